Source: an optimization exercise on an open RTL-to-GDS flow (aim: small area). Production flows keep margins and buffers that such runs may drop. RTL that was checked went through simulation tests only; none was proved equivalent to the original. Runs are listed by start time; runs that overlapped did not see each other's results, and the first one shown may already differ from the original design. Some runs may be left out. An edit can pass the tests and still lose a function that they never use. Function not checked in runs 1, 2 and 4 to 7: the RTL went through the layout flow alone.

## flow/run.sh

```bash
#!/bin/bash
# synth_recipe.tcl (not shown) runs the flow's synth.tcl, then flattens the netlist and writes it again
# the make line also repeats each setting of config.mk as NAME=value (left out here)
make -C /OpenROAD-flow-scripts/flow DESIGN_CONFIG=/design/flow/config.mk WORK_HOME=/design/flow/orfs CLKGATE_MAP_FILE= SYNTH_SCRIPT=/design/flow/synth_recipe.tcl finish
```

## flow/config.mk

```make
export PLATFORM = sky130hd
export DESIGN_NAME = SonarOnChip
export DESIGN_NICKNAME = SonarOnChip
export VERILOG_FILES = /design/flow/design.v
export SDC_FILE = /design/flow/constraint.sdc
export NUM_CORES = 4
export LEC_CHECK = 0
export CAP_MARGIN = 20
export CORE_MARGIN = 2
export CORE_UTILIZATION = 45
export PLACE_DENSITY = 0.6
export SLEW_MARGIN = 20
```

## flow/constraint.sdc

```tcl
create_clock -name core_clock -period 12.0 [get_ports {wb_clk_i}]
set_input_delay 2.4000 -clock core_clock [delete_from_list [all_inputs] [get_ports {wb_clk_i}]]
set_output_delay 2.4000 -clock core_clock [all_outputs]
set_load 0.01 [all_outputs]
```

## flow/design.v

```verilog
module RSS0 #(parameter N = 16)(
  input clk, we, rst,
  input              data_in,
  output reg [N-1:0] data_out
);
   wire signed[N-1:0] pre_dec_sum;
   wire signed[N-1:0] dec_out;
   wire signed [N-1:0] sum0;
   wire signed [N-1:0] sum1;
  reg [N-1:0] ff0; 
  reg [N-1:0] ff1;
  reg [N-1:0] ff2;
  reg [N-1:0] ff3; 
  reg [N-1:0] ff4;
  reg [N-1:0] ff5;
  reg [N-1:0] ff6; 
  reg [N-1:0] ff7;
  reg [N-1:0] ff8;
  reg [N-1:0] ff9; 
  reg [N-1:0] ff10;
  reg [N-1:0] ff11;
  reg [N-1:0] ff12; 
  reg [N-1:0] ff13;
  reg [N-1:0] ff14;
  reg [N-1:0] ff15; 
  reg [N-1:0] ff16;
  reg [N-1:0] ff17;
  reg [N-1:0] ff18; 
  reg [N-1:0] ff19;
  reg [N-1:0] ff20;
  reg [N-1:0] ff21; 
  reg [N-1:0] ff22;
  reg [N-1:0] ff23;
  reg [N-1:0] ff24; 
  reg [N-1:0] ff25;
  reg [N-1:0] ff26;
  reg [N-1:0] ff27; 
  reg [N-1:0] ff28;
  reg [N-1:0] ff29;
  reg [N-1:0] ff30; 
  reg [N-1:0] ff31;
  reg [N-1:0] ff32;
   wire [N-1 : 0] data_N_in;
   assign data_N_in = data_in;
   assign sum0 = data_N_in-ff31;
   assign sum1 = sum0+ff32;
  always @(posedge clk)
    begin
      if (rst) begin
        ff0 <= 0;
        ff1 <= 0;
        ff2 <= 0;
        ff3 <= 0;
        ff4 <= 0;
        ff5 <= 0;
        ff6 <= 0;
        ff7 <= 0;
        ff8 <= 0;
        ff9 <= 0;
        ff10 <= 0;
        ff11 <= 0;
        ff12 <= 0;
        ff13 <= 0;
        ff14 <= 0;
        ff15 <= 0;
        ff16 <= 0;
        ff17 <= 0;
        ff18 <= 0;
        ff19 <= 0;
        ff20 <= 0;
        ff21 <= 0;
        ff22 <= 0;
        ff23 <= 0;
        ff24 <= 0;
        ff25 <= 0;
        ff26 <= 0;
        ff27 <= 0;
        ff28 <= 0;
        ff29 <= 0;
        ff30 <= 0;
        ff31 <= 0;
        ff32 <= 0;
        data_out <= 0; 
      end
      else if (we) begin
        ff0 <= data_in;
        ff1 <= ff0;
        ff2 <= ff1;
        ff3 <= ff2;
        ff4 <= ff3;
        ff5 <= ff4;
        ff6 <= ff5;
        ff7 <= ff6;
        ff8 <= ff7;
        ff9 <= ff8;
        ff10 <= ff9;
        ff11 <= ff10;
        ff12 <= ff11;
        ff13 <= ff12;
        ff14 <= ff13;
        ff15 <= ff14;
        ff16 <= ff15;
        ff17 <= ff16;
        ff18 <= ff17;
        ff19 <= ff18;
        ff20 <= ff19;
        ff21 <= ff20;
        ff22 <= ff21;
        ff23 <= ff22;
        ff24 <= ff23;
        ff25 <= ff24;
        ff26 <= ff25;
        ff27 <= ff26;
        ff28 <= ff27;
        ff29 <= ff28;
        ff30 <= ff29;
        ff31 <= ff30;
        ff32 <= sum1;
        data_out <= dec_out;  
      end
    end
     DEC dec(clk,we,rst,sum1,dec_out);
endmodule
module PRE_DEC#(parameter N=16)(
  				input[N-1:0] data_in,
  				input rst,clk,we,Ctrl,
  				output reg[N-1:0] data_out);
  wire [N-1:0] sum;
  wire[N-1:0] mux_o;
  wire[N-1:0] ff_to_sum;
  assign mux_o = (Ctrl) ? 0:data_in;  
  assign sum = data_in+ff_to_sum;	  
  always @(posedge clk)
    begin
      if (rst) begin
        data_out <= 0; 
      end
      else if (we) begin
        data_out <= sum;  
      end
   end
  FF ff(mux_o,rst,clk,we,ff_to_sum);
endmodule
module FF#(parameter N=16)(
  	input[N-1:0] data_i,
	input rst,clk,we,
  	output reg[N-1:0] Q);
  always @(posedge clk)  
	begin
      if(rst) Q<=0;  
         else if(we)
			Q<=data_i;
	end
endmodule
module DEC #(parameter N=16, parameter R=10)(
input clk, we, rst,
input [N-1:0] data_in,
output reg [N-1:0] data_out);
 reg [3:0] local_counter;  
  always @(posedge clk)
     begin
       if (rst) begin
         data_out <= 0;
         local_counter <= 0;
       end
       else begin
            if(we) begin
              if (data_in >= 0 || data_in <= 0) begin
             		local_counter <= local_counter + 1;               
                if (local_counter == R) begin
                      data_out <= data_in;  
                      local_counter <= 1;   
                   end  
                end
             end
   		end   
  end
endmodule 
module CLOCK_DIVIDER #(parameter N=8)( 
input clk, rst,
input [N-1:0] C,
output reg we_pcm);
  reg [N-1:0] count;  
  always @(posedge clk)
     begin
       if (rst) begin
         we_pcm <= 1'b0;
         count <= 0;
       end
       else begin
            count <= count + 1;               
                if (count == C-1) begin
			if (we_pcm) we_pcm <= 1'b0;
                      	else we_pcm <= 1'b1;
		   count <= 0;   
                end 
   	end   
  end
endmodule 
module REG(clk,rst,ce, D, Q);
	parameter n=16;  
  input wire [n-1:0] D;
	input wire rst,clk,ce;
  output reg [n-1:0] Q;
  always @(posedge clk)
	begin
      if(rst) Q<=0;
		else 
          if(ce)
			Q<=D;
	end
endmodule
module signext(
  input  wire [15:0] data_i,
  output wire [31:0] data_o);
  assign data_o = {{16{data_i[15]}},data_i};
endmodule
module MULTI   #(parameter n =32)  (data_i,amplify, multiplier_o);
  input   wire [n-1:0]   data_i;
  input   wire [n-1:0]   amplify;
  output  wire [n-1:0]   multiplier_o;
  assign multiplier_o = data_i * amplify; 
endmodule
module Abs
  #(  parameter n=32)( 
  input  [n-1:0] data_in,
  output [n-1:0] data_out);
  assign data_out = ~data_in[n-1] ? data_in : ~data_in; 
endmodule
module IIR_Filter
  #(
    parameter N  = 16)
  (
    input wire clk,
    input wire rst,
    input wire en,
    input wire [N-1:0] X,
    input wire [N-1:0] a0,
    input wire [N-1:0] a1,
    input wire [N-1:0] a2,
    input wire [N-1:0] b1,
    input wire [N-1:0] b2,
    output reg  valid,
    output reg [2*N-1:0] Y);
  reg [N-1:0] X1, X2;
  reg [N-1:0] Y1, Y2;
  wire [N-1:0] Yt;
  always@(posedge clk) begin
    if(rst ==1'b1) 
    begin
      Y1 <= 0;
      Y2 <= 0;
      X1 <= 0;
      X2 <= 0;
			Y <= 0;
			valid <=0;
    end
    else if(en == 1'b1) 
    begin 
      Y1 <= Y;
      Y2 <= Y1;
      X1 <= X;
      X2 <= X1;
  	  Y <= X*a0 + X1*a1 + a2*X2 - Y1*b1 + Y2*b2;
			valid <=1;
    end
		else 
			valid <=0;
  end
endmodule
module MAF_FILTER
(
  input wire clk,
  input wire rst,
  input wire we,
  input wire [32-1:0]data_in,
  output wire [32-1:0] data_out 
);
wire [32-1:0] connect_wire[4:0];  
wire [32-1:0] connect_wire_adder[4-2:0];  
  wire [32-1:0] connect_wire_shifter[1:0];  
assign data_out = connect_wire_shifter[0];   
assign connect_wire[0] = data_in;
genvar i;
generate
   for (i=1; i <= 4; i=i+1) begin
     dff DFF(clk, rst, we, connect_wire[i-1], connect_wire[i]);
      if(i == 1)
        adder ADD(clk, rst, we,connect_wire[i], connect_wire[i+1], connect_wire_adder[0]);
      if( i <= 4-1 && i > 1 )
        adder ADD(clk, rst, we, connect_wire_adder[i-2], connect_wire[i+1], connect_wire_adder[i-1]);
      if( i == 4 )
        shifter shift(clk, rst, we, connect_wire_adder[i-2], connect_wire_shifter[0]);
   end     
endgenerate
endmodule
module dff (
  input      clk,
  input      rst,
  input		 we,
  input      [32-1:0] d,
  output reg     [32-1:0] q);
  always @(posedge clk)
  begin
	if (rst) begin
      	q <= 0;
    end
    else begin
    	if (we) begin
         q <= d;
        end
    end 
  end
endmodule
module adder(
    input clk,
  	input rst,
    input we,
    input [32-1:0] data_in_a,
    input [32-1:0] data_in_b,
    output reg [32-1:0] data_out_adder);
    always @(posedge clk) begin
      if (rst) begin
        data_out_adder <= 0;
      end
      else begin
        if (we) begin
        	data_out_adder <= data_in_a + data_in_b;
        end
      end
     end
endmodule
module shifter(
  input clk,
  input rst,
  input we,
  input [32-1:0] data_in_shifter,
  output reg [32-1:0] data_out_shifter);
    always @(posedge clk) begin
      if (rst) begin
      	data_out_shifter <= 0;
      end
      else begin
        if (we) begin
        	data_out_shifter <= data_in_shifter >> 2;
        end
      end
    end
endmodule
module comparator #(parameter n=32)(data_i,threshold,compare_o);
  input wire [n-1:0] data_i, threshold;  
  output wire compare_o;  
  assign compare_o = (data_i >= threshold) ? 1'b1:1'b0;
endmodule
module SonarOnChip(
    input wire wb_clk_i,
    input wire wb_rst_i,
    input wire wbs_stb_i,
    input wire wbs_cyc_i,
    input wire wbs_we_i,
    input wire [3:0] wbs_sel_i,
    input wire [31:0] wbs_dat_i,
    input wire [31:0] wbs_adr_i,
    output wire wbs_ack_o,
    output wire [31:0] wbs_dat_o,
    input wire  [37:0] io_in,
    output wire [37:0] io_out,
    output wire [37:0] io_oeb
	);
  localparam BUS_WIDTH = 16;
  wire clk;
  wire rst;
  assign io_oeb = 38'h00FFFF0000;
  assign clk = wb_clk_i;
  assign rst = wb_rst_i;
  wire mclk;
  wire [2*BUS_WIDTH-1:0] maf_o;
  wire compare_ch1_out;
  assign io_out = {21'd0, compare_ch1_out, 14'd0, mclk, 1'b0};
  wire [BUS_WIDTH-1:0] pcm_reg_i;
  wire [BUS_WIDTH-1:0] pcm_reg_o;
  wire [2*BUS_WIDTH-1:0] pcm32, pcm32abs;
  wire ce;
  assign ce = 1;
  wire [2*BUS_WIDTH-1:0] mul_o;
	reg [31:0] rdata;
	reg wbs_done;
	wire wb_valid;
	assign wbs_ack_o = wbs_done;
	assign wb_valid = wbs_cyc_i && wbs_stb_i;
	assign wbs_dat_o = rdata;
	localparam CONTROL_ADDR = 'd0;
	localparam A0_ADDR = 'd1;
	localparam A1_ADDR = 'd2;
	localparam A2_ADDR = 'd3;
	localparam B1_ADDR = 'd4;
	localparam B2_ADDR = 'd5;
	localparam AMP_ADDR = 'd6;
	localparam THRESHOLD_ADDR = 'd7;
	localparam PCM_ADDR = 'd8;
	localparam IIR_ADDR = 'd9;
	localparam MAF_ADDR = 'd10;
	localparam STATUS_ADDR = 'd11;
	reg [BUS_WIDTH-1:0] control;
	reg [BUS_WIDTH-1:0] amp;
	reg [BUS_WIDTH-1:0] a0;
	reg [BUS_WIDTH-1:0] a1;
	reg [BUS_WIDTH-1:0] a2;
	reg [BUS_WIDTH-1:0] b1;
	reg [BUS_WIDTH-1:0] b2;
  reg [2*BUS_WIDTH-1:0] threshold;
  reg [7:0] pdm_clk_div_reg;
  reg [7:0] pcm_clk_div_reg;
	wire iir_valid;
	wire [2*BUS_WIDTH-1:0]iir_data;
	always@(posedge clk) begin
		if(rst) begin
			wbs_done <= 0;
			control <= 0;
			threshold <= 0;
			a0 <= 0;
			a1 <= 0;
			a2 <= 0;
			b1 <= 0;
			b2 <= 0;
      amp <= 0;
      pdm_clk_div_reg <= 8'h09;
      pcm_clk_div_reg <= 8'h65;
		end
		else begin
			wbs_done <= 0;
			if(wb_valid) begin
				if(wbs_we_i) begin
				case(wbs_adr_i[5:2])
					CONTROL_ADDR		: control <= wbs_dat_i[15:0];
					A0_ADDR					: a0 <= wbs_dat_i[15:0];
					A1_ADDR					: a1 <= wbs_dat_i[15:0];
					A2_ADDR					: a2 <= wbs_dat_i[15:0];
					B1_ADDR					: b1 <= wbs_dat_i[15:0];
					B2_ADDR					: b2 <= wbs_dat_i[15:0];
					AMP_ADDR				: amp <= wbs_dat_i[15:0];
					THRESHOLD_ADDR	: threshold <= wbs_dat_i;
					default:;
				endcase
				end
				wbs_done <= 1;
			end
		end
	end
	always@(posedge clk) begin
		if(rst)
			rdata <= 0;
		else
			case(wbs_adr_i[5:2])
				CONTROL_ADDR		: rdata <= {16'd0, control};
				A0_ADDR					: rdata <= {16'd0, a0};
				A1_ADDR					: rdata <= {16'd0, a1};
				A2_ADDR					: rdata <= {16'd0, a2};
				B1_ADDR					: rdata <= {16'd0, b1};
				B2_ADDR					: rdata <= {16'd0, b2};
				AMP_ADDR				: rdata <= {16'd0, amp};
				THRESHOLD_ADDR	: rdata <= threshold;
				PCM_ADDR				: rdata <= {16'd0, pcm_reg_o};
				IIR_ADDR				: rdata <= iir_data;
				MAF_ADDR				: rdata <= maf_o;
				STATUS_ADDR			: rdata <= {30'd0, mclk, compare_ch1_out};
				default					: rdata <= 0;
			endcase
	end
  wire mic_in;
  assign mic_in = io_in[0];
  wire [BUS_WIDTH-1:0] cic_out;
  RSS0  cicmodule(clk, mclk, rst, mic_in, cic_out);
  assign pcm_reg_i = cic_out;
  REG pcm_reg(clk, rst, control[0], pcm_reg_i, pcm_reg_o);
  signext se(pcm_reg_o, pcm32);
	wire [2*BUS_WIDTH-1:0]mul_i;
	assign mul_i = (io_in[4]) ? pcm32 : iir_data;
  MULTI mul(mul_i, {16'd0, amp}, mul_o);
  Abs  abs(mul_o, pcm32abs);
	IIR_Filter u_Filter(
    .clk(clk),
    .rst(rst),
    .en(ce),
    .X(pcm_reg_o),
    .a0(a0),
    .a1(a1),
    .a2(a2),
    .b1(b1),
    .b2(b2),
    .valid(iir_valid),
    .Y(iir_data)
		);
  MAF_FILTER maf(clk, rst, ce, pcm32abs, maf_o);
  comparator comp(maf_o, threshold, compare_ch1_out);
  wire [7:0] pdm_clkdiv_i;
  assign pdm_clkdiv_i = pdm_clk_div_reg;
  CLOCK_DIVIDER divpdm(clk, rst, pdm_clkdiv_i, mclk);
  wire [7:0] pcm_clkdiv_i;
  wire  we_pcm;
  assign pcm_clkdiv_i = pcm_clk_div_reg;
  CLOCK_DIVIDER divpcm(clk, rst, pcm_clkdiv_i, we_pcm);
endmodule
```

==> summary.md, run 1 <==
| Metric | Value |
|---|---|
| Outcome | finished clean |
| Routed vias | between 50000 and 60000 |
| Core area | roughly 180000 um^2 |
| H-tree depth | 3 |
| Layout cells sized above 1 | 0.0310 |
| Crit path required time | between 10 and 15 ns |
| HPWL Detailed | 189 mm |
| # rows | approximately 160 |
| Syn Std Cell Area | 80600 um^2 |
| Pre-CTS setup slack | approximately 1.1 ns |
| Worst setup slack after layout | ~1.7 ns |
| WL/cell | 20.9 um |
| Critical path class | in -> reg |
| Largest net degree at the start of global routing | around 180 |
| Avg Synthesized Cell Area | 9.07 um^2 |
| CTS root buf | clkbuf_16 |
| Slew headroom | 0.142 |
| DRT Wirelength | ~230 mm |
| CP endpoint kind | flip-flop |
| Initial DRC Count | roughly 3800 |
| Sum Neg Setup Slack | 0 ns |
| Number of synthesized flops with an enable pin | 0 |
| Sequential-to-total area share from yosys stat | 0.157 |
| Commonest non-fill, non-tap cell in the layout | inv_1 |
| Placer Congestion | roughly 0.96 |
| Highest Clock Rate | 0.0971 GHz |
| Clock-pin slew on the worst setup and hold paths | about 0.060 ns |
| Die height | ~430 um |
| Die area | 183000 um^2 |
| Final Cycle Share | 0.858 |
| Synth cell types | 83 |
| Fill cell total of the finished layout | between 15000 and 20000 |
| Slew Limit Fails | 0 |
| Synth warn | 10 |
| Worst-Margin Slew | approximately 1.3 ns |
| Worst skew pair latency | slightly above 0.7 ns |
| Most frequent cells in the layout | 1778 x inv_1, 1520 x fa_1, 1362 x nand2_1 |
| PortBufs | between 70 and 80 |
| GR Util All Layers | 0.264 |
| Arrival @ worst endpoint | around 11 ns |
| P&R area growth vs syn | 6.32% |
| Most common flop cell mapped by yosys | dfxtp_1 |
| Clock sink total | about 630 |
| Hold buffers post-CTS | 0 |
| Clock Skews | around 0.037 ns |
| Crit Path Max Fanout | 38 |
| FF+latch count, synth | about 630 |
| Hold Path Class | reg -> reg |
| Pre-antenna DRT Iters | 9 |
| Synth Instances | 8887 |
| Drt drc | 0 |
| Starting Density | 0.452 |
| Layout Utilization | 0.481 |
| Grt ovf | 0 |
| Async S/R FF share, synth | 0 |
| Setup bufs post-CTS | 0 |
| CTS tree | built |
| Die Wd | between 400 and 500 um |
| CTS buffer count | 76 |
| Count of boundary I/O pins | 220 |
| Tmin final | 10.30 ns |
| Setup-failing EPs final | 0 |
| RSZ-0062 raised after global routing | no |
| Max-cap violations | 0 |
| ANT nets after route | 0 |
| Global-route wire length before repair | 367 mm |
| Startpoint Class | input pin |
| Fin nets | around 11000 |
| Initial antenna violation count | 21 |
| CTS resizes | 0 |
| Hold Vio Cnt, Final | 0 |
| CTS Buffer Depth | 3 |
| Vias per cell | ~5.2 |
| Number of global-route vias before repair | 62431 |
## area by class of cell
type	instances	area (um^2)	share of cell area
Multi-Input combinational cell	6035	59300	0.692
Sequential cell	634	12700	0.148
Inverter	1778	6670	0.0778
Tap cell	2355	2950	0.0344
Clock buffer	106	2220	0.0258
Timing Repair Buffer	164	1440	0.0168
Clock inverter	30	408	0.00476
Antenna cell	11	27.5	0.000321
## routing by layer
layer / track usage / up-vias / share of wire
li1: - / 26028 / -
met1: 0.328 / 29610 / 0.40
met2: 0.445 / 1838 / 0.48
met3: 0.0460 / 543 / 0.066
met4: 0.128 / 10 / 0.056
met5: 0 / - / 0.00023
## state kept, by name (all words and copies together), names as in the netlist, 30 cells and up
name	count
maf.genblk1.genblk3.shift.data_out_shifter	30
threshold	32
maf.genblk1.genblk1.ADD.data_out_adder	32
maf.genblk1.genblk2.ADD.data_out_adder	62
maf.genblk1.DFF.q	128
u_Filter.Y	32
rdata	32
## Yosys cell counts, types with 5 or more instances
library cell	number	area, um^2
inv_1	1778	6670
fa_1	1520	30400
nand2_1	1362	5110
and2_1	699	4370
dfxtp_1	634	12700
ha_1	613	7670
clkbuf_1	407	1530
nor2_1	315	1180
a21oi_1	285	1430
nor2b_1	229	1430
xnor2_1	153	1340
buf_4	86	646
mux2i_1	81	811
a21o_1	71	533
o21ai_0	71	355
xor2_1	67	587
nor3_1	45	225
nand2b_1	34	213
nand3_1	31	155
o21a_1	31	233
a221oi_1	30	263
a222oi_1	29	290
a22o_1	28	245
a31oi_1	23	144
a211oi_1	21	158
mux2_2	18	203
and3_1	17	106
o21bai_1	16	120
nand4_1	15	93.8
a22oi_1	11	82.6
o22ai_1	11	68.8
o21ai_1	9	45.0
or3_1	9	56.3
a211o_1	8	70.1
and2_0	7	43.8
buf_1	7	26.3
o31ai_1	7	52.6
o2111ai_1	6	52.6
o211ai_1	6	45.0
clkbuf_2	5	25.0
nor3b_1	5	37.5
nor4b_1	5	43.8
o41ai_1	5	43.8
## metrics by stage
stage	hold WS, ns	instances	cell area [um^2]
6_report	0.421	11113	85700
4_1_cts	0.409	11102	85700
3_5_place_dp	0.423	10966	83100
5_1_grt	0.436	11105	85700
3_3_place_gp	0.425	10966	83100
2_1_floorplan	0.414	8960	80900
## critical path: stages
cell	delay [ns]
buf_2	0.76
nand2_1	0.60
o21ai_1	0.74
nand2_1	0.18
fa_1	0.54
inv_1	0.06
fa_1	0.48
inv_1	0.05
fa_1	0.49
fa_1	0.55
fa_1	0.51
inv_1	0.05
fa_1	0.44
ha_1	0.38
a21o_1	0.21
a21o_1	0.17
a21o_1	0.21
nand4_1	0.10
nand3_1	0.12
o41ai_2	0.52
o21ai_1	0.25
xor2_4	0.16
buf_4	0.45
and3_1	0.28
nor3_2	0.06
## path summary, 6_finish.rpt
path              slack (ns)  cells after the start                                         start                                               end
setup reg to reg        1.96                     28                                         a2[4]                                    u_Filter.Y[30]
hold reg to reg         0.42                      1  maf.genblk1[3].genblk2.ADD.data_out_adder[9]  maf.genblk1[4].genblk3.shift.data_out_shifter[7]
setup / recovery        1.70                     25                                      io_in[4]                           maf.genblk1[1].DFF.q[7]
hold / removal          0.42                      1  maf.genblk1[3].genblk2.ADD.data_out_adder[9]  maf.genblk1[4].genblk3.shift.data_out_shifter[7]
## cell families (layout without fill, tap and decap cells)
kind of cell / after synthesis / after routing / share of synthesized area
fa+ha+maj: 2133 / 2133 / 0.472
compound gates: 705 / 705 / 0.0569
simple gates: 2796 / 2796 / 0.164
xor+xnor: 223 / 223 / 0.0245
other cells: 2 / 86 / 0.0000931
flops: 634 / 634 / 0.157
buf+inv: 2291 / 2078 / 0.111
mux: 103 / 103 / 0.0133
Power of run 1 is not shown: the default activity estimate is doubtful for this run.
==> run 2: too many edits to list; what changed since run 1 <==
flow/design.v: 503 -> 8509 lines; modules unchanged: 0
  GAIN_MUL: new, 1819 lines, not shown
  FA: new, 4 lines
  HA: new, 4 lines
  IIR_SUM: new, 6373 lines, shown in part
  MAF_SUM: new, 148 lines
  SonarOnChip: edited, 149 -> 161 lines
  removed: RSS0, PRE_DEC, FF, DEC, CLOCK_DIVIDER, REG, signext, MULTI, Abs, IIR_Filter, MAF_FILTER, dff, adder, shifter, comparator
==> module FA as of run 2 <==
module FA(input wire a, input wire b, input wire ci, output wire s, output wire co);
  assign s = a ^ b ^ ci;
  assign co = (a & b) | (a & ci) | (b & ci);
endmodule
==> module HA as of run 2 <==
module HA(input wire a, input wire b, output wire s, output wire co);
  assign s = a ^ b;
  assign co = a & b;
endmodule
==> module IIR_SUM as of run 2, first 122 of 6373 lines <==
module IIR_SUM(
  input  wire [15:0] X, X1, X2, Y1n, Y2,
  input  wire [15:0] a0, a1, a2, b1n, b2,
  output wire [31:0] Sn);
  wire i_p1;
  wire i_p2;
  wire i_p3;
  wire i_p4;
  wire i_p5;
  wire i_p6;
  wire i_p7;
  wire i_p8;
  wire i_p9;
  wire i_p10;
  wire i_p11;
  wire i_p12;
  wire i_p13;
  wire i_p14;
  wire i_p15;
  wire i_p16;
  wire i_p17;
  wire i_p18;
  wire i_p19;
  wire i_p20;
  wire i_p21;
  wire i_p22;
  wire i_p23;
  wire i_p24;
  wire i_p25;
  wire i_p26;
  wire i_p27;
  wire i_p28;
  wire i_p29;
  wire i_p30;
  wire i_p31;
  wire i_p32;
  wire i_p33;
  wire i_p34;
  wire i_p35;
  wire i_p36;
  wire i_p37;
  wire i_p38;
  wire i_p39;
  wire i_p40;
  wire i_p41;
  wire i_p42;
  wire i_p43;
  wire i_p44;
  wire i_p45;
  wire i_p46;
  wire i_p47;
  wire i_p48;
  wire i_p49;
  wire i_p50;
  wire i_p51;
  wire i_p52;
  wire i_p53;
  wire i_p54;
  wire i_p55;
  wire i_p56;
  wire i_p57;
  wire i_p58;
  wire i_p59;
  wire i_p60;
  wire i_p61;
  wire i_p62;
  wire i_p63;
  wire i_p64;
  wire i_p65;
  wire i_p66;
  wire i_p67;
  wire i_p68;
  wire i_p69;
  wire i_p70;
  wire i_p71;
  wire i_p72;
  wire i_p73;
  wire i_p74;
  wire i_p75;
  wire i_p76;
  wire i_p77;
  wire i_p78;
  wire i_p79;
  wire i_p80;
  wire i_p81;
  wire i_p82;
  wire i_p83;
  wire i_p84;
  wire i_p85;
  wire i_p86;
  wire i_p87;
  wire i_p88;
  wire i_p89;
  wire i_p90;
  wire i_p91;
  wire i_p92;
  wire i_p93;
  wire i_p94;
  wire i_p95;
  wire i_p96;
  wire i_p97;
  wire i_p98;
  wire i_p99;
  wire i_p100;
  wire i_p101;
  wire i_p102;
  wire i_p103;
  wire i_p104;
  wire i_p105;
  wire i_p106;
  wire i_p107;
  wire i_p108;
  wire i_p109;
  wire i_p110;
  wire i_p111;
  wire i_p112;
  wire i_p113;
  wire i_p114;
  wire i_p115;
  wire i_p116;
  wire i_p117;
  wire i_p118;
==> module MAF_SUM as of run 2 <==
module MAF_SUM(
  input  wire [30:0] d4, d5,
  input  wire        v4, v5,
  output wire [31:0] sn);
  wire [30:0] pn = ~(d4 & {31{v4}});
  wire [30:0] qn = ~(d5 & {31{v5}});
  wire m_s1;
  wire m_c2;
  wire m_s3;
  wire m_c4;
  wire m_s5;
  wire m_c6;
  wire m_s7;
  wire m_c8;
  wire m_s9;
  wire m_c10;
  wire m_s11;
  wire m_c12;
  wire m_s13;
  wire m_c14;
  wire m_s15;
  wire m_c16;
  wire m_s17;
  wire m_c18;
  wire m_s19;
  wire m_c20;
  wire m_s21;
  wire m_c22;
  wire m_s23;
  wire m_c24;
  wire m_s25;
  wire m_c26;
  wire m_s27;
  wire m_c28;
  wire m_s29;
  wire m_c30;
  wire m_s31;
  wire m_c32;
  wire m_s33;
  wire m_c34;
  wire m_s35;
  wire m_c36;
  wire m_s37;
  wire m_c38;
  wire m_s39;
  wire m_c40;
  wire m_s41;
  wire m_c42;
  wire m_s43;
  wire m_c44;
  wire m_s45;
  wire m_c46;
  wire m_s47;
  wire m_c48;
  wire m_s49;
  wire m_c50;
  wire m_s51;
  wire m_c52;
  wire m_s53;
  wire m_c54;
  wire m_s55;
  wire m_c56;
  wire m_s57;
  wire m_c58;
  wire m_s59;
  wire m_c60;
  wire m_s61;
  wire m_c62;
  wire m_s63;
  wire m_c64;
  wire m_s65;
  wire m_c66;
  wire m_s67;
  wire m_c68;
  wire m_s69;
  wire m_c70;
  wire m_s71;
  wire m_c72;
  wire m_s73;
  wire m_c74;
  wire m_s75;
  wire m_c76;
  wire m_s77;
  wire m_c78;
  wire m_s79;
  wire m_c80;
  wire m_s81;
  wire m_c82;
  wire m_s83;
  wire m_c84;
  FA mf2 (.a(pn[1]), .b(qn[0]), .ci(qn[1]), .s(m_s1), .co(m_c2));
  FA mf4 (.a(pn[2]), .b(qn[1]), .ci(qn[2]), .s(m_s3), .co(m_c4));
  FA mf6 (.a(pn[3]), .b(qn[2]), .ci(qn[3]), .s(m_s5), .co(m_c6));
  FA mf8 (.a(pn[4]), .b(qn[3]), .ci(qn[4]), .s(m_s7), .co(m_c8));
  FA mf10 (.a(pn[5]), .b(qn[4]), .ci(qn[5]), .s(m_s9), .co(m_c10));
  FA mf12 (.a(pn[6]), .b(qn[5]), .ci(qn[6]), .s(m_s11), .co(m_c12));
  FA mf14 (.a(pn[7]), .b(qn[6]), .ci(qn[7]), .s(m_s13), .co(m_c14));
  FA mf16 (.a(pn[8]), .b(qn[7]), .ci(qn[8]), .s(m_s15), .co(m_c16));
  FA mf18 (.a(pn[9]), .b(qn[8]), .ci(qn[9]), .s(m_s17), .co(m_c18));
  FA mf20 (.a(pn[10]), .b(qn[10]), .ci(qn[9]), .s(m_s19), .co(m_c20));
  FA mf22 (.a(pn[11]), .b(qn[10]), .ci(qn[11]), .s(m_s21), .co(m_c22));
  FA mf24 (.a(pn[12]), .b(qn[11]), .ci(qn[12]), .s(m_s23), .co(m_c24));
  FA mf26 (.a(pn[13]), .b(qn[12]), .ci(qn[13]), .s(m_s25), .co(m_c26));
  FA mf28 (.a(pn[14]), .b(qn[13]), .ci(qn[14]), .s(m_s27), .co(m_c28));
  FA mf30 (.a(pn[15]), .b(qn[14]), .ci(qn[15]), .s(m_s29), .co(m_c30));
  FA mf32 (.a(pn[16]), .b(qn[15]), .ci(qn[16]), .s(m_s31), .co(m_c32));
  FA mf34 (.a(pn[17]), .b(qn[16]), .ci(qn[17]), .s(m_s33), .co(m_c34));
  FA mf36 (.a(pn[18]), .b(qn[17]), .ci(qn[18]), .s(m_s35), .co(m_c36));
  FA mf38 (.a(pn[19]), .b(qn[18]), .ci(qn[19]), .s(m_s37), .co(m_c38));
  FA mf40 (.a(pn[20]), .b(qn[19]), .ci(qn[20]), .s(m_s39), .co(m_c40));
  FA mf42 (.a(pn[21]), .b(qn[20]), .ci(qn[21]), .s(m_s41), .co(m_c42));
  FA mf44 (.a(pn[22]), .b(qn[21]), .ci(qn[22]), .s(m_s43), .co(m_c44));
  FA mf46 (.a(pn[23]), .b(qn[22]), .ci(qn[23]), .s(m_s45), .co(m_c46));
  FA mf48 (.a(pn[24]), .b(qn[23]), .ci(qn[24]), .s(m_s47), .co(m_c48));
  FA mf50 (.a(pn[25]), .b(qn[24]), .ci(qn[25]), .s(m_s49), .co(m_c50));
  FA mf52 (.a(pn[26]), .b(qn[25]), .ci(qn[26]), .s(m_s51), .co(m_c52));
  FA mf54 (.a(pn[27]), .b(qn[26]), .ci(qn[27]), .s(m_s53), .co(m_c54));
  FA mf56 (.a(pn[28]), .b(qn[27]), .ci(qn[28]), .s(m_s55), .co(m_c56));
  FA mf58 (.a(pn[29]), .b(qn[28]), .ci(qn[29]), .s(m_s57), .co(m_c58));
  FA mf60 (.a(pn[30]), .b(qn[29]), .ci(qn[30]), .s(m_s59), .co(m_c60));
  assign m_s61 = ~(pn[0] ^ qn[0]);
  assign m_c62 = pn[0] | qn[0];
  assign sn[0] = m_s61;
  assign m_s63 = ~(m_s1 ^ m_c62);
  assign m_c64 = m_s1 | m_c62;
  assign sn[1] = m_s63;
  FA mf66 (.a(m_c2), .b(m_s3), .ci(m_c64), .s(m_s65), .co(m_c66));
  assign sn[2] = m_s65;
  FA mf68 (.a(m_c4), .b(m_s5), .ci(m_c66), .s(m_s67), .co(m_c68));
  assign sn[3] = m_s67;
  FA mf70 (.a(m_c6), .b(m_s7), .ci(m_c68), .s(m_s69), .co(m_c70));
  assign sn[4] = m_s69;
  FA mf72 (.a(m_c8), .b(m_s9), .ci(m_c70), .s(m_s71), .co(m_c72));
  assign sn[5] = m_s71;
  FA mf74 (.a(m_c10), .b(m_s11), .ci(m_c72), .s(m_s73), .co(m_c74));
  assign sn[6] = m_s73;
  FA mf76 (.a(m_c12), .b(m_s13), .ci(m_c74), .s(m_s75), .co(m_c76));
  assign sn[7] = m_s75;
  FA mf78 (.a(m_c14), .b(m_s15), .ci(m_c76), .s(m_s77), .co(m_c78));
  assign sn[8] = m_s77;
  FA mf80 (.a(m_c16), .b(m_s17), .ci(m_c78), .s(m_s79), .co(m_c80));
  assign sn[9] = m_s79;
  FA mf82 (.a(m_c18), .b(m_s19), .ci(m_c80), .s(m_s81), .co(m_c82));
  assign sn[10] = m_s81;
  FA mf84 (.a(m_c20), .b(m_s21), .ci(m_c82), .s(m_s83), .co(m_c84));
  assign sn[11] = m_s83;
  assign sn[31:12] = {qn[30], m_c58, m_c56, m_c54, m_c52, m_c50, m_c48, m_c46, m_c44, m_c42, m_c40, m_c38, m_c36, m_c34, m_c32, m_c30, m_c28, m_c26, m_c24, m_c22} + {m_c60, m_s59, m_s57, m_s55, m_s53, m_s51, m_s49, m_s47, m_s45, m_s43, m_s41, m_s39, m_s37, m_s35, m_s33, m_s31, m_s29, m_s27, m_s25, m_s23} + m_c84;
endmodule
==> module SonarOnChip as of run 2 <==
module SonarOnChip(
    input wire wb_clk_i,
    input wire wb_rst_i,
    input wire wbs_stb_i,
    input wire wbs_cyc_i,
    input wire wbs_we_i,
    input wire [3:0] wbs_sel_i,
    input wire [31:0] wbs_dat_i,
    input wire [31:0] wbs_adr_i,
    output wire wbs_ack_o,
    output wire [31:0] wbs_dat_o,
    input wire  [37:0] io_in,
    output wire [37:0] io_out,
    output wire [37:0] io_oeb
  );
  wire clk = wb_clk_i;
  wire rst = wb_rst_i;
  assign io_oeb = 38'h00FFFF0000;
  reg        wbs_done;
  reg [15:0] control, a0, a1, a2, b2, amp;
  reg [31:0] threshold;
  reg [31:0] rdata;
  wire       wb_valid = wbs_cyc_i & wbs_stb_i;
  wire [3:0] adr = wbs_adr_i[5:2];
  assign wbs_ack_o = wbs_done;
  assign wbs_dat_o = rdata;
  wire        wr = wb_valid & wbs_we_i;
  wire [31:0] wdat = wbs_dat_i & {32{~rst}};
  reg  [15:0] b1n;
  wire [15:0] b1 = ~b1n;
  always @(posedge clk) begin
    wbs_done <= wb_valid & ~rst;
    if (rst | (wr & (adr == 4'd0))) control   <= wdat[15:0];
    if (rst | (wr & (adr == 4'd1))) a0        <= wdat[15:0];
    if (rst | (wr & (adr == 4'd2))) a1        <= wdat[15:0];
    if (rst | (wr & (adr == 4'd3))) a2        <= wdat[15:0];
    if (rst | (wr & (adr == 4'd4))) b1n       <= ~wdat[15:0];
    if (rst | (wr & (adr == 4'd5))) b2        <= wdat[15:0];
    if (rst | (wr & (adr == 4'd6))) amp       <= wdat[15:0];
    if (rst | (wr & (adr == 4'd7))) threshold <= wdat;
  end
  reg [3:0] div_cnt;
  reg       mclk;
  always @(posedge clk) begin
    if (rst) begin
      div_cnt <= 4'd0;
      mclk <= 1'b0;
    end else if (div_cnt == 4'd8) begin
      div_cnt <= 4'd0;
      mclk <= ~mclk;
    end else
      div_cnt <= div_cnt + 4'd1;
  end
  reg [31:0] sr;
  reg [15:0] acc;
  reg [3:0]  dec_cnt;
  reg [15:0] cic_out;
  wire mic = io_in[0];
  wire up = mclk & mic & ~sr[31];
  wire dn = mclk & ~mic & sr[31];
  wire [15:0] acc_next;
  wire [15:0] acc_c;
  HA u_acc0(.a(acc[0]), .b(up | dn), .s(acc_next[0]), .co(acc_c[1]));
  genvar j;
  generate
    for (j = 1; j < 16; j = j + 1) begin : g_acc
      if (j < 15) begin : g_fa
        FA u_fa(.a(acc[j]), .b(dn), .ci(acc_c[j]), .s(acc_next[j]), .co(acc_c[j+1]));
      end else begin : g_top
        assign acc_next[j] = acc[j] ^ dn ^ acc_c[j];
      end
    end
  endgenerate
  always @(posedge clk) begin
    if (rst) begin
      sr <= 32'd0;
      acc <= 16'd0;
      dec_cnt <= 4'd0;
      cic_out <= 16'd0;
    end else begin
      acc <= acc_next;
      if (mclk) begin
        sr <= {sr[30:0], mic};
        if (dec_cnt == 4'd10)
          dec_cnt <= 4'd11;
        else if (dec_cnt == 4'd11) begin
          dec_cnt <= 4'd2;
          cic_out <= acc;
        end else
          dec_cnt <= dec_cnt + 4'd1;
      end
    end
  end
  reg [15:0] pcm;
  always @(posedge clk)
    if (rst) pcm <= 16'd0;
    else if (control[0]) pcm <= cic_out;
  reg [15:0] X1, X2, Y1n, Y2;
  reg [31:0] Y;
  wire [31:0] iir_sn;
  IIR_SUM u_iir(.X(pcm), .X1(X1), .X2(X2), .Y1n(Y1n), .Y2(Y2),
                .a0(a0), .a1(a1), .a2(a2), .b1n(b1n), .b2(b2), .Sn(iir_sn));
  always @(posedge clk) begin
    if (rst) begin
      X1 <= 16'd0; X2 <= 16'd0; Y1n <= 16'hffff; Y2 <= 16'd0; Y <= 32'd0;
    end else begin
      X1 <= pcm; X2 <= X1; Y1n <= ~Y[15:0]; Y2 <= ~Y1n; Y <= ~iir_sn;
    end
  end
  wire [31:0] mul_i = io_in[4] ? {{16{pcm[15]}}, pcm} : Y;
  wire [31:0] mn;
  GAIN_MUL u_gain(.mi(mul_i), .amp(amp), .mn(mn));
  wire [30:0] x = mn[30:0] ^ {31{mn[31]}};
  reg [30:0] d1, d2, d3, d4, d5;
  reg [5:1]  v;
  reg [29:0] maf;
  wire [31:0] maf_sn;
  MAF_SUM u_maf(.d4(d4), .d5(d5), .v4(v[4]), .v5(v[5]), .sn(maf_sn));
  always @(posedge clk) begin
    d1 <= x; d2 <= d1; d3 <= d2; d4 <= d3; d5 <= d4;
  end
  always @(posedge clk) begin
    if (rst) begin
      v <= 5'd0;
      maf <= 30'd0;
    end else begin
      v <= {v[4:1], 1'b1};
      maf <= ~maf_sn[31:2];
    end
  end
  wire [30:0] cmp_c;
  assign cmp_c[0] = 1'b1;
  genvar k;
  generate
    for (k = 0; k < 30; k = k + 1) begin : g_cmp
      assign cmp_c[k+1] = (maf[k] & ~threshold[k]) | (maf[k] & cmp_c[k]) | (~threshold[k] & cmp_c[k]);
    end
  endgenerate
  wire detect = cmp_c[30] & ~threshold[30] & ~threshold[31];
  assign io_out = {21'd0, detect, 14'd0, mclk, 1'b0};
  always @(posedge clk) begin
    if (rst)
      rdata <= 32'd0;
    else
      case (adr)
        4'd0:  rdata <= {16'd0, control};
        4'd1:  rdata <= {16'd0, a0};
        4'd2:  rdata <= {16'd0, a1};
        4'd3:  rdata <= {16'd0, a2};
        4'd4:  rdata <= {16'd0, b1};
        4'd5:  rdata <= {16'd0, b2};
        4'd6:  rdata <= {16'd0, amp};
        4'd7:  rdata <= threshold;
        4'd8:  rdata <= {16'd0, pcm};
        4'd9:  rdata <= Y;
        4'd10: rdata <= {2'b00, maf};
        4'd11: rdata <= {30'd0, mclk, detect};
        default: rdata <= 32'd0;
      endcase
  end
endmodule
--- a/flow/config.mk
+++ b/flow/config.mk
@@ -7,6 +7,9 @@
 export LEC_CHECK = 0
 export CAP_MARGIN = 20
 export CORE_MARGIN = 2
-export CORE_UTILIZATION = 45
-export PLACE_DENSITY = 0.6
+export CORE_UTILIZATION = 70
+export CTS_BUF_LIST = sky130_fd_sc_hd__clkbuf_4 sky130_fd_sc_hd__clkbuf_8
+export PLACE_DENSITY = 0.8
 export SLEW_MARGIN = 20
+export SYNTH_HIERARCHICAL = 1
+export SYNTH_MINIMUM_KEEP_SIZE = 0
==> summary.md, run 2 <==
| Metric | Value |
|---|---|
| M3 GR Usage | 0.310 (was 0.0460) |
| Final Cycle Share | 0.969 (was 0.858) |
| Core area | 88000 um^2 (was 178000 um^2) |
| Layout cells sized above 1 | 0.0801 (was 0.0310) |
| Die area | 90800 um^2 (was 183000 um^2) |
| Worst-Margin Slew | 1.20 ns (was 1.28 ns) |
| Highest Clock Rate | 0.0860 GHz (was 0.0971 GHz) |
| Arrival @ worst endpoint | 12.27 ns (was 10.84 ns) |
| CTS tree | built (unchanged) |
| CTS root buf | clkbuf_8 (was clkbuf_16) |
| Clock Skews | 0.0913 ns (was 0.0374 ns) |
| Hold Vio Cnt, Final | 0 (unchanged) |
| CP endpoint kind | flip-flop (unchanged) |
| HPWL Detailed | 171 mm (was 189 mm) |
| Slowest CP cell | dfxtp_1 (was buf_2) |
| RSZ-0062 raised after global routing | no (unchanged) |
| Sum Neg Setup Slack | 0 ns (unchanged) |
| WL/cell | 33.6 um (was 20.9 um) |
| DRT Wirelength | 229 mm (was 232 mm) |
| Cell mode on critical path | fa_1 (unchanged) |
| PortBufs | 77 (unchanged) |
| M2 GR Usage | 0.702 (was 0.445) |
| Outcome | finished clean (unchanged) |
| ANT nets after route | 0 (unchanged) |
| Avg Synthesized Cell Area | 10.9 um^2 (was 9.07 um^2) |
| Hold_ws | 0.318 ns (was 0.421 ns) |
| Vias per cell | 7.02 (was 5.22) |
| Setup bufs post-CTS | 0 (unchanged) |
| Startpoint Class | flip-flop (was input pin) |
| Fin nets | 7378 (was 10933) |
| Pre-antenna DRT Iters | 13 (was 9) |
| Count of boundary I/O pins | 220 (unchanged) |
| CTS Buffer Depth | 3 (unchanged) |
| Routed vias | 47917 (was 58029) |
| Most used routing layer | met2 (unchanged) |
| Clock-pin slew on the worst setup and hold paths | 0.06 ns (about the same) |
| Slew Limit Fails | 0 (unchanged) |
| Tmin final | 11.63 ns (was 10.30 ns) |
| Die height | 301 um (was 427 um) |
| Crit Path Max Fanout | 5 (was 38) |
| Drt drc | 0 (unchanged) |
| Number of global-route vias before repair | 50853 (was 62431) |
| # rows | 109 (was 155) |
| Crit path required time | 12.64 ns (was 12.54 ns) |
| CTS buffer count | 91 (was 76) |
| Starting Density | 0.703 (was 0.452) |
| Clock sink total | 552 (was 634) |
| Hold Path Class | reg -> reg (unchanged) |
| GR Util All Layers | 0.523 (was 0.264) |
| Initial DRC Count | 8736 (was 3791) |
| Most frequent cells in the layout | 1605 x nand2_1, 1599 x fa_1, 422 x nor2_1 (was 1778 x inv_1, 1520 x fa_1, 1362 x nand2_1) |
| Grt ovf | 0 (unchanged) |
| Met1 usage in global routing | 0.612 (was 0.328) |
| Largest net degree at the start of global routing | 103 (was 184) |
| CTS resizes | 0 (unchanged) |
| Critical Path Max Stage Delay | 0.80 ns (was 0.76 ns) |
| Slew headroom | 0.201 (was 0.142) |
| Syn Std Cell Area | 61900 um^2 (was 80600 um^2) |
| Critical path class | reg -> reg (was in -> reg) |
| Fill cell total of the finished layout | 5997 (was 16972) |
| Register Area | 12500 um^2 (was 12700 um^2) |
| Synth warn | 7 (was 10) |
| Initial antenna violation count | 15 (was 21) |
| Placer Congestion | 1.13 (was 0.964) |
| H-tree depth | 3 (unchanged) |
| Hold buffers post-CTS | 0 (unchanged) |
| Setup-failing EPs final | 0 (unchanged) |
| Synth Instances | 5701 (was 8887) |
| Commonest non-fill, non-tap cell in the layout | nand2_1 (was inv_1) |
| P&R area growth vs syn | 6.08% (was 6.32%) |
| Worst skew pair latency | 0.83 ns (was 0.71 ns) |
| Die Wd | 301 um (was 427 um) |
| Global-route wire length before repair | 334 mm (was 367 mm) |
| Footprint of the multi-input gates | 46500 um^2 (was 59300 um^2) |
| Max-cap violations | 0 (unchanged) |
==> run 2: final timing paths <==
check        startpoint     end  slack [ns]  cells after the start
min reg2reg      d3[25]  d4[25]        0.32                      0
min              d3[25]  d4[25]        0.32                      0
max               X2[2]   Y[28]        0.37                     28
max reg2reg       X2[2]   Y[28]        0.37                     28
==> run 2: per-layer routing <==
metal	part of all wire	up-vias
met5	0.0032	-
met4	0.11	34
met3	0.19	1811
met2	0.40	5345
met1	0.30	23549
li1	-	17178
==> run 2: area by class of cell <==
class                      count  share of cell area
antenna                       12            0.000458
clock buffer                 138              0.0270
clock inverter                28             0.00591
inverter                     133             0.00761
multi-input combinational   4488               0.708
sequential                   552               0.190
tap                         1165              0.0222
timing repair buffer         305              0.0382
==> run 2: per-stage QoR <==
stage | instances | utilization | setup slack (ns) | area (um^2)
finish | 6821 | 0.746 | 0.374 | 65600
global route | 6815 | 0.746 | 0.278 | 65600
CTS | 6808 | 0.746 | 0.672 | 65600
detailed placement | 6642 | 0.721 | 0.284 | 63400
global placement | 6642 | 0.721 | 0.411 | 63400
floorplan | 5773 | - | 0.374 | 62100
==> run 2: critical path, delay by kind of cell, from the launching register on <==
family	cells	cell delay, ns
AO/OA/AOI/OAI	2	0.38
flip-flops	1	0.80
XOR/XNOR	1	0.13
AND/OR/NAND/NOR	5	1.32
adder cells (fa/ha/maj)	20	8.87
Power of run 2 is not shown: the default activity estimate is doubtful for this run.
==> run 3: changes to the inputs <==
--- a/flow/design.v
+++ b/flow/design.v
@@ -1826,8 +1826,8 @@
   assign co = a & b;
 endmodule
 module IIR_SUM(
-  input  wire [15:0] X, X1, X2, Y1n, Y2,
-  input  wire [15:0] a0, a1, a2, b1n, b2,
+  input  wire [15:0] X, X1, X2, Y1, Y2,
+  input  wire [15:0] a0, a1, a2, b1, b2,
   output wire [31:0] Sn);
   wire i_p1;
   wire i_p2;
@@ -6396,262 +6396,262 @@
   assign i_p766 = ~(X2[15] & a2[13]);
   assign i_p767 = ~(X2[15] & a2[14]);
   assign i_p768 = ~(X2[15] & a2[15]);
-  assign i_p769 = ~(Y1n[0] | b1n[0]);
-  assign i_p770 = ~(Y1n[0] | b1n[1]);
-  assign i_p771 = ~(Y1n[0] | b1n[2]);
-  assign i_p772 = ~(Y1n[0] | b1n[3]);
-  assign i_p773 = ~(Y1n[0] | b1n[4]);
-  assign i_p774 = ~(Y1n[0] | b1n[5]);
-  assign i_p775 = ~(Y1n[0] | b1n[6]);
-  assign i_p776 = ~(Y1n[0] | b1n[7]);
-  assign i_p777 = ~(Y1n[0] | b1n[8]);
-  assign i_p778 = ~(Y1n[0] | b1n[9]);
-  assign i_p779 = ~(Y1n[0] | b1n[10]);
-  assign i_p780 = ~(Y1n[0] | b1n[11]);
-  assign i_p781 = ~(Y1n[0] | b1n[12]);
-  assign i_p782 = ~(Y1n[0] | b1n[13]);
-  assign i_p783 = ~(Y1n[0] | b1n[14]);
-  assign i_p784 = ~(Y1n[0] | b1n[15]);
-  assign i_p785 = ~(Y1n[1] | b1n[0]);
-  assign i_p786 = ~(Y1n[1] | b1n[1]);
-  assign i_p787 = ~(Y1n[1] | b1n[2]);
-  assign i_p788 = ~(Y1n[1] | b1n[3]);
-  assign i_p789 = ~(Y1n[1] | b1n[4]);
-  assign i_p790 = ~(Y1n[1] | b1n[5]);
-  assign i_p791 = ~(Y1n[1] | b1n[6]);
-  assign i_p792 = ~(Y1n[1] | b1n[7]);
-  assign i_p793 = ~(Y1n[1] | b1n[8]);
-  assign i_p794 = ~(Y1n[1] | b1n[9]);
-  assign i_p795 = ~(Y1n[1] | b1n[10]);
-  assign i_p796 = ~(Y1n[1] | b1n[11]);
-  assign i_p797 = ~(Y1n[1] | b1n[12]);
-  assign i_p798 = ~(Y1n[1] | b1n[13]);
-  assign i_p799 = ~(Y1n[1] | b1n[14]);
-  assign i_p800 = ~(Y1n[1] | b1n[15]);
-  assign i_p801 = ~(Y1n[2] | b1n[0]);
-  assign i_p802 = ~(Y1n[2] | b1n[1]);
-  assign i_p803 = ~(Y1n[2] | b1n[2]);
-  assign i_p804 = ~(Y1n[2] | b1n[3]);
-  assign i_p805 = ~(Y1n[2] | b1n[4]);
-  assign i_p806 = ~(Y1n[2] | b1n[5]);
-  assign i_p807 = ~(Y1n[2] | b1n[6]);
-  assign i_p808 = ~(Y1n[2] | b1n[7]);
-  assign i_p809 = ~(Y1n[2] | b1n[8]);
-  assign i_p810 = ~(Y1n[2] | b1n[9]);
-  assign i_p811 = ~(Y1n[2] | b1n[10]);
-  assign i_p812 = ~(Y1n[2] | b1n[11]);
-  assign i_p813 = ~(Y1n[2] | b1n[12]);
-  assign i_p814 = ~(Y1n[2] | b1n[13]);
-  assign i_p815 = ~(Y1n[2] | b1n[14]);
-  assign i_p816 = ~(Y1n[2] | b1n[15]);
-  assign i_p817 = ~(Y1n[3] | b1n[0]);
-  assign i_p818 = ~(Y1n[3] | b1n[1]);
-  assign i_p819 = ~(Y1n[3] | b1n[2]);
-  assign i_p820 = ~(Y1n[3] | b1n[3]);
-  assign i_p821 = ~(Y1n[3] | b1n[4]);
-  assign i_p822 = ~(Y1n[3] | b1n[5]);
-  assign i_p823 = ~(Y1n[3] | b1n[6]);
-  assign i_p824 = ~(Y1n[3] | b1n[7]);
-  assign i_p825 = ~(Y1n[3] | b1n[8]);
-  assign i_p826 = ~(Y1n[3] | b1n[9]);
-  assign i_p827 = ~(Y1n[3] | b1n[10]);
-  assign i_p828 = ~(Y1n[3] | b1n[11]);
-  assign i_p829 = ~(Y1n[3] | b1n[12]);
-  assign i_p830 = ~(Y1n[3] | b1n[13]);
-  assign i_p831 = ~(Y1n[3] | b1n[14]);
-  assign i_p832 = ~(Y1n[3] | b1n[15]);
-  assign i_p833 = ~(Y1n[4] | b1n[0]);
-  assign i_p834 = ~(Y1n[4] | b1n[1]);
-  assign i_p835 = ~(Y1n[4] | b1n[2]);
-  assign i_p836 = ~(Y1n[4] | b1n[3]);
-  assign i_p837 = ~(Y1n[4] | b1n[4]);
-  assign i_p838 = ~(Y1n[4] | b1n[5]);
-  assign i_p839 = ~(Y1n[4] | b1n[6]);
-  assign i_p840 = ~(Y1n[4] | b1n[7]);
-  assign i_p841 = ~(Y1n[4] | b1n[8]);
-  assign i_p842 = ~(Y1n[4] | b1n[9]);
-  assign i_p843 = ~(Y1n[4] | b1n[10]);
-  assign i_p844 = ~(Y1n[4] | b1n[11]);
-  assign i_p845 = ~(Y1n[4] | b1n[12]);
-  assign i_p846 = ~(Y1n[4] | b1n[13]);
-  assign i_p847 = ~(Y1n[4] | b1n[14]);
-  assign i_p848 = ~(Y1n[4] | b1n[15]);
-  assign i_p849 = ~(Y1n[5] | b1n[0]);
-  assign i_p850 = ~(Y1n[5] | b1n[1]);
-  assign i_p851 = ~(Y1n[5] | b1n[2]);
-  assign i_p852 = ~(Y1n[5] | b1n[3]);
-  assign i_p853 = ~(Y1n[5] | b1n[4]);
-  assign i_p854 = ~(Y1n[5] | b1n[5]);
-  assign i_p855 = ~(Y1n[5] | b1n[6]);
-  assign i_p856 = ~(Y1n[5] | b1n[7]);
-  assign i_p857 = ~(Y1n[5] | b1n[8]);
-  assign i_p858 = ~(Y1n[5] | b1n[9]);
-  assign i_p859 = ~(Y1n[5] | b1n[10]);
-  assign i_p860 = ~(Y1n[5] | b1n[11]);
-  assign i_p861 = ~(Y1n[5] | b1n[12]);
-  assign i_p862 = ~(Y1n[5] | b1n[13]);
-  assign i_p863 = ~(Y1n[5] | b1n[14]);
-  assign i_p864 = ~(Y1n[5] | b1n[15]);
-  assign i_p865 = ~(Y1n[6] | b1n[0]);
-  assign i_p866 = ~(Y1n[6] | b1n[1]);
-  assign i_p867 = ~(Y1n[6] | b1n[2]);
-  assign i_p868 = ~(Y1n[6] | b1n[3]);
-  assign i_p869 = ~(Y1n[6] | b1n[4]);
-  assign i_p870 = ~(Y1n[6] | b1n[5]);
-  assign i_p871 = ~(Y1n[6] | b1n[6]);
-  assign i_p872 = ~(Y1n[6] | b1n[7]);
-  assign i_p873 = ~(Y1n[6] | b1n[8]);
-  assign i_p874 = ~(Y1n[6] | b1n[9]);
-  assign i_p875 = ~(Y1n[6] | b1n[10]);
-  assign i_p876 = ~(Y1n[6] | b1n[11]);
-  assign i_p877 = ~(Y1n[6] | b1n[12]);
-  assign i_p878 = ~(Y1n[6] | b1n[13]);
-  assign i_p879 = ~(Y1n[6] | b1n[14]);
-  assign i_p880 = ~(Y1n[6] | b1n[15]);
-  assign i_p881 = ~(Y1n[7] | b1n[0]);
-  assign i_p882 = ~(Y1n[7] | b1n[1]);
-  assign i_p883 = ~(Y1n[7] | b1n[2]);
-  assign i_p884 = ~(Y1n[7] | b1n[3]);
-  assign i_p885 = ~(Y1n[7] | b1n[4]);
-  assign i_p886 = ~(Y1n[7] | b1n[5]);
-  assign i_p887 = ~(Y1n[7] | b1n[6]);
-  assign i_p888 = ~(Y1n[7] | b1n[7]);
-  assign i_p889 = ~(Y1n[7] | b1n[8]);
-  assign i_p890 = ~(Y1n[7] | b1n[9]);
-  assign i_p891 = ~(Y1n[7] | b1n[10]);
-  assign i_p892 = ~(Y1n[7] | b1n[11]);
-  assign i_p893 = ~(Y1n[7] | b1n[12]);
-  assign i_p894 = ~(Y1n[7] | b1n[13]);
-  assign i_p895 = ~(Y1n[7] | b1n[14]);
-  assign i_p896 = ~(Y1n[7] | b1n[15]);
-  assign i_p897 = ~(Y1n[8] | b1n[0]);
-  assign i_p898 = ~(Y1n[8] | b1n[1]);
-  assign i_p899 = ~(Y1n[8] | b1n[2]);
-  assign i_p900 = ~(Y1n[8] | b1n[3]);
-  assign i_p901 = ~(Y1n[8] | b1n[4]);
-  assign i_p902 = ~(Y1n[8] | b1n[5]);
-  assign i_p903 = ~(Y1n[8] | b1n[6]);
-  assign i_p904 = ~(Y1n[8] | b1n[7]);
-  assign i_p905 = ~(Y1n[8] | b1n[8]);
-  assign i_p906 = ~(Y1n[8] | b1n[9]);
-  assign i_p907 = ~(Y1n[8] | b1n[10]);
-  assign i_p908 = ~(Y1n[8] | b1n[11]);
-  assign i_p909 = ~(Y1n[8] | b1n[12]);
-  assign i_p910 = ~(Y1n[8] | b1n[13]);
-  assign i_p911 = ~(Y1n[8] | b1n[14]);
-  assign i_p912 = ~(Y1n[8] | b1n[15]);
-  assign i_p913 = ~(Y1n[9] | b1n[0]);
-  assign i_p914 = ~(Y1n[9] | b1n[1]);
-  assign i_p915 = ~(Y1n[9] | b1n[2]);
-  assign i_p916 = ~(Y1n[9] | b1n[3]);
-  assign i_p917 = ~(Y1n[9] | b1n[4]);
-  assign i_p918 = ~(Y1n[9] | b1n[5]);
-  assign i_p919 = ~(Y1n[9] | b1n[6]);
-  assign i_p920 = ~(Y1n[9] | b1n[7]);
-  assign i_p921 = ~(Y1n[9] | b1n[8]);
-  assign i_p922 = ~(Y1n[9] | b1n[9]);
-  assign i_p923 = ~(Y1n[9] | b1n[10]);
-  assign i_p924 = ~(Y1n[9] | b1n[11]);
-  assign i_p925 = ~(Y1n[9] | b1n[12]);
-  assign i_p926 = ~(Y1n[9] | b1n[13]);
-  assign i_p927 = ~(Y1n[9] | b1n[14]);
-  assign i_p928 = ~(Y1n[9] | b1n[15]);
-  assign i_p929 = ~(Y1n[10] | b1n[0]);
-  assign i_p930 = ~(Y1n[10] | b1n[1]);
-  assign i_p931 = ~(Y1n[10] | b1n[2]);
-  assign i_p932 = ~(Y1n[10] | b1n[3]);
-  assign i_p933 = ~(Y1n[10] | b1n[4]);
-  assign i_p934 = ~(Y1n[10] | b1n[5]);
-  assign i_p935 = ~(Y1n[10] | b1n[6]);
-  assign i_p936 = ~(Y1n[10] | b1n[7]);
-  assign i_p937 = ~(Y1n[10] | b1n[8]);
-  assign i_p938 = ~(Y1n[10] | b1n[9]);
-  assign i_p939 = ~(Y1n[10] | b1n[10]);
-  assign i_p940 = ~(Y1n[10] | b1n[11]);
-  assign i_p941 = ~(Y1n[10] | b1n[12]);
-  assign i_p942 = ~(Y1n[10] | b1n[13]);
-  assign i_p943 = ~(Y1n[10] | b1n[14]);
-  assign i_p944 = ~(Y1n[10] | b1n[15]);
-  assign i_p945 = ~(Y1n[11] | b1n[0]);
-  assign i_p946 = ~(Y1n[11] | b1n[1]);
-  assign i_p947 = ~(Y1n[11] | b1n[2]);
-  assign i_p948 = ~(Y1n[11] | b1n[3]);
-  assign i_p949 = ~(Y1n[11] | b1n[4]);
-  assign i_p950 = ~(Y1n[11] | b1n[5]);
-  assign i_p951 = ~(Y1n[11] | b1n[6]);
-  assign i_p952 = ~(Y1n[11] | b1n[7]);
-  assign i_p953 = ~(Y1n[11] | b1n[8]);
-  assign i_p954 = ~(Y1n[11] | b1n[9]);
-  assign i_p955 = ~(Y1n[11] | b1n[10]);
-  assign i_p956 = ~(Y1n[11] | b1n[11]);
-  assign i_p957 = ~(Y1n[11] | b1n[12]);
-  assign i_p958 = ~(Y1n[11] | b1n[13]);
-  assign i_p959 = ~(Y1n[11] | b1n[14]);
-  assign i_p960 = ~(Y1n[11] | b1n[15]);
-  assign i_p961 = ~(Y1n[12] | b1n[0]);
-  assign i_p962 = ~(Y1n[12] | b1n[1]);
-  assign i_p963 = ~(Y1n[12] | b1n[2]);
-  assign i_p964 = ~(Y1n[12] | b1n[3]);
-  assign i_p965 = ~(Y1n[12] | b1n[4]);
-  assign i_p966 = ~(Y1n[12] | b1n[5]);
-  assign i_p967 = ~(Y1n[12] | b1n[6]);
-  assign i_p968 = ~(Y1n[12] | b1n[7]);
-  assign i_p969 = ~(Y1n[12] | b1n[8]);
-  assign i_p970 = ~(Y1n[12] | b1n[9]);
-  assign i_p971 = ~(Y1n[12] | b1n[10]);
-  assign i_p972 = ~(Y1n[12] | b1n[11]);
-  assign i_p973 = ~(Y1n[12] | b1n[12]);
-  assign i_p974 = ~(Y1n[12] | b1n[13]);
-  assign i_p975 = ~(Y1n[12] | b1n[14]);
-  assign i_p976 = ~(Y1n[12] | b1n[15]);
-  assign i_p977 = ~(Y1n[13] | b1n[0]);
-  assign i_p978 = ~(Y1n[13] | b1n[1]);
-  assign i_p979 = ~(Y1n[13] | b1n[2]);
-  assign i_p980 = ~(Y1n[13] | b1n[3]);
-  assign i_p981 = ~(Y1n[13] | b1n[4]);
-  assign i_p982 = ~(Y1n[13] | b1n[5]);
-  assign i_p983 = ~(Y1n[13] | b1n[6]);
-  assign i_p984 = ~(Y1n[13] | b1n[7]);
-  assign i_p985 = ~(Y1n[13] | b1n[8]);
-  assign i_p986 = ~(Y1n[13] | b1n[9]);
-  assign i_p987 = ~(Y1n[13] | b1n[10]);
-  assign i_p988 = ~(Y1n[13] | b1n[11]);
-  assign i_p989 = ~(Y1n[13] | b1n[12]);
-  assign i_p990 = ~(Y1n[13] | b1n[13]);
-  assign i_p991 = ~(Y1n[13] | b1n[14]);
-  assign i_p992 = ~(Y1n[13] | b1n[15]);
-  assign i_p993 = ~(Y1n[14] | b1n[0]);
-  assign i_p994 = ~(Y1n[14] | b1n[1]);
-  assign i_p995 = ~(Y1n[14] | b1n[2]);
-  assign i_p996 = ~(Y1n[14] | b1n[3]);
-  assign i_p997 = ~(Y1n[14] | b1n[4]);
-  assign i_p998 = ~(Y1n[14] | b1n[5]);
-  assign i_p999 = ~(Y1n[14] | b1n[6]);
-  assign i_p1000 = ~(Y1n[14] | b1n[7]);
-  assign i_p1001 = ~(Y1n[14] | b1n[8]);
-  assign i_p1002 = ~(Y1n[14] | b1n[9]);
-  assign i_p1003 = ~(Y1n[14] | b1n[10]);
-  assign i_p1004 = ~(Y1n[14] | b1n[11]);
-  assign i_p1005 = ~(Y1n[14] | b1n[12]);
-  assign i_p1006 = ~(Y1n[14] | b1n[13]);
-  assign i_p1007 = ~(Y1n[14] | b1n[14]);
-  assign i_p1008 = ~(Y1n[14] | b1n[15]);
-  assign i_p1009 = ~(Y1n[15] | b1n[0]);
-  assign i_p1010 = ~(Y1n[15] | b1n[1]);
-  assign i_p1011 = ~(Y1n[15] | b1n[2]);
-  assign i_p1012 = ~(Y1n[15] | b1n[3]);
-  assign i_p1013 = ~(Y1n[15] | b1n[4]);
-  assign i_p1014 = ~(Y1n[15] | b1n[5]);
-  assign i_p1015 = ~(Y1n[15] | b1n[6]);
-  assign i_p1016 = ~(Y1n[15] | b1n[7]);
-  assign i_p1017 = ~(Y1n[15] | b1n[8]);
-  assign i_p1018 = ~(Y1n[15] | b1n[9]);
-  assign i_p1019 = ~(Y1n[15] | b1n[10]);
-  assign i_p1020 = ~(Y1n[15] | b1n[11]);
-  assign i_p1021 = ~(Y1n[15] | b1n[12]);
-  assign i_p1022 = ~(Y1n[15] | b1n[13]);
-  assign i_p1023 = ~(Y1n[15] | b1n[14]);
-  assign i_p1024 = ~(Y1n[15] | b1n[15]);
+  assign i_p769 = (Y1[0] & b1[0]);
+  assign i_p770 = (Y1[0] & b1[1]);
+  assign i_p771 = (Y1[0] & b1[2]);
+  assign i_p772 = (Y1[0] & b1[3]);
+  assign i_p773 = (Y1[0] & b1[4]);
+  assign i_p774 = (Y1[0] & b1[5]);
+  assign i_p775 = (Y1[0] & b1[6]);
+  assign i_p776 = (Y1[0] & b1[7]);
+  assign i_p777 = (Y1[0] & b1[8]);
+  assign i_p778 = (Y1[0] & b1[9]);
+  assign i_p779 = (Y1[0] & b1[10]);
+  assign i_p780 = (Y1[0] & b1[11]);
+  assign i_p781 = (Y1[0] & b1[12]);
+  assign i_p782 = (Y1[0] & b1[13]);
+  assign i_p783 = (Y1[0] & b1[14]);
+  assign i_p784 = (Y1[0] & b1[15]);
+  assign i_p785 = (Y1[1] & b1[0]);
+  assign i_p786 = (Y1[1] & b1[1]);
+  assign i_p787 = (Y1[1] & b1[2]);
+  assign i_p788 = (Y1[1] & b1[3]);
+  assign i_p789 = (Y1[1] & b1[4]);
+  assign i_p790 = (Y1[1] & b1[5]);
+  assign i_p791 = (Y1[1] & b1[6]);
+  assign i_p792 = (Y1[1] & b1[7]);
+  assign i_p793 = (Y1[1] & b1[8]);
+  assign i_p794 = (Y1[1] & b1[9]);
+  assign i_p795 = (Y1[1] & b1[10]);
+  assign i_p796 = (Y1[1] & b1[11]);
+  assign i_p797 = (Y1[1] & b1[12]);
+  assign i_p798 = (Y1[1] & b1[13]);
+  assign i_p799 = (Y1[1] & b1[14]);
+  assign i_p800 = (Y1[1] & b1[15]);
+  assign i_p801 = (Y1[2] & b1[0]);
+  assign i_p802 = (Y1[2] & b1[1]);
+  assign i_p803 = (Y1[2] & b1[2]);
+  assign i_p804 = (Y1[2] & b1[3]);
+  assign i_p805 = (Y1[2] & b1[4]);
+  assign i_p806 = (Y1[2] & b1[5]);
+  assign i_p807 = (Y1[2] & b1[6]);
+  assign i_p808 = (Y1[2] & b1[7]);
+  assign i_p809 = (Y1[2] & b1[8]);
+  assign i_p810 = (Y1[2] & b1[9]);
+  assign i_p811 = (Y1[2] & b1[10]);
+  assign i_p812 = (Y1[2] & b1[11]);
+  assign i_p813 = (Y1[2] & b1[12]);
+  assign i_p814 = (Y1[2] & b1[13]);
+  assign i_p815 = (Y1[2] & b1[14]);
+  assign i_p816 = (Y1[2] & b1[15]);
+  assign i_p817 = (Y1[3] & b1[0]);
+  assign i_p818 = (Y1[3] & b1[1]);
+  assign i_p819 = (Y1[3] & b1[2]);
+  assign i_p820 = (Y1[3] & b1[3]);
+  assign i_p821 = (Y1[3] & b1[4]);
+  assign i_p822 = (Y1[3] & b1[5]);
+  assign i_p823 = (Y1[3] & b1[6]);
+  assign i_p824 = (Y1[3] & b1[7]);
+  assign i_p825 = (Y1[3] & b1[8]);
+  assign i_p826 = (Y1[3] & b1[9]);
+  assign i_p827 = (Y1[3] & b1[10]);
+  assign i_p828 = (Y1[3] & b1[11]);
+  assign i_p829 = (Y1[3] & b1[12]);
+  assign i_p830 = (Y1[3] & b1[13]);
+  assign i_p831 = (Y1[3] & b1[14]);
+  assign i_p832 = (Y1[3] & b1[15]);
+  assign i_p833 = (Y1[4] & b1[0]);
+  assign i_p834 = (Y1[4] & b1[1]);
+  assign i_p835 = (Y1[4] & b1[2]);
+  assign i_p836 = (Y1[4] & b1[3]);
+  assign i_p837 = (Y1[4] & b1[4]);
+  assign i_p838 = (Y1[4] & b1[5]);
+  assign i_p839 = (Y1[4] & b1[6]);
+  assign i_p840 = (Y1[4] & b1[7]);
+  assign i_p841 = (Y1[4] & b1[8]);
+  assign i_p842 = (Y1[4] & b1[9]);
+  assign i_p843 = (Y1[4] & b1[10]);
+  assign i_p844 = (Y1[4] & b1[11]);
+  assign i_p845 = (Y1[4] & b1[12]);
+  assign i_p846 = (Y1[4] & b1[13]);
+  assign i_p847 = (Y1[4] & b1[14]);
+  assign i_p848 = (Y1[4] & b1[15]);
+  assign i_p849 = (Y1[5] & b1[0]);
+  assign i_p850 = (Y1[5] & b1[1]);
+  assign i_p851 = (Y1[5] & b1[2]);
+  assign i_p852 = (Y1[5] & b1[3]);
+  assign i_p853 = (Y1[5] & b1[4]);
+  assign i_p854 = (Y1[5] & b1[5]);
+  assign i_p855 = (Y1[5] & b1[6]);
+  assign i_p856 = (Y1[5] & b1[7]);
+  assign i_p857 = (Y1[5] & b1[8]);
+  assign i_p858 = (Y1[5] & b1[9]);
+  assign i_p859 = (Y1[5] & b1[10]);
+  assign i_p860 = (Y1[5] & b1[11]);
+  assign i_p861 = (Y1[5] & b1[12]);
+  assign i_p862 = (Y1[5] & b1[13]);
+  assign i_p863 = (Y1[5] & b1[14]);
+  assign i_p864 = (Y1[5] & b1[15]);
+  assign i_p865 = (Y1[6] & b1[0]);
+  assign i_p866 = (Y1[6] & b1[1]);
+  assign i_p867 = (Y1[6] & b1[2]);
+  assign i_p868 = (Y1[6] & b1[3]);
+  assign i_p869 = (Y1[6] & b1[4]);
+  assign i_p870 = (Y1[6] & b1[5]);
+  assign i_p871 = (Y1[6] & b1[6]);
+  assign i_p872 = (Y1[6] & b1[7]);
+  assign i_p873 = (Y1[6] & b1[8]);
+  assign i_p874 = (Y1[6] & b1[9]);
+  assign i_p875 = (Y1[6] & b1[10]);
+  assign i_p876 = (Y1[6] & b1[11]);
+  assign i_p877 = (Y1[6] & b1[12]);
+  assign i_p878 = (Y1[6] & b1[13]);
+  assign i_p879 = (Y1[6] & b1[14]);
+  assign i_p880 = (Y1[6] & b1[15]);
+  assign i_p881 = (Y1[7] & b1[0]);
+  assign i_p882 = (Y1[7] & b1[1]);
+  assign i_p883 = (Y1[7] & b1[2]);
+  assign i_p884 = (Y1[7] & b1[3]);
+  assign i_p885 = (Y1[7] & b1[4]);
+  assign i_p886 = (Y1[7] & b1[5]);
+  assign i_p887 = (Y1[7] & b1[6]);
+  assign i_p888 = (Y1[7] & b1[7]);
+  assign i_p889 = (Y1[7] & b1[8]);
+  assign i_p890 = (Y1[7] & b1[9]);
+  assign i_p891 = (Y1[7] & b1[10]);
+  assign i_p892 = (Y1[7] & b1[11]);
+  assign i_p893 = (Y1[7] & b1[12]);
+  assign i_p894 = (Y1[7] & b1[13]);
+  assign i_p895 = (Y1[7] & b1[14]);
+  assign i_p896 = (Y1[7] & b1[15]);
+  assign i_p897 = (Y1[8] & b1[0]);
+  assign i_p898 = (Y1[8] & b1[1]);
+  assign i_p899 = (Y1[8] & b1[2]);
+  assign i_p900 = (Y1[8] & b1[3]);
+  assign i_p901 = (Y1[8] & b1[4]);
+  assign i_p902 = (Y1[8] & b1[5]);
+  assign i_p903 = (Y1[8] & b1[6]);
+  assign i_p904 = (Y1[8] & b1[7]);
+  assign i_p905 = (Y1[8] & b1[8]);
+  assign i_p906 = (Y1[8] & b1[9]);
+  assign i_p907 = (Y1[8] & b1[10]);
+  assign i_p908 = (Y1[8] & b1[11]);
+  assign i_p909 = (Y1[8] & b1[12]);
+  assign i_p910 = (Y1[8] & b1[13]);
+  assign i_p911 = (Y1[8] & b1[14]);
+  assign i_p912 = (Y1[8] & b1[15]);
+  assign i_p913 = (Y1[9] & b1[0]);
+  assign i_p914 = (Y1[9] & b1[1]);
+  assign i_p915 = (Y1[9] & b1[2]);
+  assign i_p916 = (Y1[9] & b1[3]);
+  assign i_p917 = (Y1[9] & b1[4]);
+  assign i_p918 = (Y1[9] & b1[5]);
+  assign i_p919 = (Y1[9] & b1[6]);
+  assign i_p920 = (Y1[9] & b1[7]);
+  assign i_p921 = (Y1[9] & b1[8]);
+  assign i_p922 = (Y1[9] & b1[9]);
+  assign i_p923 = (Y1[9] & b1[10]);
+  assign i_p924 = (Y1[9] & b1[11]);
+  assign i_p925 = (Y1[9] & b1[12]);
+  assign i_p926 = (Y1[9] & b1[13]);
+  assign i_p927 = (Y1[9] & b1[14]);
+  assign i_p928 = (Y1[9] & b1[15]);
+  assign i_p929 = (Y1[10] & b1[0]);
+  assign i_p930 = (Y1[10] & b1[1]);
+  assign i_p931 = (Y1[10] & b1[2]);
+  assign i_p932 = (Y1[10] & b1[3]);
+  assign i_p933 = (Y1[10] & b1[4]);
+  assign i_p934 = (Y1[10] & b1[5]);
+  assign i_p935 = (Y1[10] & b1[6]);
+  assign i_p936 = (Y1[10] & b1[7]);
+  assign i_p937 = (Y1[10] & b1[8]);
+  assign i_p938 = (Y1[10] & b1[9]);
+  assign i_p939 = (Y1[10] & b1[10]);
+  assign i_p940 = (Y1[10] & b1[11]);
+  assign i_p941 = (Y1[10] & b1[12]);
+  assign i_p942 = (Y1[10] & b1[13]);
+  assign i_p943 = (Y1[10] & b1[14]);
+  assign i_p944 = (Y1[10] & b1[15]);
+  assign i_p945 = (Y1[11] & b1[0]);
+  assign i_p946 = (Y1[11] & b1[1]);
+  assign i_p947 = (Y1[11] & b1[2]);
+  assign i_p948 = (Y1[11] & b1[3]);
+  assign i_p949 = (Y1[11] & b1[4]);
+  assign i_p950 = (Y1[11] & b1[5]);
+  assign i_p951 = (Y1[11] & b1[6]);
+  assign i_p952 = (Y1[11] & b1[7]);
+  assign i_p953 = (Y1[11] & b1[8]);
+  assign i_p954 = (Y1[11] & b1[9]);
+  assign i_p955 = (Y1[11] & b1[10]);
+  assign i_p956 = (Y1[11] & b1[11]);
+  assign i_p957 = (Y1[11] & b1[12]);
+  assign i_p958 = (Y1[11] & b1[13]);
+  assign i_p959 = (Y1[11] & b1[14]);
+  assign i_p960 = (Y1[11] & b1[15]);
+  assign i_p961 = (Y1[12] & b1[0]);
+  assign i_p962 = (Y1[12] & b1[1]);
+  assign i_p963 = (Y1[12] & b1[2]);
+  assign i_p964 = (Y1[12] & b1[3]);
+  assign i_p965 = (Y1[12] & b1[4]);
+  assign i_p966 = (Y1[12] & b1[5]);
+  assign i_p967 = (Y1[12] & b1[6]);
+  assign i_p968 = (Y1[12] & b1[7]);
+  assign i_p969 = (Y1[12] & b1[8]);
+  assign i_p970 = (Y1[12] & b1[9]);
+  assign i_p971 = (Y1[12] & b1[10]);
+  assign i_p972 = (Y1[12] & b1[11]);
+  assign i_p973 = (Y1[12] & b1[12]);
+  assign i_p974 = (Y1[12] & b1[13]);
+  assign i_p975 = (Y1[12] & b1[14]);
+  assign i_p976 = (Y1[12] & b1[15]);
+  assign i_p977 = (Y1[13] & b1[0]);
+  assign i_p978 = (Y1[13] & b1[1]);
+  assign i_p979 = (Y1[13] & b1[2]);
+  assign i_p980 = (Y1[13] & b1[3]);
+  assign i_p981 = (Y1[13] & b1[4]);
+  assign i_p982 = (Y1[13] & b1[5]);
+  assign i_p983 = (Y1[13] & b1[6]);
+  assign i_p984 = (Y1[13] & b1[7]);
+  assign i_p985 = (Y1[13] & b1[8]);
+  assign i_p986 = (Y1[13] & b1[9]);
+  assign i_p987 = (Y1[13] & b1[10]);
+  assign i_p988 = (Y1[13] & b1[11]);
+  assign i_p989 = (Y1[13] & b1[12]);
+  assign i_p990 = (Y1[13] & b1[13]);
+  assign i_p991 = (Y1[13] & b1[14]);
+  assign i_p992 = (Y1[13] & b1[15]);
+  assign i_p993 = (Y1[14] & b1[0]);
+  assign i_p994 = (Y1[14] & b1[1]);
+  assign i_p995 = (Y1[14] & b1[2]);
+  assign i_p996 = (Y1[14] & b1[3]);
+  assign i_p997 = (Y1[14] & b1[4]);
+  assign i_p998 = (Y1[14] & b1[5]);
+  assign i_p999 = (Y1[14] & b1[6]);
+  assign i_p1000 = (Y1[14] & b1[7]);
+  assign i_p1001 = (Y1[14] & b1[8]);
+  assign i_p1002 = (Y1[14] & b1[9]);
+  assign i_p1003 = (Y1[14] & b1[10]);
+  assign i_p1004 = (Y1[14] & b1[11]);
+  assign i_p1005 = (Y1[14] & b1[12]);
+  assign i_p1006 = (Y1[14] & b1[13]);
+  assign i_p1007 = (Y1[14] & b1[14]);
+  assign i_p1008 = (Y1[14] & b1[15]);
+  assign i_p1009 = (Y1[15] & b1[0]);
+  assign i_p1010 = (Y1[15] & b1[1]);
+  assign i_p1011 = (Y1[15] & b1[2]);
+  assign i_p1012 = (Y1[15] & b1[3]);
+  assign i_p1013 = (Y1[15] & b1[4]);
+  assign i_p1014 = (Y1[15] & b1[5]);
+  assign i_p1015 = (Y1[15] & b1[6]);
+  assign i_p1016 = (Y1[15] & b1[7]);
+  assign i_p1017 = (Y1[15] & b1[8]);
+  assign i_p1018 = (Y1[15] & b1[9]);
+  assign i_p1019 = (Y1[15] & b1[10]);
+  assign i_p1020 = (Y1[15] & b1[11]);
+  assign i_p1021 = (Y1[15] & b1[12]);
+  assign i_p1022 = (Y1[15] & b1[13]);
+  assign i_p1023 = (Y1[15] & b1[14]);
+  assign i_p1024 = (Y1[15] & b1[15]);
   assign i_p1025 = ~(Y2[0] & b2[0]);
   assign i_p1026 = ~(Y2[0] & b2[1]);
   assign i_p1027 = ~(Y2[0] & b2[2]);
@@ -8365,27 +8365,33 @@
   wire rst = wb_rst_i;
   assign io_oeb = 38'h00FFFF0000;
   reg        wbs_done;
-  reg [15:0] control, a0, a1, a2, b2, amp;
+  reg [15:0] control, a0, a1, a2, b1, b2, amp;
   reg [31:0] threshold;
   reg [31:0] rdata;
   wire       wb_valid = wbs_cyc_i & wbs_stb_i;
   wire [3:0] adr = wbs_adr_i[5:2];
   assign wbs_ack_o = wbs_done;
   assign wbs_dat_o = rdata;
-  wire        wr = wb_valid & wbs_we_i;
-  wire [31:0] wdat = wbs_dat_i & {32{~rst}};
-  reg  [15:0] b1n;
-  wire [15:0] b1 = ~b1n;
   always @(posedge clk) begin
-    wbs_done <= wb_valid & ~rst;
-    if (rst | (wr & (adr == 4'd0))) control   <= wdat[15:0];
-    if (rst | (wr & (adr == 4'd1))) a0        <= wdat[15:0];
-    if (rst | (wr & (adr == 4'd2))) a1        <= wdat[15:0];
-    if (rst | (wr & (adr == 4'd3))) a2        <= wdat[15:0];
-    if (rst | (wr & (adr == 4'd4))) b1n       <= ~wdat[15:0];
-    if (rst | (wr & (adr == 4'd5))) b2        <= wdat[15:0];
-    if (rst | (wr & (adr == 4'd6))) amp       <= wdat[15:0];
-    if (rst | (wr & (adr == 4'd7))) threshold <= wdat;
+    if (rst) begin
+      wbs_done <= 1'b0;
+      control <= 16'd0; a0 <= 16'd0; a1 <= 16'd0; a2 <= 16'd0;
+      b1 <= 16'd0; b2 <= 16'd0; amp <= 16'd0; threshold <= 32'd0;
+    end else begin
+      wbs_done <= wb_valid;
+      if (wb_valid && wbs_we_i)
+        case (adr)
+          4'd0: control   <= wbs_dat_i[15:0];
+          4'd1: a0        <= wbs_dat_i[15:0];
+          4'd2: a1        <= wbs_dat_i[15:0];
+          4'd3: a2        <= wbs_dat_i[15:0];
+          4'd4: b1        <= wbs_dat_i[15:0];
+          4'd5: b2        <= wbs_dat_i[15:0];
+          4'd6: amp       <= wbs_dat_i[15:0];
+          4'd7: threshold <= wbs_dat_i;
+          default: ;
+        endcase
+    end
   end
   reg [3:0] div_cnt;
   reg       mclk;
@@ -8406,19 +8412,7 @@
   wire mic = io_in[0];
   wire up = mclk & mic & ~sr[31];
   wire dn = mclk & ~mic & sr[31];
-  wire [15:0] acc_next;
-  wire [15:0] acc_c;
-  HA u_acc0(.a(acc[0]), .b(up | dn), .s(acc_next[0]), .co(acc_c[1]));
-  genvar j;
-  generate
-    for (j = 1; j < 16; j = j + 1) begin : g_acc
-      if (j < 15) begin : g_fa
-        FA u_fa(.a(acc[j]), .b(dn), .ci(acc_c[j]), .s(acc_next[j]), .co(acc_c[j+1]));
-      end else begin : g_top
-        assign acc_next[j] = acc[j] ^ dn ^ acc_c[j];
-      end
-    end
-  endgenerate
+  wire [15:0] acc_next = acc + {{15{dn}}, up | dn};
   always @(posedge clk) begin
     if (rst) begin
       sr <= 32'd0;
@@ -8443,16 +8437,16 @@
   always @(posedge clk)
     if (rst) pcm <= 16'd0;
     else if (control[0]) pcm <= cic_out;
-  reg [15:0] X1, X2, Y1n, Y2;
+  reg [15:0] X1, X2, Y1, Y2;
   reg [31:0] Y;
   wire [31:0] iir_sn;
-  IIR_SUM u_iir(.X(pcm), .X1(X1), .X2(X2), .Y1n(Y1n), .Y2(Y2),
-                .a0(a0), .a1(a1), .a2(a2), .b1n(b1n), .b2(b2), .Sn(iir_sn));
+  IIR_SUM u_iir(.X(pcm), .X1(X1), .X2(X2), .Y1(Y1), .Y2(Y2),
+                .a0(a0), .a1(a1), .a2(a2), .b1(b1), .b2(b2), .Sn(iir_sn));
   always @(posedge clk) begin
     if (rst) begin
-      X1 <= 16'd0; X2 <= 16'd0; Y1n <= 16'hffff; Y2 <= 16'd0; Y <= 32'd0;
+      X1 <= 16'd0; X2 <= 16'd0; Y1 <= 16'd0; Y2 <= 16'd0; Y <= 32'd0;
     end else begin
-      X1 <= pcm; X2 <= X1; Y1n <= ~Y[15:0]; Y2 <= ~Y1n; Y <= ~iir_sn;
+      X1 <= pcm; X2 <= X1; Y1 <= Y[15:0]; Y2 <= Y1; Y <= ~iir_sn;
     end
   end
   wire [31:0] mul_i = io_in[4] ? {{16{pcm[15]}}, pcm} : Y;
@@ -8476,15 +8470,7 @@
       maf <= ~maf_sn[31:2];
     end
   end
-  wire [30:0] cmp_c;
-  assign cmp_c[0] = 1'b1;
-  genvar k;
-  generate
-    for (k = 0; k < 30; k = k + 1) begin : g_cmp
-      assign cmp_c[k+1] = (maf[k] & ~threshold[k]) | (maf[k] & cmp_c[k]) | (~threshold[k] & cmp_c[k]);
-    end
-  endgenerate
-  wire detect = cmp_c[30] & ~threshold[30] & ~threshold[31];
+  wire detect = {2'b00, maf} >= threshold;
   assign io_out = {21'd0, detect, 14'd0, mclk, 1'b0};
   always @(posedge clk) begin
     if (rst)
--- a/flow/config.mk
+++ b/flow/config.mk
@@ -7,9 +7,8 @@
 export LEC_CHECK = 0
 export CAP_MARGIN = 20
 export CORE_MARGIN = 2
-export CORE_UTILIZATION = 70
-export CTS_BUF_LIST = sky130_fd_sc_hd__clkbuf_4 sky130_fd_sc_hd__clkbuf_8
-export PLACE_DENSITY = 0.8
+export CORE_UTILIZATION = 65
+export PLACE_DENSITY = 0.75
 export SLEW_MARGIN = 20
 export SYNTH_HIERARCHICAL = 1
 export SYNTH_MINIMUM_KEEP_SIZE = 0
==> summary.md, run 3 <==
| Metric | Value |
|---|---|
| Footprint of the multi-input gates | 49300 um^2 (was 46500 um^2) |
| Hold Vio Cnt, Final | 0 (unchanged) |
| Drt drc | 0 (unchanged) |
| Highest Clock Rate | 0.0864 GHz (was 0.0860 GHz) |
| Register Area | 11100 um^2 (was 12500 um^2) |
| Critical Path Max Stage Delay | 0.71 ns (was 0.80 ns) |
| Starting Density | 0.656 (was 0.703) |
| Fin nets | 7883 (was 7378) |
| Startpoint Class | flip-flop (unchanged) |
| Setup-failing EPs final | 0 (unchanged) |
| Hold Crit Depth | 0 (unchanged) |
| Avg Synthesized Cell Area | 10.3 um^2 (was 10.9 um^2) |
| Tmin final | 11.57 ns (was 11.63 ns) |
| CP endpoint kind | flip-flop (unchanged) |
| Cell mode on critical path | fa_1 (unchanged) |
| Worst skew pair latency | 0.66 ns (was 0.83 ns) |
| CTS resizes | 0 (unchanged) |
| Die area | 100000 um^2 (was 90800 um^2) |
| Setup bufs post-CTS | 0 (unchanged) |
| Clock-pin slew on the worst setup and hold paths | 0.06 ns (about the same) |
| Vias per cell | 7.01 (was 7.02) |
| Sum Neg Setup Slack | 0 ns (unchanged) |
| Clock Skews | 0.0290 ns (was 0.0913 ns) |
| Layout cells sized above 1 | 0.0729 (was 0.0801) |
| Worst R2R Start | pcm[1] (was X2[2]) |
| Final Cycle Share | 0.964 (was 0.969) |
| RSZ-0062 raised after global routing | no (unchanged) |
| Worst R2R End | Y[28] (unchanged) |
| Core area | 96700 um^2 (was 88000 um^2) |
| Synth warn | 7 (unchanged) |
| P&R area growth vs syn | 6.81% (was 6.08%) |
| Routed vias | 52137 (was 47917) |
| Critical path class | reg -> reg (unchanged) |
| Hold buffers post-CTS | 0 (unchanged) |
| Crit path required time | 12.51 ns (was 12.64 ns) |
| WL/cell | 35.5 um (was 33.6 um) |
| Fill cell total of the finished layout | 7275 (was 5997) |
| Slowest CP cell | or4b_2 (was dfxtp_1) |
| Number of global-route vias before repair | 53399 (was 50853) |
| Max-cap violations | 0 (unchanged) |
| CTS tree | built (unchanged) |
| Internal reg-to-reg setup slack | 0.43 ns (was 0.37 ns) |
| Outcome | finished clean (unchanged) |
| Grt ovf | 0 (unchanged) |
| Global-route wire length before repair | 375 mm (was 334 mm) |
| Worst r2r path cells | 29 (was 28) |
| PortBufs | 77 (unchanged) |
| Placer Congestion | 1.17 (was 1.13) |
| ANT nets after route | 0 (unchanged) |
| Die height | 316 um (was 301 um) |
| Initial DRC Count | 9027 (was 8736) |
| Largest net degree at the start of global routing | 206 (was 103) |
| Worst-Margin Slew | 1.32 ns (was 1.20 ns) |
| Arrival @ worst endpoint | 12.07 ns (was 12.27 ns) |
| Slew headroom | 0.118 (was 0.201) |
| # rows | 114 (was 109) |
| Clock sink total | 552 (unchanged) |
| Hold_sp | d3[5] (was d3[25]) |
| Crit Path Max Fanout | 8 (was 5) |
| HPWL Detailed | 196 mm (was 171 mm) |
| H-tree depth | 3 (unchanged) |
| Syn Std Cell Area | 63400 um^2 (was 61900 um^2) |
| Die Wd | 316 um (was 301 um) |
| Count of boundary I/O pins | 220 (unchanged) |
| DRT Wirelength | 264 mm (was 229 mm) |
| Slew Limit Fails | 0 (unchanged) |
| WHS Endpoint | d4[5] (was d4[25]) |
| Most frequent cells in the layout | 1855 x nand2_1, 1586 x fa_1, 550 x dfxtp_1 (was 1605 x nand2_1, 1599 x fa_1, 422 x nor2_1) |
| Initial antenna violation count | 46 (was 15) |
| Synth Instances | 6170 (was 5701) |
| Pre-antenna DRT Iters | 11 (was 13) |
| GR Util All Layers | 0.543 (was 0.523) |
| CTS root buf | clkbuf_16 (was clkbuf_8) |
| CTS Buffer Depth | 3 (unchanged) |
| Commonest non-fill, non-tap cell in the layout | nand2_1 (unchanged) |
| Hold Path Class | reg -> reg (unchanged) |
| CTS buffer count | 66 (was 91) |
run 3: worst max-delay path, delay by kind of cell, from the launching register on:
kind	cells	cell delay, ns
buffers and inverters	1	0.20
adders and majority gates	20	8.80
xor gates and xnor gates	1	0.11
AOI/OAI and AO/OA	2	0.38
and+or+nand+nor	5	1.29
DFF	1	0.65
run 3: cell type report:
type                       instances  share of cell area
sequential                       552               0.163
clock buffer                      81              0.0267
antenna                           65             0.00240
inverter                         127             0.00704
tap                             1276              0.0236
clock inverter                    35             0.00626
multi-input combinational       4942               0.728
timing repair buffer             356              0.0429
run 3: per-stage QoR:
step	area [um^2]	hold slack (ns)	cells	util	setup slack [ns]
6_report	67700	0.321	7434	0.700	0.431
5_1_grt	67600	0.327	7389	0.699	0.137
4_1_cts	67500	0.321	7367	0.698	0.526
3_5_place_dp	65300	0.312	7251	0.675	0.115
3_3_place_gp	65300	0.310	7250	0.675	0.220
2_1_floorplan	63700	0.310	6242	-	0.374
run 3: how the worst max path moves through the flow:
stage	end	startpoint	slack [ns]	cells past startpoint
finish	Y[28]	pcm[1]	0.43	29
global route	Y[28]	a0[1]	0.14	29
CTS	Y[28]	pcm[1]	0.53	29
global placement	d1[3]	io_in[4]	0.22	25
floorplan	d1[0]	io_in[4]	0.37	29
detailed placement	d1[17]	io_in[4]	0.11	25
run 3: per-layer routing:
layer  share of wire  global-route usage  vias up  wire, um
li1                -                   -    18726         -
met1            0.32               0.648    25501     85500
met2            0.38               0.695     5866     99100
met3            0.19               0.350     2004     50800
met4            0.11               0.398       40     27900
met5          0.0024              0.0507        -       641
Power of run 3 is not shown: the default activity estimate is doubtful for this run.
==> run 4: changes to the inputs <==
--- a/flow/design.v
+++ b/flow/design.v
@@ -1461,25 +1461,29 @@
   FA gf406 (.a(g_p124), .b(g_p151), .ci(g_p37), .s(g_s405), .co(g_c406));
   FA gf408 (.a(g_p6), .b(g_p67), .ci(g_p96), .s(g_s407), .co(g_c408));
   FA gf410 (.a(g_c400), .b(g_s405), .ci(g_s407), .s(g_s409), .co(g_c410));
-  FA gf412 (.a(g_c402), .b(g_s409), .ci(g_c404), .s(g_s411), .co(g_c412));
+  assign g_s411 = ~(g_c402 ^ g_s409);
+  assign g_c412 = g_c402 | g_s409;
   FA gf414 (.a(g_p125), .b(g_p152), .ci(g_p178), .s(g_s413), .co(g_c414));
   FA gf416 (.a(g_p38), .b(g_p68), .ci(g_p7), .s(g_s415), .co(g_c416));
   FA gf418 (.a(g_p97), .b(g_c406), .ci(g_c408), .s(g_s417), .co(g_c418));
   FA gf420 (.a(g_s413), .b(g_s415), .ci(g_c410), .s(g_s419), .co(g_c420));
-  FA gf422 (.a(g_s417), .b(g_s419), .ci(g_c412), .s(g_s421), .co(g_c422));
+  assign g_s421 = ~(g_s417 ^ g_c412);
+  assign g_c422 = g_s417 | g_c412;
   FA gf424 (.a(g_p126), .b(g_p153), .ci(g_p179), .s(g_s423), .co(g_c424));
   FA gf426 (.a(g_p204), .b(g_p39), .ci(g_p69), .s(g_s425), .co(g_c426));
   FA gf428 (.a(g_p8), .b(g_p98), .ci(g_c414), .s(g_s427), .co(g_c428));
   FA gf430 (.a(g_c416), .b(g_s423), .ci(g_s425), .s(g_s429), .co(g_c430));
   FA gf432 (.a(g_c418), .b(g_s427), .ci(g_s429), .s(g_s431), .co(g_c432));
-  FA gf434 (.a(g_c420), .b(g_s431), .ci(g_c422), .s(g_s433), .co(g_c434));
+  assign g_s433 = ~(g_c420 ^ g_s431);
+  assign g_c434 = g_c420 | g_s431;
   FA gf436 (.a(g_p127), .b(g_p154), .ci(g_p180), .s(g_s435), .co(g_c436));
   FA gf438 (.a(g_p205), .b(g_p229), .ci(g_p40), .s(g_s437), .co(g_c438));
   FA gf440 (.a(g_p70), .b(g_p9), .ci(g_p99), .s(g_s439), .co(g_c440));
   FA gf442 (.a(g_c424), .b(g_c426), .ci(g_s435), .s(g_s441), .co(g_c442));
   FA gf444 (.a(g_s437), .b(g_s439), .ci(g_c428), .s(g_s443), .co(g_c444));
   FA gf446 (.a(g_c430), .b(g_s441), .ci(g_s443), .s(g_s445), .co(g_c446));
-  FA gf448 (.a(g_c432), .b(g_s445), .ci(g_c434), .s(g_s447), .co(g_c448));
+  assign g_s447 = ~(g_c432 ^ g_c434);
+  assign g_c448 = g_c432 | g_c434;
   FA gf450 (.a(g_p10), .b(g_p100), .ci(g_p128), .s(g_s449), .co(g_c450));
   FA gf452 (.a(g_p155), .b(g_p181), .ci(g_p206), .s(g_s451), .co(g_c452));
   FA gf454 (.a(g_p230), .b(g_p253), .ci(g_p41), .s(g_s453), .co(g_c454));
@@ -1487,7 +1491,8 @@
   FA gf458 (.a(g_c440), .b(g_s449), .ci(g_s451), .s(g_s457), .co(g_c458));
   FA gf460 (.a(g_s453), .b(g_c442), .ci(g_s455), .s(g_s459), .co(g_c460));
   FA gf462 (.a(g_s457), .b(g_c444), .ci(g_s459), .s(g_s461), .co(g_c462));
-  FA gf464 (.a(g_c446), .b(g_s461), .ci(g_c448), .s(g_s463), .co(g_c464));
+  assign g_s463 = ~(g_c446 ^ g_s461);
+  assign g_c464 = g_c446 | g_s461;
   FA gf466 (.a(g_p101), .b(g_p11), .ci(g_p129), .s(g_s465), .co(g_c466));
   FA gf468 (.a(g_p156), .b(g_p182), .ci(g_p207), .s(g_s467), .co(g_c468));
   FA gf470 (.a(g_p231), .b(g_p254), .ci(g_p276), .s(g_s469), .co(g_c470));
@@ -1496,7 +1501,8 @@
   FA gf476 (.a(g_s467), .b(g_s469), .ci(g_c456), .s(g_s475), .co(g_c476));
   FA gf478 (.a(g_c458), .b(g_s471), .ci(g_s473), .s(g_s477), .co(g_c478));
   FA gf480 (.a(g_c460), .b(g_s475), .ci(g_s477), .s(g_s479), .co(g_c480));
-  FA gf482 (.a(g_c462), .b(g_s479), .ci(g_c464), .s(g_s481), .co(g_c482));
+  assign g_s481 = ~(g_c462 ^ g_s479);
+  assign g_c482 = g_c462 | g_s479;
   FA gf484 (.a(g_p102), .b(g_p12), .ci(g_p130), .s(g_s483), .co(g_c484));
   FA gf486 (.a(g_p157), .b(g_p183), .ci(g_p208), .s(g_s485), .co(g_c486));
   FA gf488 (.a(g_p232), .b(g_p255), .ci(g_p277), .s(g_s487), .co(g_c488));
@@ -1506,7 +1512,7 @@
   FA gf496 (.a(g_s489), .b(g_c472), .ci(g_c474), .s(g_s495), .co(g_c496));
   FA gf498 (.a(g_s491), .b(g_s493), .ci(g_c476), .s(g_s497), .co(g_c498));
   FA gf500 (.a(g_c478), .b(g_s495), .ci(g_s497), .s(g_s499), .co(g_c500));
-  FA gf502 (.a(g_c480), .b(g_s499), .ci(g_c482), .s(g_s501), .co(g_c502));
+  FA gf502 (.a(g_c480), .b(g_c482), .ci(g_s499), .s(g_s501), .co(g_c502));
   FA gf504 (.a(g_p103), .b(g_p13), .ci(g_p131), .s(g_s503), .co(g_c504));
   FA gf506 (.a(g_p158), .b(g_p184), .ci(g_p209), .s(g_s505), .co(g_c506));
   FA gf508 (.a(g_p233), .b(g_p256), .ci(g_p278), .s(g_s507), .co(g_c508));
@@ -1517,7 +1523,8 @@
   FA gf518 (.a(g_c492), .b(g_c494), .ci(g_s511), .s(g_s517), .co(g_c518));
   FA gf520 (.a(g_s513), .b(g_s515), .ci(g_c496), .s(g_s519), .co(g_c520));
   FA gf522 (.a(g_s517), .b(g_c498), .ci(g_s519), .s(g_s521), .co(g_c522));
-  FA gf524 (.a(g_c500), .b(g_s521), .ci(g_c502), .s(g_s523), .co(g_c524));
+  assign g_s523 = ~(g_c500 ^ g_s521);
+  assign g_c524 = g_c500 | g_s521;
   FA gf526 (.a(g_p104), .b(g_p132), .ci(g_p14), .s(g_s525), .co(g_c526));
   FA gf528 (.a(g_p159), .b(g_p185), .ci(g_p210), .s(g_s527), .co(g_c528));
   FA gf530 (.a(g_p234), .b(g_p257), .ci(g_p279), .s(g_s529), .co(g_c530));
@@ -1529,7 +1536,8 @@
   FA gf542 (.a(g_c516), .b(g_s533), .ci(g_s535), .s(g_s541), .co(g_c542));
   FA gf544 (.a(g_s537), .b(g_c518), .ci(g_s539), .s(g_s543), .co(g_c544));
   FA gf546 (.a(g_s541), .b(g_c520), .ci(g_s543), .s(g_s545), .co(g_c546));
-  FA gf548 (.a(g_c522), .b(g_s545), .ci(g_c524), .s(g_s547), .co(g_c548));
+  assign g_s547 = ~(g_c522 ^ g_s545);
+  assign g_c548 = g_c522 | g_s545;
   FA gf550 (.a(g_p105), .b(g_p133), .ci(g_p15), .s(g_s549), .co(g_c550));
   FA gf552 (.a(g_p160), .b(g_p186), .ci(g_p211), .s(g_s551), .co(g_c552));
   FA gf554 (.a(g_p235), .b(g_p258), .ci(g_p280), .s(g_s553), .co(g_c554));
@@ -1542,7 +1550,8 @@
   FA gf568 (.a(g_s559), .b(g_s561), .ci(g_s563), .s(g_s567), .co(g_c568));
   FA gf570 (.a(g_c540), .b(g_c542), .ci(g_s565), .s(g_s569), .co(g_c570));
   FA gf572 (.a(g_s567), .b(g_c544), .ci(g_s569), .s(g_s571), .co(g_c572));
-  FA gf574 (.a(g_c546), .b(g_s571), .ci(g_c548), .s(g_s573), .co(g_c574));
+  assign g_s573 = ~(g_c546 ^ g_s571);
+  assign g_c574 = g_c546 | g_s571;
   FA gf576 (.a(g_p106), .b(g_p134), .ci(g_p16), .s(g_s575), .co(g_c576));
   FA gf578 (.a(g_p161), .b(g_p187), .ci(g_p212), .s(g_s577), .co(g_c578));
   FA gf580 (.a(g_p236), .b(g_p259), .ci(g_p281), .s(g_s579), .co(g_c580));
@@ -1556,7 +1565,8 @@
   FA gf596 (.a(g_s587), .b(g_s589), .ci(g_c566), .s(g_s595), .co(g_c596));
   FA gf598 (.a(g_s591), .b(g_c568), .ci(g_s593), .s(g_s597), .co(g_c598));
   FA gf600 (.a(g_s595), .b(g_c570), .ci(g_s597), .s(g_s599), .co(g_c600));
-  FA gf602 (.a(g_c572), .b(g_s599), .ci(g_c574), .s(g_s601), .co(g_c602));
+  assign g_s601 = ~(g_c572 ^ g_s599);
+  assign g_c602 = g_c572 | g_s599;
   FA gf604 (.a(g_p107), .b(g_p135), .ci(g_p162), .s(g_s603), .co(g_c604));
   FA gf606 (.a(g_p17), .b(g_p188), .ci(g_p213), .s(g_s605), .co(g_c606));
   FA gf608 (.a(g_p237), .b(g_p260), .ci(g_p282), .s(g_s607), .co(g_c608));
@@ -1794,28 +1804,22 @@
   assign g_s1043 = ~(g_s403 ^ g_c1042);
   assign g_c1044 = g_s403 | g_c1042;
   assign mn[4] = g_s1043;
-  assign g_s1045 = ~(g_s411 ^ g_c1044);
-  assign g_c1046 = g_s411 | g_c1044;
+  FA gf1046 (.a(g_s411), .b(g_c404), .ci(g_c1044), .s(g_s1045), .co(g_c1046));
   assign mn[5] = g_s1045;
-  assign g_s1047 = ~(g_s421 ^ g_c1046);
-  assign g_c1048 = g_s421 | g_c1046;
+  FA gf1048 (.a(g_s419), .b(g_s421), .ci(g_c1046), .s(g_s1047), .co(g_c1048));
   assign mn[6] = g_s1047;
-  assign g_s1049 = ~(g_s433 ^ g_c1048);
-  assign g_c1050 = g_s433 | g_c1048;
+  FA gf1050 (.a(g_c422), .b(g_s433), .ci(g_c1048), .s(g_s1049), .co(g_c1050));
   assign mn[7] = g_s1049;
-  assign g_s1051 = ~(g_s447 ^ g_c1050);
-  assign g_c1052 = g_s447 | g_c1050;
+  FA gf1052 (.a(g_s445), .b(g_s447), .ci(g_c1050), .s(g_s1051), .co(g_c1052));
   assign mn[8] = g_s1051;
-  assign g_s1053 = ~(g_s463 ^ g_c1052);
-  assign g_c1054 = g_s463 | g_c1052;
+  FA gf1054 (.a(g_c448), .b(g_s463), .ci(g_c1052), .s(g_s1053), .co(g_c1054));
   assign mn[9] = g_s1053;
-  assign g_s1055 = ~(g_s481 ^ g_c1054);
-  assign g_c1056 = g_s481 | g_c1054;
+  FA gf1056 (.a(g_c464), .b(g_s481), .ci(g_c1054), .s(g_s1055), .co(g_c1056));
   assign mn[10] = g_s1055;
   assign g_s1057 = ~(g_s501 ^ g_c1056);
   assign g_c1058 = g_s501 | g_c1056;
   assign mn[11] = g_s1057;
-  assign mn[31:12] = {g_c1022, g_c994, g_c966, g_c938, g_c910, g_c882, g_c854, g_c826, g_c798, g_c770, g_c742, g_c714, g_c686, g_c658, g_c630, g_s629, g_s601, g_s573, g_s547, g_s523} + {g_x1036, g_s1021, g_s993, g_s965, g_s937, g_s909, g_s881, g_s853, g_s825, g_s797, g_s769, g_s741, g_s713, g_s685, g_s657, g_c602, 1'b1, 1'b1, 1'b1, 1'b1} + g_c1058;
+  assign mn[31:12] = {g_c1022, g_c994, g_c966, g_c938, g_c910, g_c882, g_c854, g_c826, g_c798, g_c770, g_c742, g_c714, g_c686, g_c658, g_c630, g_c602, g_c574, g_c548, g_c524, g_s523} + {g_x1036, g_s1021, g_s993, g_s965, g_s937, g_s909, g_s881, g_s853, g_s825, g_s797, g_s769, g_s741, g_s713, g_s685, g_s657, g_s629, g_s601, g_s573, g_s547, g_c502} + g_c1058;
 endmodule
 module FA(input wire a, input wire b, input wire ci, output wire s, output wire co);
   assign s = a ^ b ^ ci;
@@ -1826,8 +1830,8 @@
   assign co = a & b;
 endmodule
 module IIR_SUM(
-  input  wire [15:0] X, X1, X2, Y1, Y2,
-  input  wire [15:0] a0, a1, a2, b1, b2,
+  input  wire [15:0] X, X1, X2, Y1n, Y2,
+  input  wire [15:0] a0, a1, a2, b1n, b2,
   output wire [31:0] Sn);
   wire i_p1;
   wire i_p2;
@@ -5620,14 +5624,6 @@
   wire i_c3789;
   wire i_s3790;
   wire i_c3791;
-  wire i_s3792;
-  wire i_c3793;
-  wire i_s3794;
-  wire i_c3795;
-  wire i_s3796;
-  wire i_c3797;
-  wire i_s3798;
-  wire i_c3799;
   assign i_p1 = ~(X[0] & a0[0]);
   assign i_p2 = ~(X[0] & a0[1]);
   assign i_p3 = ~(X[0] & a0[2]);
@@ -6396,262 +6392,262 @@
   assign i_p766 = ~(X2[15] & a2[13]);
   assign i_p767 = ~(X2[15] & a2[14]);
   assign i_p768 = ~(X2[15] & a2[15]);
-  assign i_p769 = (Y1[0] & b1[0]);
-  assign i_p770 = (Y1[0] & b1[1]);
-  assign i_p771 = (Y1[0] & b1[2]);
-  assign i_p772 = (Y1[0] & b1[3]);
-  assign i_p773 = (Y1[0] & b1[4]);
-  assign i_p774 = (Y1[0] & b1[5]);
-  assign i_p775 = (Y1[0] & b1[6]);
-  assign i_p776 = (Y1[0] & b1[7]);
-  assign i_p777 = (Y1[0] & b1[8]);
-  assign i_p778 = (Y1[0] & b1[9]);
-  assign i_p779 = (Y1[0] & b1[10]);
-  assign i_p780 = (Y1[0] & b1[11]);
-  assign i_p781 = (Y1[0] & b1[12]);
-  assign i_p782 = (Y1[0] & b1[13]);
-  assign i_p783 = (Y1[0] & b1[14]);
-  assign i_p784 = (Y1[0] & b1[15]);
-  assign i_p785 = (Y1[1] & b1[0]);
-  assign i_p786 = (Y1[1] & b1[1]);
-  assign i_p787 = (Y1[1] & b1[2]);
-  assign i_p788 = (Y1[1] & b1[3]);
-  assign i_p789 = (Y1[1] & b1[4]);
-  assign i_p790 = (Y1[1] & b1[5]);
-  assign i_p791 = (Y1[1] & b1[6]);
-  assign i_p792 = (Y1[1] & b1[7]);
-  assign i_p793 = (Y1[1] & b1[8]);
-  assign i_p794 = (Y1[1] & b1[9]);
-  assign i_p795 = (Y1[1] & b1[10]);
-  assign i_p796 = (Y1[1] & b1[11]);
-  assign i_p797 = (Y1[1] & b1[12]);
-  assign i_p798 = (Y1[1] & b1[13]);
-  assign i_p799 = (Y1[1] & b1[14]);
-  assign i_p800 = (Y1[1] & b1[15]);
-  assign i_p801 = (Y1[2] & b1[0]);
-  assign i_p802 = (Y1[2] & b1[1]);
-  assign i_p803 = (Y1[2] & b1[2]);
-  assign i_p804 = (Y1[2] & b1[3]);
-  assign i_p805 = (Y1[2] & b1[4]);
-  assign i_p806 = (Y1[2] & b1[5]);
-  assign i_p807 = (Y1[2] & b1[6]);
-  assign i_p808 = (Y1[2] & b1[7]);
-  assign i_p809 = (Y1[2] & b1[8]);
-  assign i_p810 = (Y1[2] & b1[9]);
-  assign i_p811 = (Y1[2] & b1[10]);
-  assign i_p812 = (Y1[2] & b1[11]);
-  assign i_p813 = (Y1[2] & b1[12]);
-  assign i_p814 = (Y1[2] & b1[13]);
-  assign i_p815 = (Y1[2] & b1[14]);
-  assign i_p816 = (Y1[2] & b1[15]);
-  assign i_p817 = (Y1[3] & b1[0]);
-  assign i_p818 = (Y1[3] & b1[1]);
-  assign i_p819 = (Y1[3] & b1[2]);
-  assign i_p820 = (Y1[3] & b1[3]);
-  assign i_p821 = (Y1[3] & b1[4]);
-  assign i_p822 = (Y1[3] & b1[5]);
-  assign i_p823 = (Y1[3] & b1[6]);
-  assign i_p824 = (Y1[3] & b1[7]);
-  assign i_p825 = (Y1[3] & b1[8]);
-  assign i_p826 = (Y1[3] & b1[9]);
-  assign i_p827 = (Y1[3] & b1[10]);
-  assign i_p828 = (Y1[3] & b1[11]);
-  assign i_p829 = (Y1[3] & b1[12]);
-  assign i_p830 = (Y1[3] & b1[13]);
-  assign i_p831 = (Y1[3] & b1[14]);
-  assign i_p832 = (Y1[3] & b1[15]);
-  assign i_p833 = (Y1[4] & b1[0]);
-  assign i_p834 = (Y1[4] & b1[1]);
-  assign i_p835 = (Y1[4] & b1[2]);
-  assign i_p836 = (Y1[4] & b1[3]);
-  assign i_p837 = (Y1[4] & b1[4]);
-  assign i_p838 = (Y1[4] & b1[5]);
-  assign i_p839 = (Y1[4] & b1[6]);
-  assign i_p840 = (Y1[4] & b1[7]);
-  assign i_p841 = (Y1[4] & b1[8]);
-  assign i_p842 = (Y1[4] & b1[9]);
-  assign i_p843 = (Y1[4] & b1[10]);
-  assign i_p844 = (Y1[4] & b1[11]);
-  assign i_p845 = (Y1[4] & b1[12]);
-  assign i_p846 = (Y1[4] & b1[13]);
-  assign i_p847 = (Y1[4] & b1[14]);
-  assign i_p848 = (Y1[4] & b1[15]);
-  assign i_p849 = (Y1[5] & b1[0]);
-  assign i_p850 = (Y1[5] & b1[1]);
-  assign i_p851 = (Y1[5] & b1[2]);
-  assign i_p852 = (Y1[5] & b1[3]);
-  assign i_p853 = (Y1[5] & b1[4]);
-  assign i_p854 = (Y1[5] & b1[5]);
-  assign i_p855 = (Y1[5] & b1[6]);
-  assign i_p856 = (Y1[5] & b1[7]);
-  assign i_p857 = (Y1[5] & b1[8]);
-  assign i_p858 = (Y1[5] & b1[9]);
-  assign i_p859 = (Y1[5] & b1[10]);
-  assign i_p860 = (Y1[5] & b1[11]);
-  assign i_p861 = (Y1[5] & b1[12]);
-  assign i_p862 = (Y1[5] & b1[13]);
-  assign i_p863 = (Y1[5] & b1[14]);
-  assign i_p864 = (Y1[5] & b1[15]);
-  assign i_p865 = (Y1[6] & b1[0]);
-  assign i_p866 = (Y1[6] & b1[1]);
-  assign i_p867 = (Y1[6] & b1[2]);
-  assign i_p868 = (Y1[6] & b1[3]);
-  assign i_p869 = (Y1[6] & b1[4]);
-  assign i_p870 = (Y1[6] & b1[5]);
-  assign i_p871 = (Y1[6] & b1[6]);
-  assign i_p872 = (Y1[6] & b1[7]);
-  assign i_p873 = (Y1[6] & b1[8]);
-  assign i_p874 = (Y1[6] & b1[9]);
-  assign i_p875 = (Y1[6] & b1[10]);
-  assign i_p876 = (Y1[6] & b1[11]);
-  assign i_p877 = (Y1[6] & b1[12]);
-  assign i_p878 = (Y1[6] & b1[13]);
-  assign i_p879 = (Y1[6] & b1[14]);
-  assign i_p880 = (Y1[6] & b1[15]);
-  assign i_p881 = (Y1[7] & b1[0]);
-  assign i_p882 = (Y1[7] & b1[1]);
-  assign i_p883 = (Y1[7] & b1[2]);
-  assign i_p884 = (Y1[7] & b1[3]);
-  assign i_p885 = (Y1[7] & b1[4]);
-  assign i_p886 = (Y1[7] & b1[5]);
-  assign i_p887 = (Y1[7] & b1[6]);
-  assign i_p888 = (Y1[7] & b1[7]);
-  assign i_p889 = (Y1[7] & b1[8]);
-  assign i_p890 = (Y1[7] & b1[9]);
-  assign i_p891 = (Y1[7] & b1[10]);
-  assign i_p892 = (Y1[7] & b1[11]);
-  assign i_p893 = (Y1[7] & b1[12]);
-  assign i_p894 = (Y1[7] & b1[13]);
-  assign i_p895 = (Y1[7] & b1[14]);
-  assign i_p896 = (Y1[7] & b1[15]);
-  assign i_p897 = (Y1[8] & b1[0]);
-  assign i_p898 = (Y1[8] & b1[1]);
-  assign i_p899 = (Y1[8] & b1[2]);
-  assign i_p900 = (Y1[8] & b1[3]);
-  assign i_p901 = (Y1[8] & b1[4]);
-  assign i_p902 = (Y1[8] & b1[5]);
-  assign i_p903 = (Y1[8] & b1[6]);
-  assign i_p904 = (Y1[8] & b1[7]);
-  assign i_p905 = (Y1[8] & b1[8]);
-  assign i_p906 = (Y1[8] & b1[9]);
-  assign i_p907 = (Y1[8] & b1[10]);
-  assign i_p908 = (Y1[8] & b1[11]);
-  assign i_p909 = (Y1[8] & b1[12]);
-  assign i_p910 = (Y1[8] & b1[13]);
-  assign i_p911 = (Y1[8] & b1[14]);
-  assign i_p912 = (Y1[8] & b1[15]);
-  assign i_p913 = (Y1[9] & b1[0]);
-  assign i_p914 = (Y1[9] & b1[1]);
-  assign i_p915 = (Y1[9] & b1[2]);
-  assign i_p916 = (Y1[9] & b1[3]);
-  assign i_p917 = (Y1[9] & b1[4]);
-  assign i_p918 = (Y1[9] & b1[5]);
-  assign i_p919 = (Y1[9] & b1[6]);
-  assign i_p920 = (Y1[9] & b1[7]);
-  assign i_p921 = (Y1[9] & b1[8]);
-  assign i_p922 = (Y1[9] & b1[9]);
-  assign i_p923 = (Y1[9] & b1[10]);
-  assign i_p924 = (Y1[9] & b1[11]);
-  assign i_p925 = (Y1[9] & b1[12]);
-  assign i_p926 = (Y1[9] & b1[13]);
-  assign i_p927 = (Y1[9] & b1[14]);
-  assign i_p928 = (Y1[9] & b1[15]);
-  assign i_p929 = (Y1[10] & b1[0]);
-  assign i_p930 = (Y1[10] & b1[1]);
-  assign i_p931 = (Y1[10] & b1[2]);
-  assign i_p932 = (Y1[10] & b1[3]);
-  assign i_p933 = (Y1[10] & b1[4]);
-  assign i_p934 = (Y1[10] & b1[5]);
-  assign i_p935 = (Y1[10] & b1[6]);
-  assign i_p936 = (Y1[10] & b1[7]);
-  assign i_p937 = (Y1[10] & b1[8]);
-  assign i_p938 = (Y1[10] & b1[9]);
-  assign i_p939 = (Y1[10] & b1[10]);
-  assign i_p940 = (Y1[10] & b1[11]);
-  assign i_p941 = (Y1[10] & b1[12]);
-  assign i_p942 = (Y1[10] & b1[13]);
-  assign i_p943 = (Y1[10] & b1[14]);
-  assign i_p944 = (Y1[10] & b1[15]);
-  assign i_p945 = (Y1[11] & b1[0]);
-  assign i_p946 = (Y1[11] & b1[1]);
-  assign i_p947 = (Y1[11] & b1[2]);
-  assign i_p948 = (Y1[11] & b1[3]);
-  assign i_p949 = (Y1[11] & b1[4]);
-  assign i_p950 = (Y1[11] & b1[5]);
-  assign i_p951 = (Y1[11] & b1[6]);
-  assign i_p952 = (Y1[11] & b1[7]);
-  assign i_p953 = (Y1[11] & b1[8]);
-  assign i_p954 = (Y1[11] & b1[9]);
-  assign i_p955 = (Y1[11] & b1[10]);
-  assign i_p956 = (Y1[11] & b1[11]);
-  assign i_p957 = (Y1[11] & b1[12]);
-  assign i_p958 = (Y1[11] & b1[13]);
-  assign i_p959 = (Y1[11] & b1[14]);
-  assign i_p960 = (Y1[11] & b1[15]);
-  assign i_p961 = (Y1[12] & b1[0]);
-  assign i_p962 = (Y1[12] & b1[1]);
-  assign i_p963 = (Y1[12] & b1[2]);
-  assign i_p964 = (Y1[12] & b1[3]);
-  assign i_p965 = (Y1[12] & b1[4]);
-  assign i_p966 = (Y1[12] & b1[5]);
-  assign i_p967 = (Y1[12] & b1[6]);
-  assign i_p968 = (Y1[12] & b1[7]);
-  assign i_p969 = (Y1[12] & b1[8]);
-  assign i_p970 = (Y1[12] & b1[9]);
-  assign i_p971 = (Y1[12] & b1[10]);
-  assign i_p972 = (Y1[12] & b1[11]);
-  assign i_p973 = (Y1[12] & b1[12]);
-  assign i_p974 = (Y1[12] & b1[13]);
-  assign i_p975 = (Y1[12] & b1[14]);
-  assign i_p976 = (Y1[12] & b1[15]);
-  assign i_p977 = (Y1[13] & b1[0]);
-  assign i_p978 = (Y1[13] & b1[1]);
-  assign i_p979 = (Y1[13] & b1[2]);
-  assign i_p980 = (Y1[13] & b1[3]);
-  assign i_p981 = (Y1[13] & b1[4]);
-  assign i_p982 = (Y1[13] & b1[5]);
-  assign i_p983 = (Y1[13] & b1[6]);
-  assign i_p984 = (Y1[13] & b1[7]);
-  assign i_p985 = (Y1[13] & b1[8]);
-  assign i_p986 = (Y1[13] & b1[9]);
-  assign i_p987 = (Y1[13] & b1[10]);
-  assign i_p988 = (Y1[13] & b1[11]);
-  assign i_p989 = (Y1[13] & b1[12]);
-  assign i_p990 = (Y1[13] & b1[13]);
-  assign i_p991 = (Y1[13] & b1[14]);
-  assign i_p992 = (Y1[13] & b1[15]);
-  assign i_p993 = (Y1[14] & b1[0]);
-  assign i_p994 = (Y1[14] & b1[1]);
-  assign i_p995 = (Y1[14] & b1[2]);
-  assign i_p996 = (Y1[14] & b1[3]);
-  assign i_p997 = (Y1[14] & b1[4]);
-  assign i_p998 = (Y1[14] & b1[5]);
-  assign i_p999 = (Y1[14] & b1[6]);
-  assign i_p1000 = (Y1[14] & b1[7]);
-  assign i_p1001 = (Y1[14] & b1[8]);
-  assign i_p1002 = (Y1[14] & b1[9]);
-  assign i_p1003 = (Y1[14] & b1[10]);
-  assign i_p1004 = (Y1[14] & b1[11]);
-  assign i_p1005 = (Y1[14] & b1[12]);
-  assign i_p1006 = (Y1[14] & b1[13]);
-  assign i_p1007 = (Y1[14] & b1[14]);
-  assign i_p1008 = (Y1[14] & b1[15]);
-  assign i_p1009 = (Y1[15] & b1[0]);
-  assign i_p1010 = (Y1[15] & b1[1]);
-  assign i_p1011 = (Y1[15] & b1[2]);
-  assign i_p1012 = (Y1[15] & b1[3]);
-  assign i_p1013 = (Y1[15] & b1[4]);
-  assign i_p1014 = (Y1[15] & b1[5]);
-  assign i_p1015 = (Y1[15] & b1[6]);
-  assign i_p1016 = (Y1[15] & b1[7]);
-  assign i_p1017 = (Y1[15] & b1[8]);
-  assign i_p1018 = (Y1[15] & b1[9]);
-  assign i_p1019 = (Y1[15] & b1[10]);
-  assign i_p1020 = (Y1[15] & b1[11]);
-  assign i_p1021 = (Y1[15] & b1[12]);
-  assign i_p1022 = (Y1[15] & b1[13]);
-  assign i_p1023 = (Y1[15] & b1[14]);
-  assign i_p1024 = (Y1[15] & b1[15]);
+  assign i_p769 = ~(Y1n[0] | b1n[0]);
+  assign i_p770 = ~(Y1n[0] | b1n[1]);
+  assign i_p771 = ~(Y1n[0] | b1n[2]);
+  assign i_p772 = ~(Y1n[0] | b1n[3]);
+  assign i_p773 = ~(Y1n[0] | b1n[4]);
+  assign i_p774 = ~(Y1n[0] | b1n[5]);
+  assign i_p775 = ~(Y1n[0] | b1n[6]);
+  assign i_p776 = ~(Y1n[0] | b1n[7]);
+  assign i_p777 = ~(Y1n[0] | b1n[8]);
+  assign i_p778 = ~(Y1n[0] | b1n[9]);
+  assign i_p779 = ~(Y1n[0] | b1n[10]);
+  assign i_p780 = ~(Y1n[0] | b1n[11]);
+  assign i_p781 = ~(Y1n[0] | b1n[12]);
+  assign i_p782 = ~(Y1n[0] | b1n[13]);
+  assign i_p783 = ~(Y1n[0] | b1n[14]);
+  assign i_p784 = ~(Y1n[0] | b1n[15]);
+  assign i_p785 = ~(Y1n[1] | b1n[0]);
+  assign i_p786 = ~(Y1n[1] | b1n[1]);
+  assign i_p787 = ~(Y1n[1] | b1n[2]);
+  assign i_p788 = ~(Y1n[1] | b1n[3]);
+  assign i_p789 = ~(Y1n[1] | b1n[4]);
+  assign i_p790 = ~(Y1n[1] | b1n[5]);
+  assign i_p791 = ~(Y1n[1] | b1n[6]);
+  assign i_p792 = ~(Y1n[1] | b1n[7]);
+  assign i_p793 = ~(Y1n[1] | b1n[8]);
+  assign i_p794 = ~(Y1n[1] | b1n[9]);
+  assign i_p795 = ~(Y1n[1] | b1n[10]);
+  assign i_p796 = ~(Y1n[1] | b1n[11]);
+  assign i_p797 = ~(Y1n[1] | b1n[12]);
+  assign i_p798 = ~(Y1n[1] | b1n[13]);
+  assign i_p799 = ~(Y1n[1] | b1n[14]);
+  assign i_p800 = ~(Y1n[1] | b1n[15]);
+  assign i_p801 = ~(Y1n[2] | b1n[0]);
+  assign i_p802 = ~(Y1n[2] | b1n[1]);
+  assign i_p803 = ~(Y1n[2] | b1n[2]);
+  assign i_p804 = ~(Y1n[2] | b1n[3]);
+  assign i_p805 = ~(Y1n[2] | b1n[4]);
+  assign i_p806 = ~(Y1n[2] | b1n[5]);
+  assign i_p807 = ~(Y1n[2] | b1n[6]);
+  assign i_p808 = ~(Y1n[2] | b1n[7]);
+  assign i_p809 = ~(Y1n[2] | b1n[8]);
+  assign i_p810 = ~(Y1n[2] | b1n[9]);
+  assign i_p811 = ~(Y1n[2] | b1n[10]);
+  assign i_p812 = ~(Y1n[2] | b1n[11]);
+  assign i_p813 = ~(Y1n[2] | b1n[12]);
+  assign i_p814 = ~(Y1n[2] | b1n[13]);
+  assign i_p815 = ~(Y1n[2] | b1n[14]);
+  assign i_p816 = ~(Y1n[2] | b1n[15]);
+  assign i_p817 = ~(Y1n[3] | b1n[0]);
+  assign i_p818 = ~(Y1n[3] | b1n[1]);
+  assign i_p819 = ~(Y1n[3] | b1n[2]);
+  assign i_p820 = ~(Y1n[3] | b1n[3]);
+  assign i_p821 = ~(Y1n[3] | b1n[4]);
+  assign i_p822 = ~(Y1n[3] | b1n[5]);
+  assign i_p823 = ~(Y1n[3] | b1n[6]);
+  assign i_p824 = ~(Y1n[3] | b1n[7]);
+  assign i_p825 = ~(Y1n[3] | b1n[8]);
+  assign i_p826 = ~(Y1n[3] | b1n[9]);
+  assign i_p827 = ~(Y1n[3] | b1n[10]);
+  assign i_p828 = ~(Y1n[3] | b1n[11]);
+  assign i_p829 = ~(Y1n[3] | b1n[12]);
+  assign i_p830 = ~(Y1n[3] | b1n[13]);
+  assign i_p831 = ~(Y1n[3] | b1n[14]);
+  assign i_p832 = ~(Y1n[3] | b1n[15]);
+  assign i_p833 = ~(Y1n[4] | b1n[0]);
+  assign i_p834 = ~(Y1n[4] | b1n[1]);
+  assign i_p835 = ~(Y1n[4] | b1n[2]);
+  assign i_p836 = ~(Y1n[4] | b1n[3]);
+  assign i_p837 = ~(Y1n[4] | b1n[4]);
+  assign i_p838 = ~(Y1n[4] | b1n[5]);
+  assign i_p839 = ~(Y1n[4] | b1n[6]);
+  assign i_p840 = ~(Y1n[4] | b1n[7]);
+  assign i_p841 = ~(Y1n[4] | b1n[8]);
+  assign i_p842 = ~(Y1n[4] | b1n[9]);
+  assign i_p843 = ~(Y1n[4] | b1n[10]);
+  assign i_p844 = ~(Y1n[4] | b1n[11]);
+  assign i_p845 = ~(Y1n[4] | b1n[12]);
+  assign i_p846 = ~(Y1n[4] | b1n[13]);
+  assign i_p847 = ~(Y1n[4] | b1n[14]);
+  assign i_p848 = ~(Y1n[4] | b1n[15]);
+  assign i_p849 = ~(Y1n[5] | b1n[0]);
+  assign i_p850 = ~(Y1n[5] | b1n[1]);
+  assign i_p851 = ~(Y1n[5] | b1n[2]);
+  assign i_p852 = ~(Y1n[5] | b1n[3]);
+  assign i_p853 = ~(Y1n[5] | b1n[4]);
+  assign i_p854 = ~(Y1n[5] | b1n[5]);
+  assign i_p855 = ~(Y1n[5] | b1n[6]);
+  assign i_p856 = ~(Y1n[5] | b1n[7]);
+  assign i_p857 = ~(Y1n[5] | b1n[8]);
+  assign i_p858 = ~(Y1n[5] | b1n[9]);
+  assign i_p859 = ~(Y1n[5] | b1n[10]);
+  assign i_p860 = ~(Y1n[5] | b1n[11]);
+  assign i_p861 = ~(Y1n[5] | b1n[12]);
+  assign i_p862 = ~(Y1n[5] | b1n[13]);
+  assign i_p863 = ~(Y1n[5] | b1n[14]);
+  assign i_p864 = ~(Y1n[5] | b1n[15]);
+  assign i_p865 = ~(Y1n[6] | b1n[0]);
+  assign i_p866 = ~(Y1n[6] | b1n[1]);
+  assign i_p867 = ~(Y1n[6] | b1n[2]);
+  assign i_p868 = ~(Y1n[6] | b1n[3]);
+  assign i_p869 = ~(Y1n[6] | b1n[4]);
+  assign i_p870 = ~(Y1n[6] | b1n[5]);
+  assign i_p871 = ~(Y1n[6] | b1n[6]);
+  assign i_p872 = ~(Y1n[6] | b1n[7]);
+  assign i_p873 = ~(Y1n[6] | b1n[8]);
+  assign i_p874 = ~(Y1n[6] | b1n[9]);
+  assign i_p875 = ~(Y1n[6] | b1n[10]);
+  assign i_p876 = ~(Y1n[6] | b1n[11]);
+  assign i_p877 = ~(Y1n[6] | b1n[12]);
+  assign i_p878 = ~(Y1n[6] | b1n[13]);
+  assign i_p879 = ~(Y1n[6] | b1n[14]);
+  assign i_p880 = ~(Y1n[6] | b1n[15]);
+  assign i_p881 = ~(Y1n[7] | b1n[0]);
+  assign i_p882 = ~(Y1n[7] | b1n[1]);
+  assign i_p883 = ~(Y1n[7] | b1n[2]);
+  assign i_p884 = ~(Y1n[7] | b1n[3]);
+  assign i_p885 = ~(Y1n[7] | b1n[4]);
+  assign i_p886 = ~(Y1n[7] | b1n[5]);
+  assign i_p887 = ~(Y1n[7] | b1n[6]);
+  assign i_p888 = ~(Y1n[7] | b1n[7]);
+  assign i_p889 = ~(Y1n[7] | b1n[8]);
+  assign i_p890 = ~(Y1n[7] | b1n[9]);
+  assign i_p891 = ~(Y1n[7] | b1n[10]);
+  assign i_p892 = ~(Y1n[7] | b1n[11]);
+  assign i_p893 = ~(Y1n[7] | b1n[12]);
+  assign i_p894 = ~(Y1n[7] | b1n[13]);
+  assign i_p895 = ~(Y1n[7] | b1n[14]);
+  assign i_p896 = ~(Y1n[7] | b1n[15]);
+  assign i_p897 = ~(Y1n[8] | b1n[0]);
+  assign i_p898 = ~(Y1n[8] | b1n[1]);
+  assign i_p899 = ~(Y1n[8] | b1n[2]);
+  assign i_p900 = ~(Y1n[8] | b1n[3]);
+  assign i_p901 = ~(Y1n[8] | b1n[4]);
+  assign i_p902 = ~(Y1n[8] | b1n[5]);
+  assign i_p903 = ~(Y1n[8] | b1n[6]);
+  assign i_p904 = ~(Y1n[8] | b1n[7]);
+  assign i_p905 = ~(Y1n[8] | b1n[8]);
+  assign i_p906 = ~(Y1n[8] | b1n[9]);
+  assign i_p907 = ~(Y1n[8] | b1n[10]);
+  assign i_p908 = ~(Y1n[8] | b1n[11]);
+  assign i_p909 = ~(Y1n[8] | b1n[12]);
+  assign i_p910 = ~(Y1n[8] | b1n[13]);
+  assign i_p911 = ~(Y1n[8] | b1n[14]);
+  assign i_p912 = ~(Y1n[8] | b1n[15]);
+  assign i_p913 = ~(Y1n[9] | b1n[0]);
+  assign i_p914 = ~(Y1n[9] | b1n[1]);
+  assign i_p915 = ~(Y1n[9] | b1n[2]);
+  assign i_p916 = ~(Y1n[9] | b1n[3]);
+  assign i_p917 = ~(Y1n[9] | b1n[4]);
+  assign i_p918 = ~(Y1n[9] | b1n[5]);
+  assign i_p919 = ~(Y1n[9] | b1n[6]);
+  assign i_p920 = ~(Y1n[9] | b1n[7]);
+  assign i_p921 = ~(Y1n[9] | b1n[8]);
+  assign i_p922 = ~(Y1n[9] | b1n[9]);
+  assign i_p923 = ~(Y1n[9] | b1n[10]);
+  assign i_p924 = ~(Y1n[9] | b1n[11]);
+  assign i_p925 = ~(Y1n[9] | b1n[12]);
+  assign i_p926 = ~(Y1n[9] | b1n[13]);
+  assign i_p927 = ~(Y1n[9] | b1n[14]);
+  assign i_p928 = ~(Y1n[9] | b1n[15]);
+  assign i_p929 = ~(Y1n[10] | b1n[0]);
+  assign i_p930 = ~(Y1n[10] | b1n[1]);
+  assign i_p931 = ~(Y1n[10] | b1n[2]);
+  assign i_p932 = ~(Y1n[10] | b1n[3]);
+  assign i_p933 = ~(Y1n[10] | b1n[4]);
+  assign i_p934 = ~(Y1n[10] | b1n[5]);
+  assign i_p935 = ~(Y1n[10] | b1n[6]);
+  assign i_p936 = ~(Y1n[10] | b1n[7]);
+  assign i_p937 = ~(Y1n[10] | b1n[8]);
+  assign i_p938 = ~(Y1n[10] | b1n[9]);
+  assign i_p939 = ~(Y1n[10] | b1n[10]);
+  assign i_p940 = ~(Y1n[10] | b1n[11]);
+  assign i_p941 = ~(Y1n[10] | b1n[12]);
+  assign i_p942 = ~(Y1n[10] | b1n[13]);
+  assign i_p943 = ~(Y1n[10] | b1n[14]);
+  assign i_p944 = ~(Y1n[10] | b1n[15]);
+  assign i_p945 = ~(Y1n[11] | b1n[0]);
+  assign i_p946 = ~(Y1n[11] | b1n[1]);
+  assign i_p947 = ~(Y1n[11] | b1n[2]);
+  assign i_p948 = ~(Y1n[11] | b1n[3]);
+  assign i_p949 = ~(Y1n[11] | b1n[4]);
+  assign i_p950 = ~(Y1n[11] | b1n[5]);
+  assign i_p951 = ~(Y1n[11] | b1n[6]);
+  assign i_p952 = ~(Y1n[11] | b1n[7]);
+  assign i_p953 = ~(Y1n[11] | b1n[8]);
+  assign i_p954 = ~(Y1n[11] | b1n[9]);
+  assign i_p955 = ~(Y1n[11] | b1n[10]);
+  assign i_p956 = ~(Y1n[11] | b1n[11]);
+  assign i_p957 = ~(Y1n[11] | b1n[12]);
+  assign i_p958 = ~(Y1n[11] | b1n[13]);
+  assign i_p959 = ~(Y1n[11] | b1n[14]);
+  assign i_p960 = ~(Y1n[11] | b1n[15]);
+  assign i_p961 = ~(Y1n[12] | b1n[0]);
+  assign i_p962 = ~(Y1n[12] | b1n[1]);
+  assign i_p963 = ~(Y1n[12] | b1n[2]);
+  assign i_p964 = ~(Y1n[12] | b1n[3]);
+  assign i_p965 = ~(Y1n[12] | b1n[4]);
+  assign i_p966 = ~(Y1n[12] | b1n[5]);
+  assign i_p967 = ~(Y1n[12] | b1n[6]);
+  assign i_p968 = ~(Y1n[12] | b1n[7]);
+  assign i_p969 = ~(Y1n[12] | b1n[8]);
+  assign i_p970 = ~(Y1n[12] | b1n[9]);
+  assign i_p971 = ~(Y1n[12] | b1n[10]);
+  assign i_p972 = ~(Y1n[12] | b1n[11]);
+  assign i_p973 = ~(Y1n[12] | b1n[12]);
+  assign i_p974 = ~(Y1n[12] | b1n[13]);
+  assign i_p975 = ~(Y1n[12] | b1n[14]);
+  assign i_p976 = ~(Y1n[12] | b1n[15]);
+  assign i_p977 = ~(Y1n[13] | b1n[0]);
+  assign i_p978 = ~(Y1n[13] | b1n[1]);
+  assign i_p979 = ~(Y1n[13] | b1n[2]);
+  assign i_p980 = ~(Y1n[13] | b1n[3]);
+  assign i_p981 = ~(Y1n[13] | b1n[4]);
+  assign i_p982 = ~(Y1n[13] | b1n[5]);
+  assign i_p983 = ~(Y1n[13] | b1n[6]);
+  assign i_p984 = ~(Y1n[13] | b1n[7]);
+  assign i_p985 = ~(Y1n[13] | b1n[8]);
+  assign i_p986 = ~(Y1n[13] | b1n[9]);
+  assign i_p987 = ~(Y1n[13] | b1n[10]);
+  assign i_p988 = ~(Y1n[13] | b1n[11]);
+  assign i_p989 = ~(Y1n[13] | b1n[12]);
+  assign i_p990 = ~(Y1n[13] | b1n[13]);
+  assign i_p991 = ~(Y1n[13] | b1n[14]);
+  assign i_p992 = ~(Y1n[13] | b1n[15]);
+  assign i_p993 = ~(Y1n[14] | b1n[0]);
+  assign i_p994 = ~(Y1n[14] | b1n[1]);
+  assign i_p995 = ~(Y1n[14] | b1n[2]);
+  assign i_p996 = ~(Y1n[14] | b1n[3]);
+  assign i_p997 = ~(Y1n[14] | b1n[4]);
+  assign i_p998 = ~(Y1n[14] | b1n[5]);
+  assign i_p999 = ~(Y1n[14] | b1n[6]);
+  assign i_p1000 = ~(Y1n[14] | b1n[7]);
+  assign i_p1001 = ~(Y1n[14] | b1n[8]);
+  assign i_p1002 = ~(Y1n[14] | b1n[9]);
+  assign i_p1003 = ~(Y1n[14] | b1n[10]);
+  assign i_p1004 = ~(Y1n[14] | b1n[11]);
+  assign i_p1005 = ~(Y1n[14] | b1n[12]);
+  assign i_p1006 = ~(Y1n[14] | b1n[13]);
+  assign i_p1007 = ~(Y1n[14] | b1n[14]);
+  assign i_p1008 = ~(Y1n[14] | b1n[15]);
+  assign i_p1009 = ~(Y1n[15] | b1n[0]);
+  assign i_p1010 = ~(Y1n[15] | b1n[1]);
+  assign i_p1011 = ~(Y1n[15] | b1n[2]);
+  assign i_p1012 = ~(Y1n[15] | b1n[3]);
+  assign i_p1013 = ~(Y1n[15] | b1n[4]);
+  assign i_p1014 = ~(Y1n[15] | b1n[5]);
+  assign i_p1015 = ~(Y1n[15] | b1n[6]);
+  assign i_p1016 = ~(Y1n[15] | b1n[7]);
+  assign i_p1017 = ~(Y1n[15] | b1n[8]);
+  assign i_p1018 = ~(Y1n[15] | b1n[9]);
+  assign i_p1019 = ~(Y1n[15] | b1n[10]);
+  assign i_p1020 = ~(Y1n[15] | b1n[11]);
+  assign i_p1021 = ~(Y1n[15] | b1n[12]);
+  assign i_p1022 = ~(Y1n[15] | b1n[13]);
+  assign i_p1023 = ~(Y1n[15] | b1n[14]);
+  assign i_p1024 = ~(Y1n[15] | b1n[15]);
   assign i_p1025 = ~(Y2[0] & b2[0]);
   assign i_p1026 = ~(Y2[0] & b2[1]);
   assign i_p1027 = ~(Y2[0] & b2[2]);
@@ -7015,7 +7011,8 @@
   FA if1490 (.a(i_s1481), .b(i_c1428), .ci(i_s1483), .s(i_s1489), .co(i_c1490));
   FA if1492 (.a(i_c1430), .b(i_s1485), .ci(i_s1487), .s(i_s1491), .co(i_c1492));
   FA if1494 (.a(i_c1432), .b(i_s1489), .ci(i_s1491), .s(i_s1493), .co(i_c1494));
-  FA if1496 (.a(i_c1434), .b(i_s1493), .ci(i_c1436), .s(i_s1495), .co(i_c1496));
+  assign i_s1495 = ~(i_c1434 ^ i_s1493);
+  assign i_c1496 = i_c1434 | i_s1493;
   HA ih1498 (.a(i_p1032), .b(i_p1047), .s(i_s1497), .co(i_c1498));
   FA if1500 (.a(i_p1062), .b(i_p1077), .ci(i_p1092), .s(i_s1499), .co(i_c1500));
   FA if1502 (.a(i_p1107), .b(i_p1122), .ci(i_p113), .s(i_s1501), .co(i_c1502));
@@ -7050,7 +7047,8 @@
   FA if1560 (.a(i_s1551), .b(i_c1488), .ci(i_s1553), .s(i_s1559), .co(i_c1560));
   FA if1562 (.a(i_s1555), .b(i_c1490), .ci(i_s1557), .s(i_s1561), .co(i_c1562));
   FA if1564 (.a(i_c1492), .b(i_s1559), .ci(i_s1561), .s(i_s1563), .co(i_c1564));
-  FA if1566 (.a(i_c1494), .b(i_s1563), .ci(i_c1496), .s(i_s1565), .co(i_c1566));
+  assign i_s1565 = ~(i_c1494 ^ i_c1496);
+  assign i_c1566 = i_c1494 | i_c1496;
   HA ih1568 (.a(i_p1033), .b(i_p1048), .s(i_s1567), .co(i_c1568));
   FA if1570 (.a(i_p1063), .b(i_p1078), .ci(i_p1093), .s(i_s1569), .co(i_c1570));
   FA if1572 (.a(i_p1108), .b(i_p1123), .ci(i_p1138), .s(i_s1571), .co(i_c1572));
@@ -7135,7 +7133,8 @@
   FA if1730 (.a(i_c1636), .b(i_s1723), .ci(i_c1638), .s(i_s1729), .co(i_c1730));
   FA if1732 (.a(i_s1725), .b(i_s1727), .ci(i_c1640), .s(i_s1731), .co(i_c1732));
   FA if1734 (.a(i_c1642), .b(i_s1729), .ci(i_s1731), .s(i_s1733), .co(i_c1734));
-  FA if1736 (.a(i_c1644), .b(i_s1733), .ci(i_c1646), .s(i_s1735), .co(i_c1736));
+  assign i_s1735 = ~(i_c1644 ^ i_s1733);
+  assign i_c1736 = i_c1644 | i_s1733;
   HA ih1738 (.a(i_p101), .b(i_p1035), .s(i_s1737), .co(i_c1738));
   FA if1740 (.a(i_p1050), .b(i_p1065), .ci(i_p1080), .s(i_s1739), .co(i_c1740));
   FA if1742 (.a(i_p1095), .b(i_p11), .ci(i_p1110), .s(i_s1741), .co(i_c1742));
@@ -7185,7 +7184,8 @@
   FA if1830 (.a(i_c1726), .b(i_s1823), .ci(i_s1825), .s(i_s1829), .co(i_c1830));
   FA if1832 (.a(i_c1728), .b(i_s1827), .ci(i_c1730), .s(i_s1831), .co(i_c1832));
   FA if1834 (.a(i_s1829), .b(i_c1732), .ci(i_s1831), .s(i_s1833), .co(i_c1834));
-  FA if1836 (.a(i_c1734), .b(i_s1833), .ci(i_c1736), .s(i_s1835), .co(i_c1836));
+  assign i_s1835 = ~(i_c1734 ^ i_s1833);
+  assign i_c1836 = i_c1734 | i_s1833;
   HA ih1838 (.a(i_p102), .b(i_p1036), .s(i_s1837), .co(i_c1838));
   FA if1840 (.a(i_p1051), .b(i_p1066), .ci(i_p1081), .s(i_s1839), .co(i_c1840));
   FA if1842 (.a(i_p1096), .b(i_p1111), .ci(i_p1126), .s(i_s1841), .co(i_c1842));
@@ -7240,7 +7240,8 @@
   FA if1940 (.a(i_c1826), .b(i_s1933), .ci(i_c1828), .s(i_s1939), .co(i_c1940));
   FA if1942 (.a(i_s1935), .b(i_s1937), .ci(i_c1830), .s(i_s1941), .co(i_c1942));
   FA if1944 (.a(i_s1939), .b(i_c1832), .ci(i_s1941), .s(i_s1943), .co(i_c1944));
-  FA if1946 (.a(i_c1834), .b(i_s1943), .ci(i_c1836), .s(i_s1945), .co(i_c1946));
+  assign i_s1945 = ~(i_c1834 ^ i_s1943);
+  assign i_c1946 = i_c1834 | i_s1943;
   HA ih1948 (.a(i_p103), .b(i_p1037), .s(i_s1947), .co(i_c1948));
   FA if1950 (.a(i_p1052), .b(i_p1067), .ci(i_p1082), .s(i_s1949), .co(i_c1950));
   FA if1952 (.a(i_p1097), .b(i_p1112), .ci(i_p1127), .s(i_s1951), .co(i_c1952));
@@ -7300,7 +7301,7 @@
   FA if2060 (.a(i_s2053), .b(i_c1936), .ci(i_c1938), .s(i_s2059), .co(i_c2060));
   FA if2062 (.a(i_s2055), .b(i_s2057), .ci(i_c1940), .s(i_s2061), .co(i_c2062));
   FA if2064 (.a(i_s2059), .b(i_c1942), .ci(i_s2061), .s(i_s2063), .co(i_c2064));
-  FA if2066 (.a(i_c1944), .b(i_s2063), .ci(i_c1946), .s(i_s2065), .co(i_c2066));
+  FA if2066 (.a(i_c1944), .b(i_c1946), .ci(i_s2063), .s(i_s2065), .co(i_c2066));
   HA ih2068 (.a(i_p1038), .b(i_p104), .s(i_s2067), .co(i_c2068));
   FA if2070 (.a(i_p1053), .b(i_p1068), .ci(i_p1083), .s(i_s2069), .co(i_c2070));
   FA if2072 (.a(i_p1098), .b(i_p1113), .ci(i_p1128), .s(i_s2071), .co(i_c2072));
@@ -7365,7 +7366,8 @@
   FA if2190 (.a(i_c2056), .b(i_s2183), .ci(i_c2058), .s(i_s2189), .co(i_c2190));
   FA if2192 (.a(i_s2185), .b(i_s2187), .ci(i_c2060), .s(i_s2191), .co(i_c2192));
   FA if2194 (.a(i_s2189), .b(i_c2062), .ci(i_s2191), .s(i_s2193), .co(i_c2194));
-  FA if2196 (.a(i_c2064), .b(i_s2193), .ci(i_c2066), .s(i_s2195), .co(i_c2196));
+  assign i_s2195 = ~(i_c2064 ^ i_s2193);
+  assign i_c2196 = i_c2064 | i_s2193;
   HA ih2198 (.a(i_p1039), .b(i_p105), .s(i_s2197), .co(i_c2198));
   FA if2200 (.a(i_p1054), .b(i_p1069), .ci(i_p1084), .s(i_s2199), .co(i_c2200));
   FA if2202 (.a(i_p1099), .b(i_p1114), .ci(i_p1129), .s(i_s2201), .co(i_c2202));
@@ -7435,7 +7437,8 @@
   FA if2330 (.a(i_c2186), .b(i_s2323), .ci(i_s2325), .s(i_s2329), .co(i_c2330));
   FA if2332 (.a(i_c2188), .b(i_s2327), .ci(i_c2190), .s(i_s2331), .co(i_c2332));
   FA if2334 (.a(i_s2329), .b(i_c2192), .ci(i_s2331), .s(i_s2333), .co(i_c2334));
-  FA if2336 (.a(i_c2194), .b(i_s2333), .ci(i_c2196), .s(i_s2335), .co(i_c2336));
+  assign i_s2335 = ~(i_c2194 ^ i_s2333);
+  assign i_c2336 = i_c2194 | i_s2333;
   HA ih2338 (.a(i_p1009), .b(i_p1040), .s(i_s2337), .co(i_c2338));
   FA if2340 (.a(i_p1055), .b(i_p106), .ci(i_p1070), .s(i_s2339), .co(i_c2340));
   FA if2342 (.a(i_p1085), .b(i_p1100), .ci(i_p1115), .s(i_s2341), .co(i_c2342));
@@ -7510,7 +7513,8 @@
   FA if2480 (.a(i_c2326), .b(i_s2473), .ci(i_s2475), .s(i_s2479), .co(i_c2480));
   FA if2482 (.a(i_c2328), .b(i_s2477), .ci(i_c2330), .s(i_s2481), .co(i_c2482));
   FA if2484 (.a(i_s2479), .b(i_c2332), .ci(i_s2481), .s(i_s2483), .co(i_c2484));
-  FA if2486 (.a(i_c2334), .b(i_s2483), .ci(i_c2336), .s(i_s2485), .co(i_c2486));
+  assign i_s2485 = ~(i_c2334 ^ i_s2483);
+  assign i_c2486 = i_c2334 | i_s2483;
   HA ih2488 (.a(i_p1010), .b(i_p1056), .s(i_s2487), .co(i_c2488));
   FA if2490 (.a(i_p107), .b(i_p1071), .ci(i_p1086), .s(i_s2489), .co(i_c2490));
   FA if2492 (.a(i_p1101), .b(i_p1116), .ci(i_p1131), .s(i_s2491), .co(i_c2492));
@@ -7585,7 +7589,8 @@
   FA if2630 (.a(i_s2623), .b(i_c2476), .ci(i_c2478), .s(i_s2629), .co(i_c2630));
   FA if2632 (.a(i_s2625), .b(i_s2627), .ci(i_c2480), .s(i_s2631), .co(i_c2632));
   FA if2634 (.a(i_c2482), .b(i_s2629), .ci(i_s2631), .s(i_s2633), .co(i_c2634));
-  FA if2636 (.a(i_c2484), .b(i_s2633), .ci(i_c2486), .s(i_s2635), .co(i_c2636));
+  assign i_s2635 = ~(i_c2484 ^ i_s2633);
+  assign i_c2636 = i_c2484 | i_s2633;
   FA if2638 (.a(i_p1011), .b(i_p1072), .ci(i_p108), .s(i_s2637), .co(i_c2638));
   FA if2640 (.a(i_p1087), .b(i_p1102), .ci(i_p1117), .s(i_s2639), .co(i_c2640));
   FA if2642 (.a(i_p1132), .b(i_p1147), .ci(i_p1162), .s(i_s2641), .co(i_c2642));
@@ -7657,7 +7662,7 @@
   FA if2774 (.a(i_s2767), .b(i_c2626), .ci(i_c2628), .s(i_s2773), .co(i_c2774));
   FA if2776 (.a(i_s2769), .b(i_s2771), .ci(i_c2630), .s(i_s2775), .co(i_c2776));
   FA if2778 (.a(i_s2773), .b(i_c2632), .ci(i_s2775), .s(i_s2777), .co(i_c2778));
-  FA if2780 (.a(i_c2634), .b(i_s2777), .ci(i_c2636), .s(i_s2779), .co(i_c2780));
+  FA if2780 (.a(i_c2634), .b(i_c2636), .ci(i_s2777), .s(i_s2779), .co(i_c2780));
   FA if2782 (.a(i_p1012), .b(i_p1088), .ci(i_p109), .s(i_s2781), .co(i_c2782));
   FA if2784 (.a(i_p1103), .b(i_p1118), .ci(i_p1133), .s(i_s2783), .co(i_c2784));
   FA if2786 (.a(i_p1148), .b(i_p1163), .ci(i_p1178), .s(i_s2785), .co(i_c2786));
@@ -7725,7 +7730,8 @@
   FA if2910 (.a(i_s2903), .b(i_c2770), .ci(i_s2905), .s(i_s2909), .co(i_c2910));
   FA if2912 (.a(i_c2772), .b(i_s2907), .ci(i_c2774), .s(i_s2911), .co(i_c2912));
   FA if2914 (.a(i_s2909), .b(i_c2776), .ci(i_s2911), .s(i_s2913), .co(i_c2914));
-  FA if2916 (.a(i_c2778), .b(i_s2913), .ci(i_c2780), .s(i_s2915), .co(i_c2916));
+  assign i_s2915 = ~(i_c2778 ^ i_s2913);
+  assign i_c2916 = i_c2778 | i_s2913;
   FA if2918 (.a(i_p1013), .b(i_p110), .ci(i_p1104), .s(i_s2917), .co(i_c2918));
   FA if2920 (.a(i_p1119), .b(i_p1134), .ci(i_p1149), .s(i_s2919), .co(i_c2920));
   FA if2922 (.a(i_p1164), .b(i_p1179), .ci(i_p1194), .s(i_s2921), .co(i_c2922));
@@ -8172,31 +8178,16 @@
   assign i_s3782 = ~(i_s1435 ^ i_c3781);
   assign i_c3783 = i_s1435 | i_c3781;
   assign Sn[5] = i_s3782;
-  assign i_s3784 = ~(i_s1495 ^ i_c3783);
-  assign i_c3785 = i_s1495 | i_c3783;
+  FA if3785 (.a(i_s1495), .b(i_c1436), .ci(i_c3783), .s(i_s3784), .co(i_c3785));
   assign Sn[6] = i_s3784;
-  assign i_s3786 = ~(i_s1565 ^ i_c3785);
-  assign i_c3787 = i_s1565 | i_c3785;
+  FA if3787 (.a(i_s1563), .b(i_s1565), .ci(i_c3785), .s(i_s3786), .co(i_c3787));
   assign Sn[7] = i_s3786;
   assign i_s3788 = ~(i_s1645 ^ i_c3787);
   assign i_c3789 = i_s1645 | i_c3787;
   assign Sn[8] = i_s3788;
-  assign i_s3790 = ~(i_s1735 ^ i_c3789);
-  assign i_c3791 = i_s1735 | i_c3789;
+  FA if3791 (.a(i_c1646), .b(i_s1735), .ci(i_c3789), .s(i_s3790), .co(i_c3791));
   assign Sn[9] = i_s3790;
-  assign i_s3792 = ~(i_s1835 ^ i_c3791);
-  assign i_c3793 = i_s1835 | i_c3791;
-  assign Sn[10] = i_s3792;
-  assign i_s3794 = ~(i_s1945 ^ i_c3793);
-  assign i_c3795 = i_s1945 | i_c3793;
-  assign Sn[11] = i_s3794;
-  assign i_s3796 = ~(i_s2065 ^ i_c3795);
-  assign i_c3797 = i_s2065 | i_c3795;
-  assign Sn[12] = i_s3796;
-  assign i_s3798 = ~(i_s2195 ^ i_c3797);
-  assign i_c3799 = i_s2195 | i_c3797;
-  assign Sn[13] = i_s3798;
-  assign Sn[31:14] = {i_x3771, i_s3767, i_s3751, i_s3725, i_c3644, i_c3588, i_s3587, i_c3446, i_s3445, i_c3264, i_c3158, i_s3157, i_s3041, i_s2915, i_s2779, i_s2635, i_s2485, i_s2335} + {i_c3768, i_c3752, i_c3726, i_c3690, i_s3689, i_s3643, i_c3522, i_s3521, i_c3360, i_s3359, i_s3263, i_c3042, i_c2916, 1'b1, 1'b1, 1'b1, 1'b1, 1'b1} + i_c3799;
+  assign Sn[31:10] = {i_x3771, i_s3767, i_s3751, i_s3725, i_c3644, i_c3588, i_s3587, i_c3446, i_s3445, i_c3264, i_c3158, i_s3157, i_c2916, i_s2915, i_s2779, i_c2486, i_c2336, i_c2196, i_s2195, i_s2065, i_c1836, i_c1736} + {i_c3768, i_c3752, i_c3726, i_c3690, i_s3689, i_s3643, i_c3522, i_s3521, i_c3360, i_s3359, i_s3263, i_c3042, i_s3041, i_c2780, 1'b1, i_s2635, i_s2485, i_s2335, i_c2066, 1'b1, i_s1945, i_s1835} + i_c3791;
 endmodule
 module MAF_SUM(
   input  wire [30:0] d4, d5,
@@ -8288,6 +8279,16 @@
   wire m_c82;
   wire m_s83;
   wire m_c84;
+  wire m_s85;
+  wire m_c86;
+  wire m_s87;
+  wire m_c88;
+  wire m_s89;
+  wire m_c90;
+  wire m_s91;
+  wire m_c92;
+  wire m_s93;
+  wire m_c94;
   FA mf2 (.a(pn[1]), .b(qn[0]), .ci(qn[1]), .s(m_s1), .co(m_c2));
   FA mf4 (.a(pn[2]), .b(qn[1]), .ci(qn[2]), .s(m_s3), .co(m_c4));
   FA mf6 (.a(pn[3]), .b(qn[2]), .ci(qn[3]), .s(m_s5), .co(m_c6));
@@ -8344,7 +8345,17 @@
   assign sn[10] = m_s81;
   FA mf84 (.a(m_c20), .b(m_s21), .ci(m_c82), .s(m_s83), .co(m_c84));
   assign sn[11] = m_s83;
-  assign sn[31:12] = {qn[30], m_c58, m_c56, m_c54, m_c52, m_c50, m_c48, m_c46, m_c44, m_c42, m_c40, m_c38, m_c36, m_c34, m_c32, m_c30, m_c28, m_c26, m_c24, m_c22} + {m_c60, m_s59, m_s57, m_s55, m_s53, m_s51, m_s49, m_s47, m_s45, m_s43, m_s41, m_s39, m_s37, m_s35, m_s33, m_s31, m_s29, m_s27, m_s25, m_s23} + m_c84;
+  FA mf86 (.a(m_c22), .b(m_s23), .ci(m_c84), .s(m_s85), .co(m_c86));
+  assign sn[12] = m_s85;
+  FA mf88 (.a(m_c24), .b(m_s25), .ci(m_c86), .s(m_s87), .co(m_c88));
+  assign sn[13] = m_s87;
+  FA mf90 (.a(m_c26), .b(m_s27), .ci(m_c88), .s(m_s89), .co(m_c90));
+  assign sn[14] = m_s89;
+  FA mf92 (.a(m_c28), .b(m_s29), .ci(m_c90), .s(m_s91), .co(m_c92));
+  assign sn[15] = m_s91;
+  FA mf94 (.a(m_c30), .b(m_s31), .ci(m_c92), .s(m_s93), .co(m_c94));
+  assign sn[16] = m_s93;
+  assign sn[31:17] = {qn[30], m_c58, m_c56, m_c54, m_c52, m_c50, m_c48, m_c46, m_c44, m_c42, m_c40, m_c38, m_c36, m_c34, m_c32} + {m_c60, m_s59, m_s57, m_s55, m_s53, m_s51, m_s49, m_s47, m_s45, m_s43, m_s41, m_s39, m_s37, m_s35, m_s33} + m_c94;
 endmodule
 module SonarOnChip(
     input wire wb_clk_i,
@@ -8365,33 +8376,27 @@
   wire rst = wb_rst_i;
   assign io_oeb = 38'h00FFFF0000;
   reg        wbs_done;
-  reg [15:0] control, a0, a1, a2, b1, b2, amp;
+  reg [15:0] control, a0, a1, a2, b2, amp;
   reg [31:0] threshold;
   reg [31:0] rdata;
   wire       wb_valid = wbs_cyc_i & wbs_stb_i;
   wire [3:0] adr = wbs_adr_i[5:2];
   assign wbs_ack_o = wbs_done;
   assign wbs_dat_o = rdata;
+  wire        wr = wb_valid & wbs_we_i;
+  wire [31:0] wdat = wbs_dat_i & {32{~rst}};
+  reg  [15:0] b1n;
+  wire [15:0] b1 = ~b1n;
   always @(posedge clk) begin
-    if (rst) begin
-      wbs_done <= 1'b0;
-      control <= 16'd0; a0 <= 16'd0; a1 <= 16'd0; a2 <= 16'd0;
-      b1 <= 16'd0; b2 <= 16'd0; amp <= 16'd0; threshold <= 32'd0;
-    end else begin
-      wbs_done <= wb_valid;
-      if (wb_valid && wbs_we_i)
-        case (adr)
-          4'd0: control   <= wbs_dat_i[15:0];
-          4'd1: a0        <= wbs_dat_i[15:0];
-          4'd2: a1        <= wbs_dat_i[15:0];
-          4'd3: a2        <= wbs_dat_i[15:0];
-          4'd4: b1        <= wbs_dat_i[15:0];
-          4'd5: b2        <= wbs_dat_i[15:0];
-          4'd6: amp       <= wbs_dat_i[15:0];
-          4'd7: threshold <= wbs_dat_i;
-          default: ;
-        endcase
-    end
+    wbs_done <= wb_valid & ~rst;
+    if (rst | (wr & (adr == 4'd0))) control   <= wdat[15:0];
+    if (rst | (wr & (adr == 4'd1))) a0        <= wdat[15:0];
+    if (rst | (wr & (adr == 4'd2))) a1        <= wdat[15:0];
+    if (rst | (wr & (adr == 4'd3))) a2        <= wdat[15:0];
+    if (rst | (wr & (adr == 4'd4))) b1n       <= ~wdat[15:0];
+    if (rst | (wr & (adr == 4'd5))) b2        <= wdat[15:0];
+    if (rst | (wr & (adr == 4'd6))) amp       <= wdat[15:0];
+    if (rst | (wr & (adr == 4'd7))) threshold <= wdat;
   end
   reg [3:0] div_cnt;
   reg       mclk;
@@ -8412,7 +8417,19 @@
   wire mic = io_in[0];
   wire up = mclk & mic & ~sr[31];
   wire dn = mclk & ~mic & sr[31];
-  wire [15:0] acc_next = acc + {{15{dn}}, up | dn};
+  wire [15:0] acc_next;
+  wire [15:0] acc_c;
+  HA u_acc0(.a(acc[0]), .b(up | dn), .s(acc_next[0]), .co(acc_c[1]));
+  genvar j;
+  generate
+    for (j = 1; j < 16; j = j + 1) begin : g_acc
+      if (j < 15) begin : g_fa
+        FA u_fa(.a(acc[j]), .b(dn), .ci(acc_c[j]), .s(acc_next[j]), .co(acc_c[j+1]));
+      end else begin : g_top
+        assign acc_next[j] = acc[j] ^ dn ^ acc_c[j];
+      end
+    end
+  endgenerate
   always @(posedge clk) begin
     if (rst) begin
       sr <= 32'd0;
@@ -8437,29 +8454,31 @@
   always @(posedge clk)
     if (rst) pcm <= 16'd0;
     else if (control[0]) pcm <= cic_out;
-  reg [15:0] X1, X2, Y1, Y2;
+  reg [15:0] X1, X2, Y1n, Y2;
   reg [31:0] Y;
   wire [31:0] iir_sn;
-  IIR_SUM u_iir(.X(pcm), .X1(X1), .X2(X2), .Y1(Y1), .Y2(Y2),
-                .a0(a0), .a1(a1), .a2(a2), .b1(b1), .b2(b2), .Sn(iir_sn));
+  IIR_SUM u_iir(.X(pcm), .X1(X1), .X2(X2), .Y1n(Y1n), .Y2(Y2),
+                .a0(a0), .a1(a1), .a2(a2), .b1n(b1n), .b2(b2), .Sn(iir_sn));
   always @(posedge clk) begin
     if (rst) begin
-      X1 <= 16'd0; X2 <= 16'd0; Y1 <= 16'd0; Y2 <= 16'd0; Y <= 32'd0;
+      X1 <= 16'd0; X2 <= 16'd0; Y1n <= 16'hffff; Y2 <= 16'd0; Y <= 32'd0;
     end else begin
-      X1 <= pcm; X2 <= X1; Y1 <= Y[15:0]; Y2 <= Y1; Y <= ~iir_sn;
+      X1 <= pcm; X2 <= X1; Y1n <= ~Y[15:0]; Y2 <= ~Y1n; Y <= ~iir_sn;
     end
   end
   wire [31:0] mul_i = io_in[4] ? {{16{pcm[15]}}, pcm} : Y;
   wire [31:0] mn;
   GAIN_MUL u_gain(.mi(mul_i), .amp(amp), .mn(mn));
-  wire [30:0] x = mn[30:0] ^ {31{mn[31]}};
-  reg [30:0] d1, d2, d3, d4, d5;
+  reg [31:0] d1n;
+  reg [30:0] d2, d3, d4, d5;
   reg [5:1]  v;
   reg [29:0] maf;
   wire [31:0] maf_sn;
   MAF_SUM u_maf(.d4(d4), .d5(d5), .v4(v[4]), .v5(v[5]), .sn(maf_sn));
   always @(posedge clk) begin
-    d1 <= x; d2 <= d1; d3 <= d2; d4 <= d3; d5 <= d4;
+    d1n <= mn;
+    d2 <= d1n[30:0] ^ {31{d1n[31]}};
+    d3 <= d2; d4 <= d3; d5 <= d4;
   end
   always @(posedge clk) begin
     if (rst) begin
@@ -8470,7 +8489,15 @@
       maf <= ~maf_sn[31:2];
     end
   end
-  wire detect = {2'b00, maf} >= threshold;
+  wire [30:0] cmp_c;
+  assign cmp_c[0] = 1'b1;
+  genvar k;
+  generate
+    for (k = 0; k < 30; k = k + 1) begin : g_cmp
+      assign cmp_c[k+1] = (maf[k] & ~threshold[k]) | (maf[k] & cmp_c[k]) | (~threshold[k] & cmp_c[k]);
+    end
+  endgenerate
+  wire detect = cmp_c[30] & ~threshold[30] & ~threshold[31];
   assign io_out = {21'd0, detect, 14'd0, mclk, 1'b0};
   always @(posedge clk) begin
     if (rst)
--- a/flow/config.mk
+++ b/flow/config.mk
@@ -7,8 +7,8 @@
 export LEC_CHECK = 0
 export CAP_MARGIN = 20
 export CORE_MARGIN = 2
-export CORE_UTILIZATION = 65
-export PLACE_DENSITY = 0.75
+export CORE_UTILIZATION = 45
+export PLACE_DENSITY = 0.6
 export SLEW_MARGIN = 20
 export SYNTH_HIERARCHICAL = 1
 export SYNTH_MINIMUM_KEEP_SIZE = 0
==> summary.md, run 4 <==
| Metric | Value |
|---|---|
| Crit path required time | 12.54 ns (was 12.51 ns) |
| Synth warn | 7 (unchanged) |
| Initial antenna violation count | 16 (was 46) |
| CTS tree | built (unchanged) |
| DRT Wirelength | 246 mm (was 264 mm) |
| Die area | 141000 um^2 (was 100000 um^2) |
| Drt drc | 0 (unchanged) |
| Core area | 137000 um^2 (was 96700 um^2) |
| Fin nets | 7391 (was 7883) |
| # rows | 136 (was 114) |
| Critical path class | in -> reg (was reg -> reg) |
| Vias per cell | 6.19 (was 7.01) |
| Number of global-route vias before repair | 48372 (was 53399) |
| Clock Skews | 0.0643 ns (was 0.0290 ns) |
| CP delay by family, top | adder cells (unchanged) |
| Cell mode on critical path | fa_1 (unchanged) |
| Global-route wire length before repair | 347 mm (was 375 mm) |
| Max-cap violations | 0 (unchanged) |
| Pre-antenna DRT Iters | 10 (was 11) |
| Arrival @ worst endpoint | 10.26 ns (was 12.07 ns) |
| Hold Path Class | reg -> reg (unchanged) |
| CTS resizes | 0 (unchanged) |
| Die Wd | 376 um (was 316 um) |
| Most frequent cells in the layout | 1598 x nand2_1, 1597 x fa_1, 416 x nor2_1 (was 1855 x nand2_1, 1586 x fa_1, 550 x dfxtp_1) |
| CTS Buffer Depth | 3 (unchanged) |
| Crit Path Max Fanout | 28 (was 8) |
| Slew Limit Fails | 0 (unchanged) |
| Layout cells sized above 1 | 0.0726 (was 0.0729) |
| Startpoint Class | input pin (was flip-flop) |
| Highest Clock Rate | 0.103 GHz (was 0.0864 GHz) |
| CTS root buf | clkbuf_16 (unchanged) |
| Slew headroom | 0.167 (was 0.118) |
| Worst skew pair latency | 0.69 ns (was 0.66 ns) |
| PortBufs | 77 (unchanged) |
| Synth Instances | 5747 (was 6170) |
| HPWL Detailed | 179 mm (was 196 mm) |
| Critical Path Max Stage Delay | 0.76 ns (was 0.71 ns) |
| Setup bufs post-CTS | 0 (unchanged) |
| Hold Vio Cnt, Final | 0 (unchanged) |
| Worst-Margin Slew | 1.25 ns (was 1.32 ns) |
| Starting Density | 0.453 (was 0.656) |
| Routed vias | 45999 (was 52137) |
| CP endpoint kind | flip-flop (unchanged) |
| WL/cell | 33.0 um (was 35.5 um) |
| Clock-pin slew on the worst setup and hold paths | 0.06 ns (about the same) |
| Placer Congestion | 1.04 (was 1.17) |
| CTS buffer count | 66 (unchanged) |
| H-tree depth | 3 (unchanged) |
| Grt ovf | 0 (unchanged) |
| Initial DRC Count | 6473 (was 9027) |
| Slowest CP cell | clkdlybuf4s50_1 (was or4b_2) |
| Commonest non-fill, non-tap cell in the layout | nand2_1 (unchanged) |
| Fill cell total of the finished layout | 12397 (was 7275) |
| Die height | 376 um (was 316 um) |
| Buf/Inv on CP | 5 (was 1) |
| Outcome | finished clean (unchanged) |
| Largest net degree at the start of global routing | 87 (was 206) |
| Hold buffers post-CTS | 0 (unchanged) |
| Syn Std Cell Area | 62200 um^2 (was 63400 um^2) |
| Clock sink total | 553 (was 552) |
| Count of boundary I/O pins | 220 (unchanged) |
| P&R area growth vs syn | 7.31% (was 6.81%) |
| ANT nets after route | 0 (unchanged) |
| Tmin final | 9.72 ns (was 11.57 ns) |
| Final Cycle Share | 0.810 (was 0.964) |
| Sum Neg Setup Slack | 0 ns (unchanged) |
| GR Util All Layers | 0.351 (was 0.543) |
| Setup-failing EPs final | 0 (unchanged) |
| Avg Synthesized Cell Area | 10.8 um^2 (was 10.3 um^2) |
| RSZ-0062 raised after global routing | no (unchanged) |
## run 4: area by class of cell
type                       count  area, um^2  area share
multi-input combinational   4484       46600       0.698
sequential                   553       12500       0.188
timing repair buffer         286        2360      0.0354
tap                         1794        2240      0.0337
clock buffer                  85        1870      0.0280
inverter                     188         706      0.0106
clock inverter                35         402     0.00602
antenna                        8        20.0    0.000300
## run 4: worst register-to-register path, delay by kind of cell, from the launching register on
family | cells | cell delay, ns
flops | 1 | 1.17
fa+ha+maj | 14 | 5.46
compound gates | 6 | 1.63
simple gates | 2 | 0.31
xor+xnor | 1 | 0.19
buf+inv | 6 | 0.41
## run 4: path summary, 6_finish.rpt
path	from	to	slack, ns	cells past startpoint
setup / recovery	io_in[4]	d1n[30]	2.28	26
hold / removal	d2[2]	d3[2]	0.31	0
setup reg to reg	a0[0]	Y[24]	2.68	29
hold reg to reg	d2[2]	d3[2]	0.31	0
## run 4: routing by layer
metal,track usage,share of wire
met1,0.445,0.35
met2,0.495,0.42
met3,0.150,0.15
met4,0.217,0.077
met5,0.0123,0.0011
## run 4: per-stage QoR
stage	area, um^2	hold slack [ns]	setup slack [ns]	std cells	util
floorplan	62400	0.310	2.76	5819	-
detailed placement	64400	0.312	1.74	7304	0.469
finish	66700	0.313	2.28	7433	0.486
global placement	64400	0.310	1.81	7304	0.469
CTS	66600	0.317	2.45	7424	0.485
global route	66700	0.325	2.04	7425	0.486
Power of run 4 is not shown: the default activity estimate is doubtful for this run.
==> run 5: changes to the inputs <==
==> flow/flow/run.sh (new file) <==
#!/bin/bash
# Standard layout, with clock tree synthesis told not to add dummy loads.
set -euo pipefail
export CTS_ARGS="-sink_clustering_enable -repair_clock_nets -dont_use_dummy_load"
bash standard.sh > standard_make.log 2>&1
==> flow/standard.sh (new file) <==
#!/bin/bash
# synth_recipe.tcl (not shown) runs the flow's synth.tcl, then flattens the netlist and writes it again
# the make line also repeats each setting of config.mk as NAME=value (left out here)
make -C /OpenROAD-flow-scripts/flow DESIGN_CONFIG=/design/flow/config.mk WORK_HOME=/design/flow/orfs CLKGATE_MAP_FILE= SYNTH_SCRIPT=/design/flow/synth_recipe.tcl "${@:-finish}"
removed: flow/run.sh
==> summary.md, run 5 <==
| Metric | Value |
|---|---|
| Final instance area | 66100 um^2 (was 66700 um^2) |
| CTS buffer count | 66 (unchanged) |
| Critical path class | in -> reg (unchanged) |
| CTS Buffer Depth | 3 (unchanged) |
| ANT nets after route | 0 (unchanged) |
| Die height | 376 um (unchanged) |
| WL met2 | 102 mm (about the same) |
| Commonest non-fill, non-tap cell in the layout | nand2_1 (unchanged) |
| Syn Std Cell Area | 62200 um^2 (unchanged) |
| WL/cell | 33.3 um (was 33.0 um) |
| Most frequent cells in the layout | 1598 x nand2_1, 1597 x fa_1, 416 x nor2_1 (unchanged) |
| Worst skew pair latency | 0.67 ns (was 0.69 ns) |
| Internal reg-to-reg setup slack | 2.67 ns (was 2.68 ns) |
| Clock-pin slew on the worst setup and hold paths | 0.05 ns (was 0.06 ns) |
| Placer Congestion | 1.04 (unchanged) |
| Synth Instances | 5747 (unchanged) |
| Worst r2r path cells | 29 (unchanged) |
| Routed vias | 45763 (was 45999) |
| CTS tree | built (unchanged) |
| DRT Wirelength | 246 mm (about the same) |
| Vias per cell | 6.21 (was 6.19) |
| Count of boundary I/O pins | 220 (unchanged) |
| Worst setup slack after layout | 2.27 ns (was 2.28 ns) |
| Hold Crit Depth | 0 (unchanged) |
| Hold_sp | d3[17] (was d2[2]) |
| CP endpoint kind | flip-flop (unchanged) |
| Worst R2R End | Y[24] (unchanged) |
| DP Area | 64400 um^2 (unchanged) |
| Met1 WL | 87.6 mm (was 87.2 mm) |
| Number of global-route vias before repair | 48250 (was 48372) |
| Footprint of the multi-input gates | 46600 um^2 (unchanged) |
| Die area | 141000 um^2 (unchanged) |
| Top sig layer | met5 (unchanged) |
| PortBufs | 77 (unchanged) |
| Register Area | 12500 um^2 (unchanged) |
| Setup bufs post-CTS | 0 (unchanged) |
| Die Wd | 376 um (unchanged) |
| Pre-CTS setup slack | 1.74 ns (unchanged) |
| Crit path required time | 12.52 ns (was 12.54 ns) |
| HPWL Detailed | 179 mm (unchanged) |
| H-tree depth | 3 (unchanged) |
| Initial antenna violation count | 12 (was 16) |
| Worst-Margin Slew | 1.25 ns (about the same) |
| Setup-failing EPs final | 0 (unchanged) |
| CTS resizes | 0 (unchanged) |
| Worst R2R Start | a0[0] (unchanged) |
| WHS Endpoint | d4[17] (was d3[2]) |
| Highest Clock Rate | 0.103 GHz (about the same) |
| Hold_ws | 0.311 ns (was 0.313 ns) |
| Drt drc | 0 (unchanged) |
| Global-route wire length before repair | 346 mm (was 347 mm) |
| Starting Density | 0.453 (unchanged) |
| Hold buffers post-CTS | 0 (unchanged) |
| Largest net degree at the start of global routing | 87 (unchanged) |
| RSZ-0062 raised after global routing | no (unchanged) |
| Clock sink total | 553 (unchanged) |
| Fill cell total of the finished layout | 12448 (was 12397) |
| Avg Synthesized Cell Area | 10.8 um^2 (unchanged) |
| CTS root buf | clkbuf_16 (unchanged) |
| Outcome | finished clean (unchanged) |
| Synth warn | 7 (unchanged) |
| WL met3 | 37.2 mm (was 37.1 mm) |
| Layout cells sized above 1 | 0.0662 (was 0.0726) |
| Hold Vio Cnt, Final | 0 (unchanged) |
| Initial DRC Count | 6310 (was 6473) |
| Grt ovf | 0 (unchanged) |
| Fin nets | 7391 (unchanged) |
| P&R area growth vs syn | 6.29% (was 7.31%) |
| Slew Limit Fails | 0 (unchanged) |
| Clock Skews | 0.0701 ns (was 0.0643 ns) |
| Tmin final | 9.73 ns (was 9.72 ns) |
| Arrival @ worst endpoint | 10.24 ns (was 10.26 ns) |
| Core area | 137000 um^2 (unchanged) |
| Final Cycle Share | 0.811 (was 0.810) |
| Slew headroom | 0.168 (was 0.167) |
| Worst setup path startpoint | io_in[4] (unchanged) |
| Crit Path Max Fanout | 28 (unchanged) |
| Max-cap violations | 0 (unchanged) |
| Startpoint Class | input pin (unchanged) |
| GR Util All Layers | 0.351 (about the same) |
| Sum Neg Setup Slack | 0 ns (unchanged) |
| Pre-antenna DRT Iters | 10 (unchanged) |
| Hold Path Class | reg -> reg (unchanged) |
| # rows | 136 (unchanged) |
[run 5: area by class of cell]
class / count / area share
multi-input combinational: 4484 / 0.705
sequential: 553 / 0.190
clock buffer: 66 / 0.0250
timing repair buffer: 286 / 0.0358
tap: 1794 / 0.0340
antenna: 3 / 0.000114
inverter: 188 / 0.0107
[run 5: worst max-delay path, cell delays in order]
cell and delay [ns]:
clkdlybuf4s50_1 0.77, buf_4 0.44, mux2_2 0.56, nand2_1 0.17, fa_1 0.56, fa_1 0.51, inv_1 0.04, ha_1 0.26
inv_1 0.05, fa_1 0.42, fa_1 0.39, fa_1 0.39, fa_1 0.39, fa_1 0.38, fa_1 0.37, inv_1 0.07
ha_1 0.16, fa_1 0.22, fa_1 0.24, nor2b_1 0.07, o21a_1 0.21, o21ai_0 0.37, a21o_1 0.27, a21oi_2 0.08
o311a_1 0.30, xnor2_1 0.12
[run 5: stage by stage]
step                      std cells  utilization
after global routing           7372        0.481
after floorplan                5819            -
after CTS                      7370        0.481
after detailed placement       7304        0.469
final                          7374        0.481
after global placement         7304        0.469
[run 5: worst max path at each step]
| stage | end | slack [ns] |
|---|---|---|
| 3_5_place_dp | d1n[30] | 1.74 |
| 2_1_floorplan | d1n[30] | 2.76 |
| 3_3_place_gp | d1n[30] | 1.81 |
| 6_report | d1n[30] | 2.27 |
| 5_1_grt | d1n[30] | 2.01 |
| 4_1_cts | d1n[30] | 2.42 |
[run 5: routing by layer]
metal,global-route usage,vias to the layer above
li1,-,17098
met1,0.443,23635
met2,0.496,3974
met3,0.152,1042
met4,0.211,14
met5,0.0137,-
Power of run 5 is not shown: the default activity estimate is doubtful for this run.
==> run 6: changes to the inputs <==
--- a/flow/config.mk
+++ b/flow/config.mk
@@ -8,6 +8,7 @@
 export CAP_MARGIN = 20
 export CORE_MARGIN = 2
 export CORE_UTILIZATION = 45
+export GPL_TIMING_DRIVEN = 0
 export PLACE_DENSITY = 0.6
 export SLEW_MARGIN = 20
 export SYNTH_HIERARCHICAL = 1
==> summary.md, run 6 <==
| Metric | Value |
|---|---|
| Most frequent cells in the layout | 1598 x nand2_1, 1597 x fa_1, 435 x clkbuf_1 (was 1598 x nand2_1, 1597 x fa_1, 416 x nor2_1) |
| Clock-pin slew on the worst setup and hold paths | 0.06 ns (was 0.05 ns) |
| H-tree depth | 2 (was 3) |
| Arrival @ worst endpoint | 11.13 ns (was 10.24 ns) |
| Global-route wire length before repair | 367 mm (was 346 mm) |
| Fin nets | 7782 (was 7391) |
| Pre-antenna DRT Iters | 9 (was 10) |
| Grt ovf | 0 (unchanged) |
| Number of global-route vias before repair | 48978 (was 48250) |
| Hold buffers post-CTS | 0 (unchanged) |
| Crit path required time | 12.46 ns (was 12.52 ns) |
| WL/cell | 33.6 um (was 33.3 um) |
| Die area | 141000 um^2 (unchanged) |
| Worst-Margin Slew | 1.28 ns (was 1.25 ns) |
| Clock Skews | 0.141 ns (was 0.0701 ns) |
| Die Wd | 376 um (unchanged) |
| CTS buffer count | 56 (was 66) |
| Final Cycle Share | 0.890 (was 0.811) |
| Tmin final | 10.68 ns (was 9.73 ns) |
| Outcome | finished clean (unchanged) |
| Drt drc | 0 (unchanged) |
| Startpoint Class | flip-flop (was input pin) |
| Initial antenna violation count | 20 (was 12) |
| Setup bufs post-CTS | 0 (unchanged) |
| Count of boundary I/O pins | 220 (unchanged) |
| Crit Path Max Fanout | 10 (was 28) |
| Buf/Inv on CP | 5 (unchanged) |
| Initial DRC Count | 6087 (was 6310) |
| Clock sink total | 553 (unchanged) |
| HPWL Detailed | 214 mm (was 179 mm) |
| Commonest non-fill, non-tap cell in the layout | nand2_1 (unchanged) |
| Worst skew pair latency | 0.71 ns (was 0.67 ns) |
| Layout Cells excl Fill | 7769 (was 7374) |
| Synth Instances | 5747 (unchanged) |
| DRT Wirelength | 261 mm (was 246 mm) |
| Avg Synthesized Cell Area | 10.8 um^2 (unchanged) |
| Setup-failing EPs final | 0 (unchanged) |
| Slowest CP cell | clkbuf_1 (was clkdlybuf4s50_1) |
| Critical Path Max Stage Delay | 0.94 ns (was 0.77 ns) |
| RSZ-0062 raised after global routing | no (unchanged) |
| Layout cells sized above 1 | 0.0494 (was 0.0662) |
| CP delay by family, top | adder cells (unchanged) |
| Routed vias | 45991 (was 45763) |
| Max-cap violations | 0 (unchanged) |
| # rows | 136 (unchanged) |
| Sum Neg Setup Slack | 0 ns (unchanged) |
| Cell mode on critical path | fa_1 (unchanged) |
| ANT nets after route | 0 (unchanged) |
| Placer Congestion | 1.02 (was 1.04) |
| CTS Buffer Depth | 3 (unchanged) |
| CTS root buf | clkbuf_16 (unchanged) |
| GR Util All Layers | 0.376 (was 0.351) |
| Hold Path Class | reg -> reg (unchanged) |
| CP endpoint kind | flip-flop (unchanged) |
| Slew Limit Fails | 0 (unchanged) |
| Hold Vio Cnt, Final | 0 (unchanged) |
| # placed instances | 7704 (was 7304) |
| PortBufs | 74 (was 77) |
| Synth warn | 7 (unchanged) |
| CTS tree | built (unchanged) |
| Largest net degree at the start of global routing | 17 (was 87) |
| Hold_ws | 0.314 ns (was 0.311 ns) |
| Highest Clock Rate | 0.0937 GHz (was 0.103 GHz) |
| P&R area growth vs syn | 7.98% (was 6.29%) |
| Die height | 376 um (unchanged) |
| Vias per cell | 5.92 (was 6.21) |
| CTS resizes | 0 (unchanged) |
| Core area | 137000 um^2 (unchanged) |
| Critical path class | reg -> reg (was in -> reg) |
| Syn Std Cell Area | 62200 um^2 (unchanged) |
| Layout Utilization | 0.489 (was 0.481) |
| Starting Density | 0.453 (unchanged) |
| Slew headroom | 0.148 (was 0.168) |
run 6: path summary, 6_finish.rpt:
kind	startpoint	end	slack, ns	cells past startpoint
setup reg to reg	pcm[4]	Y[31]	1.32	25
setup / recovery	pcm[4]	Y[31]	1.32	25
hold reg to reg	d3[28]	d4[28]	0.31	0
hold / removal	d3[28]	d4[28]	0.31	0
run 6: layout make-up:
type / count / area (um^2)
multi-input combinational: 4484 / 46500
inverter: 188 / 706
buffer: 594 / 2740
clock buffer: 56 / 1400
fill: 12730 / 70200
sequential: 553 / 12500
antenna: 7 / 17.5
tap: 1794 / 2240
timing repair buffer: 93 / 941
run 6: stage by stage:
step,cell area [um^2],setup slack (ns)
3_5_place_dp,65700,1.22
3_3_place_gp,65400,0.894
2_1_floorplan,62400,2.76
6_report,67100,1.32
5_1_grt,67100,1.30
4_1_cts,67100,1.62
run 6: routing by layer:
| metal | GRT usage | vias to the layer above | part of all wire |
|---|---|---|---|
| met1 | 0.502 | 24068 | 0.38 |
| met5 | 0 | - | 0.00039 |
| met2 | 0.565 | 3275 | 0.44 |
| met4 | 0.193 | 12 | 0.065 |
| li1 | - | 17890 | - |
| met3 | 0.100 | 746 | 0.12 |
Power of run 6 is not shown: the default activity estimate is doubtful for this run.
==> run 7: changes to the inputs <==
==> flow/flow/run.sh (replaced) <==
#!/bin/bash
# Standard layout; clock tree synthesis adds no dummy loads and builds the
# tree from small clock buffers.
set -euo pipefail
export CTS_ARGS="-sink_clustering_enable -repair_clock_nets -dont_use_dummy_load -buf_list sky130_fd_sc_hd__clkbuf_4"
bash standard.sh > standard_make.log 2>&1
--- a/flow/config.mk
+++ b/flow/config.mk
@@ -8,7 +8,6 @@
 export CAP_MARGIN = 20
 export CORE_MARGIN = 2
 export CORE_UTILIZATION = 45
-export GPL_TIMING_DRIVEN = 0
 export PLACE_DENSITY = 0.6
 export SLEW_MARGIN = 20
 export SYNTH_HIERARCHICAL = 1
==> summary.md, run 7 <==
| Metric | Value |
|---|---|
| Outcome | finished clean (unchanged) |
| Core area | 137000 um^2 (unchanged) |
| Die height | 376 um (unchanged) |
| Clock-pin slew on the worst setup and hold paths | 0.06 ns (about the same) |
| Worst-Margin Slew | 1.27 ns (was 1.28 ns) |
| Worst skew pair latency | 1.02 ns (was 0.71 ns) |
| Die area | 141000 um^2 (unchanged) |
| Arrival @ worst endpoint | 10.17 ns (was 11.13 ns) |
| Commonest non-fill, non-tap cell in the layout | nand2_1 (unchanged) |
| Sum Neg Setup Slack | 0 ns (unchanged) |
| Die Wd | 376 um (unchanged) |
| Worst R2R Start | a0[0] (was pcm[4]) |
| Tmin final | 9.37 ns (was 10.68 ns) |
| WL/cell | 33.0 um (was 33.6 um) |
| Starting Density | 0.453 (unchanged) |
| Grt ovf | 0 (unchanged) |
| Initial antenna violation count | 16 (was 20) |
| Pre-antenna DRT Iters | 7 (was 9) |
| # rows | 136 (unchanged) |
| Routed vias | 46278 (was 45991) |
| Global-route wire length before repair | 348 mm (was 367 mm) |
| DRT Wirelength | 246 mm (was 261 mm) |
| CTS tree | built (unchanged) |
| Highest Clock Rate | 0.107 GHz (was 0.0937 GHz) |
| Worst r2r path cells | 29 (was 25) |
| Slew Limit Fails | 0 (unchanged) |
| CTS root buf | clkbuf_4 (was clkbuf_16) |
| Number of global-route vias before repair | 48767 (was 48978) |
| GR Util All Layers | 0.352 (was 0.376) |
| Slew headroom | 0.156 (was 0.148) |
| Crit Path Max Fanout | 17 (was 10) |
| P&R area growth vs syn | 5.44% (was 7.98%) |
| Setup bufs post-CTS | 0 (unchanged) |
| Fill cell total of the finished layout | 12544 (was 12730) |
| Cell mode on critical path | fa_1 (unchanged) |
| ANT nets after route | 0 (unchanged) |
| Count of boundary I/O pins | 220 (unchanged) |
| Internal reg-to-reg setup slack | 2.63 ns (was 1.32 ns) |
| CTS resizes | 0 (unchanged) |
| CP endpoint kind | flip-flop (unchanged) |
| Final Cycle Share | 0.781 (was 0.890) |
| Hold buffers post-CTS | 0 (unchanged) |
| Synth warn | 7 (unchanged) |
| PortBufs | 77 (was 74) |
| Layout cells sized above 1 | 0.0800 (was 0.0494) |
| CTS buffer count | 150 (was 56) |
| HPWL Detailed | 179 mm (was 214 mm) |
| Crit path required time | 12.79 ns (was 12.46 ns) |
| Placer Congestion | 1.04 (was 1.02) |
| Fin nets | 7475 (was 7782) |
| Syn Std Cell Area | 62200 um^2 (unchanged) |
| Max-cap violations | 0 (unchanged) |
| H-tree depth | 4 (was 2) |
| Clock Skews | 0.129 ns (was 0.141 ns) |
| Initial DRC Count | 6223 (was 6087) |
| CTS Buffer Depth | 3 (unchanged) |
| Largest net degree at the start of global routing | 87 (was 17) |
| Slowest CP cell | edfxtp_1 (was clkbuf_1) |
| RSZ-0062 raised after global routing | no (unchanged) |
| Startpoint Class | flip-flop (unchanged) |
| Synth Instances | 5747 (unchanged) |
| Critical path class | reg -> reg (unchanged) |
| Avg Synthesized Cell Area | 10.8 um^2 (unchanged) |
| Drt drc | 0 (unchanged) |
| Vias per cell | 6.20 (was 5.92) |
| Most frequent cells in the layout | 1598 x nand2_1, 1597 x fa_1, 416 x nor2_1 (was 1598 x nand2_1, 1597 x fa_1, 435 x clkbuf_1) |
| Hold_sp | d2[2] (was d3[28]) |
| Hold Crit Depth | 0 (unchanged) |
| Clock sink total | 553 (unchanged) |
| Critical Path Max Stage Delay | 1.18 ns (was 0.94 ns) |
| Worst R2R End | Y[24] (was Y[31]) |
| Hold Vio Cnt, Final | 0 (unchanged) |
| Hold Path Class | reg -> reg (unchanged) |
| Setup-failing EPs final | 0 (unchanged) |
| WHS Endpoint | d3[2] (was d4[28]) |
-- run 7: cell type report --
| type | count | area (um^2) | share of cell area |
|---|---|---|---|
| Tap cell | 1794 | 2240 | 0.0343 |
| Clock buffer | 150 | 1130 | 0.0172 |
| Sequential cell | 553 | 12500 | 0.191 |
| Multi-Input combinational cell | 4484 | 46600 | 0.710 |
| Antenna cell | 6 | 15.0 | 0.000229 |
| Timing Repair Buffer | 286 | 2350 | 0.0359 |
| Inverter | 188 | 706 | 0.0108 |
-- run 7: how the worst max path moves through the flow --
stage	startpoint	end	slack, ns	depth (start not counted)
floorplan	io_in[4]	d1n[30]	2.76	28
global placement	io_in[4]	d1n[30]	1.81	26
detailed placement	io_in[4]	d1n[30]	1.74	26
CTS	v[4]	maf[27]	2.78	30
global route	a0[0]	Y[24]	2.47	29
finish	a0[0]	Y[24]	2.63	29
-- run 7: critical path: cells and delay by family (launching register included) --
kind | cells | cell delay [ns]
adder cells (fa/ha/maj) | 14 | 5.45
flip-flops | 1 | 1.18
AND/OR/NAND/NOR | 2 | 0.31
XOR/XNOR | 1 | 0.19
AO/OA/AOI/OAI | 6 | 1.59
buffers and inverters | 6 | 0.40
-- run 7: layer usage --
layer	wire length, um	GRT usage	vias up
li1	-	-	17301
met1	88000	0.446	23938
met2	103000	0.500	4032
met3	37600	0.154	997
met4	17600	0.205	10
met5	62	0.00377	-
-- run 7: stage by stage --
stage          hold slack (ns)  cell area, um^2  utilization  cells  worst slack [ns]
5_1_grt                  0.296            65500        0.477   7456              2.47
3_3_place_gp             0.310            64400        0.469   7304              1.81
6_report                 0.282            65500        0.477   7461              2.63
4_1_cts                  0.283            65500        0.477   7454              2.78
3_5_place_dp             0.312            64400        0.469   7304              1.74
2_1_floorplan            0.310            62400            -   5819              2.76
Power of run 7 is not shown: the default activity estimate is doubtful for this run.
==> run 8: changes to the inputs <==
--- a/flow/design.v
+++ b/flow/design.v
@@ -1060,6 +1060,10 @@
   wire g_c1056;
   wire g_s1057;
   wire g_c1058;
+  wire g_s1059;
+  wire g_c1060;
+  wire g_s1061;
+  wire g_c1062;
   assign g_p1 = ~(mi[0] & amp[0]);
   assign g_p2 = ~(mi[1] & amp[0]);
   assign g_p3 = ~(mi[2] & amp[0]);
@@ -1819,7 +1823,11 @@
   assign g_s1057 = ~(g_s501 ^ g_c1056);
   assign g_c1058 = g_s501 | g_c1056;
   assign mn[11] = g_s1057;
-  assign mn[31:12] = {g_c1022, g_c994, g_c966, g_c938, g_c910, g_c882, g_c854, g_c826, g_c798, g_c770, g_c742, g_c714, g_c686, g_c658, g_c630, g_c602, g_c574, g_c548, g_c524, g_s523} + {g_x1036, g_s1021, g_s993, g_s965, g_s937, g_s909, g_s881, g_s853, g_s825, g_s797, g_s769, g_s741, g_s713, g_s685, g_s657, g_s629, g_s601, g_s573, g_s547, g_c502} + g_c1058;
+  FA gf1060 (.a(g_s523), .b(g_c502), .ci(g_c1058), .s(g_s1059), .co(g_c1060));
+  assign mn[12] = g_s1059;
+  FA gf1062 (.a(g_c524), .b(g_s547), .ci(g_c1060), .s(g_s1061), .co(g_c1062));
+  assign mn[13] = g_s1061;
+  assign mn[31:14] = {g_c1022, g_c994, g_c966, g_c938, g_c910, g_c882, g_c854, g_c826, g_c798, g_c770, g_c742, g_c714, g_c686, g_c658, g_c630, g_c602, g_c574, g_c548} + {g_x1036, g_s1021, g_s993, g_s965, g_s937, g_s909, g_s881, g_s853, g_s825, g_s797, g_s769, g_s741, g_s713, g_s685, g_s657, g_s629, g_s601, g_s573} + g_c1062;
 endmodule
 module FA(input wire a, input wire b, input wire ci, output wire s, output wire co);
   assign s = a ^ b ^ ci;
@@ -5624,6 +5632,12 @@
   wire i_c3789;
   wire i_s3790;
   wire i_c3791;
+  wire i_s3792;
+  wire i_c3793;
+  wire i_s3794;
+  wire i_c3795;
+  wire i_s3796;
+  wire i_c3797;
   assign i_p1 = ~(X[0] & a0[0]);
   assign i_p2 = ~(X[0] & a0[1]);
   assign i_p3 = ~(X[0] & a0[2]);
@@ -8187,7 +8201,14 @@
   assign Sn[8] = i_s3788;
   FA if3791 (.a(i_c1646), .b(i_s1735), .ci(i_c3789), .s(i_s3790), .co(i_c3791));
   assign Sn[9] = i_s3790;
-  assign Sn[31:10] = {i_x3771, i_s3767, i_s3751, i_s3725, i_c3644, i_c3588, i_s3587, i_c3446, i_s3445, i_c3264, i_c3158, i_s3157, i_c2916, i_s2915, i_s2779, i_c2486, i_c2336, i_c2196, i_s2195, i_s2065, i_c1836, i_c1736} + {i_c3768, i_c3752, i_c3726, i_c3690, i_s3689, i_s3643, i_c3522, i_s3521, i_c3360, i_s3359, i_s3263, i_c3042, i_s3041, i_c2780, 1'b1, i_s2635, i_s2485, i_s2335, i_c2066, 1'b1, i_s1945, i_s1835} + i_c3791;
+  FA if3793 (.a(i_c1736), .b(i_s1835), .ci(i_c3791), .s(i_s3792), .co(i_c3793));
+  assign Sn[10] = i_s3792;
+  FA if3795 (.a(i_c1836), .b(i_s1945), .ci(i_c3793), .s(i_s3794), .co(i_c3795));
+  assign Sn[11] = i_s3794;
+  assign i_s3796 = ~(i_s2065 ^ i_c3795);
+  assign i_c3797 = i_s2065 | i_c3795;
+  assign Sn[12] = i_s3796;
+  assign Sn[31:13] = {i_x3771, i_s3767, i_s3751, i_s3725, i_c3644, i_c3588, i_s3587, i_c3446, i_s3445, i_c3264, i_c3158, i_s3157, i_c2916, i_s2915, i_s2779, i_c2486, i_c2336, i_c2196, i_s2195} + {i_c3768, i_c3752, i_c3726, i_c3690, i_s3689, i_s3643, i_c3522, i_s3521, i_c3360, i_s3359, i_s3263, i_c3042, i_s3041, i_c2780, 1'b1, i_s2635, i_s2485, i_s2335, i_c2066} + i_c3797;
 endmodule
 module MAF_SUM(
   input  wire [30:0] d4, d5,
@@ -8289,6 +8310,14 @@
   wire m_c92;
   wire m_s93;
   wire m_c94;
+  wire m_s95;
+  wire m_c96;
+  wire m_s97;
+  wire m_c98;
+  wire m_s99;
+  wire m_c100;
+  wire m_s101;
+  wire m_c102;
   FA mf2 (.a(pn[1]), .b(qn[0]), .ci(qn[1]), .s(m_s1), .co(m_c2));
   FA mf4 (.a(pn[2]), .b(qn[1]), .ci(qn[2]), .s(m_s3), .co(m_c4));
   FA mf6 (.a(pn[3]), .b(qn[2]), .ci(qn[3]), .s(m_s5), .co(m_c6));
@@ -8355,7 +8384,15 @@
   assign sn[15] = m_s91;
   FA mf94 (.a(m_c30), .b(m_s31), .ci(m_c92), .s(m_s93), .co(m_c94));
   assign sn[16] = m_s93;
-  assign sn[31:17] = {qn[30], m_c58, m_c56, m_c54, m_c52, m_c50, m_c48, m_c46, m_c44, m_c42, m_c40, m_c38, m_c36, m_c34, m_c32} + {m_c60, m_s59, m_s57, m_s55, m_s53, m_s51, m_s49, m_s47, m_s45, m_s43, m_s41, m_s39, m_s37, m_s35, m_s33} + m_c94;
+  FA mf96 (.a(m_c32), .b(m_s33), .ci(m_c94), .s(m_s95), .co(m_c96));
+  assign sn[17] = m_s95;
+  FA mf98 (.a(m_c34), .b(m_s35), .ci(m_c96), .s(m_s97), .co(m_c98));
+  assign sn[18] = m_s97;
+  FA mf100 (.a(m_c36), .b(m_s37), .ci(m_c98), .s(m_s99), .co(m_c100));
+  assign sn[19] = m_s99;
+  FA mf102 (.a(m_c38), .b(m_s39), .ci(m_c100), .s(m_s101), .co(m_c102));
+  assign sn[20] = m_s101;
+  assign sn[31:21] = {qn[30], m_c58, m_c56, m_c54, m_c52, m_c50, m_c48, m_c46, m_c44, m_c42, m_c40} + {m_c60, m_s59, m_s57, m_s55, m_s53, m_s51, m_s49, m_s47, m_s45, m_s43, m_s41} + m_c102;
 endmodule
 module SonarOnChip(
     input wire wb_clk_i,
==> flow/flow/run.sh (replaced) <==
#!/bin/bash
# Standard layout, with clock tree synthesis told not to add dummy loads.
set -euo pipefail
export CTS_ARGS="-sink_clustering_enable -repair_clock_nets -dont_use_dummy_load"
bash standard.sh > standard_make.log 2>&1
==> summary.md, run 8 <==
| Metric | Value |
|---|---|
| Outcome | finished clean (unchanged) |
| CTS Buffer Depth | 3 (unchanged) |
| Worst setup path startpoint | v[5] (was a0[0]) |
| Worst-Margin Slew | 1.22 ns (was 1.27 ns) |
| Cell mode on critical path | fa_1 (unchanged) |
| P&R area growth vs syn | 5.84% (was 5.44%) |
| Largest net degree at the start of global routing | 102 (was 87) |
| Pre-antenna DRT Iters | 8 (was 7) |
| Setup bufs post-CTS | 0 (unchanged) |
| Slew headroom | 0.190 (was 0.156) |
| Critical path class | reg -> reg (unchanged) |
| Starting Density | 0.452 (was 0.453) |
| CTS tree | built (unchanged) |
| Worst R2R Start | v[5] (was a0[0]) |
| Slew Limit Fails | 0 (unchanged) |
| CTS buffer count | 60 (was 150) |
| Arrival @ worst endpoint | 11.07 ns (was 10.17 ns) |
| Hold Vio Cnt, Final | 0 (unchanged) |
| CP endpoint | maf[27] (was Y[24]) |
| Die area | 140000 um^2 (was 141000 um^2) |
| Slowest CP cell | fa_1 (was edfxtp_1) |
| Worst r2r path cells | 34 (was 29) |
| Count of boundary I/O pins | 220 (unchanged) |
| Fin nets | 7327 (was 7475) |
| Hold Path Class | reg -> reg (unchanged) |
| Avg Synthesized Cell Area | 10.8 um^2 (about the same) |
| Clock sink total | 553 (unchanged) |
| Worst skew pair latency | 0.73 ns (was 1.02 ns) |
| Synth Instances | 5708 (was 5747) |
| CP endpoint kind | flip-flop (unchanged) |
| Crit path required time | 12.49 ns (was 12.79 ns) |
| CTS resizes | 0 (unchanged) |
| PortBufs | 77 (unchanged) |
| Final Cycle Share | 0.882 (was 0.781) |
| Commonest non-fill, non-tap cell in the layout | nand2_1 (unchanged) |
| Grt ovf | 0 (unchanged) |
| Routed vias | 44134 (was 46278) |
| Sum Neg Setup Slack | 0 ns (unchanged) |
| Die height | 375 um (was 376 um) |
| Startpoint Class | flip-flop (unchanged) |
| Crit Path Max Fanout | 31 (was 17) |
| Syn Std Cell Area | 61800 um^2 (was 62200 um^2) |
| Internal reg-to-reg setup slack | 1.42 ns (was 2.63 ns) |
| Fill cell total of the finished layout | 12421 (was 12544) |
| Setup-failing EPs final | 0 (unchanged) |
| GR Util All Layers | 0.330 (was 0.352) |
| Layout cells sized above 1 | 0.0584 (was 0.0800) |
| Clock Skews | 0.130 ns (was 0.129 ns) |
| ANT nets after route | 0 (unchanged) |
| WL/cell | 31.1 um (was 33.0 um) |
| Critical Path Max Stage Delay | 0.45 ns (was 1.18 ns) |
| Drt drc | 0 (unchanged) |
| Max-cap violations | 0 (unchanged) |
| Most frequent cells in the layout | 1607 x nand2_1, 1605 x fa_1, 411 x nor2_1 (was 1598 x nand2_1, 1597 x fa_1, 416 x nor2_1) |
| Initial antenna violation count | 6 (was 16) |
| Worst R2R End | maf[27] (was Y[24]) |
| H-tree depth | 2 (was 4) |
| CTS root buf | clkbuf_16 (was clkbuf_4) |
| Initial DRC Count | 6052 (was 6223) |
| Highest Clock Rate | 0.0945 GHz (was 0.107 GHz) |
| Tmin final | 10.58 ns (was 9.37 ns) |
| Die Wd | 375 um (was 376 um) |
| Number of global-route vias before repair | 47691 (was 48767) |
| HPWL Detailed | 172 mm (was 179 mm) |
| Synth warn | 7 (unchanged) |
| Global-route wire length before repair | 330 mm (was 348 mm) |
| Vias per cell | 6.04 (was 6.20) |
| DRT Wirelength | 227 mm (was 246 mm) |
| Hold buffers post-CTS | 0 (unchanged) |
| # rows | 136 (unchanged) |
| RSZ-0062 raised after global routing | no (unchanged) |
| Placer Congestion | 1.01 (was 1.04) |
| Clock-pin slew on the worst setup and hold paths | 0.06 ns (about the same) |
| Core area | 137000 um^2 (about the same) |
-- run 8: worst max-delay path, delay by kind of cell, from the launching register on --
kind / cells / cell delay, ns
compound gates: 2 / 0.22
fa+ha+maj: 23 / 8.56
simple gates: 4 / 0.67
buf+inv: 4 / 0.52
flops: 1 / 0.30
xor+xnor: 1 / 0.15
-- run 8: how the worst min path moves through the flow --
| stage | cells past startpoint | to | from | slack, ns |
|---|---|---|---|---|
| after floorplan | 0 | d3[0] | d2[0] | 0.31 |
| after global placement | 0 | d3[25] | d2[25] | 0.31 |
| after detailed placement | 0 | d3[19] | d2[19] | 0.31 |
| after CTS | 0 | d3[6] | d2[6] | 0.32 |
| after global routing | 0 | d3[25] | d2[25] | 0.33 |
| final | 0 | d3[6] | d2[6] | 0.32 |
-- run 8: metrics by stage --
stage           util  instance area (um^2)  cells  hold slack (ns)  setup slack, ns
5_1_grt        0.478                 65400   7306            0.326            0.832
6_report       0.478                 65500   7311            0.319             1.42
3_5_place_dp   0.467                 63900   7246            0.312            0.892
2_1_floorplan      -                 62100   5780            0.310             1.78
3_3_place_gp   0.467                 63900   7245            0.311            0.867
4_1_cts        0.478                 65400   7306            0.322             1.27
-- run 8: layout make-up --
class / instances / area [um^2] / area share
clock buffer: 60 / 1500 / 0.0229
multi-input combinational: 4438 / 46200 / 0.706
sequential: 553 / 12500 / 0.191
antenna: 5 / 12.5 / 0.000191
tap: 1794 / 2240 / 0.0343
timing repair buffer: 273 / 2250 / 0.0344
inverter: 188 / 706 / 0.0108
-- run 8: per-layer routing --
metal	track usage	vias to the layer above	part of all wire
li1	-	16845	-
met1	0.424	22898	0.36
met2	0.475	3501	0.42
met3	0.109	882	0.13
met4	0.223	8	0.087
met5	0.00789	-	0.00086
Power of run 8 is not shown: the default activity estimate is doubtful for this run.
==> run 9: changes to the inputs <==
==> flow/flow/run.sh (replaced) <==
#!/bin/bash
# Standard layout; clock tree synthesis adds no dummy loads and builds the
# tree from small clock buffers.
set -euo pipefail
export CTS_ARGS="-sink_clustering_enable -repair_clock_nets -dont_use_dummy_load -buf_list sky130_fd_sc_hd__clkbuf_4"
bash standard.sh > standard_make.log 2>&1
==> summary.md, run 9 <==
| Metric | Value |
|---|---|
| CTS Buffer Depth | 3 (unchanged) |
| Worst R2R Start | v[4] (was v[5]) |
| Number of global-route vias before repair | 48347 (was 47691) |
| Final instance area | 65100 um^2 (was 65500 um^2) |
| Final Cycle Share | 0.885 (was 0.882) |
| Outcome | finished clean (unchanged) |
| Starting Density | 0.452 (unchanged) |
| Tmin final | 10.62 ns (was 10.58 ns) |
| Global-route wire length before repair | 332 mm (was 330 mm) |
| Initial DRC Count | 6059 (was 6052) |
| Layout Utilization | 0.475 (was 0.478) |
| Crit path required time | 12.79 ns (was 12.49 ns) |
| Synth Instances | 5708 (unchanged) |
| Worst R2R End | maf[27] (unchanged) |
| Clock sink total | 553 (unchanged) |
| CTS tree | built (unchanged) |
| Fin nets | 7416 (was 7327) |
| ANT nets after route | 0 (unchanged) |
| Vias per cell | 6.04 (about the same) |
| DRT Wirelength | 229 mm (was 227 mm) |
| Syn Std Cell Area | 61800 um^2 (unchanged) |
| Worst skew pair latency | 1.06 ns (was 0.73 ns) |
| Count of boundary I/O pins | 220 (unchanged) |
| H-tree depth | 4 (was 2) |
| Top sig layer | met5 (unchanged) |
| WP depth | 34 (unchanged) |
| Core area | 137000 um^2 (unchanged) |
| Setup-failing EPs final | 0 (unchanged) |
| WL met3 | 30.8 mm (was 30.5 mm) |
| CTS buffer count | 149 (was 60) |
| Clock-pin slew on the worst setup and hold paths | 0.06 ns (about the same) |
| Largest net degree at the start of global routing | 102 (unchanged) |
| Crit Path Max Fanout | 32 (was 31) |
| Critical Path Max Stage Delay | 0.49 ns (was 0.45 ns) |
| HPWL Detailed | 172 mm (unchanged) |
| # placed instances | 7246 (unchanged) |
| DP Area | 63900 um^2 (unchanged) |
| CP endpoint kind | flip-flop (unchanged) |
| Layout cells sized above 1 | 0.0734 (was 0.0584) |
| Routed vias | 44727 (was 44134) |
| PortBufs | 77 (unchanged) |
| Sum Neg Setup Slack | 0 ns (unchanged) |
| Hold_sp | d2[4] (was d2[6]) |
| WL met2 | 98.3 mm (was 96.2 mm) |
| Pre-antenna DRT Iters | 6 (was 8) |
| Die height | 375 um (unchanged) |
| Avg Synthesized Cell Area | 10.8 um^2 (unchanged) |
| Slew headroom | 0.183 (was 0.190) |
| CTS resizes | 0 (unchanged) |
| Internal reg-to-reg setup slack | 1.38 ns (was 1.42 ns) |
| P&R area growth vs syn | 5.24% (was 5.84%) |
| Max-cap violations | 0 (unchanged) |
| Placer Congestion | 1.01 (unchanged) |
| Drt drc | 0 (unchanged) |
| Layout Cells excl Fill | 7405 (was 7311) |
| Die Wd | 375 um (unchanged) |
| WL/cell | 30.9 um (was 31.1 um) |
| Slew Limit Fails | 0 (unchanged) |
| Hold Vio Cnt, Final | 0 (unchanged) |
| Worst-Margin Slew | 1.23 ns (was 1.22 ns) |
| GR Util All Layers | 0.332 (was 0.330) |
| Clock Skews | 0.164 ns (was 0.130 ns) |
| Met1 WL | 80.6 mm (was 80.9 mm) |
| Cell mode on critical path | fa_1 (unchanged) |
| Grt ovf | 0 (unchanged) |
| Slowest CP cell | fa_1 (unchanged) |
| Commonest non-fill, non-tap cell in the layout | nand2_1 (unchanged) |
| Setup bufs post-CTS | 0 (unchanged) |
| CTS root buf | clkbuf_4 (was clkbuf_16) |
| # rows | 136 (unchanged) |
| Die area | 140000 um^2 (unchanged) |
| Highest Clock Rate | 0.0942 GHz (was 0.0945 GHz) |
| Hold Crit Depth | 0 (unchanged) |
| RSZ-0062 raised after global routing | no (unchanged) |
| WHS Endpoint | d3[4] (was d3[6]) |
| Initial antenna violation count | 11 (was 6) |
| Synth warn | 7 (unchanged) |
| Startpoint Class | flip-flop (unchanged) |
| Hold Path Class | reg -> reg (unchanged) |
| Worst r2r path cells | 34 (unchanged) |
| Most frequent cells in the layout | 1607 x nand2_1, 1605 x fa_1, 411 x nor2_1 (unchanged) |
| Buf/Inv on CP | 4 (unchanged) |
| CP delay by family, top | adder cells (unchanged) |
| Critical path class | reg -> reg (unchanged) |
| Hold buffers post-CTS | 0 (unchanged) |
| Arrival @ worst endpoint | 11.41 ns (was 11.07 ns) |
==> run 9: worst max-delay path by stage <==
stage,slack [ns],endpoint,from
floorplan,1.78,d1n[30],io_in[4]
global placement,0.87,d1n[30],io_in[4]
detailed placement,0.89,d1n[30],io_in[4]
CTS,1.24,maf[27],v[4]
global route,0.82,maf[27],v[4]
finish,1.38,maf[27],v[4]
==> run 9: final cells by class <==
type,instances,area (um^2)
diodes,10,25.0
clock buffers,149,1120
repair buffers,273,2250
inverters,188,706
flip-flops and latches,553,12500
multi-input cells,4438,46200
fillers,12544,71900
well taps,1794,2240
==> run 9: layer usage <==
metal  GRT usage  up-vias
met4       0.225        8
li1            -    17070
met2       0.481     3588
met5           0        -
met1       0.420    23220
met3       0.117      841
==> run 9: worst reg2reg max path, delay by kind of cell, from the launching register on <==
kind,cells,cell delay [ns]
AOI/OAI and AO/OA,2,0.22
xor gates and xnor gates,1,0.15
adders and majority gates,23,8.62
buffers and inverters,4,0.53
DFF,1,0.30
and+or+nand+nor,4,0.64
==> run 9: stage by stage <==
step | setup WS, ns | hold slack, ns
floorplan | 1.78 | 0.310
global placement | 0.867 | 0.311
detailed placement | 0.892 | 0.312
CTS | 1.24 | 0.275
global route | 0.824 | 0.264
finish | 1.38 | 0.273
Power of run 9 is not shown: the default activity estimate is doubtful for this run.
==> run 10: changes to the inputs <==
==> flow/flow/run.sh (replaced) <==
#!/bin/bash
# Standard layout; clock tree synthesis adds no dummy loads and builds the
# tree from clkbuf_8 cells driving clusters of up to 16 flip-flops.
set -euo pipefail
export CTS_ARGS="-sink_clustering_enable -repair_clock_nets -dont_use_dummy_load -buf_list sky130_fd_sc_hd__clkbuf_8 -sink_clustering_size 16 -sink_clustering_max_diameter 60"
bash standard.sh > standard_make.log 2>&1
==> summary.md, run 10 <==
| Metric | Value |
|---|---|
| CTS buffer count | 50 (was 149) |
| Clock sink total | 553 (unchanged) |
| Starting Density | 0.452 (unchanged) |
| Worst-Margin Slew | 1.25 ns (was 1.23 ns) |
| Vias per cell | 6.04 (about the same) |
| Placer Congestion | 1.01 (unchanged) |
| Initial antenna violation count | 10 (was 11) |
| GR Util All Layers | 0.330 (was 0.332) |
| Pre-antenna DRT Iters | 8 (was 6) |
| Number of global-route vias before repair | 47609 (was 48347) |
| Routed vias | 44088 (was 44727) |
| Fill cell total of the finished layout | 12518 (was 12544) |
| Max-cap violations | 0 (unchanged) |
| Worst setup slack after layout | 1.39 ns (was 1.38 ns) |
| Critical Path Max Stage Delay | 0.48 ns (was 0.49 ns) |
| # placed instances | 7246 (unchanged) |
| Clock Skews | 0.165 ns (was 0.164 ns) |
| WL/cell | 31.2 um (was 30.9 um) |
| Arrival @ worst endpoint | 11.17 ns (was 11.41 ns) |
| Slowest CP cell | fa_1 (unchanged) |
| Hold buffers post-CTS | 0 (unchanged) |
| Slew headroom | 0.166 (was 0.183) |
| Setup-failing EPs final | 0 (unchanged) |
| CTS resizes | 0 (unchanged) |
| Grt ovf | 0 (unchanged) |
| Clock-pin slew on the worst setup and hold paths | 0.09 ns (was 0.06 ns) |
| Crit Path Max Fanout | 31 (was 32) |
| Synth Instances | 5708 (unchanged) |
| Crit path required time | 12.56 ns (was 12.79 ns) |
| Die height | 375 um (unchanged) |
| Final Cycle Share | 0.884 (was 0.885) |
| RSZ-0062 raised after global routing | no (unchanged) |
| Most frequent cells in the layout | 1607 x nand2_1, 1605 x fa_1, 411 x nor2_1 (unchanged) |
| Core area | 137000 um^2 (unchanged) |
| ANT nets after route | 0 (unchanged) |
| P&R area growth vs syn | 4.54% (was 5.24%) |
| Sum Neg Setup Slack | 0 ns (unchanged) |
| Setup bufs post-CTS | 0 (unchanged) |
| CTS root buf | clkbuf_8 (was clkbuf_4) |
| Global-route wire length before repair | 330 mm (was 332 mm) |
| Drt drc | 0 (unchanged) |
| Slew Limit Fails | 0 (unchanged) |
| Count of boundary I/O pins | 220 (unchanged) |
| Die Wd | 375 um (unchanged) |
| # rows | 136 (unchanged) |
| Cell mode on critical path | fa_1 (unchanged) |
| Layout cells sized above 1 | 0.0567 (was 0.0734) |
| Commonest non-fill, non-tap cell in the layout | nand2_1 (unchanged) |
| Hold Vio Cnt, Final | 0 (unchanged) |
| Avg Synthesized Cell Area | 10.8 um^2 (unchanged) |
| CTS Buffer Depth | 3 (unchanged) |
| Hold Path Class | reg -> reg (unchanged) |
| Synth warn | 7 (unchanged) |
| DRT Wirelength | 228 mm (was 229 mm) |
| CP endpoint kind | flip-flop (unchanged) |
| Tmin final | 10.61 ns (was 10.62 ns) |
| Largest net degree at the start of global routing | 102 (unchanged) |
| Layout Cells excl Fill | 7304 (was 7405) |
| Critical path class | reg -> reg (unchanged) |
| Worst skew pair latency | 0.81 ns (was 1.06 ns) |
| Pre-CTS setup slack | 0.892 ns (unchanged) |
| HPWL Detailed | 172 mm (unchanged) |
| PortBufs | 77 (unchanged) |
| Syn Std Cell Area | 61800 um^2 (unchanged) |
| Die area | 140000 um^2 (unchanged) |
| H-tree depth | 2 (was 4) |
| Fin nets | 7317 (was 7416) |
| Initial DRC Count | 5736 (was 6059) |
| Startpoint Class | flip-flop (unchanged) |
| Highest Clock Rate | 0.0943 GHz (was 0.0942 GHz) |
| CTS tree | built (unchanged) |
| Outcome | finished clean (unchanged) |
[run 10: per-layer routing]
| metal | track usage | vias to the layer above | part of all wire |
|---|---|---|---|
| li1 | - | 16823 | - |
| met4 | 0.216 | 14 | 0.082 |
| met2 | 0.477 | 3466 | 0.43 |
| met3 | 0.113 | 835 | 0.14 |
| met1 | 0.421 | 22950 | 0.35 |
| met5 | 0.00789 | - | 0.0010 |
[run 10: path summary, 6_finish.rpt]
path | start | endpoint | slack [ns] | depth (start not counted)
worst max-delay path | v[5] | maf[27] | 1.39 | 34
worst min-delay path | d3[21] | d4[21] | 0.30 | 0
worst min register to register | d3[21] | d4[21] | 0.30 | 0
worst max register to register | v[5] | maf[27] | 1.39 | 34
[run 10: stage by stage]
step	hold WS [ns]	utilization	area (um^2)
global route	0.300	0.472	64600
CTS	0.297	0.472	64600
detailed placement	0.312	0.467	63900
global placement	0.311	0.467	63900
finish	0.295	0.472	64700
floorplan	0.310	-	62100
[run 10: critical path: cells and delay by family, from the launching register on]
family          cells  cell delay, ns
fa+ha+maj          23            8.61
buf+inv             4            0.52
xor+xnor            1            0.15
compound gates      2            0.22
simple gates        4            0.65
flops               1            0.32
[run 10: area by class of cell]
cell class | count | area, um^2 | area share
multi-input combinational | 4438 | 46200 | 0.715
clock buffer | 50 | 688 | 0.0106
sequential | 553 | 12500 | 0.194
inverter | 188 | 706 | 0.0109
tap | 1794 | 2240 | 0.0347
antenna | 8 | 20.0 | 0.000310
timing repair buffer | 273 | 2250 | 0.0349
Power of run 10 is not shown: the default activity estimate is doubtful for this run.
==> run 11: changes to the inputs <==
==> flow/flow/run.sh (replaced) <==
#!/bin/bash
# Standard layout; clock tree synthesis adds no dummy loads and builds the
# tree from small clock buffers.
set -euo pipefail
export CTS_ARGS="-sink_clustering_enable -repair_clock_nets -dont_use_dummy_load -buf_list sky130_fd_sc_hd__clkbuf_4"
bash standard.sh > standard_make.log 2>&1
--- a/flow/config.mk
+++ b/flow/config.mk
@@ -5,10 +5,10 @@
 export SDC_FILE = /design/flow/constraint.sdc
 export NUM_CORES = 4
 export LEC_CHECK = 0
-export CAP_MARGIN = 20
+export CAP_MARGIN = 5
 export CORE_MARGIN = 2
 export CORE_UTILIZATION = 45
 export PLACE_DENSITY = 0.6
-export SLEW_MARGIN = 20
+export SLEW_MARGIN = 5
 export SYNTH_HIERARCHICAL = 1
 export SYNTH_MINIMUM_KEEP_SIZE = 0
==> summary.md, run 11 <==
| Metric | Value |
|---|---|
| Outcome | finished clean (unchanged) |
| Highest Clock Rate | 0.0945 GHz (was 0.0943 GHz) |
| Die height | 375 um (unchanged) |
| Slew Limit Fails | 0 (unchanged) |
| H-tree depth | 4 (was 2) |
| Hold Path Class | reg -> reg (unchanged) |
| Worst r2r path cells | 34 (unchanged) |
| Syn Std Cell Area | 61800 um^2 (unchanged) |
| Worst setup slack after layout | 1.41 ns (was 1.39 ns) |
| WL/cell | 30.9 um (was 31.2 um) |
| Starting Density | 0.452 (unchanged) |
| Hold Crit Depth | 0 (unchanged) |
| CTS Buffer Depth | 3 (unchanged) |
| Critical path class | reg -> reg (unchanged) |
| Crit Path Max Fanout | 32 (was 31) |
| Die Wd | 375 um (unchanged) |
| WL met2 | 98.3 mm (was 97.1 mm) |
| Number of global-route vias before repair | 48214 (was 47609) |
| WL met3 | 31.3 mm (was 31.2 mm) |
| Tmin final | 10.59 ns (was 10.61 ns) |
| Cell mode on critical path | fa_1 (unchanged) |
| Fill cell total of the finished layout | 12580 (was 12518) |
| GR Util All Layers | 0.332 (was 0.330) |
| Hold buffers post-CTS | 0 (unchanged) |
| HPWL Detailed | 172 mm (about the same) |
| PortBufs | 77 (unchanged) |
| Max-cap violations | 0 (unchanged) |
| Worst-Margin Slew | 1.40 ns (was 1.25 ns) |
| Die area | 140000 um^2 (unchanged) |
| Avg Synthesized Cell Area | 10.8 um^2 (unchanged) |
| Initial antenna violation count | 12 (was 10) |
| CTS tree | built (unchanged) |
| Count of boundary I/O pins | 220 (unchanged) |
| Critical Path Max Stage Delay | 0.49 ns (was 0.48 ns) |
| Initial DRC Count | 5868 (was 5736) |
| CTS root buf | clkbuf_4 (was clkbuf_8) |
| P&R area growth vs syn | 5.22% (was 4.54%) |
| Routed vias | 44710 (was 44088) |
| Global-route wire length before repair | 332 mm (was 330 mm) |
| Slowest CP cell | fa_1 (unchanged) |
| Commonest non-fill, non-tap cell in the layout | nand2_1 (unchanged) |
| Clock Skews | 0.117 ns (was 0.165 ns) |
| Pre-antenna DRT Iters | 9 (was 8) |
| Synth warn | 7 (unchanged) |
| Met1 WL | 80.3 mm (about the same) |
| Grt ovf | 0 (unchanged) |
| Final Cycle Share | 0.882 (was 0.884) |
| Startpoint Class | flip-flop (unchanged) |
| Setup-failing EPs final | 0 (unchanged) |
| Worst skew pair latency | 1.07 ns (was 0.81 ns) |
| ANT nets after route | 0 (unchanged) |
| Synth Instances | 5708 (unchanged) |
| DRT Wirelength | 229 mm (was 228 mm) |
| RSZ-0062 raised after global routing | no (unchanged) |
| Crit path required time | 12.84 ns (was 12.56 ns) |
| Pre-CTS setup slack | 0.880 ns (was 0.892 ns) |
| Layout Utilization | 0.475 (was 0.472) |
| Largest net degree at the start of global routing | 102 (unchanged) |
| CP endpoint kind | flip-flop (unchanged) |
| CTS resizes | 0 (unchanged) |
| Placer Congestion | 1.01 (unchanged) |
| Vias per cell | 6.03 (was 6.04) |
| Drt drc | 0 (unchanged) |
| Slew headroom | 0.0681 (was 0.166) |
| Fin nets | 7416 (was 7317) |
| Top sig layer | met5 (unchanged) |
| Sum Neg Setup Slack | 0 ns (unchanged) |
| Layout cells sized above 1 | 0.0734 (was 0.0567) |
| Clock-pin slew on the worst setup and hold paths | 0.05 ns (was 0.09 ns) |
| # rows | 136 (unchanged) |
| Clock sink total | 553 (unchanged) |
| Core area | 137000 um^2 (unchanged) |
| Most frequent cells in the layout | 1607 x nand2_1, 1605 x fa_1, 411 x nor2_1 (unchanged) |
| Hold Vio Cnt, Final | 0 (unchanged) |
| Arrival @ worst endpoint | 11.43 ns (was 11.17 ns) |
| CTS buffer count | 150 (was 50) |
| Setup bufs post-CTS | 0 (unchanged) |
[run 11: per-stage QoR]
stage | cell area (um^2) | hold slack [ns] | cells
floorplan | 62100 | 0.310 | 5780
global placement | 63900 | 0.311 | 7245
detailed placement | 63900 | 0.312 | 7245
CTS | 65000 | 0.303 | 7395
global route | 65100 | 0.311 | 7401
finish | 65100 | 0.310 | 7409
[run 11: cell type report]
| type | instances | area [um^2] | area share |
|---|---|---|---|
| Clock buffer | 150 | 1130 | 0.0173 |
| Multi-Input combinational cell | 4438 | 46200 | 0.710 |
| Inverter | 188 | 706 | 0.0108 |
| Timing Repair Buffer | 272 | 2240 | 0.0344 |
| Tap cell | 1794 | 2240 | 0.0345 |
| Sequential cell | 553 | 12500 | 0.192 |
| Antenna cell | 14 | 35.0 | 0.000538 |
[run 11: layer usage]
layer / track usage / vias to the layer above
li1: - / 17076
met1: 0.417 / 23187
met2: 0.482 / 3528
met3: 0.122 / 903
met4: 0.220 / 16
met5: 0 / -
[run 11: final timing paths]
kind               from  endpoint  slack, ns
hold reg to reg   d4[7]     d5[7]       0.31
setup / recovery   v[4]   maf[27]       1.41
hold / removal    d4[7]     d5[7]       0.31
setup reg to reg   v[4]   maf[27]       1.41
[run 11: critical path, delay by kind of cell, from the launching register on]
kind,cells,cell delay (ns)
DFF,1,0.30
and+or+nand+nor,4,0.65
buffers and inverters,4,0.54
xor gates and xnor gates,1,0.16
AOI/OAI and AO/OA,2,0.23
adders and majority gates,23,8.57
Power of run 11 is not shown: the default activity estimate is doubtful for this run.
==> run 12: changes to the inputs <==
==> flow/flow/run.sh (replaced) <==
#!/bin/bash
# Standard layout; clock tree synthesis adds no dummy loads and builds the
# tree from small clock buffers driving clusters of up to 8 flip-flops.
set -euo pipefail
export CTS_ARGS="-sink_clustering_enable -repair_clock_nets -dont_use_dummy_load -buf_list sky130_fd_sc_hd__clkbuf_4 -sink_clustering_size 8 -sink_clustering_max_diameter 50"
bash standard.sh > standard_make.log 2>&1
--- a/flow/config.mk
+++ b/flow/config.mk
@@ -5,10 +5,10 @@
 export SDC_FILE = /design/flow/constraint.sdc
 export NUM_CORES = 4
 export LEC_CHECK = 0
-export CAP_MARGIN = 5
+export CAP_MARGIN = 20
 export CORE_MARGIN = 2
 export CORE_UTILIZATION = 45
 export PLACE_DENSITY = 0.6
-export SLEW_MARGIN = 5
+export SLEW_MARGIN = 20
 export SYNTH_HIERARCHICAL = 1
 export SYNTH_MINIMUM_KEEP_SIZE = 0
==> summary.md, run 12 <==
| Metric | Value |
|---|---|
| Pre-CTS setup slack | 0.892 ns (was 0.880 ns) |
| Tmin final | 10.59 ns (about the same) |
| M3 GR Usage | 0.114 (was 0.122) |
| Commonest non-fill, non-tap cell in the layout | nand2_1 (unchanged) |
| Sum Neg Setup Slack | 0 ns (unchanged) |
| Critical Path Max Stage Delay | 0.49 ns (about the same) |
| Syn Std Cell Area | 61800 um^2 (unchanged) |
| Number of global-route vias before repair | 47837 (was 48214) |
| Clock-pin slew on the worst setup and hold paths | 0.09 ns (was 0.05 ns) |
| Worst R2R End | maf[27] (unchanged) |
| Die height | 375 um (unchanged) |
| Initial antenna violation count | 11 (was 12) |
| Die Wd | 375 um (unchanged) |
| Fill cell total of the finished layout | 12539 (was 12580) |
| Pre-antenna DRT Iters | 6 (was 9) |
| Worst setup path startpoint | v[4] (unchanged) |
| Hold Vio Cnt, Final | 0 (unchanged) |
| Slew headroom | 0.216 (was 0.0681) |
| Most frequent cells in the layout | 1607 x nand2_1, 1605 x fa_1, 411 x nor2_1 (unchanged) |
| Crit Path Max Fanout | 32 (unchanged) |
| Avg Synthesized Cell Area | 10.8 um^2 (unchanged) |
| Initial DRC Count | 5875 (was 5868) |
| Outcome | finished clean (unchanged) |
| Hold Path Class | reg -> reg (unchanged) |
| Clock Skews | 0.146 ns (was 0.117 ns) |
| Max-cap violations | 0 (unchanged) |
| CP endpoint kind | flip-flop (unchanged) |
| Critical path class | reg -> reg (unchanged) |
| Internal reg-to-reg setup slack | 1.41 ns (about the same) |
| RSZ-0062 raised after global routing | no (unchanged) |
| CTS tree | built (unchanged) |
| Die area | 140000 um^2 (unchanged) |
| DRT Wirelength | 228 mm (was 229 mm) |
| CTS resizes | 0 (unchanged) |
| Setup-failing EPs final | 0 (unchanged) |
| Worst r2r path cells | 34 (unchanged) |
| ANT nets after route | 0 (unchanged) |
| Placer Congestion | 1.01 (unchanged) |
| Routed vias | 44266 (was 44710) |
| H-tree depth | 3 (was 4) |
| Largest net degree at the start of global routing | 102 (unchanged) |
| Met1 usage in global routing | 0.422 (was 0.417) |
| Starting Density | 0.452 (unchanged) |
| Final Cycle Share | 0.883 (was 0.882) |
| Crit path required time | 12.82 ns (was 12.84 ns) |
| GR Util All Layers | 0.331 (was 0.332) |
| Synth Instances | 5708 (unchanged) |
| # rows | 136 (unchanged) |
| Setup bufs post-CTS | 0 (unchanged) |
| M2 GR Usage | 0.479 (was 0.482) |
| Worst-Margin Slew | 1.18 ns (was 1.40 ns) |
| Startpoint Class | flip-flop (unchanged) |
| Arrival @ worst endpoint | 11.41 ns (was 11.43 ns) |
| P&R area growth vs syn | 4.48% (was 5.22%) |
| Hold buffers post-CTS | 0 (unchanged) |
| Slowest CP cell | fa_1 (unchanged) |
| Hold Crit Depth | 0 (unchanged) |
| Synth warn | 7 (unchanged) |
| Global-route wire length before repair | 331 mm (was 332 mm) |
| Grt ovf | 0 (unchanged) |
| Layout cells sized above 1 | 0.0630 (was 0.0734) |
| Count of boundary I/O pins | 220 (unchanged) |
| Vias per cell | 6.03 (about the same) |
| CTS root buf | clkbuf_4 (unchanged) |
| Fin nets | 7354 (was 7416) |
| WL/cell | 31.0 um (was 30.9 um) |
| Hold_sp | d3[18] (was d4[7]) |
| WHS Endpoint | d4[18] (was d5[7]) |
| Core area | 137000 um^2 (unchanged) |
| CTS buffer count | 87 (was 150) |
| Drt drc | 0 (unchanged) |
| Worst setup slack after layout | 1.41 ns (about the same) |
| Worst R2R Start | v[4] (unchanged) |
| Most used routing layer | met2 (unchanged) |
| Slew Limit Fails | 0 (unchanged) |
| Highest Clock Rate | 0.0944 GHz (was 0.0945 GHz) |
| Clock sink total | 553 (unchanged) |
| Worst skew pair latency | 1.03 ns (was 1.07 ns) |
| CTS Buffer Depth | 3 (unchanged) |
| Cell mode on critical path | fa_1 (unchanged) |
| HPWL Detailed | 172 mm (about the same) |
| PortBufs | 77 (unchanged) |
run 12: final cells by class:
| cell class | instances | area (um^2) | share of cell area |
|---|---|---|---|
| Clock buffer | 87 | 653 | 0.0101 |
| Timing Repair Buffer | 273 | 2250 | 0.0349 |
| Tap cell | 1794 | 2240 | 0.0347 |
| Inverter | 188 | 706 | 0.0109 |
| Antenna cell | 9 | 22.5 | 0.000349 |
| Multi-Input combinational cell | 4438 | 46200 | 0.715 |
| Sequential cell | 553 | 12500 | 0.194 |
run 12: worst max path at each step:
stage	to	cells past startpoint
CTS	maf[27]	34
global route	maf[27]	34
finish	maf[27]	34
detailed placement	d1n[30]	30
floorplan	d1n[30]	32
global placement	d1n[30]	30
run 12: critical path: cells and delay by family, from the launching register on:
kind | cells | cell delay (ns)
adder cells (fa/ha/maj) | 23 | 8.61
AND/OR/NAND/NOR | 4 | 0.64
AO/OA/AOI/OAI | 2 | 0.22
XOR/XNOR | 1 | 0.15
buffers and inverters | 4 | 0.53
flip-flops | 1 | 0.32
run 12: per-layer routing:
| metal | vias up | part of all wire | routed length, um |
|---|---|---|---|
| met5 | - | 0.00043 | 99 |
| met3 | 869 | 0.13 | 30500 |
| met2 | 3498 | 0.43 | 97400 |
| met1 | 22960 | 0.35 | 80700 |
| met4 | 14 | 0.084 | 19100 |
| li1 | 16925 | - | - |
run 12: through the flow:
stage | hold WS [ns] | util | std cells | cell area, um^2
2_1_floorplan | 0.310 | - | 5780 | 62100
3_3_place_gp | 0.311 | 0.467 | 7245 | 63900
3_5_place_dp | 0.312 | 0.467 | 7246 | 63900
4_1_cts | 0.281 | 0.472 | 7333 | 64600
5_1_grt | 0.280 | 0.472 | 7338 | 64600
6_report | 0.297 | 0.472 | 7342 | 64600
Power of run 12 is not shown: the default activity estimate is doubtful for this run.
--- run 13: outline of the changes from run 12 ---
flow/design.v: 8559 -> 8559 lines; modules unchanged: 3
  GAIN_MUL: edited, 1831 -> 1831 lines, not shown
  IIR_SUM: edited, 6373 -> 6373 lines, shown in part
  MAF_SUM: edited, 184 -> 184 lines
==> module IIR_SUM, changes in run 13, first 25 of 1088 lines <==
@@ -5079,31 +5079,31 @@
   assign i_p1278 = ~(Y2[15] & b2[13]);
   assign i_p1279 = ~(Y2[15] & b2[14]);
   assign i_p1280 = ~(Y2[15] & b2[15]);
-  HA ih1282 (.a(i_p1), .b(i_p1025), .s(i_s1281), .co(i_c1282));
-  FA if1284 (.a(i_p257), .b(i_p513), .ci(i_p769), .s(i_s1283), .co(i_c1284));
-  HA ih1286 (.a(i_p1026), .b(i_p1041), .s(i_s1285), .co(i_c1286));
-  FA if1288 (.a(i_p17), .b(i_p2), .ci(i_p258), .s(i_s1287), .co(i_c1288));
-  FA if1290 (.a(i_p273), .b(i_p514), .ci(i_p529), .s(i_s1289), .co(i_c1290));
-  FA if1292 (.a(i_p770), .b(i_p785), .ci(i_c1282), .s(i_s1291), .co(i_c1292));
+  HA ih1282 (.a(i_p1), .b(i_p257), .s(i_s1281), .co(i_c1282));
+  FA if1284 (.a(i_p513), .b(i_p769), .ci(i_p1025), .s(i_s1283), .co(i_c1284));
+  HA ih1286 (.a(i_p2), .b(i_p17), .s(i_s1285), .co(i_c1286));
+  FA if1288 (.a(i_p258), .b(i_p273), .ci(i_p514), .s(i_s1287), .co(i_c1288));
+  FA if1290 (.a(i_p529), .b(i_p770), .ci(i_p785), .s(i_s1289), .co(i_c1290));
+  FA if1292 (.a(i_p1026), .b(i_p1041), .ci(i_c1282), .s(i_s1291), .co(i_c1292));
   FA if1294 (.a(i_c1284), .b(i_s1285), .ci(i_s1287), .s(i_s1293), .co(i_c1294));
   FA if1296 (.a(i_s1289), .b(i_s1291), .ci(i_s1293), .s(i_s1295), .co(i_c1296));
-  HA ih1298 (.a(i_p1027), .b(i_p1042), .s(i_s1297), .co(i_c1298));
-  FA if1300 (.a(i_p1057), .b(i_p18), .ci(i_p259), .s(i_s1299), .co(i_c1300));
-  FA if1302 (.a(i_p274), .b(i_p289), .ci(i_p3), .s(i_s1301), .co(i_c1302));
-  FA if1304 (.a(i_p33), .b(i_p515), .ci(i_p530), .s(i_s1303), .co(i_c1304));
-  FA if1306 (.a(i_p545), .b(i_p771), .ci(i_p786), .s(i_s1305), .co(i_c1306));
-  FA if1308 (.a(i_p801), .b(i_c1286), .ci(i_c1288), .s(i_s1307), .co(i_c1308));
+  HA ih1298 (.a(i_p3), .b(i_p18), .s(i_s1297), .co(i_c1298));
==> module MAF_SUM as of run 13 <==
module MAF_SUM(
  input  wire [30:0] d4, d5,
  input  wire        v4, v5,
  output wire [31:0] sn);
  wire [30:0] pn = ~(d4 & {31{v4}});
  wire [30:0] qn = ~(d5 & {31{v5}});
  wire m_s1;
  wire m_c2;
  wire m_s3;
  wire m_c4;
  wire m_s5;
  wire m_c6;
  wire m_s7;
  wire m_c8;
  wire m_s9;
  wire m_c10;
  wire m_s11;
  wire m_c12;
  wire m_s13;
  wire m_c14;
  wire m_s15;
  wire m_c16;
  wire m_s17;
  wire m_c18;
  wire m_s19;
  wire m_c20;
  wire m_s21;
  wire m_c22;
  wire m_s23;
  wire m_c24;
  wire m_s25;
  wire m_c26;
  wire m_s27;
  wire m_c28;
  wire m_s29;
  wire m_c30;
  wire m_s31;
  wire m_c32;
  wire m_s33;
  wire m_c34;
  wire m_s35;
  wire m_c36;
  wire m_s37;
  wire m_c38;
  wire m_s39;
  wire m_c40;
  wire m_s41;
  wire m_c42;
  wire m_s43;
  wire m_c44;
  wire m_s45;
  wire m_c46;
  wire m_s47;
  wire m_c48;
  wire m_s49;
  wire m_c50;
  wire m_s51;
  wire m_c52;
  wire m_s53;
  wire m_c54;
  wire m_s55;
  wire m_c56;
  wire m_s57;
  wire m_c58;
  wire m_s59;
  wire m_c60;
  wire m_s61;
  wire m_c62;
  wire m_s63;
  wire m_c64;
  wire m_s65;
  wire m_c66;
  wire m_s67;
  wire m_c68;
  wire m_s69;
  wire m_c70;
  wire m_s71;
  wire m_c72;
  wire m_s73;
  wire m_c74;
  wire m_s75;
  wire m_c76;
  wire m_s77;
  wire m_c78;
  wire m_s79;
  wire m_c80;
  wire m_s81;
  wire m_c82;
  wire m_s83;
  wire m_c84;
  wire m_s85;
  wire m_c86;
  wire m_s87;
  wire m_c88;
  wire m_s89;
  wire m_c90;
  wire m_s91;
  wire m_c92;
  wire m_s93;
  wire m_c94;
  wire m_s95;
  wire m_c96;
  wire m_s97;
  wire m_c98;
  wire m_s99;
  wire m_c100;
  wire m_s101;
  wire m_c102;
  FA mf2 (.a(qn[0]), .b(pn[1]), .ci(qn[1]), .s(m_s1), .co(m_c2));
  FA mf4 (.a(qn[1]), .b(pn[2]), .ci(qn[2]), .s(m_s3), .co(m_c4));
  FA mf6 (.a(qn[2]), .b(pn[3]), .ci(qn[3]), .s(m_s5), .co(m_c6));
  FA mf8 (.a(qn[3]), .b(pn[4]), .ci(qn[4]), .s(m_s7), .co(m_c8));
  FA mf10 (.a(qn[4]), .b(pn[5]), .ci(qn[5]), .s(m_s9), .co(m_c10));
  FA mf12 (.a(qn[5]), .b(pn[6]), .ci(qn[6]), .s(m_s11), .co(m_c12));
  FA mf14 (.a(qn[6]), .b(pn[7]), .ci(qn[7]), .s(m_s13), .co(m_c14));
  FA mf16 (.a(qn[7]), .b(pn[8]), .ci(qn[8]), .s(m_s15), .co(m_c16));
  FA mf18 (.a(qn[8]), .b(pn[9]), .ci(qn[9]), .s(m_s17), .co(m_c18));
  FA mf20 (.a(qn[9]), .b(pn[10]), .ci(qn[10]), .s(m_s19), .co(m_c20));
  FA mf22 (.a(qn[10]), .b(pn[11]), .ci(qn[11]), .s(m_s21), .co(m_c22));
  FA mf24 (.a(qn[11]), .b(pn[12]), .ci(qn[12]), .s(m_s23), .co(m_c24));
  FA mf26 (.a(qn[12]), .b(pn[13]), .ci(qn[13]), .s(m_s25), .co(m_c26));
  FA mf28 (.a(qn[13]), .b(pn[14]), .ci(qn[14]), .s(m_s27), .co(m_c28));
  FA mf30 (.a(qn[14]), .b(pn[15]), .ci(qn[15]), .s(m_s29), .co(m_c30));
  FA mf32 (.a(qn[15]), .b(pn[16]), .ci(qn[16]), .s(m_s31), .co(m_c32));
  FA mf34 (.a(qn[16]), .b(pn[17]), .ci(qn[17]), .s(m_s33), .co(m_c34));
  FA mf36 (.a(qn[17]), .b(pn[18]), .ci(qn[18]), .s(m_s35), .co(m_c36));
  FA mf38 (.a(qn[18]), .b(pn[19]), .ci(qn[19]), .s(m_s37), .co(m_c38));
  FA mf40 (.a(qn[19]), .b(pn[20]), .ci(qn[20]), .s(m_s39), .co(m_c40));
  FA mf42 (.a(qn[20]), .b(pn[21]), .ci(qn[21]), .s(m_s41), .co(m_c42));
  FA mf44 (.a(qn[21]), .b(pn[22]), .ci(qn[22]), .s(m_s43), .co(m_c44));
  FA mf46 (.a(qn[22]), .b(pn[23]), .ci(qn[23]), .s(m_s45), .co(m_c46));
  FA mf48 (.a(qn[23]), .b(pn[24]), .ci(qn[24]), .s(m_s47), .co(m_c48));
  FA mf50 (.a(qn[24]), .b(pn[25]), .ci(qn[25]), .s(m_s49), .co(m_c50));
  FA mf52 (.a(qn[25]), .b(pn[26]), .ci(qn[26]), .s(m_s51), .co(m_c52));
  FA mf54 (.a(qn[26]), .b(pn[27]), .ci(qn[27]), .s(m_s53), .co(m_c54));
  FA mf56 (.a(qn[27]), .b(pn[28]), .ci(qn[28]), .s(m_s55), .co(m_c56));
  FA mf58 (.a(qn[28]), .b(pn[29]), .ci(qn[29]), .s(m_s57), .co(m_c58));
  FA mf60 (.a(qn[29]), .b(pn[30]), .ci(qn[30]), .s(m_s59), .co(m_c60));
  assign m_s61 = ~(pn[0] ^ qn[0]);
  assign m_c62 = pn[0] | qn[0];
  assign sn[0] = m_s61;
  assign m_s63 = ~(m_s1 ^ m_c62);
  assign m_c64 = m_s1 | m_c62;
  assign sn[1] = m_s63;
  FA mf66 (.a(m_c2), .b(m_s3), .ci(m_c64), .s(m_s65), .co(m_c66));
  assign sn[2] = m_s65;
  FA mf68 (.a(m_c4), .b(m_s5), .ci(m_c66), .s(m_s67), .co(m_c68));
  assign sn[3] = m_s67;
  FA mf70 (.a(m_c6), .b(m_s7), .ci(m_c68), .s(m_s69), .co(m_c70));
  assign sn[4] = m_s69;
  FA mf72 (.a(m_c8), .b(m_s9), .ci(m_c70), .s(m_s71), .co(m_c72));
  assign sn[5] = m_s71;
  FA mf74 (.a(m_c10), .b(m_s11), .ci(m_c72), .s(m_s73), .co(m_c74));
  assign sn[6] = m_s73;
  FA mf76 (.a(m_c12), .b(m_s13), .ci(m_c74), .s(m_s75), .co(m_c76));
  assign sn[7] = m_s75;
  FA mf78 (.a(m_c14), .b(m_s15), .ci(m_c76), .s(m_s77), .co(m_c78));
  assign sn[8] = m_s77;
  FA mf80 (.a(m_c16), .b(m_s17), .ci(m_c78), .s(m_s79), .co(m_c80));
  assign sn[9] = m_s79;
  FA mf82 (.a(m_c18), .b(m_s19), .ci(m_c80), .s(m_s81), .co(m_c82));
  assign sn[10] = m_s81;
  FA mf84 (.a(m_c20), .b(m_s21), .ci(m_c82), .s(m_s83), .co(m_c84));
  assign sn[11] = m_s83;
  FA mf86 (.a(m_c22), .b(m_s23), .ci(m_c84), .s(m_s85), .co(m_c86));
  assign sn[12] = m_s85;
  FA mf88 (.a(m_c24), .b(m_s25), .ci(m_c86), .s(m_s87), .co(m_c88));
  assign sn[13] = m_s87;
  FA mf90 (.a(m_c26), .b(m_s27), .ci(m_c88), .s(m_s89), .co(m_c90));
  assign sn[14] = m_s89;
  FA mf92 (.a(m_c28), .b(m_s29), .ci(m_c90), .s(m_s91), .co(m_c92));
  assign sn[15] = m_s91;
  FA mf94 (.a(m_c30), .b(m_s31), .ci(m_c92), .s(m_s93), .co(m_c94));
  assign sn[16] = m_s93;
  FA mf96 (.a(m_c32), .b(m_s33), .ci(m_c94), .s(m_s95), .co(m_c96));
  assign sn[17] = m_s95;
  FA mf98 (.a(m_c34), .b(m_s35), .ci(m_c96), .s(m_s97), .co(m_c98));
  assign sn[18] = m_s97;
  FA mf100 (.a(m_c36), .b(m_s37), .ci(m_c98), .s(m_s99), .co(m_c100));
  assign sn[19] = m_s99;
  FA mf102 (.a(m_c38), .b(m_s39), .ci(m_c100), .s(m_s101), .co(m_c102));
  assign sn[20] = m_s101;
  assign sn[31:21] = {qn[30], m_c58, m_c56, m_c54, m_c52, m_c50, m_c48, m_c46, m_c44, m_c42, m_c40} + {m_c60, m_s59, m_s57, m_s55, m_s53, m_s51, m_s49, m_s47, m_s45, m_s43, m_s41} + m_c102;
endmodule
==> summary.md, run 13 <==
| Metric | Value |
|---|---|
| Outcome | finished clean (unchanged) |
| # rows | 136 (unchanged) |
| Hold buffers post-CTS | 0 (unchanged) |
| Die height | 375 um (about the same) |
| Critical path class | reg -> reg (unchanged) |
| CTS Buffer Depth | 3 (unchanged) |
| Worst-Margin Slew | 1.25 ns (was 1.18 ns) |
| Clock-pin slew on the worst setup and hold paths | 0.09 ns (about the same) |
| CP endpoint kind | flip-flop (unchanged) |
| Final Cycle Share | 0.891 (was 0.883) |
| Count of boundary I/O pins | 220 (unchanged) |
| Tmin final | 10.70 ns (was 10.59 ns) |
| Synth Instances | 5708 (unchanged) |
| Critical Path Max Stage Delay | 0.49 ns (about the same) |
| Drt drc | 0 (unchanged) |
| Layout Utilization | 0.471 (was 0.472) |
| Syn Std Cell Area | 61800 um^2 (about the same) |
| Fill cell total of the finished layout | 12502 (was 12539) |
| PortBufs | 77 (unchanged) |
| Initial antenna violation count | 12 (was 11) |
| Starting Density | 0.451 (was 0.452) |
| Fin nets | 7345 (was 7354) |
| Hold Vio Cnt, Final | 0 (unchanged) |
| Placer Congestion | 1.05 (was 1.01) |
| Number of global-route vias before repair | 47000 (was 47837) |
| P&R area growth vs syn | 4.36% (was 4.48%) |
| Clock Skews | 0.205 ns (was 0.146 ns) |
| Startpoint Class | flip-flop (unchanged) |
| WL/cell | 30.5 um (was 31.0 um) |
| M3 GR Usage | 0.117 (was 0.114) |
| Initial DRC Count | 5666 (was 5875) |
| Worst skew pair latency | 1.01 ns (was 1.03 ns) |
| Sum Neg Setup Slack | 0 ns (unchanged) |
| Met1 usage in global routing | 0.417 (was 0.422) |
| H-tree depth | 3 (unchanged) |
| Hold_ws | 0.284 ns (was 0.297 ns) |
| Grt ovf | 0 (unchanged) |
| CTS resizes | 0 (unchanged) |
| Slew Limit Fails | 0 (unchanged) |
| Hold Path Class | reg -> reg (unchanged) |
| Most frequent cells in the layout | 1608 x nand2_1, 1605 x fa_1, 411 x nor2_1 (was 1607 x nand2_1, 1605 x fa_1, 411 x nor2_1) |
| Most used routing layer | met2 (unchanged) |
| Synth warn | 7 (unchanged) |
| GR Util All Layers | 0.324 (was 0.331) |
| DRT Wirelength | 223 mm (was 228 mm) |
| HPWL Detailed | 168 mm (was 172 mm) |
| CTS root buf | clkbuf_4 (unchanged) |
| Global-route wire length before repair | 325 mm (was 331 mm) |
| Commonest non-fill, non-tap cell in the layout | nand2_1 (unchanged) |
| Layout cells sized above 1 | 0.0617 (was 0.0630) |
| Cell mode on critical path | fa_1 (unchanged) |
| Highest Clock Rate | 0.0935 GHz (was 0.0944 GHz) |
| Crit Path Max Fanout | 31 (was 32) |
| Slew headroom | 0.168 (was 0.216) |
| Die area | 140000 um^2 (about the same) |
| Slowest CP cell | fa_1 (unchanged) |
| Core area | 137000 um^2 (unchanged) |
| Clock sink total | 553 (unchanged) |
| Vias per cell | 6.00 (was 6.03) |
| Pre-antenna DRT Iters | 10 (was 6) |
| Setup bufs post-CTS | 0 (unchanged) |
| Routed vias | 43967 (was 44266) |
| Avg Synthesized Cell Area | 10.8 um^2 (about the same) |
| Die Wd | 375 um (about the same) |
| Largest net degree at the start of global routing | 142 (was 102) |
| Setup-failing EPs final | 0 (unchanged) |
| Crit path required time | 12.76 ns (was 12.82 ns) |
| RSZ-0062 raised after global routing | no (unchanged) |
| Max-cap violations | 0 (unchanged) |
| M2 GR Usage | 0.476 (was 0.479) |
| CTS buffer count | 88 (was 87) |
| Arrival @ worst endpoint | 11.46 ns (was 11.41 ns) |
| CTS tree | built (unchanged) |
| ANT nets after route | 0 (unchanged) |
-- run 13: path summary, 6_finish.rpt --
| check | start | endpoint | slack (ns) | cells after the start |
|---|---|---|---|---|
| hold reg to reg | d2[28] | d3[28] | 0.28 | 0 |
| setup reg to reg | v[5] | maf[27] | 1.30 | 34 |
| hold / removal | d2[28] | d3[28] | 0.28 | 0 |
| setup / recovery | v[5] | maf[27] | 1.30 | 34 |
-- run 13: metrics by stage --
step	cells	setup slack [ns]	cell area, um^2
floorplan	5780	1.74	62100
global placement	7236	0.968	63900
CTS	7324	1.17	64500
detailed placement	7236	0.936	63900
finish	7333	1.30	64500
global route	7327	0.746	64500
-- run 13: metal layers --
metal / wire length (um) / part of all wire
met3: 31700 / 0.14
met1: 79900 / 0.36
met5: 56 / 0.00025
met2: 96300 / 0.43
met4: 15400 / 0.069
-- run 13: layout make-up --
cell class / instances / area (um^2) / share of cell area
inverters: 188 / 706 / 0.0109
diodes: 9 / 22.5 / 0.000349
well taps: 1794 / 2240 / 0.0348
flip-flops and latches: 553 / 12500 / 0.194
clock buffers: 88 / 661 / 0.0102
multi-input cells: 4438 / 46200 / 0.716
repair buffers: 263 / 2180 / 0.0338
-- run 13: critical path: cells and delay by family (launching register included) --
kind / cells / cell delay, ns
and+or+nand+nor: 4 / 0.67
adders and majority gates: 23 / 8.64
xor gates and xnor gates: 1 / 0.15
buffers and inverters: 4 / 0.53
DFF: 1 / 0.32
AOI/OAI and AO/OA: 2 / 0.22
Power of run 13 is not shown: the default activity estimate is doubtful for this run.
==> run 14: changes to the inputs <==
==> flow/flow/run.sh (replaced) <==
#!/bin/bash
# Standard layout with two changes:
# - before the post-placement repair, the buffers that timing-driven global
#   placement put after plain flip-flops are removed and those flip-flops get
#   the drive-2 cell instead (flow/upsize.tcl); repair_design then buffers
#   whatever still needs it;
# - clock tree synthesis adds no dummy loads and builds the tree from
#   clkbuf_4 cells driving clusters of up to 8 flip-flops.
set -euo pipefail
here=$(cd "$(dirname "$0")" && pwd)
export PRE_RESIZE_TCL="$here/upsize.tcl"
export CTS_ARGS="-sink_clustering_enable -repair_clock_nets -dont_use_dummy_load -buf_list sky130_fd_sc_hd__clkbuf_4 -sink_clustering_size 8 -sink_clustering_max_diameter 50"
bash standard.sh > standard_make.log 2>&1
==> flow/flow/upsize.tcl (new file) <==
# Replace the buffers that timing-driven global placement put after
# flip-flops by a stronger drive of the flip-flop itself; repair_design,
# which runs next, buffers whatever still needs it.
# dfxtp_2 for a dfxtp_1 or dfxtp_2 driver; other drivers keep their buffers.
proc stronger { master } {
  if { [string match "*__dfxtp_\[12\]" $master] } { return "sky130_fd_sc_hd__dfxtp_2" }
  return ""
}

set block [ord::get_db_block]
set count 0
set drivers {}
set changed 1
while { $changed } {
set changed 0
foreach inst [$block getInsts] {
  set name [$inst getName]
  if { ![string match "place*" $name] } { continue }
  if { ![string match "sky130_fd_sc_hd__buf_*" [[$inst getMaster] getName]] } { continue }
  set in_net [[$inst findITerm A] getNet]
  set out_net [[$inst findITerm X] getNet]
  if { $in_net == "NULL" || $out_net == "NULL" } { continue }
  if { [llength [$out_net getBTerms]] > 0 } { continue }
  set drv ""
  foreach it [$in_net getITerms] {
    if { [$it isOutputSignal] } { set drv [$it getInst] }
  }
  if { $drv == "" } { continue }
  set bigger [stronger [[$drv getMaster] getName]]
  if { $bigger == "" } { continue }
  foreach it [$out_net getITerms] {
    if { [$it getInst] == $inst } { continue }
    $it disconnect
    $it connect $in_net
  }
  [$inst findITerm A] disconnect
  [$inst findITerm X] disconnect
  odb::dbInst_destroy $inst
  odb::dbNet_destroy $out_net
  lappend drivers $drv
  incr count
  set changed 1
}
}
set drivers [lsort -unique $drivers]
foreach d $drivers {
  set bigger [stronger [[$d getMaster] getName]]
  if { $bigger != "" } { replace_cell [$d getName] $bigger }
}
puts "upsize.tcl: removed $count buffers, upsized [llength $drivers] flip-flops"
==> summary.md, run 14 <==
| Metric | Value |
|---|---|
| Outcome | finished clean (unchanged) |
| ANT nets after route | 0 (unchanged) |
| Die height | 375 um (unchanged) |
| Worst-Margin Slew | 1.23 ns (was 1.25 ns) |
| Hold_ws | 0.283 ns (was 0.284 ns) |
| Sum Neg Setup Slack | 0 ns (unchanged) |
| Max-cap violations | 0 (unchanged) |
| Setup bufs post-CTS | 0 (unchanged) |
| CTS Buffer Depth | 3 (unchanged) |
| CTS tree | built (unchanged) |
| CTS resizes | 0 (unchanged) |
| CTS root buf | clkbuf_4 (unchanged) |
| Global-route wire length before repair | 324 mm (was 325 mm) |
| Drt drc | 0 (unchanged) |
| Fin nets | 7268 (was 7345) |
| DRT Wirelength | 222 mm (was 223 mm) |
| Startpoint Class | flip-flop (unchanged) |
| Layout Utilization | 0.468 (was 0.471) |
| Pre-antenna DRT Iters | 7 (was 10) |
| H-tree depth | 3 (unchanged) |
| Clock sink total | 553 (unchanged) |
| HPWL Detailed | 166 mm (was 168 mm) |
| Layout cells sized above 1 | 0.0622 (was 0.0617) |
| Slowest CP cell | dfxtp_2 (was fa_1) |
| Initial antenna violation count | 8 (was 12) |
| CTS buffer count | 88 (unchanged) |
| RSZ-0062 raised after global routing | no (unchanged) |
| Syn Std Cell Area | 61800 um^2 (unchanged) |
| # rows | 136 (unchanged) |
| Hold buffers post-CTS | 0 (unchanged) |
| Grt ovf | 0 (unchanged) |
| Avg Synthesized Cell Area | 10.8 um^2 (unchanged) |
| Tmin final | 10.92 ns (was 10.70 ns) |
| Critical Path Max Stage Delay | 0.76 ns (was 0.49 ns) |
| Synth warn | 7 (unchanged) |
| PortBufs | 77 (unchanged) |
| Slew headroom | 0.178 (was 0.168) |
| Setup-failing EPs final | 0 (unchanged) |
| Hold Vio Cnt, Final | 0 (unchanged) |
| Commonest non-fill, non-tap cell in the layout | nand2_1 (unchanged) |
| Arrival @ worst endpoint | 11.64 ns (was 11.46 ns) |
| Most frequent cells in the layout | 1608 x nand2_1, 1605 x fa_1, 411 x nor2_1 (unchanged) |
| WL/cell | 30.6 um (was 30.5 um) |
| Die Wd | 375 um (unchanged) |
| Starting Density | 0.451 (unchanged) |
| Highest Clock Rate | 0.0916 GHz (was 0.0935 GHz) |
| Clock-pin slew on the worst setup and hold paths | 0.10 ns (was 0.09 ns) |
| Core area | 137000 um^2 (unchanged) |
| GR Util All Layers | 0.322 (was 0.324) |
| CP endpoint kind | flip-flop (unchanged) |
| Hold Path Class | reg -> reg (unchanged) |
| Worst skew pair latency | 1.03 ns (was 1.01 ns) |
| Crit path required time | 12.72 ns (was 12.76 ns) |
| Die area | 140000 um^2 (unchanged) |
| P&R area growth vs syn | 3.58% (was 4.36%) |
| Count of boundary I/O pins | 220 (unchanged) |
| Slew Limit Fails | 0 (unchanged) |
| Clock Skews | 0.168 ns (was 0.205 ns) |
| Cell mode on critical path | fa_1 (unchanged) |
| Initial DRC Count | 5459 (was 5666) |
| Critical path class | reg -> reg (unchanged) |
| Crit Path Max Fanout | 31 (unchanged) |
| Placer Congestion | 1.05 (unchanged) |
| Vias per cell | 6.01 (was 6.00) |
| Number of global-route vias before repair | 46654 (was 47000) |
| Final Cycle Share | 0.910 (was 0.891) |
| Routed vias | 43627 (was 43967) |
| Largest net degree at the start of global routing | 142 (unchanged) |
| Synth Instances | 5708 (unchanged) |
[run 14: cell count changes in the layout (fill, tap and decap cells not counted), sizes merged]
cell and change:
buf -77, diode -2
[run 14: final timing paths]
| check | startpoint | to | slack (ns) | cells past startpoint |
|---|---|---|---|---|
| hold reg to reg | d3[21] | d4[21] | 0.28 | 0 |
| hold / removal | d3[21] | d4[21] | 0.28 | 0 |
| setup / recovery | v[5] | maf[27] | 1.08 | 33 |
| setup reg to reg | v[5] | maf[27] | 1.08 | 33 |
[run 14: final cells by class]
| class | count | area, um^2 |
|---|---|---|
| clock buffer | 88 | 661 |
| fill | 12491 | 72900 |
| antenna | 7 | 17.5 |
| tap | 1794 | 2240 |
| timing repair buffer | 186 | 1610 |
| inverter | 188 | 706 |
| multi-input combinational | 4438 | 46200 |
| sequential | 553 | 12600 |
[run 14: worst max-delay path, delay by kind of cell, from the launching register on]
family                   cells  cell delay [ns]
AND/OR/NAND/NOR              4             0.74
adder cells (fa/ha/maj)     23             8.63
AO/OA/AOI/OAI                2             0.22
flip-flops                   1             0.76
XOR/XNOR                     1             0.15
buffers and inverters        3             0.20
[run 14: stage by stage]
| stage | instances | cell area, um^2 | worst slack, ns |
|---|---|---|---|
| after floorplan | 5780 | 62100 | 1.74 |
| after global placement | 7236 | 63900 | 0.968 |
| after detailed placement | 7159 | 63400 | 0.941 |
| after CTS | 7247 | 64000 | 0.916 |
| after global routing | 7253 | 64100 | 0.355 |
| final | 7254 | 64100 | 1.08 |
[run 14: routing by layer]
metal / up-vias / global-route usage / part of all wire
li1: 16765 / - / -
met1: 22711 / 0.415 / 0.36
met2: 3386 / 0.471 / 0.43
met3: 759 / 0.121 / 0.14
met4: 6 / 0.177 / 0.068
met5: - / 0 / 0.00019
Power of run 14 is not shown: the default activity estimate is doubtful for this run.
==> run 15: changes to the inputs <==
--- a/flow/design.v
+++ b/flow/design.v
@@ -8427,14 +8427,23 @@
   always @(posedge clk) begin
     wbs_done <= wb_valid & ~rst;
     if (rst | (wr & (adr == 4'd0))) control   <= wdat[15:0];
-    if (rst | (wr & (adr == 4'd1))) a0        <= wdat[15:0];
-    if (rst | (wr & (adr == 4'd2))) a1        <= wdat[15:0];
-    if (rst | (wr & (adr == 4'd3))) a2        <= wdat[15:0];
-    if (rst | (wr & (adr == 4'd4))) b1n       <= ~wdat[15:0];
-    if (rst | (wr & (adr == 4'd5))) b2        <= wdat[15:0];
-    if (rst | (wr & (adr == 4'd6))) amp       <= wdat[15:0];
     if (rst | (wr & (adr == 4'd7))) threshold <= wdat;
   end
+  always @(posedge clk) begin
+    if (rst) begin
+      a0 <= 16'd0; a1 <= 16'd0; a2 <= 16'd0; b1n <= 16'hffff; b2 <= 16'd0; amp <= 16'd0;
+    end else if (wr) begin
+      case (adr)
+        4'd1: a0  <= wbs_dat_i[15:0];
+        4'd2: a1  <= wbs_dat_i[15:0];
+        4'd3: a2  <= wbs_dat_i[15:0];
+        4'd4: b1n <= ~wbs_dat_i[15:0];
+        4'd5: b2  <= wbs_dat_i[15:0];
+        4'd6: amp <= wbs_dat_i[15:0];
+        default: ;
+      endcase
+    end
+  end
   reg [3:0] div_cnt;
   reg       mclk;
   always @(posedge clk) begin
==> summary.md, run 15 <==
| Metric | Value |
|---|---|
| Number of global-route vias before repair | 47417 (was 46654) |
| Crit Path Max Fanout | 31 (unchanged) |
| H-tree depth | 3 (unchanged) |
| Highest Clock Rate | 0.0923 GHz (was 0.0916 GHz) |
| Setup-failing EPs final | 0 (unchanged) |
| Hold buffers post-CTS | 0 (unchanged) |
| Max-cap violations | 0 (unchanged) |
| Worst R2R Start | v[5] (unchanged) |
| Cell mode on critical path | fa_1 (unchanged) |
| Most frequent cells in the layout | 1770 x nand2_1, 1605 x fa_1, 415 x nor2_1 (was 1608 x nand2_1, 1605 x fa_1, 411 x nor2_1) |
| Worst skew pair latency | 1.03 ns (about the same) |
| WP depth | 33 (unchanged) |
| PortBufs | 77 (unchanged) |
| Layout cells sized above 1 | 0.0600 (was 0.0622) |
| Worst R2R End | maf[27] (unchanged) |
| Avg Synthesized Cell Area | 10.4 um^2 (was 10.8 um^2) |
| P&R area growth vs syn | 2.67% (was 3.58%) |
| Worst r2r path cells | 33 (unchanged) |
| Worst setup path startpoint | v[5] (unchanged) |
| CP endpoint | maf[27] (unchanged) |
| Die height | 376 um (was 375 um) |
| Critical Path Max Stage Delay | 0.73 ns (was 0.76 ns) |
| Count of boundary I/O pins | 220 (unchanged) |
| Synth warn | 7 (unchanged) |
| Pre-antenna DRT Iters | 8 (was 7) |
| Clock sink total | 553 (unchanged) |
| Synth Instances | 6006 (was 5708) |
| Vias per cell | 6.06 (was 6.01) |
| Largest net degree at the start of global routing | 97 (was 142) |
| GR Util All Layers | 0.324 (was 0.322) |
| DRT Wirelength | 225 mm (was 222 mm) |
| Hold Vio Cnt, Final | 0 (unchanged) |
| Drt drc | 0 (unchanged) |
| Starting Density | 0.453 (was 0.451) |
| CTS root buf | clkbuf_4 (unchanged) |
| Global-route wire length before repair | 328 mm (was 324 mm) |
| Slew headroom | 0.218 (was 0.178) |
| Hold Path Class | reg -> reg (unchanged) |
| Initial antenna violation count | 18 (was 8) |
| Die area | 141000 um^2 (was 140000 um^2) |
| Startpoint Class | flip-flop (unchanged) |
| Final Cycle Share | 0.902 (was 0.910) |
| Clock-pin slew on the worst setup and hold paths | 0.09 ns (was 0.10 ns) |
| Clock Skews | 0.176 ns (was 0.168 ns) |
| WL/cell | 30.2 um (was 30.6 um) |
| Sum Neg Setup Slack | 0 ns (unchanged) |
| Routed vias | 45138 (was 43627) |
| CP delay by family, top | adder cells (unchanged) |
| HPWL Detailed | 163 mm (was 166 mm) |
| Syn Std Cell Area | 62200 um^2 (was 61800 um^2) |
| Setup bufs post-CTS | 0 (unchanged) |
| Worst-Margin Slew | 1.17 ns (was 1.23 ns) |
| Slew Limit Fails | 0 (unchanged) |
| Arrival @ worst endpoint | 11.69 ns (was 11.64 ns) |
| Buf/Inv on CP | 3 (unchanged) |
| # rows | 136 (unchanged) |
| Internal reg-to-reg setup slack | 1.17 ns (was 1.08 ns) |
| Slowest CP cell | dfxtp_2 (unchanged) |
| CTS buffer count | 90 (was 88) |
| Commonest non-fill, non-tap cell in the layout | nand2_1 (unchanged) |
| CTS resizes | 0 (unchanged) |
| Placer Congestion | 1.04 (was 1.05) |
| Core area | 137000 um^2 (about the same) |
| Fin nets | 7468 (was 7268) |
| Outcome | finished clean (unchanged) |
| Hold_ws | 0.307 ns (was 0.283 ns) |
| ANT nets after route | 0 (unchanged) |
| Fill cell total of the finished layout | 12710 (was 12491) |
| RSZ-0062 raised after global routing | no (unchanged) |
| Grt ovf | 0 (unchanged) |
| CTS Buffer Depth | 3 (unchanged) |
| CP endpoint kind | flip-flop (unchanged) |
| Crit path required time | 12.86 ns (was 12.72 ns) |
| Critical path class | reg -> reg (unchanged) |
| Initial DRC Count | 6005 (was 5459) |
| Die Wd | 376 um (was 375 um) |
| CTS tree | built (unchanged) |
| Tmin final | 10.83 ns (was 10.92 ns) |
run 15: cell type report:
| cell class | count | area [um^2] | share of cell area |
|---|---|---|---|
| Tap cell | 1794 | 2240 | 0.0351 |
| Clock buffer | 90 | 676 | 0.0106 |
| Sequential cell | 553 | 11800 | 0.184 |
| Multi-Input combinational cell | 4728 | 47500 | 0.744 |
| Timing Repair Buffer | 112 | 1040 | 0.0164 |
| Inverter | 170 | 638 | 0.00999 |
| Antenna cell | 6 | 15.0 | 0.000235 |
run 15: per-layer routing:
layer  GRT usage  share of wire
met2       0.477           0.43
met3       0.114           0.14
met4       0.180          0.069
met1       0.418           0.36
met5           0        0.00051
run 15: through the flow:
stage               worst slack, ns  utilization  instance area [um^2]  instances
floorplan                      1.74            -                 62500       6078
global placement               1.09        0.467                 64200       7518
detailed placement             1.08        0.460                 63100       7356
CTS                            1.08        0.465                 63800       7446
global route                  0.537        0.465                 63900       7450
finish                         1.17        0.465                 63900       7453
run 15: worst min-delay path by stage:
stage	endpoint	start	slack [ns]	cells after the start
floorplan	d3[0]	d2[0]	0.31	0
global placement	d3[6]	d2[6]	0.31	0
detailed placement	d3[4]	d2[4]	0.31	0
CTS	d3[22]	d2[22]	0.31	0
global route	d3[22]	d2[22]	0.30	0
finish	d3[22]	d2[22]	0.31	0
Power of run 15 is not shown: the default activity estimate is doubtful for this run.

[re-timing with driven ports]
How much do the figures lean on ideal ports? The routed layouts below were timed once more, with nothing changed but the port constraints. Step 1 sets driving cells, clkbuf_16 on the clock port and buf_2 on the other inputs (assumed; they add their load-dependent delay and slew). Step 2 moves the port delays by t, midway between the first and last clock arrival at a register: inputs arrive t later, outputs are due t later. That takes back most of the time a late clock gives input paths. Three values: ideal, step 1, step 2; two values: the first two.
run | t (ns) | slack for setup (ns) | worst setup path after step 2 | latest minus earliest clock arrival (ns)
run 1 | 0.766 | 1.701 / 1.718 / 0.953 | input to register | 0.041 / 0.041
run 2 | 0.867 | 0.374 / 0.374 / 0.016 | input to register | 0.100 / 0.101
run 3 | 0.724 | 0.431 / 0.431 / -0.276 | input to register | 0.035 / 0.035
run 4 | 0.730 | 2.282 / 2.247 / 1.517 | input to register | 0.065 / 0.065
run 5 | 0.715 | 2.272 / 2.232 / 1.518 | input to register | 0.070 / 0.071
run 6 | 0.704 | 1.324 / 1.324 / 0.972 | input to register | 0.145 / 0.145
run 7 | 1.042 | 2.626 / 2.625 / 1.611 | input to register | 0.139 / 0.139
run 8 | 0.736 | 1.418 / 1.418 / 0.819 | input to register | 0.131 / 0.131
run 9 | 1.052 | 1.384 / 1.384 / 0.857 | input to register | 0.163 / 0.164
run 10 | 0.800 | 1.391 / 1.391 / 0.864 | input to register | 0.165 / 0.165
run 11 | 1.090 | 1.413 / 1.413 / 0.830 | input to register | 0.130 / 0.131
run 12 | 1.031 | 1.410 / 1.410 / 0.872 | input to register | 0.175 / 0.175
run 13 | 0.980 | 1.305 / 1.305 / 0.883 | input to register | 0.205 / 0.206
run 14 | 1.012 | 1.079 / 1.079 / 0.856 | input to register | 0.177 / 0.176
run 15 | 1.010 | 1.170 / 1.171 / 1.037 | input to register | 0.176 / 0.176
With both steps, setup timing fails in run 3, where it was met with ideal ports. The setup slack of run 7, which loses most, moves by -0.001 ns with the drivers and by -1.015 ns with both steps.
